This is an optimization exercise on Yosys and OpenROAD, whose aim is small area, not a production implementation.
Where RTL was checked, it was by simulation tests only, not by an equivalence proof against the original.
The runs stand in the order in which they began. Some may have run side by side, so a run need not build on the results above it, and the first need not be the original design.
Not every run is shown, and edits may drop behaviour that the tests do not exercise.
The RTL of runs 1 to 3, 6 to 8 and 14 was laid out without a check of its function.

==> flow/design.v <==
module fast #(
   parameter PIXEL_DEPTH = 8,
   parameter KERNEL_SIZE = 7,
   parameter PPC = 1
) (
   input bit clk,
   input bit rst_n,
   input logic [KERNEL_SIZE*(KERNEL_SIZE+PPC-1)*PIXEL_DEPTH-1:0] in_data,
   output logic [PIXEL_DEPTH-1+5:0] out_pixel
);
logic [KERNEL_SIZE-1:0][KERNEL_SIZE-1 + (PPC-1): 0][PIXEL_DEPTH-1:0] in_win;
assign in_win = in_data;
localparam LENGTH = 16;
localparam N = 9;  
logic [PIXEL_DEPTH - 1: 0] pixel_circle[LENGTH];
logic [PIXEL_DEPTH - 1: 0] pixel_diff[LENGTH];
logic [PIXEL_DEPTH - 1 + 5: 0] pixel_score;
logic [LENGTH - 1: 0] brighter;
logic [2* LENGTH - 1: 0] brighter_brighter;  
logic [LENGTH - 1: 0] bright_bitmask;
logic [LENGTH - 1: 0] darker;
logic [2* LENGTH - 1: 0] darker_darker;  
logic [LENGTH - 1: 0] dark_bitmask;
logic is_corner;
wire [PIXEL_DEPTH-1:0] center_pixel = in_win[3][3];
always_comb begin
   pixel_circle[0] = in_win[0][3];
   pixel_circle[1] = in_win[0][4];
   pixel_circle[2] = in_win[1][5];
   pixel_circle[3] = in_win[2][6];
   pixel_circle[4] = in_win[3][6];
   pixel_circle[5] = in_win[4][6];
   pixel_circle[6] = in_win[5][5];
   pixel_circle[7] = in_win[6][4];
   pixel_circle[8] = in_win[6][3];
   pixel_circle[9] = in_win[6][2];
   pixel_circle[10] = in_win[5][1];
   pixel_circle[11] = in_win[4][0];
   pixel_circle[12] = in_win[3][0];
   pixel_circle[13] = in_win[2][0];
   pixel_circle[14] = in_win[1][1];
   pixel_circle[15] = in_win[0][2];
end
always_comb begin
   pixel_score = 0;
   for(int i = 0; i < LENGTH; i++) begin
      brighter[i] = center_pixel > pixel_circle[i];
      darker[i] = center_pixel <= pixel_circle[i];
      pixel_diff[i] = (center_pixel > pixel_circle[i]) ? 
         (center_pixel - pixel_circle[i]) : (pixel_circle[i] - center_pixel);
      pixel_score += pixel_diff[i];
   end
end
assign brighter_brighter = {brighter, brighter};
assign darker_darker = {darker, darker};
always_comb begin
   for(int i = 0; i < LENGTH; i++) begin
      bright_bitmask[i] = &brighter_brighter[i +: N];
      dark_bitmask[i] = &darker_darker[i +: N];
   end
   is_corner = (|bright_bitmask) | (|dark_bitmask);
end
always_ff @(posedge clk) begin
   if(~rst_n) begin
      out_pixel <= '0;
   end else begin
      out_pixel <= is_corner ? pixel_score : '0;
   end
end
endmodule
==> flow/run.sh <==
#!/bin/bash
# synth_recipe.tcl (not shown) runs the flow's synth.tcl, then flattens the netlist and writes it again
# the make line also repeats each setting of config.mk as NAME=value (left out here)
make -C /OpenROAD-flow-scripts/flow DESIGN_CONFIG=/design/flow/config.mk WORK_HOME=/design/flow/orfs CLKGATE_MAP_FILE= SYNTH_SCRIPT=/design/flow/synth_recipe.tcl finish
==> flow/config.mk <==
export PLATFORM = sky130hd
export DESIGN_NAME = fast
export DESIGN_NICKNAME = fast
export VERILOG_FILES = /design/flow/design.v
export SDC_FILE = /design/flow/constraint.sdc
export NUM_CORES = 4
export LEC_CHECK = 0
export CAP_MARGIN = 20
export CORE_MARGIN = 2
export CORE_UTILIZATION = 40
export SLEW_MARGIN = 20
==> flow/constraint.sdc <==
create_clock -name core_clock -period 12.0 [get_ports {clk}]
set_input_delay 2.4000 -clock core_clock [delete_from_list [all_inputs] [get_ports {clk}]]
set_output_delay 2.4000 -clock core_clock [all_outputs]
set_load 0.01 [all_outputs]
==> impl_metrics.ini, run 1 <==
[clocking]
clk_path_buf_depth = 2
cts_setup_buffers = 0
cts_root_buf = clkbuf_16
numCtsBuffers = 3
cts_tree = yes
cts_hold_buf = 0
cts_sinks = 13
cts_max_level = 1
post_cts_resized = 0
path_clk_slew_ps = 50

[die]
start_util_pct = 40.61
die_h_um = 185.5
die_w_um = 185.5
core_um2 = 32450
design.portCount = 407
row_count = 66
die_area_um2 = 34420

[detailed_routing]
drc = 0
drtPass1Iterations = 5
ant_nets = 0
vias = 11410
via_per_inst = 5.233
drtIter0Drc = 784
wire_per_inst_um = 18.25
wl_um = 39780

[critical_path]
worst_path_largest_cell_delay_ps = 760
cp-end-kind = flop
cp_max_fo = 10
required_ps = 12140
worstPathArrival_ps = 11190
path_common_cell = fa_1
worstSetupPathType = in -> reg
start_kind = input port
slowest_stage = o22ai_1

[timing]
fmax_mhz = 90.44
worst_pin_slew_ps = 974.8
period_share_pct = 92.14
fin_crit_ps = 11060
rsz0062_at_grt = false
slew_viol_final = 0
finalHoldViolations = 0
tns_ps = 0
report.final.setup_viol = 0
slew_headroom_pct = 35.01

[logic_synthesis]
ys_seq_area_share_pct = 1.975
ys.flop_type = dfxtp_1
synth_area_leaders = ha_1 25%, fa_1 21%, inv_1 8.9%
ys_top_cells_by_count = 311 x inv_1, 261 x ha_1, 140 x fa_1, 102 x a21oi_1, 94 x nand2_1
synthArstFlopShare_pct = 0
ys_warn_count = 3
syn_avg_cell_area_um2 = 8.352
synth_edf_count = 0
synth-seq-cells = 13
syn_area_um2 = 13180
yosysMostFrequentCell = inv_1
ys_types = 63
synth_top_area_share_pct = 24.78
syn_inst = 1578
synth_top_area_cell = ha_1

[placement]
place_hpwl_um = 34010
gp_congestion = 0.9297
placed_cells = 2176
portBuffers = 150

[global_routing]
grt.overflow.total = 0
grt_max_degree = 19
grt_pass1_wl_um = 61630
grt_pass1_vias = 11300
antenna_found_initial = 0
gr-usage-all-layers_pct = 23.54

[finish]
top_regs = out_pixel x13
layout-drive-gt1-share_pct = 5.696
area_growth_pct = 17.50
nNetsFinal = 2534
largest_register_ffs = 13
finalNonFillerCells = 2180
largest_register = out_pixel
antenna_cells = 0

[worst_hold_path]
min_path_type = in -> reg

[run_status]
status = no timing/DRC/antenna violations

[run]
maxCapViolCount = 0
## cell families after synthesis
kind of cell / after synthesis / synth area share [%]
buf+inv: 345 / 10.07
xor+xnor: 99 / 6.579
simple gates: 276 / 10.51
mux: 95 / 7.490
compound gates: 349 / 17.33
flops: 13 / 1.975
fa+ha+maj: 401 / 46.04
## stage by stage
step | util [%] | hold slack [ps] | area (um^2) | setup WS, ps
floorplan | - | 2654 | 13180 | 1351
global placement | 47.47 | 3138 | 15410 | 662.3
detailed placement | 47.47 | 3135 | 15410 | 621.5
CTS | 47.72 | 3063 | 15490 | 852.7
global route | 47.72 | 3080 | 15490 | 454.4
finish | 47.72 | 3064 | 15490 | 942.8
## worst paths after layout
path	end	startpoint	slack [ps]	cells after the start
min	out_pixel[10]	rst_n	3060	4
max	out_pixel[11]	in_data[192]	940	28
## routing by layer
metal / up-vias / track usage, % / share of wire, %
li1: 5632 / - / -
met1: 5422 / 32.00 / 45
met2: 303 / 40.64 / 48
met3: 50 / 2.485 / 5.1
met4: 0 / 4.254 / 2.0
met5: - / 0 / 0
## cell usage in the layout (no fill, tap or decap), types with 24 or more instances in the layout
cell             instances
inv_1                  310
a21o_1                  35
ha_1                   261
nor2_1                  48
clkdlybuf4s50_1        150
mux2_2                  29
and2_1                  24
a21oi_1                102
buf_4                   38
nand4_1                 30
xnor2_1                 60
nand2_1                 94
mux2i_1                 66
xor2_1                  39
o21ai_0                 68
fa_1                   140
## layout make-up
| cell class | instances | area (um^2) |
|---|---|---|
| Tap cell | 442 | 553.0 |
| Fill cell | 3192 | 16970 |
| Inverter | 311 | 1167 |
| Timing Repair Buffer | 190 | 1827 |
| Multi-Input combinational cell | 1220 | 11600 |
| Clock buffer | 4 | 78.83 |
| Sequential cell | 13 | 260.3 |
## critical path: cells and delay by family
kind,cells,cell delay [ps]
adder cells (fa/ha/maj),9,4130
AO/OA/AOI/OAI,6,2330
buffers and inverters,7,1090
AND/OR/NAND/NOR,3,420
multiplexers,1,420
XOR/XNOR,2,380
Power of run 1 is not shown: default switching activity piles up to over one toggle a cycle in this logic, so the estimate is an artifact.
==> inputs of run 2 (changes only) <==
==> flow/design.v (replaced) <==
module fast (
   input bit clk,
   input bit rst_n,
   input logic [391:0] in_data,
   output logic [12:0] out_pixel
);
wire nc0;
wire nc1;
wire nc2;
wire nc3;
wire nc4;
wire nc5;
wire nc6;
wire nc7;
wire x8;
wire k9;
wire s10;
wire c11;
wire s12;
wire c13;
wire s14;
wire c15;
wire s16;
wire c17;
wire s18;
wire c19;
wire s20;
wire c21;
wire s22;
wire c23;
wire a24;
wire p25;
wire d26;
wire d27;
wire d28;
wire d29;
wire d30;
wire d31;
wire d32;
wire x33;
wire k34;
wire s35;
wire c36;
wire s37;
wire c38;
wire s39;
wire c40;
wire s41;
wire c42;
wire s43;
wire c44;
wire s45;
wire c46;
wire s47;
wire c48;
wire a49;
wire p50;
wire d51;
wire d52;
wire d53;
wire d54;
wire d55;
wire d56;
wire d57;
wire x58;
wire k59;
wire s60;
wire c61;
wire s62;
wire c63;
wire s64;
wire c65;
wire s66;
wire c67;
wire s68;
wire c69;
wire s70;
wire c71;
wire s72;
wire c73;
wire a74;
wire p75;
wire d76;
wire d77;
wire d78;
wire d79;
wire d80;
wire d81;
wire d82;
wire x83;
wire k84;
wire s85;
wire c86;
wire s87;
wire c88;
wire s89;
wire c90;
wire s91;
wire c92;
wire s93;
wire c94;
wire s95;
wire c96;
wire s97;
wire c98;
wire a99;
wire p100;
wire d101;
wire d102;
wire d103;
wire d104;
wire d105;
wire d106;
wire d107;
wire x108;
wire k109;
wire s110;
wire c111;
wire s112;
wire c113;
wire s114;
wire c115;
wire s116;
wire c117;
wire s118;
wire c119;
wire s120;
wire c121;
wire s122;
wire c123;
wire a124;
wire p125;
wire d126;
wire d127;
wire d128;
wire d129;
wire d130;
wire d131;
wire d132;
wire x133;
wire k134;
wire s135;
wire c136;
wire s137;
wire c138;
wire s139;
wire c140;
wire s141;
wire c142;
wire s143;
wire c144;
wire s145;
wire c146;
wire s147;
wire c148;
wire a149;
wire p150;
wire d151;
wire d152;
wire d153;
wire d154;
wire d155;
wire d156;
wire d157;
wire x158;
wire k159;
wire s160;
wire c161;
wire s162;
wire c163;
wire s164;
wire c165;
wire s166;
wire c167;
wire s168;
wire c169;
wire s170;
wire c171;
wire s172;
wire c173;
wire a174;
wire p175;
wire d176;
wire d177;
wire d178;
wire d179;
wire d180;
wire d181;
wire d182;
wire x183;
wire k184;
wire s185;
wire c186;
wire s187;
wire c188;
wire s189;
wire c190;
wire s191;
wire c192;
wire s193;
wire c194;
wire s195;
wire c196;
wire s197;
wire c198;
wire a199;
wire p200;
wire d201;
wire d202;
wire d203;
wire d204;
wire d205;
wire d206;
wire d207;
wire x208;
wire k209;
wire s210;
wire c211;
wire s212;
wire c213;
wire s214;
wire c215;
wire s216;
wire c217;
wire s218;
wire c219;
wire s220;
wire c221;
wire s222;
wire c223;
wire a224;
wire p225;
wire d226;
wire d227;
wire d228;
wire d229;
wire d230;
wire d231;
wire d232;
wire x233;
wire k234;
wire s235;
wire c236;
wire s237;
wire c238;
wire s239;
wire c240;
wire s241;
wire c242;
wire s243;
wire c244;
wire s245;
wire c246;
wire s247;
wire c248;
wire a249;
wire p250;
wire d251;
wire d252;
wire d253;
wire d254;
wire d255;
wire d256;
wire d257;
wire x258;
wire k259;
wire s260;
wire c261;
wire s262;
wire c263;
wire s264;
wire c265;
wire s266;
wire c267;
wire s268;
wire c269;
wire s270;
wire c271;
wire s272;
wire c273;
wire a274;
wire p275;
wire d276;
wire d277;
wire d278;
wire d279;
wire d280;
wire d281;
wire d282;
wire x283;
wire k284;
wire s285;
wire c286;
wire s287;
wire c288;
wire s289;
wire c290;
wire s291;
wire c292;
wire s293;
wire c294;
wire s295;
wire c296;
wire s297;
wire c298;
wire a299;
wire p300;
wire d301;
wire d302;
wire d303;
wire d304;
wire d305;
wire d306;
wire d307;
wire x308;
wire k309;
wire s310;
wire c311;
wire s312;
wire c313;
wire s314;
wire c315;
wire s316;
wire c317;
wire s318;
wire c319;
wire s320;
wire c321;
wire s322;
wire c323;
wire a324;
wire p325;
wire d326;
wire d327;
wire d328;
wire d329;
wire d330;
wire d331;
wire d332;
wire x333;
wire k334;
wire s335;
wire c336;
wire s337;
wire c338;
wire s339;
wire c340;
wire s341;
wire c342;
wire s343;
wire c344;
wire s345;
wire c346;
wire s347;
wire c348;
wire a349;
wire p350;
wire d351;
wire d352;
wire d353;
wire d354;
wire d355;
wire d356;
wire d357;
wire x358;
wire k359;
wire s360;
wire c361;
wire s362;
wire c363;
wire s364;
wire c365;
wire s366;
wire c367;
wire s368;
wire c369;
wire s370;
wire c371;
wire s372;
wire c373;
wire a374;
wire p375;
wire d376;
wire d377;
wire d378;
wire d379;
wire d380;
wire d381;
wire d382;
wire x383;
wire k384;
wire s385;
wire c386;
wire s387;
wire c388;
wire s389;
wire c390;
wire s391;
wire c392;
wire s393;
wire c394;
wire s395;
wire c396;
wire s397;
wire c398;
wire a399;
wire p400;
wire d401;
wire d402;
wire d403;
wire d404;
wire d405;
wire d406;
wire d407;
wire s408;
wire c409;
wire s410;
wire c411;
wire s412;
wire c413;
wire s414;
wire c415;
wire s416;
wire c417;
wire s418;
wire c419;
wire s420;
wire c421;
wire s422;
wire c423;
wire s424;
wire c425;
wire s426;
wire c427;
wire s428;
wire c429;
wire s430;
wire c431;
wire s432;
wire c433;
wire s434;
wire c435;
wire s436;
wire c437;
wire s438;
wire c439;
wire s440;
wire c441;
wire s442;
wire c443;
wire s444;
wire c445;
wire s446;
wire c447;
wire s448;
wire c449;
wire s450;
wire c451;
wire s452;
wire c453;
wire s454;
wire c455;
wire s456;
wire c457;
wire s458;
wire c459;
wire s460;
wire c461;
wire s462;
wire c463;
wire s464;
wire c465;
wire s466;
wire c467;
wire s468;
wire c469;
wire s470;
wire c471;
wire s472;
wire c473;
wire s474;
wire c475;
wire s476;
wire c477;
wire s478;
wire c479;
wire s480;
wire c481;
wire s482;
wire c483;
wire s484;
wire c485;
wire s486;
wire c487;
wire s488;
wire c489;
wire s490;
wire c491;
wire s492;
wire c493;
wire s494;
wire c495;
wire s496;
wire c497;
wire s498;
wire c499;
wire s500;
wire c501;
wire s502;
wire c503;
wire s504;
wire c505;
wire s506;
wire c507;
wire s508;
wire c509;
wire s510;
wire c511;
wire s512;
wire c513;
wire s514;
wire c515;
wire s516;
wire c517;
wire s518;
wire c519;
wire s520;
wire c521;
wire s522;
wire c523;
wire s524;
wire c525;
wire s526;
wire c527;
wire s528;
wire c529;
wire s530;
wire c531;
wire s532;
wire c533;
wire s534;
wire c535;
wire s536;
wire c537;
wire s538;
wire c539;
wire s540;
wire c541;
wire s542;
wire c543;
wire s544;
wire c545;
wire s546;
wire c547;
wire s548;
wire c549;
wire s550;
wire c551;
wire s552;
wire c553;
wire s554;
wire c555;
wire s556;
wire c557;
wire s558;
wire c559;
wire s560;
wire c561;
wire s562;
wire c563;
wire s564;
wire c565;
wire s566;
wire c567;
wire s568;
wire c569;
wire s570;
wire c571;
wire s572;
wire c573;
wire s574;
wire c575;
wire s576;
wire c577;
wire s578;
wire c579;
wire s580;
wire c581;
wire s582;
wire c583;
wire s584;
wire c585;
wire s586;
wire c587;
wire s588;
wire c589;
wire s590;
wire c591;
wire s592;
wire c593;
wire s594;
wire c595;
wire s596;
wire c597;
wire s598;
wire c599;
wire s600;
wire c601;
wire s602;
wire c603;
wire s604;
wire c605;
wire s606;
wire c607;
wire s608;
wire c609;
wire s610;
wire c611;
wire s612;
wire c613;
wire s614;
wire c615;
wire s616;
wire c617;
wire s618;
wire c619;
wire s620;
wire c621;
wire s622;
wire c623;
wire s624;
wire c625;
wire s626;
wire c627;
wire s628;
wire c629;
wire s630;
wire c631;
wire s632;
wire c633;
wire s634;
wire c635;
wire s636;
wire c637;
wire s638;
wire c639;
wire s640;
wire c641;
wire s642;
wire c643;
wire s644;
wire c645;
wire s646;
wire c647;
wire s648;
wire c649;
wire s650;
wire c651;
wire s652;
wire c653;
wire s654;
wire c655;
wire s656;
wire c657;
wire s658;
wire c659;
wire s660;
wire c661;
wire s662;
wire c663;
wire s664;
wire c665;
wire s666;
wire c667;
wire s668;
wire c669;
wire s670;
wire c671;
wire s672;
wire c673;
wire s674;
wire c675;
wire s676;
wire c677;
wire s678;
wire c679;
wire s680;
wire c681;
wire s682;
wire c683;
wire s684;
wire c685;
wire s686;
wire c687;
wire s688;
wire c689;
wire s690;
assign nc0 = ~in_data[192];
assign nc1 = ~in_data[193];
assign nc2 = ~in_data[194];
assign nc3 = ~in_data[195];
assign nc4 = ~in_data[196];
assign nc5 = ~in_data[197];
assign nc6 = ~in_data[198];
assign nc7 = ~in_data[199];
assign x8 = in_data[192] ^ in_data[24];
or_cell u_k9 (.a(nc0), .b(in_data[24]), .y(k9));
fa_cell u_s10 (.a(nc1), .b(in_data[25]), .c(k9), .s(s10), .co(c11));
fa_cell u_s12 (.a(nc2), .b(in_data[26]), .c(c11), .s(s12), .co(c13));
fa_cell u_s14 (.a(nc3), .b(in_data[27]), .c(c13), .s(s14), .co(c15));
fa_cell u_s16 (.a(nc4), .b(in_data[28]), .c(c15), .s(s16), .co(c17));
fa_cell u_s18 (.a(nc5), .b(in_data[29]), .c(c17), .s(s18), .co(c19));
fa_cell u_s20 (.a(nc6), .b(in_data[30]), .c(c19), .s(s20), .co(c21));
fa_cell u_s22 (.a(nc7), .b(in_data[31]), .c(c21), .s(s22), .co(c23));
assign a24 = ~c23;
assign p25 = ~(c23 | x8);
assign d26 = s10 ^ a24;
assign d27 = s12 ^ a24;
assign d28 = s14 ^ a24;
assign d29 = s16 ^ a24;
assign d30 = s18 ^ a24;
assign d31 = s20 ^ a24;
assign d32 = s22 ^ a24;
assign x33 = in_data[192] ^ in_data[32];
or_cell u_k34 (.a(nc0), .b(in_data[32]), .y(k34));
fa_cell u_s35 (.a(nc1), .b(in_data[33]), .c(k34), .s(s35), .co(c36));
fa_cell u_s37 (.a(nc2), .b(in_data[34]), .c(c36), .s(s37), .co(c38));
fa_cell u_s39 (.a(nc3), .b(in_data[35]), .c(c38), .s(s39), .co(c40));
fa_cell u_s41 (.a(nc4), .b(in_data[36]), .c(c40), .s(s41), .co(c42));
fa_cell u_s43 (.a(nc5), .b(in_data[37]), .c(c42), .s(s43), .co(c44));
fa_cell u_s45 (.a(nc6), .b(in_data[38]), .c(c44), .s(s45), .co(c46));
fa_cell u_s47 (.a(nc7), .b(in_data[39]), .c(c46), .s(s47), .co(c48));
assign a49 = ~c48;
assign p50 = ~(c48 | x33);
assign d51 = s35 ^ a49;
assign d52 = s37 ^ a49;
assign d53 = s39 ^ a49;
assign d54 = s41 ^ a49;
assign d55 = s43 ^ a49;
assign d56 = s45 ^ a49;
assign d57 = s47 ^ a49;
assign x58 = in_data[192] ^ in_data[96];
or_cell u_k59 (.a(nc0), .b(in_data[96]), .y(k59));
fa_cell u_s60 (.a(nc1), .b(in_data[97]), .c(k59), .s(s60), .co(c61));
fa_cell u_s62 (.a(nc2), .b(in_data[98]), .c(c61), .s(s62), .co(c63));
fa_cell u_s64 (.a(nc3), .b(in_data[99]), .c(c63), .s(s64), .co(c65));
fa_cell u_s66 (.a(nc4), .b(in_data[100]), .c(c65), .s(s66), .co(c67));
fa_cell u_s68 (.a(nc5), .b(in_data[101]), .c(c67), .s(s68), .co(c69));
fa_cell u_s70 (.a(nc6), .b(in_data[102]), .c(c69), .s(s70), .co(c71));
fa_cell u_s72 (.a(nc7), .b(in_data[103]), .c(c71), .s(s72), .co(c73));
assign a74 = ~c73;
assign p75 = ~(c73 | x58);
assign d76 = s60 ^ a74;
assign d77 = s62 ^ a74;
assign d78 = s64 ^ a74;
assign d79 = s66 ^ a74;
assign d80 = s68 ^ a74;
assign d81 = s70 ^ a74;
assign d82 = s72 ^ a74;
assign x83 = in_data[192] ^ in_data[160];
or_cell u_k84 (.a(nc0), .b(in_data[160]), .y(k84));
fa_cell u_s85 (.a(nc1), .b(in_data[161]), .c(k84), .s(s85), .co(c86));
fa_cell u_s87 (.a(nc2), .b(in_data[162]), .c(c86), .s(s87), .co(c88));
fa_cell u_s89 (.a(nc3), .b(in_data[163]), .c(c88), .s(s89), .co(c90));
fa_cell u_s91 (.a(nc4), .b(in_data[164]), .c(c90), .s(s91), .co(c92));
fa_cell u_s93 (.a(nc5), .b(in_data[165]), .c(c92), .s(s93), .co(c94));
fa_cell u_s95 (.a(nc6), .b(in_data[166]), .c(c94), .s(s95), .co(c96));
fa_cell u_s97 (.a(nc7), .b(in_data[167]), .c(c96), .s(s97), .co(c98));
assign a99 = ~c98;
assign p100 = ~(c98 | x83);
assign d101 = s85 ^ a99;
assign d102 = s87 ^ a99;
assign d103 = s89 ^ a99;
assign d104 = s91 ^ a99;
assign d105 = s93 ^ a99;
assign d106 = s95 ^ a99;
assign d107 = s97 ^ a99;
assign x108 = in_data[192] ^ in_data[216];
or_cell u_k109 (.a(nc0), .b(in_data[216]), .y(k109));
fa_cell u_s110 (.a(nc1), .b(in_data[217]), .c(k109), .s(s110), .co(c111));
fa_cell u_s112 (.a(nc2), .b(in_data[218]), .c(c111), .s(s112), .co(c113));
fa_cell u_s114 (.a(nc3), .b(in_data[219]), .c(c113), .s(s114), .co(c115));
fa_cell u_s116 (.a(nc4), .b(in_data[220]), .c(c115), .s(s116), .co(c117));
fa_cell u_s118 (.a(nc5), .b(in_data[221]), .c(c117), .s(s118), .co(c119));
fa_cell u_s120 (.a(nc6), .b(in_data[222]), .c(c119), .s(s120), .co(c121));
fa_cell u_s122 (.a(nc7), .b(in_data[223]), .c(c121), .s(s122), .co(c123));
assign a124 = ~c123;
assign p125 = ~(c123 | x108);
assign d126 = s110 ^ a124;
assign d127 = s112 ^ a124;
assign d128 = s114 ^ a124;
assign d129 = s116 ^ a124;
assign d130 = s118 ^ a124;
assign d131 = s120 ^ a124;
assign d132 = s122 ^ a124;
assign x133 = in_data[192] ^ in_data[272];
or_cell u_k134 (.a(nc0), .b(in_data[272]), .y(k134));
fa_cell u_s135 (.a(nc1), .b(in_data[273]), .c(k134), .s(s135), .co(c136));
fa_cell u_s137 (.a(nc2), .b(in_data[274]), .c(c136), .s(s137), .co(c138));
fa_cell u_s139 (.a(nc3), .b(in_data[275]), .c(c138), .s(s139), .co(c140));
fa_cell u_s141 (.a(nc4), .b(in_data[276]), .c(c140), .s(s141), .co(c142));
fa_cell u_s143 (.a(nc5), .b(in_data[277]), .c(c142), .s(s143), .co(c144));
fa_cell u_s145 (.a(nc6), .b(in_data[278]), .c(c144), .s(s145), .co(c146));
fa_cell u_s147 (.a(nc7), .b(in_data[279]), .c(c146), .s(s147), .co(c148));
assign a149 = ~c148;
assign p150 = ~(c148 | x133);
assign d151 = s135 ^ a149;
assign d152 = s137 ^ a149;
assign d153 = s139 ^ a149;
assign d154 = s141 ^ a149;
assign d155 = s143 ^ a149;
assign d156 = s145 ^ a149;
assign d157 = s147 ^ a149;
assign x158 = in_data[192] ^ in_data[320];
or_cell u_k159 (.a(nc0), .b(in_data[320]), .y(k159));
fa_cell u_s160 (.a(nc1), .b(in_data[321]), .c(k159), .s(s160), .co(c161));
fa_cell u_s162 (.a(nc2), .b(in_data[322]), .c(c161), .s(s162), .co(c163));
fa_cell u_s164 (.a(nc3), .b(in_data[323]), .c(c163), .s(s164), .co(c165));
fa_cell u_s166 (.a(nc4), .b(in_data[324]), .c(c165), .s(s166), .co(c167));
fa_cell u_s168 (.a(nc5), .b(in_data[325]), .c(c167), .s(s168), .co(c169));
fa_cell u_s170 (.a(nc6), .b(in_data[326]), .c(c169), .s(s170), .co(c171));
fa_cell u_s172 (.a(nc7), .b(in_data[327]), .c(c171), .s(s172), .co(c173));
assign a174 = ~c173;
assign p175 = ~(c173 | x158);
assign d176 = s160 ^ a174;
assign d177 = s162 ^ a174;
assign d178 = s164 ^ a174;
assign d179 = s166 ^ a174;
assign d180 = s168 ^ a174;
assign d181 = s170 ^ a174;
assign d182 = s172 ^ a174;
assign x183 = in_data[192] ^ in_data[368];
or_cell u_k184 (.a(nc0), .b(in_data[368]), .y(k184));
fa_cell u_s185 (.a(nc1), .b(in_data[369]), .c(k184), .s(s185), .co(c186));
fa_cell u_s187 (.a(nc2), .b(in_data[370]), .c(c186), .s(s187), .co(c188));
fa_cell u_s189 (.a(nc3), .b(in_data[371]), .c(c188), .s(s189), .co(c190));
fa_cell u_s191 (.a(nc4), .b(in_data[372]), .c(c190), .s(s191), .co(c192));
fa_cell u_s193 (.a(nc5), .b(in_data[373]), .c(c192), .s(s193), .co(c194));
fa_cell u_s195 (.a(nc6), .b(in_data[374]), .c(c194), .s(s195), .co(c196));
fa_cell u_s197 (.a(nc7), .b(in_data[375]), .c(c196), .s(s197), .co(c198));
assign a199 = ~c198;
assign p200 = ~(c198 | x183);
assign d201 = s185 ^ a199;
assign d202 = s187 ^ a199;
assign d203 = s189 ^ a199;
assign d204 = s191 ^ a199;
assign d205 = s193 ^ a199;
assign d206 = s195 ^ a199;
assign d207 = s197 ^ a199;
assign x208 = in_data[192] ^ in_data[360];
or_cell u_k209 (.a(nc0), .b(in_data[360]), .y(k209));
fa_cell u_s210 (.a(nc1), .b(in_data[361]), .c(k209), .s(s210), .co(c211));
fa_cell u_s212 (.a(nc2), .b(in_data[362]), .c(c211), .s(s212), .co(c213));
fa_cell u_s214 (.a(nc3), .b(in_data[363]), .c(c213), .s(s214), .co(c215));
fa_cell u_s216 (.a(nc4), .b(in_data[364]), .c(c215), .s(s216), .co(c217));
fa_cell u_s218 (.a(nc5), .b(in_data[365]), .c(c217), .s(s218), .co(c219));
fa_cell u_s220 (.a(nc6), .b(in_data[366]), .c(c219), .s(s220), .co(c221));
fa_cell u_s222 (.a(nc7), .b(in_data[367]), .c(c221), .s(s222), .co(c223));
assign a224 = ~c223;
assign p225 = ~(c223 | x208);
assign d226 = s210 ^ a224;
assign d227 = s212 ^ a224;
assign d228 = s214 ^ a224;
assign d229 = s216 ^ a224;
assign d230 = s218 ^ a224;
assign d231 = s220 ^ a224;
assign d232 = s222 ^ a224;
assign x233 = in_data[192] ^ in_data[352];
or_cell u_k234 (.a(nc0), .b(in_data[352]), .y(k234));
fa_cell u_s235 (.a(nc1), .b(in_data[353]), .c(k234), .s(s235), .co(c236));
fa_cell u_s237 (.a(nc2), .b(in_data[354]), .c(c236), .s(s237), .co(c238));
fa_cell u_s239 (.a(nc3), .b(in_data[355]), .c(c238), .s(s239), .co(c240));
fa_cell u_s241 (.a(nc4), .b(in_data[356]), .c(c240), .s(s241), .co(c242));
fa_cell u_s243 (.a(nc5), .b(in_data[357]), .c(c242), .s(s243), .co(c244));
fa_cell u_s245 (.a(nc6), .b(in_data[358]), .c(c244), .s(s245), .co(c246));
fa_cell u_s247 (.a(nc7), .b(in_data[359]), .c(c246), .s(s247), .co(c248));
assign a249 = ~c248;
assign p250 = ~(c248 | x233);
assign d251 = s235 ^ a249;
assign d252 = s237 ^ a249;
assign d253 = s239 ^ a249;
assign d254 = s241 ^ a249;
assign d255 = s243 ^ a249;
assign d256 = s245 ^ a249;
assign d257 = s247 ^ a249;
assign x258 = in_data[192] ^ in_data[288];
or_cell u_k259 (.a(nc0), .b(in_data[288]), .y(k259));
fa_cell u_s260 (.a(nc1), .b(in_data[289]), .c(k259), .s(s260), .co(c261));
fa_cell u_s262 (.a(nc2), .b(in_data[290]), .c(c261), .s(s262), .co(c263));
fa_cell u_s264 (.a(nc3), .b(in_data[291]), .c(c263), .s(s264), .co(c265));
fa_cell u_s266 (.a(nc4), .b(in_data[292]), .c(c265), .s(s266), .co(c267));
fa_cell u_s268 (.a(nc5), .b(in_data[293]), .c(c267), .s(s268), .co(c269));
fa_cell u_s270 (.a(nc6), .b(in_data[294]), .c(c269), .s(s270), .co(c271));
fa_cell u_s272 (.a(nc7), .b(in_data[295]), .c(c271), .s(s272), .co(c273));
assign a274 = ~c273;
assign p275 = ~(c273 | x258);
assign d276 = s260 ^ a274;
assign d277 = s262 ^ a274;
assign d278 = s264 ^ a274;
assign d279 = s266 ^ a274;
assign d280 = s268 ^ a274;
assign d281 = s270 ^ a274;
assign d282 = s272 ^ a274;
assign x283 = in_data[192] ^ in_data[224];
or_cell u_k284 (.a(nc0), .b(in_data[224]), .y(k284));
fa_cell u_s285 (.a(nc1), .b(in_data[225]), .c(k284), .s(s285), .co(c286));
fa_cell u_s287 (.a(nc2), .b(in_data[226]), .c(c286), .s(s287), .co(c288));
fa_cell u_s289 (.a(nc3), .b(in_data[227]), .c(c288), .s(s289), .co(c290));
fa_cell u_s291 (.a(nc4), .b(in_data[228]), .c(c290), .s(s291), .co(c292));
fa_cell u_s293 (.a(nc5), .b(in_data[229]), .c(c292), .s(s293), .co(c294));
fa_cell u_s295 (.a(nc6), .b(in_data[230]), .c(c294), .s(s295), .co(c296));
fa_cell u_s297 (.a(nc7), .b(in_data[231]), .c(c296), .s(s297), .co(c298));
assign a299 = ~c298;
assign p300 = ~(c298 | x283);
assign d301 = s285 ^ a299;
assign d302 = s287 ^ a299;
assign d303 = s289 ^ a299;
assign d304 = s291 ^ a299;
assign d305 = s293 ^ a299;
assign d306 = s295 ^ a299;
assign d307 = s297 ^ a299;
assign x308 = in_data[192] ^ in_data[168];
or_cell u_k309 (.a(nc0), .b(in_data[168]), .y(k309));
fa_cell u_s310 (.a(nc1), .b(in_data[169]), .c(k309), .s(s310), .co(c311));
fa_cell u_s312 (.a(nc2), .b(in_data[170]), .c(c311), .s(s312), .co(c313));
fa_cell u_s314 (.a(nc3), .b(in_data[171]), .c(c313), .s(s314), .co(c315));
fa_cell u_s316 (.a(nc4), .b(in_data[172]), .c(c315), .s(s316), .co(c317));
fa_cell u_s318 (.a(nc5), .b(in_data[173]), .c(c317), .s(s318), .co(c319));
fa_cell u_s320 (.a(nc6), .b(in_data[174]), .c(c319), .s(s320), .co(c321));
fa_cell u_s322 (.a(nc7), .b(in_data[175]), .c(c321), .s(s322), .co(c323));
assign a324 = ~c323;
assign p325 = ~(c323 | x308);
assign d326 = s310 ^ a324;
assign d327 = s312 ^ a324;
assign d328 = s314 ^ a324;
assign d329 = s316 ^ a324;
assign d330 = s318 ^ a324;
assign d331 = s320 ^ a324;
assign d332 = s322 ^ a324;
assign x333 = in_data[192] ^ in_data[112];
or_cell u_k334 (.a(nc0), .b(in_data[112]), .y(k334));
fa_cell u_s335 (.a(nc1), .b(in_data[113]), .c(k334), .s(s335), .co(c336));
fa_cell u_s337 (.a(nc2), .b(in_data[114]), .c(c336), .s(s337), .co(c338));
fa_cell u_s339 (.a(nc3), .b(in_data[115]), .c(c338), .s(s339), .co(c340));
fa_cell u_s341 (.a(nc4), .b(in_data[116]), .c(c340), .s(s341), .co(c342));
fa_cell u_s343 (.a(nc5), .b(in_data[117]), .c(c342), .s(s343), .co(c344));
fa_cell u_s345 (.a(nc6), .b(in_data[118]), .c(c344), .s(s345), .co(c346));
fa_cell u_s347 (.a(nc7), .b(in_data[119]), .c(c346), .s(s347), .co(c348));
assign a349 = ~c348;
assign p350 = ~(c348 | x333);
assign d351 = s335 ^ a349;
assign d352 = s337 ^ a349;
assign d353 = s339 ^ a349;
assign d354 = s341 ^ a349;
assign d355 = s343 ^ a349;
assign d356 = s345 ^ a349;
assign d357 = s347 ^ a349;
assign x358 = in_data[192] ^ in_data[64];
or_cell u_k359 (.a(nc0), .b(in_data[64]), .y(k359));
fa_cell u_s360 (.a(nc1), .b(in_data[65]), .c(k359), .s(s360), .co(c361));
fa_cell u_s362 (.a(nc2), .b(in_data[66]), .c(c361), .s(s362), .co(c363));
fa_cell u_s364 (.a(nc3), .b(in_data[67]), .c(c363), .s(s364), .co(c365));
fa_cell u_s366 (.a(nc4), .b(in_data[68]), .c(c365), .s(s366), .co(c367));
fa_cell u_s368 (.a(nc5), .b(in_data[69]), .c(c367), .s(s368), .co(c369));
fa_cell u_s370 (.a(nc6), .b(in_data[70]), .c(c369), .s(s370), .co(c371));
fa_cell u_s372 (.a(nc7), .b(in_data[71]), .c(c371), .s(s372), .co(c373));
assign a374 = ~c373;
assign p375 = ~(c373 | x358);
assign d376 = s360 ^ a374;
assign d377 = s362 ^ a374;
assign d378 = s364 ^ a374;
assign d379 = s366 ^ a374;
assign d380 = s368 ^ a374;
assign d381 = s370 ^ a374;
assign d382 = s372 ^ a374;
assign x383 = in_data[192] ^ in_data[16];
or_cell u_k384 (.a(nc0), .b(in_data[16]), .y(k384));
fa_cell u_s385 (.a(nc1), .b(in_data[17]), .c(k384), .s(s385), .co(c386));
fa_cell u_s387 (.a(nc2), .b(in_data[18]), .c(c386), .s(s387), .co(c388));
fa_cell u_s389 (.a(nc3), .b(in_data[19]), .c(c388), .s(s389), .co(c390));
fa_cell u_s391 (.a(nc4), .b(in_data[20]), .c(c390), .s(s391), .co(c392));
fa_cell u_s393 (.a(nc5), .b(in_data[21]), .c(c392), .s(s393), .co(c394));
fa_cell u_s395 (.a(nc6), .b(in_data[22]), .c(c394), .s(s395), .co(c396));
fa_cell u_s397 (.a(nc7), .b(in_data[23]), .c(c396), .s(s397), .co(c398));
assign a399 = ~c398;
assign p400 = ~(c398 | x383);
assign d401 = s385 ^ a399;
assign d402 = s387 ^ a399;
assign d403 = s389 ^ a399;
assign d404 = s391 ^ a399;
assign d405 = s393 ^ a399;
assign d406 = s395 ^ a399;
assign d407 = s397 ^ a399;
fa_cell u_s408 (.a(x108), .b(x133), .c(x158), .s(s408), .co(c409));
fa_cell u_s410 (.a(x183), .b(x208), .c(x233), .s(s410), .co(c411));
fa_cell u_s412 (.a(x258), .b(x283), .c(x308), .s(s412), .co(c413));
fa_cell u_s414 (.a(x33), .b(x333), .c(x358), .s(s414), .co(c415));
fa_cell u_s416 (.a(x383), .b(x58), .c(x8), .s(s416), .co(c417));
fa_cell u_s418 (.a(x83), .b(s408), .c(s410), .s(s418), .co(c419));
fa_cell u_s420 (.a(s412), .b(s414), .c(s416), .s(s420), .co(c421));
ha_cell u_s422 (.a(s418), .b(s420), .s(s422), .co(c423));
fa_cell u_s424 (.a(c409), .b(c411), .c(c413), .s(s424), .co(c425));
fa_cell u_s426 (.a(c415), .b(c417), .c(c419), .s(s426), .co(c427));
fa_cell u_s428 (.a(c421), .b(s424), .c(c423), .s(s428), .co(c429));
fa_cell u_s430 (.a(s426), .b(s428), .c(p100), .s(s430), .co(c431));
fa_cell u_s432 (.a(p125), .b(p150), .c(p175), .s(s432), .co(c433));
fa_cell u_s434 (.a(p200), .b(p225), .c(p25), .s(s434), .co(c435));
fa_cell u_s436 (.a(p250), .b(p275), .c(p300), .s(s436), .co(c437));
fa_cell u_s438 (.a(p325), .b(p350), .c(p375), .s(s438), .co(c439));
fa_cell u_s440 (.a(p400), .b(p50), .c(p75), .s(s440), .co(c441));
fa_cell u_s442 (.a(d101), .b(d126), .c(d151), .s(s442), .co(c443));
fa_cell u_s444 (.a(d176), .b(d201), .c(d226), .s(s444), .co(c445));
fa_cell u_s446 (.a(d251), .b(d26), .c(d276), .s(s446), .co(c447));
fa_cell u_s448 (.a(d301), .b(d326), .c(d351), .s(s448), .co(c449));
fa_cell u_s450 (.a(d376), .b(d401), .c(d51), .s(s450), .co(c451));
fa_cell u_s452 (.a(d76), .b(s430), .c(s432), .s(s452), .co(c453));
fa_cell u_s454 (.a(s434), .b(s436), .c(s438), .s(s454), .co(c455));
fa_cell u_s456 (.a(s440), .b(s442), .c(s444), .s(s456), .co(c457));
fa_cell u_s458 (.a(s446), .b(s448), .c(s450), .s(s458), .co(c459));
fa_cell u_s460 (.a(s452), .b(s454), .c(s456), .s(s460), .co(c461));
ha_cell u_s462 (.a(s458), .b(s460), .s(s462), .co(c463));
fa_cell u_s464 (.a(c425), .b(c427), .c(c429), .s(s464), .co(c465));
fa_cell u_s466 (.a(s464), .b(d102), .c(d127), .s(s466), .co(c467));
fa_cell u_s468 (.a(d152), .b(d177), .c(d202), .s(s468), .co(c469));
fa_cell u_s470 (.a(d227), .b(d252), .c(d27), .s(s470), .co(c471));
fa_cell u_s472 (.a(d277), .b(d302), .c(d327), .s(s472), .co(c473));
fa_cell u_s474 (.a(d352), .b(d377), .c(d402), .s(s474), .co(c475));
fa_cell u_s476 (.a(d52), .b(d77), .c(c431), .s(s476), .co(c477));
fa_cell u_s478 (.a(c433), .b(c435), .c(c437), .s(s478), .co(c479));
fa_cell u_s480 (.a(c439), .b(c441), .c(c443), .s(s480), .co(c481));
fa_cell u_s482 (.a(c445), .b(c447), .c(c449), .s(s482), .co(c483));
fa_cell u_s484 (.a(c451), .b(s466), .c(s468), .s(s484), .co(c485));
fa_cell u_s486 (.a(s470), .b(s472), .c(s474), .s(s486), .co(c487));
fa_cell u_s488 (.a(c453), .b(c455), .c(s476), .s(s488), .co(c489));
fa_cell u_s490 (.a(s478), .b(c457), .c(c459), .s(s490), .co(c491));
fa_cell u_s492 (.a(s480), .b(s482), .c(s484), .s(s492), .co(c493));
fa_cell u_s494 (.a(s486), .b(s488), .c(s490), .s(s494), .co(c495));
fa_cell u_s496 (.a(c461), .b(s492), .c(c463), .s(s496), .co(c497));
ha_cell u_s498 (.a(s494), .b(s496), .s(s498), .co(c499));
fa_cell u_s500 (.a(c465), .b(d103), .c(d128), .s(s500), .co(c501));
fa_cell u_s502 (.a(d153), .b(d178), .c(d203), .s(s502), .co(c503));
fa_cell u_s504 (.a(d228), .b(d253), .c(d278), .s(s504), .co(c505));
fa_cell u_s506 (.a(d28), .b(d303), .c(d328), .s(s506), .co(c507));
fa_cell u_s508 (.a(d353), .b(d378), .c(d403), .s(s508), .co(c509));
fa_cell u_s510 (.a(d53), .b(d78), .c(c467), .s(s510), .co(c511));
fa_cell u_s512 (.a(c469), .b(c471), .c(c473), .s(s512), .co(c513));
fa_cell u_s514 (.a(c475), .b(s500), .c(s502), .s(s514), .co(c515));
fa_cell u_s516 (.a(s504), .b(s506), .c(s508), .s(s516), .co(c517));
fa_cell u_s518 (.a(c477), .b(c479), .c(c481), .s(s518), .co(c519));
fa_cell u_s520 (.a(c483), .b(c485), .c(c487), .s(s520), .co(c521));
fa_cell u_s522 (.a(s510), .b(s512), .c(s514), .s(s522), .co(c523));
fa_cell u_s524 (.a(s516), .b(c489), .c(c491), .s(s524), .co(c525));
fa_cell u_s526 (.a(s518), .b(s520), .c(c493), .s(s526), .co(c527));
fa_cell u_s528 (.a(s522), .b(c495), .c(s524), .s(s528), .co(c529));
fa_cell u_s530 (.a(s526), .b(c497), .c(s528), .s(s530), .co(c531));
ha_cell u_s532 (.a(c499), .b(s530), .s(s532), .co(c533));
fa_cell u_s534 (.a(d104), .b(d129), .c(d154), .s(s534), .co(c535));
fa_cell u_s536 (.a(d179), .b(d204), .c(d229), .s(s536), .co(c537));
fa_cell u_s538 (.a(d254), .b(d279), .c(d29), .s(s538), .co(c539));
fa_cell u_s540 (.a(d304), .b(d329), .c(d354), .s(s540), .co(c541));
fa_cell u_s542 (.a(d379), .b(d404), .c(d54), .s(s542), .co(c543));
fa_cell u_s544 (.a(d79), .b(c501), .c(c503), .s(s544), .co(c545));
fa_cell u_s546 (.a(c505), .b(c507), .c(c509), .s(s546), .co(c547));
fa_cell u_s548 (.a(s534), .b(s536), .c(s538), .s(s548), .co(c549));
fa_cell u_s550 (.a(s540), .b(s542), .c(c511), .s(s550), .co(c551));
fa_cell u_s552 (.a(c513), .b(c515), .c(c517), .s(s552), .co(c553));
fa_cell u_s554 (.a(s544), .b(s546), .c(s548), .s(s554), .co(c555));
fa_cell u_s556 (.a(c519), .b(c521), .c(s550), .s(s556), .co(c557));
fa_cell u_s558 (.a(s552), .b(c523), .c(s554), .s(s558), .co(c559));
fa_cell u_s560 (.a(c525), .b(s556), .c(c527), .s(s560), .co(c561));
fa_cell u_s562 (.a(s558), .b(c529), .c(s560), .s(s562), .co(c563));
fa_cell u_s564 (.a(c531), .b(s562), .c(c533), .s(s564), .co(c565));
fa_cell u_s566 (.a(d105), .b(d130), .c(d155), .s(s566), .co(c567));
fa_cell u_s568 (.a(d180), .b(d205), .c(d230), .s(s568), .co(c569));
fa_cell u_s570 (.a(d255), .b(d280), .c(d30), .s(s570), .co(c571));
fa_cell u_s572 (.a(d305), .b(d330), .c(d355), .s(s572), .co(c573));
fa_cell u_s574 (.a(d380), .b(d405), .c(d55), .s(s574), .co(c575));
fa_cell u_s576 (.a(d80), .b(c535), .c(c537), .s(s576), .co(c577));
fa_cell u_s578 (.a(c539), .b(c541), .c(c543), .s(s578), .co(c579));
fa_cell u_s580 (.a(s566), .b(s568), .c(s570), .s(s580), .co(c581));
fa_cell u_s582 (.a(s572), .b(s574), .c(c545), .s(s582), .co(c583));
fa_cell u_s584 (.a(c547), .b(c549), .c(s576), .s(s584), .co(c585));
fa_cell u_s586 (.a(s578), .b(s580), .c(c551), .s(s586), .co(c587));
fa_cell u_s588 (.a(c553), .b(s582), .c(s584), .s(s588), .co(c589));
fa_cell u_s590 (.a(c555), .b(c557), .c(s586), .s(s590), .co(c591));
fa_cell u_s592 (.a(s588), .b(c559), .c(s590), .s(s592), .co(c593));
fa_cell u_s594 (.a(c561), .b(s592), .c(c563), .s(s594), .co(c595));
ha_cell u_s596 (.a(s594), .b(c565), .s(s596), .co(c597));
fa_cell u_s598 (.a(d106), .b(d131), .c(d156), .s(s598), .co(c599));
fa_cell u_s600 (.a(d181), .b(d206), .c(d231), .s(s600), .co(c601));
fa_cell u_s602 (.a(d256), .b(d281), .c(d306), .s(s602), .co(c603));
fa_cell u_s604 (.a(d31), .b(d331), .c(d356), .s(s604), .co(c605));
fa_cell u_s606 (.a(d381), .b(d406), .c(d56), .s(s606), .co(c607));
fa_cell u_s608 (.a(d81), .b(c567), .c(c569), .s(s608), .co(c609));
fa_cell u_s610 (.a(c571), .b(c573), .c(c575), .s(s610), .co(c611));
fa_cell u_s612 (.a(s598), .b(s600), .c(s602), .s(s612), .co(c613));
fa_cell u_s614 (.a(s604), .b(s606), .c(c577), .s(s614), .co(c615));
fa_cell u_s616 (.a(c579), .b(c581), .c(s608), .s(s616), .co(c617));
fa_cell u_s618 (.a(s610), .b(s612), .c(c583), .s(s618), .co(c619));
fa_cell u_s620 (.a(c585), .b(s614), .c(s616), .s(s620), .co(c621));
fa_cell u_s622 (.a(c587), .b(s618), .c(c589), .s(s622), .co(c623));
fa_cell u_s624 (.a(s620), .b(c591), .c(s622), .s(s624), .co(c625));
fa_cell u_s626 (.a(c593), .b(s624), .c(c595), .s(s626), .co(c627));
ha_cell u_s628 (.a(c597), .b(s626), .s(s628), .co(c629));
fa_cell u_s630 (.a(d107), .b(d132), .c(d157), .s(s630), .co(c631));
fa_cell u_s632 (.a(d182), .b(d207), .c(d232), .s(s632), .co(c633));
fa_cell u_s634 (.a(d257), .b(d282), .c(d307), .s(s634), .co(c635));
fa_cell u_s636 (.a(d32), .b(d332), .c(d357), .s(s636), .co(c637));
fa_cell u_s638 (.a(d382), .b(d407), .c(d57), .s(s638), .co(c639));
fa_cell u_s640 (.a(d82), .b(c599), .c(c601), .s(s640), .co(c641));
fa_cell u_s642 (.a(c603), .b(c605), .c(c607), .s(s642), .co(c643));
fa_cell u_s644 (.a(s630), .b(s632), .c(s634), .s(s644), .co(c645));
fa_cell u_s646 (.a(s636), .b(s638), .c(c609), .s(s646), .co(c647));
fa_cell u_s648 (.a(c611), .b(c613), .c(s640), .s(s648), .co(c649));
fa_cell u_s650 (.a(s642), .b(s644), .c(c615), .s(s650), .co(c651));
fa_cell u_s652 (.a(c617), .b(s646), .c(s648), .s(s652), .co(c653));
fa_cell u_s654 (.a(c619), .b(s650), .c(c621), .s(s654), .co(c655));
fa_cell u_s656 (.a(s652), .b(c623), .c(s654), .s(s656), .co(c657));
fa_cell u_s658 (.a(c625), .b(s656), .c(c627), .s(s658), .co(c659));
ha_cell u_s660 (.a(c629), .b(s658), .s(s660), .co(c661));
fa_cell u_s662 (.a(c631), .b(c633), .c(c635), .s(s662), .co(c663));
fa_cell u_s664 (.a(c637), .b(c639), .c(c641), .s(s664), .co(c665));
fa_cell u_s666 (.a(c643), .b(c645), .c(s662), .s(s666), .co(c667));
fa_cell u_s668 (.a(c647), .b(c649), .c(s664), .s(s668), .co(c669));
fa_cell u_s670 (.a(s666), .b(c651), .c(c653), .s(s670), .co(c671));
fa_cell u_s672 (.a(s668), .b(c655), .c(s670), .s(s672), .co(c673));
fa_cell u_s674 (.a(c657), .b(s672), .c(c659), .s(s674), .co(c675));
ha_cell u_s676 (.a(c661), .b(s674), .s(s676), .co(c677));
fa_cell u_s678 (.a(c663), .b(c665), .c(c667), .s(s678), .co(c679));
fa_cell u_s680 (.a(c669), .b(s678), .c(c671), .s(s680), .co(c681));
fa_cell u_s682 (.a(c673), .b(s680), .c(c675), .s(s682), .co(c683));
ha_cell u_s684 (.a(c677), .b(s682), .s(s684), .co(c685));
fa_cell u_s686 (.a(c679), .b(c681), .c(c683), .s(s686), .co(c687));
ha_cell u_s688 (.a(c685), .b(s686), .s(s688), .co(c689));
assign s690 = c687 ^ c689;
wire [15:0] A = {a399, a374, a349, a324, a299, a274, a249, a224, a199, a174, a149, a124, a99, a74, a49, a24};
wire [11:0] S = {s690, s688, s684, s676, s660, s628, s596, s564, s532, s498, s462, s422};
wire [15:0] e = ~(A ^ {A[0], A[15:1]});            
wire [15:0] q2 = e & {e[0], e[15:1]};                
wire [15:0] q4 = q2 & {q2[1:0], q2[15:2]};           
wire [15:0] q8 = q4 & {q4[3:0], q4[15:4]};           
wire is_corner = |q8;
always_ff @(posedge clk) begin
   if (~rst_n) out_pixel <= '0;
   else        out_pixel <= is_corner ? {1'b0, S} : '0;
end
endmodule
module fa_cell (input a, input b, input c, output s, output co);
assign {co, s} = {1'b0, a} + {1'b0, b} + {1'b0, c};
endmodule
module ha_cell (input a, input b, output s, output co);
assign {co, s} = {1'b0, a} + {1'b0, b};
endmodule
module or_cell (input a, input b, output y);
assign y = a | b;
endmodule
--- a/flow/config.mk
+++ b/flow/config.mk
@@ -11 +11,2 @@
 export SLEW_MARGIN = 20
+export SYNTH_HIERARCHICAL = 1
==> impl_metrics.ini, run 2 <==
[die]
die_h_um = 138.7
die_w_um = 138.7
core_um2 = 17900
row_count = 49
die_area_um2 = 19230
design.portCount = 407
start_util_pct = 40.53

[logic_synthesis]
yosysMostFrequentCell = fa_1
ys_types = 41
synth-seq-cells = 12
syn_avg_cell_area_um2 = 13.19
synth_area_leaders = fa_1 67%, xnor2_1 14%, dfxtp_1 3.3%
ys_warn_count = 7
syn_area_um2 = 7256
synth_edf_count = 0
ys.flop_type = dfxtp_1
synthArstFlopShare_pct = 0
synth_top_area_share_pct = 67.05
synth_top_area_cell = fa_1
ys_top_cells_by_count = 243 x fa_1, 113 x xnor2_1, 21 x xor2_1, 18 x nand2_1, 18 x nor2_1
ys_seq_area_share_pct = 3.311
syn_inst = 550

[critical_path]
start_kind = input port
cp-end-kind = flop
required_ps = 12180
worstPathArrival_ps = 11910
worstSetupPathType = in -> reg
cp_max_fo = 5

[global_routing]
grt_pass1_wl_um = 34500
antenna_found_initial = 0
gr-usage-all-layers_pct = 23.99
grt_max_degree = 17
grt.overflow.total = 0
grt_pass1_vias = 5840

[timing]
fmax_mhz = 85.21
report.final.setup_viol = 0
worst_pin_slew_ps = 979.7
fin_crit_ps = 11740
slew_headroom_pct = 34.69
slew_viol_final = 0
fin_ws_ps = 264.3
period_share_pct = 97.80
whs_ps = 3068
finalHoldViolations = 0

[finish]
layout-drive-gt1-share_pct = 28.95
layout_commonest_cell = fa_1
largest_register_ffs = 12
final_cell_mix = 156 x fa_1, 148 x clkdlybuf4s50_1, 87 x fa_2, 73 x xnor2_1, 47 x buf_4
area_growth_pct = 41.39
nNetsFinal = 1394
finalNonFillerCells = 975
antenna_cells = 0
top_regs = out_pixel x12
largest_register = out_pixel

[detailed_routing]
wire_per_inst_um = 22.93
vias = 4852
drc = 0
ant_nets = 0
via_per_inst = 4.976
drtIter0Drc = 267
drtPass1Iterations = 5
wl_um = 22360

[run]
maxCapViolCount = 0

[placement]
gp_congestion = 0.8754
placed_cells = 953
place_ws_ps = -685.9
portBuffers = 149
place_hpwl_um = 20120

[clocking]
cts_root_buf = clkbuf_16
path_clk_slew_ps = 60
cts_sinks = 12
cts_hold_buf = 0
cts_tree = yes
numCtsBuffers = 3
cts_max_level = 1
clk_path_buf_depth = 2

[worst_hold_path]
min_path_type = in -> reg

[run_status]
status = no timing/DRC/antenna violations
-- run 2: changes by cell type after synthesis, moves of 30 or more --
cell     previous run  this run
a21o_1             35         0
a21oi_1           102         3
fa_1              140       243
ha_1              261        10
inv_1             311         9
mux2i_1            66         2
nand2_1            94        18
nor2_1             48        18
o21ai_0            68         3
xnor2_1            60       113
-- run 2: area by class of cell --
| type | count | area, um^2 |
|---|---|---|
| Fill cell | 1464 | 7644 |
| Tap cell | 229 | 286.5 |
| Clock buffer | 4 | 88.84 |
| Sequential cell | 12 | 240.2 |
| Timing Repair Buffer | 217 | 2191 |
| Inverter | 9 | 36.28 |
| Multi-Input combinational cell | 504 | 7416 |
-- run 2: final timing paths --
check | from | endpoint | slack (ps) | cells after the start
min | rst_n | out_pixel[0] | 3070 | 3
max | in_data[193] | out_pixel[11] | 260 | 27
-- run 2: per-layer routing --
layer	vias to the layer above	global-route usage, %	routed length (um)
met3	15	2.417	1063
met4	0	4.466	301
met1	2528	33.49	9411
met2	175	41.64	11580
li1	2134	-	-
met5	-	0	0
-- run 2: stage by stage --
step	util (%)	setup TNS [ps]	instance area, um^2
3_3_place_gp	52.06	-1419	9320
2_1_floorplan	-	0	7263
3_5_place_dp	52.06	-1590	9320
6_report	57.30	0	10260
4_1_cts	53.77	0	9627
5_1_grt	57.30	-57.58	10260
-- run 2: modules after synthesis, one instance, submodules excluded --
module | cells | flops+latches | times used
fa_cell | 1 | 0 | 243
fast | 281 | 12 | 1
or_cell | 1 | 0 | 16
ha_cell | 1 | 0 | 10
-- run 2: logic make-up after synthesis --
kind of cell	count (synthesis)	synth area share, %
AO/OA/AOI/OAI	33	3.104
XOR/XNOR	134	16.18
adder cells (fa/ha/maj)	253	68.77
buffers and inverters	34	2.311
flip-flops	12	3.311
multiplexers	3	0.5863
other	1	0.05168
AND/OR/NAND/NOR	80	5.691
-- run 2: what timing repair did --
item | CTS | global route
cloned | 0 | 0
pin swaps | 18 | 39
resized for setup | 61 | 107
buffers inserted | 0 | 18
setup endpoints to repair | 3 | 2
-- run 2: critical path, stage by stage --
cell             delay, ps
clkdlybuf4s50_1        450
inv_1                   60
buf_4                  170
fa_1                   460
fa_1                   400
fa_1                   400
fa_1                   400
fa_1                   400
fa_2                   360
fa_2                   490
xnor2_2                180
fa_1                   580
fa_2                   460
fa_1                   390
fa_1                   400
fa_1                   470
fa_1                   400
fa_1                   390
fa_1                   380
fa_1                   390
fa_1                   390
fa_1                   390
fa_1                   440
ha_1                   200
xor2_1                 170
nand2_1                 90
a31oi_2                200
Power of run 2 is left out for the same reason.
==> inputs of run 3 (changes only) <==
==> flow/flow/run.sh (new file) <==
#!/bin/bash
set -euo pipefail
cat >> config.mk <<'EOT'
export BUFFER_PORTS_ARGS = -buffer_cell sky130_fd_sc_hd__buf_1
export RECOVER_POWER = 100
EOT
bash standard.sh > flow_make.log 2>&1
==> flow/standard.sh (new file) <==
#!/bin/bash
# synth_recipe.tcl (not shown) runs the flow's synth.tcl, then flattens the netlist and writes it again
# the make line also repeats each setting of config.mk as NAME=value (left out here)
make -C /OpenROAD-flow-scripts/flow DESIGN_CONFIG=/design/flow/config.mk WORK_HOME=/design/flow/orfs CLKGATE_MAP_FILE= SYNTH_SCRIPT=/design/flow/synth_recipe.tcl "${@:-finish}"
--- a/flow/config.mk
+++ b/flow/config.mk
@@ -10,3 +10,6 @@
 export CORE_UTILIZATION = 40
+export CTS_BUF_LIST = sky130_fd_sc_hd__clkbuf_4
 export SLEW_MARGIN = 20
 export SYNTH_HIERARCHICAL = 1
+export BUFFER_PORTS_ARGS = -buffer_cell sky130_fd_sc_hd__buf_1
+export RECOVER_POWER = 100
removed: flow/run.sh
==> impl_metrics.ini, run 3 <==
[run_status]
status = finished with violations
violations = capacitance limit, slew limit

[logic_synthesis]
ys_seq_area_share_pct = 3.311
synth_top_area_cell = fa_1
ys.flop_type = dfxtp_1
ys_top_cells_by_count = 243 x fa_1, 113 x xnor2_1, 21 x xor2_1, 18 x nand2_1, 18 x nor2_1
synth-seq-cells = 12
synth_edf_count = 0
yosysMostFrequentCell = fa_1
syn_avg_cell_area_um2 = 13.19
ys_types = 41
ys_warn_count = 7
syn_area_um2 = 7256
synth_top_area_share_pct = 67.05
syn_inst = 550
synthArstFlopShare_pct = 0
synth_area_leaders = fa_1 67%, xnor2_1 14%, dfxtp_1 3.3%

[worst_hold_path]
hold_end = out_pixel[0]
min_path_type = in -> reg
min_from = rst_n
holdPathStages = 3

[finish]
largest_register_ffs = 12
largest_register = out_pixel
layout-drive-gt1-share_pct = 11.65
area_growth_pct = 16.66
layout_commonest_cell = fa_1
nNetsFinal = 1369
final_cell_mix = 220 x fa_1, 149 x buf_1, 109 x xnor2_1, 40 x buf_4, 23 x fa_2
finalNonFillerCells = 951
top_regs = out_pixel x12

[timing]
worst_pin_slew_ps = 1885
report.final.setup_viol = 0
finalHoldViolations = 0
tns_ps = 0
slew_headroom_pct = -26.07
period_share_pct = 98.48
slew_viol_final = 13
fmax_mhz = 84.62
fin_crit_ps = 11820

[die]
die_h_um = 138.7
start_util_pct = 40.53
core_um2 = 17900
row_count = 49
die_w_um = 138.7
design.portCount = 407
die_area_um2 = 19230

[placement]
place_hpwl_um = 19380
placed_cells = 942
portBuffers = 149
gp_congestion = 0.9191

[detailed_routing]
wl_um = 21070
drc = 0
via_per_inst = 5.014
ant_nets = 0
vias = 4768
drtPass1Iterations = 5
drtIter0Drc = 260
wire_per_inst_um = 22.16

[global_routing]
grt_pass1_wl_um = 33250
grt_max_degree = 17
grt_pass1_vias = 5684
gr-usage-all-layers_pct = 23.08
antenna_found_initial = 1
grt.overflow.total = 0

[clocking]
cts_root_buf = clkbuf_4
cts_tree = yes
numCtsBuffers = 3
path_clk_slew_ps = 130
cts_max_level = 1
cts_sinks = 12
clk_path_buf_depth = 2

[critical_path]
critPathTopFamily = adder cells
worstPathArrival_ps = 12070
path_buf_inv = 4
start_kind = input port
worstSetupPathType = in -> reg
cp_max_fo = 5
required_ps = 12250
slowest_stage = fa_1
cp-end-kind = flop
path_common_cell = fa_1
worst_path_largest_cell_delay_ps = 530

[run]
maxCapViolCount = 1
[run 3: how the worst max path moves through the flow]
stage / cells past startpoint / end / slack (ps) / from
after floorplan: 29 / out_pixel[11] / 10 / in_data[192]
after global placement: 28 / out_pixel[11] / -270 / in_data[192]
after detailed placement: 27 / out_pixel[11] / -370 / in_data[192]
after CTS: 28 / out_pixel[11] / 8 / in_data[192]
after global routing: 28 / out_pixel[11] / -5 / in_data[193]
final: 28 / out_pixel[11] / 180 / in_data[193]
[run 3: logic make-up (layout without fill, tap and decap cells)]
kind of cell	count (synthesis)	count (layout)	synth area share [%]
adder cells (fa/ha/maj)	253	253	68.77
XOR/XNOR	134	134	16.18
AND/OR/NAND/NOR	80	80	5.691
buffers and inverters	34	205	2.311
AO/OA/AOI/OAI	33	33	3.104
flip-flops	12	12	3.311
multiplexers	3	3	0.5863
other	1	2	0.05168
[run 3: layout make-up]
type                    count  area [um^2]
inverters                   9        37.54
repair buffers            192        927.1
flip-flops and latches     12        240.2
clock inverters             1        3.754
diodes                      1        2.502
fillers                  1641         9438
multi-input cells         504         6944
clock buffers               3        22.52
well taps                 229        286.5
[run 3: repair_timing]
item / CTS / global route
setup endpoints to repair: 1 / 2
resized for setup: 1 / 30
hold buffers: 0 / 0
pin swaps: 0 / 5
buffers inserted: 0 / 3
[run 3: metrics by stage]
step           util [%]  hold WS, ps  cell area, um^2  setup WS [ps]
6_report          47.28         2618             8464          182.1
4_1_cts           46.48         2636             8322          7.869
3_5_place_dp      46.32         2788             8293         -368.0
2_1_floorplan         -         2516             7263          9.678
5_1_grt           47.28         2660             8464         -5.105
3_3_place_gp      46.32         2791             8293         -269.2
[run 3: metal layers]
metal	vias to the layer above	part of all wire, %	wire length (um)	global-route usage (%)
met1	2483	43	9013	32.67
met2	194	50	10570	39.24
met4	0	1.6	342	4.572
met3	18	5.4	1148	2.521
met5	-	0	0	0
li1	2073	-	-	-
[run 3: modules after synthesis, one instance, submodules excluded]
module / area, um^2 / flip-flops and latches
fast: 2166 / 12
or_cell: 6.256 / 0
ha_cell: 12.51 / 0
fa_cell: 20.02 / 0
Power of run 3 is left out for the same reason.
==> inputs of run 4 (changes only) <==
--- a/flow/design.v
+++ b/flow/design.v
@@ -1036,4 +1036,4 @@
 fa_cell u_s492 (.a(s480), .b(s482), .c(s484), .s(s492), .co(c493));
-fa_cell u_s494 (.a(s486), .b(s488), .c(s490), .s(s494), .co(c495));
-fa_cell u_s496 (.a(c461), .b(s492), .c(c463), .s(s496), .co(c497));
+fa_cell u_s494 (.a(s486), .b(s488), .c(c461), .s(s494), .co(c495));
+fa_cell u_s496 (.a(s490), .b(s492), .c(c463), .s(s496), .co(c497));
 ha_cell u_s498 (.a(s494), .b(s496), .s(s498), .co(c499));
@@ -1052,3 +1052,3 @@
 fa_cell u_s524 (.a(s516), .b(c489), .c(c491), .s(s524), .co(c525));
-fa_cell u_s526 (.a(s518), .b(s520), .c(c493), .s(s526), .co(c527));
+fa_cell u_s526 (.a(s518), .b(c493), .c(s520), .s(s526), .co(c527));
 fa_cell u_s528 (.a(s522), .b(c495), .c(s524), .s(s528), .co(c529));
@@ -1068,4 +1068,4 @@
 fa_cell u_s556 (.a(c519), .b(c521), .c(s550), .s(s556), .co(c557));
-fa_cell u_s558 (.a(s552), .b(c523), .c(s554), .s(s558), .co(c559));
-fa_cell u_s560 (.a(c525), .b(s556), .c(c527), .s(s560), .co(c561));
+fa_cell u_s558 (.a(c523), .b(s552), .c(s554), .s(s558), .co(c559));
+fa_cell u_s560 (.a(c525), .b(c527), .c(s556), .s(s560), .co(c561));
 fa_cell u_s562 (.a(s558), .b(c529), .c(s560), .s(s562), .co(c563));
@@ -1083,6 +1083,6 @@
 fa_cell u_s586 (.a(s578), .b(s580), .c(c551), .s(s586), .co(c587));
-fa_cell u_s588 (.a(c553), .b(s582), .c(s584), .s(s588), .co(c589));
-fa_cell u_s590 (.a(c555), .b(c557), .c(s586), .s(s590), .co(c591));
-fa_cell u_s592 (.a(s588), .b(c559), .c(s590), .s(s592), .co(c593));
-fa_cell u_s594 (.a(c561), .b(s592), .c(c563), .s(s594), .co(c595));
+fa_cell u_s588 (.a(c553), .b(s582), .c(c555), .s(s588), .co(c589));
+fa_cell u_s590 (.a(s584), .b(c557), .c(s586), .s(s590), .co(c591));
+fa_cell u_s592 (.a(c559), .b(s588), .c(c561), .s(s592), .co(c593));
+fa_cell u_s594 (.a(s590), .b(c563), .c(s592), .s(s594), .co(c595));
 ha_cell u_s596 (.a(s594), .b(c565), .s(s596), .co(c597));
@@ -1103,3 +1103,3 @@
 fa_cell u_s626 (.a(c593), .b(s624), .c(c595), .s(s626), .co(c627));
-ha_cell u_s628 (.a(c597), .b(s626), .s(s628), .co(c629));
+ha_cell u_s628 (.a(s626), .b(c597), .s(s628), .co(c629));
 fa_cell u_s630 (.a(d107), .b(d132), .c(d157), .s(s630), .co(c631));
@@ -1137,7 +1137,19 @@
 wire [11:0] S = {s690, s688, s684, s676, s660, s628, s596, s564, s532, s498, s462, s422};
-wire [15:0] e = ~(A ^ {A[0], A[15:1]});            
-wire [15:0] q2 = e & {e[0], e[15:1]};                
-wire [15:0] q4 = q2 & {q2[1:0], q2[15:2]};           
-wire [15:0] q8 = q4 & {q4[3:0], q4[15:4]};           
-wire is_corner = |q8;
+wire [15:0] e = ~(A ^ {A[0], A[15:1]});
+wire [3:0] full, suf3, suf2, pre2, pre3;
+wire [3:0] run;
+genvar j;
+generate for (j = 0; j < 4; j++) begin : blk
+   assign suf2[j] = e[4*j+2] & e[4*j+3];
+   assign suf3[j] = e[4*j+1] & suf2[j];
+   assign full[j] = e[4*j] & suf3[j];
+   assign pre2[j] = e[4*j] & e[4*j+1];
+   assign pre3[j] = pre2[j] & e[4*j+2];
+end
+for (j = 0; j < 4; j++) begin : runs
+   assign run[j] = full[(j+1)%4] & (full[j] | (suf3[j] & e[4*((j+2)%4)])
+                   | (suf2[j] & pre2[(j+2)%4]) | (e[4*j+3] & pre3[(j+2)%4]));
+end
+endgenerate
+wire is_corner = |run;
 always_ff @(posedge clk) begin
--- a/flow/flow/run.sh
+++ b/flow/flow/run.sh
@@ -4,3 +4,2 @@
 export BUFFER_PORTS_ARGS = -buffer_cell sky130_fd_sc_hd__buf_1
-export RECOVER_POWER = 100
 EOT
--- a/flow/config.mk
+++ b/flow/config.mk
@@ -14,2 +14 @@
 export BUFFER_PORTS_ARGS = -buffer_cell sky130_fd_sc_hd__buf_1
-export RECOVER_POWER = 100
==> impl_metrics.ini, run 4 <==
[run_status]
status = no timing/DRC/antenna violations

[logic_synthesis]
synth_top_area_share_pct = 66.91
syn_area_um2 = 7271
syn_avg_cell_area_um2 = 13.69
ys_warn_count = 7
synthArstFlopShare_pct = 0
ys_seq_area_share_pct = 3.304
syn_inst = 531
ys_top_cells_by_count = 243 x fa_1, 120 x xnor2_1, 28 x xor2_1, 18 x nor2_1, 16 x or2_1
synth-seq-cells = 12
ys.flop_type = dfxtp_1
ys_types = 29
synth_top_area_cell = fa_1
synth_edf_count = 0
synth_area_leaders = fa_1 67%, xnor2_1 14%, xor2_1 3.4%
yosysMostFrequentCell = fa_1

[detailed_routing]
wire_per_inst_um = 21.59
ant_nets = 0
vias = 4460
drtIter0Drc = 180
drtPass1Iterations = 5
wl_um = 19780
via_per_inst = 4.869
drc = 0

[worst_hold_path]
min_path_type = in -> reg
holdPathStages = 3
min_from = rst_n
hold_end = out_pixel[11]

[finish]
fillers = 1696
nNetsFinal = 1334
largest_register = out_pixel
largest_register_ffs = 12
layout-drive-gt1-share_pct = 7.726
finalNonFillerCells = 916
postLayoutCoreUtil_pct = 46.03
layout_commonest_cell = fa_1
top_regs = out_pixel x12
final_cell_mix = 232 x fa_1, 149 x buf_1, 118 x xnor2_1, 28 x xor2_1, 23 x buf_4
area_growth_pct = 13.34

[timing]
fmax_mhz = 85.30
slew_headroom_pct = 35.71
slew_viol_final = 0
fin_ws_ps = 276.9
fin_crit_ps = 11720
finalHoldViolations = 0
tns_ps = 0
rsz0062_at_grt = false
report.final.setup_viol = 0
period_share_pct = 97.69
worst_pin_slew_ps = 958.4

[global_routing]
gr-usage-all-layers_pct = 22.07
antenna_found_initial = 1
grt_pass1_wl_um = 31900
grt_pass1_vias = 5606
grt_max_degree = 17
grt.overflow.total = 0

[critical_path]
worstSetupPathType = in -> reg
start_kind = input port
cp_max_fo = 13
worstPathArrival_ps = 11940
required_ps = 12220
cp-end-kind = flop

[placement]
place_hpwl_um = 18910
gp_congestion = 0.9141
place_ws_ps = -235.8
portBuffers = 149
placed_cells = 909

[clocking]
cts_tree = yes
cts_max_level = 1
numCtsBuffers = 3
cts_hold_buf = 0
cts_sinks = 12
clk_path_buf_depth = 2
path_clk_slew_ps = 100
cts_root_buf = clkbuf_4

[run]
maxCapViolCount = 0

[die]
die_h_um = 138.8
core_um2 = 17900
design.portCount = 407
start_util_pct = 40.61
die_area_um2 = 19270
die_w_um = 138.8
row_count = 49
run 4: cell count changes after synthesis, moves of 4 or more:
cell     delta
a21oi_1    +11
nand4_1     -4
buf_6       +6
a31oi_1    -12
xnor2_1     +7
buf_1       -4
nand2_1     -4
xor2_1      +7
buf_2       -7
nand3_1     -6
run 4: how the worst max path moves through the flow:
stage,end,from,depth (start not counted),slack [ps]
floorplan,out_pixel[11],in_data[192],30,10
global placement,out_pixel[11],in_data[192],27,-90
detailed placement,out_pixel[11],in_data[192],27,-240
CTS,out_pixel[11],in_data[192],27,80
global route,out_pixel[11],in_data[192],27,5
finish,out_pixel[11],in_data[192],27,280
run 4: final cells by class:
| cell class | count | area, um^2 | share of cell area (%) |
|---|---|---|---|
| multi-input combinational | 487 | 6848 | 83.10 |
| timing repair buffer | 175 | 807.0 | 9.794 |
| tap | 229 | 286.5 | 3.477 |
| sequential | 12 | 240.2 | 2.915 |
| inverter | 8 | 30.03 | 0.3644 |
| clock buffer | 3 | 22.52 | 0.2733 |
| clock inverter | 1 | 3.754 | 0.04555 |
| antenna | 1 | 2.502 | 0.03037 |
run 4: logic make-up after synthesis:
logic type | count (synthesis) | share of synthesized area [%]
other | 1 | 0.05158
DFF | 12 | 3.304
buffers and inverters | 32 | 3.098
xor gates and xnor gates | 149 | 18.05
adders and majority gates | 253 | 68.63
muxes | 4 | 0.5507
AOI/OAI and AO/OA | 22 | 1.962
and+or+nand+nor | 58 | 4.354
run 4: through the flow:
stage	cell area [um^2]	hold WS, ps
after floorplan	7272	2516
after detailed placement	8114	2817
after global routing	8240	2664
after global placement	8114	2823
final	8240	2637
after CTS	8140	2619
run 4: modules after synthesis (local to each module, per instance):
module	cells inside	times used	flops+latches	area [um^2]
ha_cell	1	10	0	12.51
fast	262	1	12	2181
fa_cell	1	243	0	20.02
or_cell	1	16	0	6.256
run 4: routing by layer:
metal	vias to the layer above	global-route usage (%)	routed length (um)
met2	158	38.35	10140
met5	-	0	0
met4	0	4.625	379
li1	1934	-	-
met1	2352	30.01	8032
met3	16	2.901	1222
run 4: critical path, cell delays in order:
cell and delay [ps]:
buf_1 110, inv_2 110, or2_1 230, fa_1 370
fa_1 430, fa_1 430, fa_1 440, fa_1 400
fa_1 400, fa_1 570, xnor2_1 280, fa_1 500
fa_1 430, fa_1 420, fa_1 550, fa_1 430
fa_1 400, fa_1 420, fa_1 400, fa_1 390
fa_1 390, fa_1 390, fa_1 440, ha_1 200
xor2_1 160, nand2_1 70, a21oi_1 160
run 4: repair_timing:
| item | 4_1_cts | 5_1_grt |
|---|---|---|
| buffers inserted | 0 | 0 |
| endpoints found under the setup margin | 0 | 2 |
| gates resized for setup | 0 | 14 |
| hold endpoints to repair | 0 | 0 |
Power of run 4 is left out for the same reason.
==> inputs of run 5 (changes only) <==
--- a/flow/config.mk
+++ b/flow/config.mk
@@ -7,3 +7,3 @@
 export LEC_CHECK = 0
-export CAP_MARGIN = 20
+export CAP_MARGIN = 40
 export CORE_MARGIN = 2
@@ -11,3 +11,3 @@
 export CTS_BUF_LIST = sky130_fd_sc_hd__clkbuf_4
-export SLEW_MARGIN = 20
+export SLEW_MARGIN = 40
 export SYNTH_HIERARCHICAL = 1
==> impl_metrics.ini, run 5 <==
[clocking]
cts_hold_buf = 0
cts_sinks = 12
cts_root_buf = clkbuf_4
cts_max_level = 1
cts_setup_buffers = 0
cts_tree = yes
numCtsBuffers = 3
path_clk_slew_ps = 100
post_cts_resized = 0
clk_path_buf_depth = 2

[critical_path]
critPathLaunch = in_data[192]
required_ps = 12220
worstSetupPathType = in -> reg
cp_max_fo = 13
slowest_stage = fa_1
crit_cells = 27
start_kind = input port
cp-end-kind = flop
critPathTopFamily = adder cells
worstPathArrival_ps = 11950
critPathCapture = out_pixel[11]
path_buf_inv = 2
worst_path_largest_cell_delay_ps = 560
path_common_cell = fa_1

[timing]
slew_viol_final = 0
rsz0062_at_grt = false
fin_ws_ps = 271.0
finalHoldViolations = 0
worst_pin_slew_ps = 789.6
fin_crit_ps = 11730
slew_headroom_pct = 47.36
report.final.setup_viol = 0
period_share_pct = 97.74
fmax_mhz = 85.26

[finish]
nNetsFinal = 1332
layout_commonest_cell = fa_1
largest_register_ffs = 12
largest_register = out_pixel
final_cell_mix = 233 x fa_1, 149 x buf_1, 117 x xnor2_1, 28 x xor2_1, 23 x buf_4
area_growth_pct = 12.65
top_regs = out_pixel x12
design_area_um2 = 8190
layout-drive-gt1-share_pct = 8.041

[logic_synthesis]
synthArstFlopShare_pct = 0
ys.flop_type = dfxtp_1
syn_avg_cell_area_um2 = 13.69
ys_top_cells_by_count = 243 x fa_1, 120 x xnor2_1, 28 x xor2_1, 18 x nor2_1, 16 x or2_1
ys_types = 29
synth_top_area_cell = fa_1
synth_edf_count = 0
synth-seq-cells = 12
synth_top_area_share_pct = 66.91
syn_area_um2 = 7271
ys_warn_count = 7
syn_inst = 531
synth_area_leaders = fa_1 67%, xnor2_1 14%, xor2_1 3.4%
ys_seq_area_share_pct = 3.304
yosysMostFrequentCell = fa_1

[detailed_routing]
drtIter0Drc = 175
vias = 4465
via_per_inst = 4.885
drtPass1Iterations = 4
wl_um = 19770
drc = 0
ant_nets = 0
wire_per_inst_um = 21.63

[run_status]
status = no timing/DRC/antenna violations

[placement]
dpl-instance-area_um2 = 8114
gp_congestion = 0.9141
place_hpwl_um = 18910
portBuffers = 149
place_ws_ps = -246.1

[global_routing]
antenna_found_initial = 1
grt_pass1_wl_um = 31910
grt_max_degree = 17
grt.overflow.total = 0
grt_pass1_vias = 5654
gr-usage-all-layers_pct = 22.09

[die]
core_um2 = 17900
start_util_pct = 40.61
die_h_um = 138.8
design.portCount = 407
die_area_um2 = 19270
row_count = 49
die_w_um = 138.8

[worst_hold_path]
min_path_type = in -> reg

[run]
maxCapViolCount = 0
[run 5: cell counts after synthesis]
Identical to the previous run, type by type.
[run 5: per-layer routing]
layer / global-route usage [%] / routed length [um]
met2: 38.11 / 10080
met5: 0 / 0
met1: 29.63 / 7879
met3: 3.557 / 1375
met4: 5.104 / 435
[run 5: cells by family (layout without fill, tap and decap cells)]
logic type,Yosys count,in the layout,share of synthesized area [%]
compound gates,22,22,1.962
mux,4,4,0.5507
xor+xnor,149,149,18.05
flops,12,12,3.304
other cells,1,2,0.05158
buf+inv,32,185,3.098
fa+ha+maj,253,253,68.63
simple gates,58,58,4.354
[run 5: worst min path at each step]
stage / startpoint / endpoint / slack, ps / cells past startpoint
after floorplan: rst_n / out_pixel[0] / 2520 / 2
after global placement: out_pixel[7] / out_pixel[7] / 2820 / 1
after detailed placement: out_pixel[11] / out_pixel[11] / 2820 / 1
after CTS: rst_n / out_pixel[10] / 2620 / 3
after global routing: rst_n / out_pixel[11] / 2670 / 3
final: rst_n / out_pixel[11] / 2630 / 3
[run 5: tightest hold or removal path, stage by stage]
cell and delay [ps]:
buf_1 290, nand2_1 140, a21oi_1 40
[run 5: final cells by class]
class                      instances  area (um^2)
fill                            1678         9712
timing repair buffer             173        752.0
multi-input combinational        487         6853
clock buffer                       3        22.52
clock inverter                     1        3.754
antenna                            1        2.502
sequential                        12        240.2
tap                              229        286.5
inverter                           8        30.03
[run 5: Yosys stat by module, one instance, submodules excluded]
module / cell area (um^2) / cells inside / flops+latches
or_cell: 6.256 / 1 / 0
fa_cell: 20.02 / 1 / 0
fast: 2181 / 262 / 12
ha_cell: 12.51 / 1 / 0
[run 5: stage by stage]
| stage | setup TNS (ps) | instances | utilization, % | hold WS, ps |
|---|---|---|---|---|
| after detailed placement | -361.4 | 909 | 45.32 | 2819 |
| after CTS | 0 | 913 | 45.47 | 2615 |
| final | 0 | 914 | 45.75 | 2630 |
| after global routing | 0 | 914 | 45.75 | 2666 |
| after global placement | -99.56 | 909 | 45.32 | 2823 |
| after floorplan | 0 | 531 | - | 2516 |
Power of run 5 is left out for the same reason.
==> inputs of run 6 (changes only) <==
--- a/flow/design.v
+++ b/flow/design.v
@@ -714,3 +714,3 @@
 fa_cell u_s22 (.a(nc7), .b(in_data[31]), .c(c21), .s(s22), .co(c23));
-assign a24 = ~c23;
+inv_cell u_a24 (.a(c23), .y(a24));
 assign p25 = ~(c23 | x8);
@@ -732,3 +732,3 @@
 fa_cell u_s47 (.a(nc7), .b(in_data[39]), .c(c46), .s(s47), .co(c48));
-assign a49 = ~c48;
+inv_cell u_a49 (.a(c48), .y(a49));
 assign p50 = ~(c48 | x33);
@@ -750,3 +750,3 @@
 fa_cell u_s72 (.a(nc7), .b(in_data[103]), .c(c71), .s(s72), .co(c73));
-assign a74 = ~c73;
+inv_cell u_a74 (.a(c73), .y(a74));
 assign p75 = ~(c73 | x58);
@@ -768,3 +768,3 @@
 fa_cell u_s97 (.a(nc7), .b(in_data[167]), .c(c96), .s(s97), .co(c98));
-assign a99 = ~c98;
+inv_cell u_a99 (.a(c98), .y(a99));
 assign p100 = ~(c98 | x83);
@@ -786,3 +786,3 @@
 fa_cell u_s122 (.a(nc7), .b(in_data[223]), .c(c121), .s(s122), .co(c123));
-assign a124 = ~c123;
+inv_cell u_a124 (.a(c123), .y(a124));
 assign p125 = ~(c123 | x108);
@@ -804,3 +804,3 @@
 fa_cell u_s147 (.a(nc7), .b(in_data[279]), .c(c146), .s(s147), .co(c148));
-assign a149 = ~c148;
+inv_cell u_a149 (.a(c148), .y(a149));
 assign p150 = ~(c148 | x133);
@@ -822,3 +822,3 @@
 fa_cell u_s172 (.a(nc7), .b(in_data[327]), .c(c171), .s(s172), .co(c173));
-assign a174 = ~c173;
+inv_cell u_a174 (.a(c173), .y(a174));
 assign p175 = ~(c173 | x158);
@@ -840,3 +840,3 @@
 fa_cell u_s197 (.a(nc7), .b(in_data[375]), .c(c196), .s(s197), .co(c198));
-assign a199 = ~c198;
+inv_cell u_a199 (.a(c198), .y(a199));
 assign p200 = ~(c198 | x183);
@@ -858,3 +858,3 @@
 fa_cell u_s222 (.a(nc7), .b(in_data[367]), .c(c221), .s(s222), .co(c223));
-assign a224 = ~c223;
+inv_cell u_a224 (.a(c223), .y(a224));
 assign p225 = ~(c223 | x208);
@@ -876,3 +876,3 @@
 fa_cell u_s247 (.a(nc7), .b(in_data[359]), .c(c246), .s(s247), .co(c248));
-assign a249 = ~c248;
+inv_cell u_a249 (.a(c248), .y(a249));
 assign p250 = ~(c248 | x233);
@@ -894,3 +894,3 @@
 fa_cell u_s272 (.a(nc7), .b(in_data[295]), .c(c271), .s(s272), .co(c273));
-assign a274 = ~c273;
+inv_cell u_a274 (.a(c273), .y(a274));
 assign p275 = ~(c273 | x258);
@@ -912,3 +912,3 @@
 fa_cell u_s297 (.a(nc7), .b(in_data[231]), .c(c296), .s(s297), .co(c298));
-assign a299 = ~c298;
+inv_cell u_a299 (.a(c298), .y(a299));
 assign p300 = ~(c298 | x283);
@@ -930,3 +930,3 @@
 fa_cell u_s322 (.a(nc7), .b(in_data[175]), .c(c321), .s(s322), .co(c323));
-assign a324 = ~c323;
+inv_cell u_a324 (.a(c323), .y(a324));
 assign p325 = ~(c323 | x308);
@@ -948,3 +948,3 @@
 fa_cell u_s347 (.a(nc7), .b(in_data[119]), .c(c346), .s(s347), .co(c348));
-assign a349 = ~c348;
+inv_cell u_a349 (.a(c348), .y(a349));
 assign p350 = ~(c348 | x333);
@@ -966,3 +966,3 @@
 fa_cell u_s372 (.a(nc7), .b(in_data[71]), .c(c371), .s(s372), .co(c373));
-assign a374 = ~c373;
+inv_cell u_a374 (.a(c373), .y(a374));
 assign p375 = ~(c373 | x358);
@@ -984,3 +984,3 @@
 fa_cell u_s397 (.a(nc7), .b(in_data[23]), .c(c396), .s(s397), .co(c398));
-assign a399 = ~c398;
+inv_cell u_a399 (.a(c398), .y(a399));
 assign p400 = ~(c398 | x383);
@@ -1135,5 +1135,5 @@
 assign s690 = c687 ^ c689;
-wire [15:0] A = {a399, a374, a349, a324, a299, a274, a249, a224, a199, a174, a149, a124, a99, a74, a49, a24};
+wire [15:0] B = {c398, c373, c348, c323, c298, c273, c248, c223, c198, c173, c148, c123, c98, c73, c48, c23};
 wire [11:0] S = {s690, s688, s684, s676, s660, s628, s596, s564, s532, s498, s462, s422};
-wire [15:0] e = ~(A ^ {A[0], A[15:1]});
+wire [15:0] e = ~(B ^ {B[0], B[15:1]});
 wire [3:0] full, suf3, suf2, pre2, pre3;
@@ -1165,2 +1165,5 @@
 endmodule
+module inv_cell (input a, output y);
+assign y = ~a;
+endmodule
 module or_cell (input a, input b, output y);
==> impl_metrics.ini, run 6 <==
[logic_synthesis]
ys_top_cells_by_count = 243 x fa_1, 139 x xor2_1, 24 x inv_1, 18 x nor2_1
syn_inst = 551
synth-seq-cells = 12
yosysMostFrequentCell = fa_1
synth_top_area_share_pct = 66.21
syn_area_um2 = 7347
ys_types = 30
ys_warn_count = 7
synth_edf_count = 0
synth_top_area_cell = fa_1
ys_seq_area_share_pct = 3.270
synth_area_leaders = fa_1 66%, xor2_1 17%, dfxtp_1 3.3%
syn_avg_cell_area_um2 = 13.33
ys.flop_type = dfxtp_1
synthArstFlopShare_pct = 0

[finish]
layout_commonest_cell = fa_1
area_growth_pct = 17.66
nNetsFinal = 1366
layout-drive-gt1-share_pct = 17.97
largest_register_ffs = 12
top_regs = out_pixel x12
largest_register = out_pixel
final_cell_mix = 216 x fa_1, 148 x buf_1, 120 x xor2_1, 42 x buf_4, 27 x fa_2
postLayoutCoreUtil_pct = 48.12
design_area_um2 = 8645

[run]
maxCapViolCount = 0

[critical_path]
slowest_stage = fa_2
required_ps = 12200
cp-end-kind = flop
cp_max_fo = 7
worst_path_largest_cell_delay_ps = 590
path_common_cell = fa_1
worstPathArrival_ps = 11910
worstSetupPathType = in -> reg
start_kind = input port

[timing]
finalHoldViolations = 0
fmax_mhz = 85.40
worst_pin_slew_ps = 649.6
slew_viol_final = 0
rsz0062_at_grt = false
fin_crit_ps = 11710
report.final.setup_viol = 0
period_share_pct = 97.58
tns_ps = 0
slew_headroom_pct = 56.63

[placement]
gp_congestion = 0.9603
dpl-instance-area_um2 = 8351
portBuffers = 149
place_hpwl_um = 19420

[clocking]
numCtsBuffers = 3
cts_sinks = 12
clk_path_buf_depth = 2
cts_root_buf = clkbuf_4
cts_max_level = 1
path_clk_slew_ps = 70
cts_tree = yes

[detailed_routing]
drtPass1Iterations = 4
wl_um = 20470
via_per_inst = 4.754
vias = 4507
ant_nets = 0
wire_per_inst_um = 21.59
drc = 0
drtIter0Drc = 134

[worst_hold_path]
holdPathStages = 3
hold_end = out_pixel[4]
min_path_type = in -> reg
min_from = rst_n

[die]
die_area_um2 = 19470
die_w_um = 139.5
design.portCount = 407
start_util_pct = 40.90
die_h_um = 139.5
row_count = 49
core_um2 = 17960

[global_routing]
gr-usage-all-layers_pct = 21.94
grt_max_degree = 17
grt.overflow.total = 0
grt_pass1_vias = 5611
antenna_found_initial = 1
grt_pass1_wl_um = 31780

[run_status]
status = no timing/DRC/antenna violations
-- run 6: cell count changes in the layout (fill, tap and decap cells not counted), sizes merged --
cell and delta:
or3 -2, clkbuf +2, a2bb2oi +2, xnor2 -110, o32ai +2, clkinvlp +1, buf +20, xor2 +110
mux2i -2, nand2 -2, inv +15, mux2 +2, a21oi -4
-- run 6: logic make-up after synthesis --
logic type	synth area share [%]
adders and majority gates	67.92
and+or+nand+nor	4.360
other	0.05104
muxes	0.6811
DFF	3.270
AOI/OAI and AO/OA	2.146
buffers and inverters	3.815
xor gates and xnor gates	17.76
-- run 6: worst max-delay path, delay by kind of cell --
family | cells | cell delay (ps)
adders and majority gates | 20 | 8210
buffers and inverters | 4 | 570
and+or+nand+nor | 2 | 310
xor gates and xnor gates | 2 | 280
AOI/OAI and AO/OA | 1 | 120
-- run 6: per-stage QoR --
step                      hold slack, ps  setup slack, ps  std cells
final                               2520            290.4        948
after global routing                2550            8.910        948
after CTS                           2513            50.99        944
after detailed placement            2789           -207.7        940
after global placement              2792           -167.3        940
after floorplan                     2516            25.81        551
-- run 6: per-module statistics from Yosys, one instance, submodules excluded --
| module | copies in the design | cell area, um^2 | flip-flops and latches |
|---|---|---|---|
| inv_cell | 16 | 3.754 | 0 |
| fast | 1 | 2197 | 12 |
| fa_cell | 243 | 20.02 | 0 |
| ha_cell | 10 | 12.51 | 0 |
| or_cell | 16 | 6.256 | 0 |
-- run 6: routing by layer --
| metal | GRT usage (%) | wire length, um |
|---|---|---|
| met4 | 2.977 | 258 |
| met3 | 2.856 | 1185 |
| met2 | 38.78 | 10780 |
| met5 | 0 | 0 |
| met1 | 29.87 | 8246 |
-- run 6: cell type report --
class	instances	area (um^2)
well taps	229	286.5
flip-flops and latches	12	240.2
fillers	1640	9319
clock buffers	3	22.52
clock inverters	1	3.754
inverters	24	98.84
repair buffers	195	943.4
diodes	1	2.502
multi-input cells	483	7047
-- run 6: worst max-delay path by stage --
stage / startpoint / to / slack (ps) / cells past startpoint
after floorplan: in_data[192] / out_pixel[11] / 30 / 30
after global placement: in_data[192] / out_pixel[11] / -170 / 28
after detailed placement: in_data[192] / out_pixel[11] / -210 / 28
after CTS: in_data[192] / out_pixel[11] / 50 / 28
after global routing: in_data[192] / out_pixel[11] / 9 / 30
final: in_data[192] / out_pixel[11] / 290 / 29
-- run 6: repair_timing --
| action | in CTS | in global routing |
|---|---|---|
| hold endpoints to repair | 0 | 0 |
| setup endpoints to repair | 0 | 2 |
| gates resized for setup | 0 | 66 |
| hold buffers | 0 | 0 |
| buffers inserted | 0 | 3 |
Power of run 6 is left out for the same reason.
==> inputs of run 7 (changes only) <==
--- a/flow/design.v
+++ b/flow/design.v
@@ -1137,19 +1137,4 @@
 wire [11:0] S = {s690, s688, s684, s676, s660, s628, s596, s564, s532, s498, s462, s422};
-wire [15:0] e = ~(B ^ {B[0], B[15:1]});
-wire [3:0] full, suf3, suf2, pre2, pre3;
-wire [3:0] run;
-genvar j;
-generate for (j = 0; j < 4; j++) begin : blk
-   assign suf2[j] = e[4*j+2] & e[4*j+3];
-   assign suf3[j] = e[4*j+1] & suf2[j];
-   assign full[j] = e[4*j] & suf3[j];
-   assign pre2[j] = e[4*j] & e[4*j+1];
-   assign pre3[j] = pre2[j] & e[4*j+2];
-end
-for (j = 0; j < 4; j++) begin : runs
-   assign run[j] = full[(j+1)%4] & (full[j] | (suf3[j] & e[4*((j+2)%4)])
-                   | (suf2[j] & pre2[(j+2)%4]) | (e[4*j+3] & pre3[(j+2)%4]));
-end
-endgenerate
-wire is_corner = |run;
+wire is_corner;
+corner_cell u_corner (.b(B), .y(is_corner));
 always_ff @(posedge clk) begin
@@ -1165,2 +1150,12 @@
 endmodule
+module corner_cell (input [15:0] b, output y);
+wire [15:0] a = ~b;
+wire [15:0] a2 = b & {b[0], b[15:1]};
+wire [15:0] a4 = a2 & {a2[1:0], a2[15:2]};
+wire [15:0] a8 = a4 & {a4[3:0], a4[15:4]};
+wire [15:0] b2 = a & {a[0], a[15:1]};
+wire [15:0] b4 = b2 & {b2[1:0], b2[15:2]};
+wire [15:0] b8 = b4 & {b4[3:0], b4[15:4]};
+assign y = (|(a8 & {a8[0], a8[15:1]})) | (|(b8 & {b8[0], b8[15:1]}));
+endmodule
 module inv_cell (input a, output y);
==> impl_metrics.ini, run 7 <==
[critical_path]
worst_path_largest_cell_delay_ps = 550
slowest_stage = fa_1
start_kind = input port
worstPathArrival_ps = 11920
cp_max_fo = 7
path_buf_inv = 3
path_common_cell = fa_1
cp-end-kind = flop
critPathTopFamily = adder cells
worstSetupPathType = in -> reg
required_ps = 12160

[clocking]
path_clk_slew_ps = 70
cts_tree = yes
cts_sinks = 12
numCtsBuffers = 3
clk_path_buf_depth = 2
cts_root_buf = clkbuf_4
cts_max_level = 1
cts_setup_buffers = 0

[logic_synthesis]
synth_top_area_cell = fa_1
ys_seq_area_share_pct = 3.383
yosysMostFrequentCell = fa_1
syn_avg_cell_area_um2 = 13.40
synth_edf_count = 0
syn_inst = 530
syn_area_um2 = 7101
ys_types = 34
synth_area_leaders = fa_1 69%, xor2_1 16%, dfxtp_1 3.4%
ys_warn_count = 7
synth-seq-cells = 12
ys_top_cells_by_count = 243 x fa_1, 129 x xor2_1, 24 x inv_1, 23 x nor2_1
ys.flop_type = dfxtp_1
synthArstFlopShare_pct = 0
synth_top_area_share_pct = 68.51

[die]
die_w_um = 137.2
core_um2 = 17300
design.portCount = 407
die_h_um = 137.2
die_area_um2 = 18830
start_util_pct = 41.05
row_count = 48

[timing]
slew_headroom_pct = 55.88
finalHoldViolations = 0
report.final.setup_viol = 0
period_share_pct = 97.98
fmax_mhz = 85.06
worst_pin_slew_ps = 660.9
rsz0062_at_grt = false
fin_crit_ps = 11760
whs_ps = 2554
slew_viol_final = 0

[global_routing]
grt_pass1_wl_um = 31360
grt_max_degree = 17
antenna_found_initial = 2
grt_pass1_vias = 5594
gr-usage-all-layers_pct = 23.09
grt.overflow.total = 0

[finish]
largest_register = out_pixel
layout-drive-gt1-share_pct = 11.84
area_growth_pct = 16.60
nNetsFinal = 1350
finalNonFillerCells = 926
fillers = 1616
postLayoutCoreUtil_pct = 47.87
layout_commonest_cell = fa_1
top_regs = out_pixel x12
antenna_cells = 0
multi_input_area_um2 = 6760
final_cell_mix = 230 x fa_1, 149 x buf_1, 119 x xor2_1, 38 x buf_4, 22 x nor2_1
seq_area_um2 = 240.2
largest_register_ffs = 12

[detailed_routing]
vias = 4590
wl_um = 20160
drtPass1Iterations = 4
drc = 0
drtIter0Drc = 176
ant_nets = 0
wire_per_inst_um = 21.77
via_per_inst = 4.957

[placement]
place_hpwl_um = 18980
portBuffers = 149
placed_cells = 923
gp_congestion = 0.9594

[run_status]
status = no timing/DRC/antenna violations

[worst_hold_path]
min_path_type = in -> reg

[run]
maxCapViolCount = 0
## run 7: changes by cell type after synthesis, moves of 9 or more
cell	change
clkbuf_1	-14
and3_1	+12
xor2_1	-10
xnor2_1	-10
buf_2	+10
nand2_1	-9
## run 7: cells by family after synthesis
family	after synthesis	synth area share, %
compound gates	24	2.379
xor+xnor	129	15.91
fa+ha+maj	253	70.27
buf+inv	45	3.049
flops	12	3.383
other cells	1	0.05281
simple gates	66	4.951
## run 7: area by class of cell
class | instances | area share, %
Timing Repair Buffer | 189 | 10.68
Sequential cell | 12 | 2.902
Multi-Input combinational cell | 473 | 81.65
Tap cell | 225 | 3.400
Inverter | 24 | 1.088
Clock buffer | 3 | 0.2720
## run 7: modules after synthesis, one instance, submodules excluded
module | cells | flops+latches | cell area [um^2] | times used
fa_cell | 1 | 0 | 20.02 | 243
or_cell | 1 | 0 | 6.256 | 16
fast | 199 | 12 | 1665 | 1
ha_cell | 1 | 0 | 12.51 | 10
inv_cell | 1 | 0 | 3.754 | 16
corner_cell | 46 | 0 | 285.3 | 1
## run 7: worst paths after layout
check	start	endpoint	slack, ps	cells past startpoint
worst max-delay path	in_data[192]	out_pixel[11]	240	27
worst min-delay path	rst_n	out_pixel[1]	2550	2
## run 7: timing repair
item,CTS,global route
gates resized for setup,0,34
hold buffers,0,0
endpoints found under the setup margin,0,2
## run 7: routing by layer
layer  global-route usage, %  share of wire [%]  vias to the layer above  wire (um)
li1                        -                  -                     1964          -
met1                   33.65                 43                     2399       8643
met4                   3.494                1.7                        0        337
met3                   3.642                7.0                       24       1412
met2                   37.62                 48                      203       9769
met5                       0                  0                        -          0
## run 7: stage by stage
step	TNS, ps	setup WS, ps	instance area [um^2]
2_1_floorplan	0	168.2	7101
3_3_place_gp	-173.5	-124.5	8140
3_5_place_dp	-413.1	-247.6	8140
4_1_cts	0	55.62	8163
5_1_grt	0	1.466	8279
6_report	0	243.0	8279
Power of run 7 is left out for the same reason.
==> inputs of run 8 (changes only) <==
--- a/flow/design.v
+++ b/flow/design.v
@@ -697,2 +697,16 @@
 wire s690;
+wire s691;
+wire c692;
+wire s693;
+wire c694;
+wire s695;
+wire c696;
+wire s697;
+wire c698;
+wire s699;
+wire s700;
+wire s701;
+wire s702;
+wire s703;
+wire s704;
 assign nc0 = ~in_data[192];
@@ -1000,139 +1014,150 @@
 fa_cell u_s420 (.a(s412), .b(s414), .c(s416), .s(s420), .co(c421));
-ha_cell u_s422 (.a(s418), .b(s420), .s(s422), .co(c423));
-fa_cell u_s424 (.a(c409), .b(c411), .c(c413), .s(s424), .co(c425));
-fa_cell u_s426 (.a(c415), .b(c417), .c(c419), .s(s426), .co(c427));
-fa_cell u_s428 (.a(c421), .b(s424), .c(c423), .s(s428), .co(c429));
-fa_cell u_s430 (.a(s426), .b(s428), .c(p100), .s(s430), .co(c431));
-fa_cell u_s432 (.a(p125), .b(p150), .c(p175), .s(s432), .co(c433));
-fa_cell u_s434 (.a(p200), .b(p225), .c(p25), .s(s434), .co(c435));
-fa_cell u_s436 (.a(p250), .b(p275), .c(p300), .s(s436), .co(c437));
-fa_cell u_s438 (.a(p325), .b(p350), .c(p375), .s(s438), .co(c439));
-fa_cell u_s440 (.a(p400), .b(p50), .c(p75), .s(s440), .co(c441));
-fa_cell u_s442 (.a(d101), .b(d126), .c(d151), .s(s442), .co(c443));
-fa_cell u_s444 (.a(d176), .b(d201), .c(d226), .s(s444), .co(c445));
-fa_cell u_s446 (.a(d251), .b(d26), .c(d276), .s(s446), .co(c447));
-fa_cell u_s448 (.a(d301), .b(d326), .c(d351), .s(s448), .co(c449));
-fa_cell u_s450 (.a(d376), .b(d401), .c(d51), .s(s450), .co(c451));
-fa_cell u_s452 (.a(d76), .b(s430), .c(s432), .s(s452), .co(c453));
-fa_cell u_s454 (.a(s434), .b(s436), .c(s438), .s(s454), .co(c455));
-fa_cell u_s456 (.a(s440), .b(s442), .c(s444), .s(s456), .co(c457));
-fa_cell u_s458 (.a(s446), .b(s448), .c(s450), .s(s458), .co(c459));
-fa_cell u_s460 (.a(s452), .b(s454), .c(s456), .s(s460), .co(c461));
-ha_cell u_s462 (.a(s458), .b(s460), .s(s462), .co(c463));
-fa_cell u_s464 (.a(c425), .b(c427), .c(c429), .s(s464), .co(c465));
-fa_cell u_s466 (.a(s464), .b(d102), .c(d127), .s(s466), .co(c467));
-fa_cell u_s468 (.a(d152), .b(d177), .c(d202), .s(s468), .co(c469));
-fa_cell u_s470 (.a(d227), .b(d252), .c(d27), .s(s470), .co(c471));
-fa_cell u_s472 (.a(d277), .b(d302), .c(d327), .s(s472), .co(c473));
-fa_cell u_s474 (.a(d352), .b(d377), .c(d402), .s(s474), .co(c475));
-fa_cell u_s476 (.a(d52), .b(d77), .c(c431), .s(s476), .co(c477));
-fa_cell u_s478 (.a(c433), .b(c435), .c(c437), .s(s478), .co(c479));
-fa_cell u_s480 (.a(c439), .b(c441), .c(c443), .s(s480), .co(c481));
-fa_cell u_s482 (.a(c445), .b(c447), .c(c449), .s(s482), .co(c483));
-fa_cell u_s484 (.a(c451), .b(s466), .c(s468), .s(s484), .co(c485));
-fa_cell u_s486 (.a(s470), .b(s472), .c(s474), .s(s486), .co(c487));
-fa_cell u_s488 (.a(c453), .b(c455), .c(s476), .s(s488), .co(c489));
-fa_cell u_s490 (.a(s478), .b(c457), .c(c459), .s(s490), .co(c491));
-fa_cell u_s492 (.a(s480), .b(s482), .c(s484), .s(s492), .co(c493));
-fa_cell u_s494 (.a(s486), .b(s488), .c(c461), .s(s494), .co(c495));
-fa_cell u_s496 (.a(s490), .b(s492), .c(c463), .s(s496), .co(c497));
-ha_cell u_s498 (.a(s494), .b(s496), .s(s498), .co(c499));
-fa_cell u_s500 (.a(c465), .b(d103), .c(d128), .s(s500), .co(c501));
-fa_cell u_s502 (.a(d153), .b(d178), .c(d203), .s(s502), .co(c503));
-fa_cell u_s504 (.a(d228), .b(d253), .c(d278), .s(s504), .co(c505));
-fa_cell u_s506 (.a(d28), .b(d303), .c(d328), .s(s506), .co(c507));
-fa_cell u_s508 (.a(d353), .b(d378), .c(d403), .s(s508), .co(c509));
-fa_cell u_s510 (.a(d53), .b(d78), .c(c467), .s(s510), .co(c511));
-fa_cell u_s512 (.a(c469), .b(c471), .c(c473), .s(s512), .co(c513));
-fa_cell u_s514 (.a(c475), .b(s500), .c(s502), .s(s514), .co(c515));
+fa_cell u_s422 (.a(c409), .b(c411), .c(c413), .s(s422), .co(c423));
+fa_cell u_s424 (.a(c415), .b(c417), .c(c419), .s(s424), .co(c425));
+fa_cell u_s426 (.a(c421), .b(s422), .c(s424), .s(s426), .co(c427));
+fa_cell u_s428 (.a(s426), .b(p100), .c(p125), .s(s428), .co(c429));
+fa_cell u_s430 (.a(p150), .b(p175), .c(p200), .s(s430), .co(c431));
+fa_cell u_s432 (.a(p225), .b(p25), .c(p250), .s(s432), .co(c433));
+fa_cell u_s434 (.a(p275), .b(p300), .c(p325), .s(s434), .co(c435));
+fa_cell u_s436 (.a(p350), .b(p375), .c(p400), .s(s436), .co(c437));
+fa_cell u_s438 (.a(p50), .b(p75), .c(d101), .s(s438), .co(c439));
+fa_cell u_s440 (.a(d126), .b(d151), .c(d176), .s(s440), .co(c441));
+fa_cell u_s442 (.a(d201), .b(d226), .c(d251), .s(s442), .co(c443));
+fa_cell u_s444 (.a(d26), .b(d276), .c(d301), .s(s444), .co(c445));
+fa_cell u_s446 (.a(d326), .b(d351), .c(d376), .s(s446), .co(c447));
+fa_cell u_s448 (.a(d401), .b(d51), .c(d76), .s(s448), .co(c449));
+fa_cell u_s450 (.a(s428), .b(s430), .c(s432), .s(s450), .co(c451));
+fa_cell u_s452 (.a(s434), .b(s436), .c(s438), .s(s452), .co(c453));
+fa_cell u_s454 (.a(s440), .b(s442), .c(s444), .s(s454), .co(c455));
+fa_cell u_s456 (.a(s446), .b(s448), .c(s450), .s(s456), .co(c457));
+ha_cell u_s458 (.a(s452), .b(s454), .s(s458), .co(c459));
+fa_cell u_s460 (.a(c423), .b(c425), .c(c427), .s(s460), .co(c461));
+fa_cell u_s462 (.a(s460), .b(d102), .c(d127), .s(s462), .co(c463));
+fa_cell u_s464 (.a(d152), .b(d177), .c(d202), .s(s464), .co(c465));
+fa_cell u_s466 (.a(d227), .b(d252), .c(d27), .s(s466), .co(c467));
+fa_cell u_s468 (.a(d277), .b(d302), .c(d327), .s(s468), .co(c469));
+fa_cell u_s470 (.a(d352), .b(d377), .c(d402), .s(s470), .co(c471));
+fa_cell u_s472 (.a(d52), .b(d77), .c(c429), .s(s472), .co(c473));
+fa_cell u_s474 (.a(c431), .b(c433), .c(c435), .s(s474), .co(c475));
+fa_cell u_s476 (.a(c437), .b(c439), .c(c441), .s(s476), .co(c477));
+fa_cell u_s478 (.a(c443), .b(c445), .c(c447), .s(s478), .co(c479));
+fa_cell u_s480 (.a(c449), .b(s462), .c(s464), .s(s480), .co(c481));
+fa_cell u_s482 (.a(s466), .b(s468), .c(s470), .s(s482), .co(c483));
+fa_cell u_s484 (.a(c451), .b(s472), .c(s474), .s(s484), .co(c485));
+fa_cell u_s486 (.a(c453), .b(c455), .c(s476), .s(s486), .co(c487));
+fa_cell u_s488 (.a(s478), .b(s480), .c(s482), .s(s488), .co(c489));
+fa_cell u_s490 (.a(c457), .b(s484), .c(c459), .s(s490), .co(c491));
+ha_cell u_s492 (.a(s486), .b(s488), .s(s492), .co(c493));
+fa_cell u_s494 (.a(c461), .b(d103), .c(d128), .s(s494), .co(c495));
+fa_cell u_s496 (.a(d153), .b(d178), .c(d203), .s(s496), .co(c497));
+fa_cell u_s498 (.a(d228), .b(d253), .c(d278), .s(s498), .co(c499));
+fa_cell u_s500 (.a(d28), .b(d303), .c(d328), .s(s500), .co(c501));
+fa_cell u_s502 (.a(d353), .b(d378), .c(d403), .s(s502), .co(c503));
+fa_cell u_s504 (.a(d53), .b(d78), .c(c463), .s(s504), .co(c505));
+fa_cell u_s506 (.a(c465), .b(c467), .c(c469), .s(s506), .co(c507));
+fa_cell u_s508 (.a(c471), .b(s494), .c(s496), .s(s508), .co(c509));
+fa_cell u_s510 (.a(s498), .b(s500), .c(s502), .s(s510), .co(c511));
+fa_cell u_s512 (.a(c473), .b(c475), .c(c477), .s(s512), .co(c513));
+fa_cell u_s514 (.a(c479), .b(c481), .c(c483), .s(s514), .co(c515));
 fa_cell u_s516 (.a(s504), .b(s506), .c(s508), .s(s516), .co(c517));
-fa_cell u_s518 (.a(c477), .b(c479), .c(c481), .s(s518), .co(c519));
-fa_cell u_s520 (.a(c483), .b(c485), .c(c487), .s(s520), .co(c521));
-fa_cell u_s522 (.a(s510), .b(s512), .c(s514), .s(s522), .co(c523));
-fa_cell u_s524 (.a(s516), .b(c489), .c(c491), .s(s524), .co(c525));
-fa_cell u_s526 (.a(s518), .b(c493), .c(s520), .s(s526), .co(c527));
-fa_cell u_s528 (.a(s522), .b(c495), .c(s524), .s(s528), .co(c529));
-fa_cell u_s530 (.a(s526), .b(c497), .c(s528), .s(s530), .co(c531));
-ha_cell u_s532 (.a(c499), .b(s530), .s(s532), .co(c533));
-fa_cell u_s534 (.a(d104), .b(d129), .c(d154), .s(s534), .co(c535));
-fa_cell u_s536 (.a(d179), .b(d204), .c(d229), .s(s536), .co(c537));
-fa_cell u_s538 (.a(d254), .b(d279), .c(d29), .s(s538), .co(c539));
-fa_cell u_s540 (.a(d304), .b(d329), .c(d354), .s(s540), .co(c541));
-fa_cell u_s542 (.a(d379), .b(d404), .c(d54), .s(s542), .co(c543));
-fa_cell u_s544 (.a(d79), .b(c501), .c(c503), .s(s544), .co(c545));
-fa_cell u_s546 (.a(c505), .b(c507), .c(c509), .s(s546), .co(c547));
-fa_cell u_s548 (.a(s534), .b(s536), .c(s538), .s(s548), .co(c549));
-fa_cell u_s550 (.a(s540), .b(s542), .c(c511), .s(s550), .co(c551));
-fa_cell u_s552 (.a(c513), .b(c515), .c(c517), .s(s552), .co(c553));
-fa_cell u_s554 (.a(s544), .b(s546), .c(s548), .s(s554), .co(c555));
-fa_cell u_s556 (.a(c519), .b(c521), .c(s550), .s(s556), .co(c557));
-fa_cell u_s558 (.a(c523), .b(s552), .c(s554), .s(s558), .co(c559));
-fa_cell u_s560 (.a(c525), .b(c527), .c(s556), .s(s560), .co(c561));
-fa_cell u_s562 (.a(s558), .b(c529), .c(s560), .s(s562), .co(c563));
-fa_cell u_s564 (.a(c531), .b(s562), .c(c533), .s(s564), .co(c565));
-fa_cell u_s566 (.a(d105), .b(d130), .c(d155), .s(s566), .co(c567));
-fa_cell u_s568 (.a(d180), .b(d205), .c(d230), .s(s568), .co(c569));
-fa_cell u_s570 (.a(d255), .b(d280), .c(d30), .s(s570), .co(c571));
-fa_cell u_s572 (.a(d305), .b(d330), .c(d355), .s(s572), .co(c573));
-fa_cell u_s574 (.a(d380), .b(d405), .c(d55), .s(s574), .co(c575));
-fa_cell u_s576 (.a(d80), .b(c535), .c(c537), .s(s576), .co(c577));
-fa_cell u_s578 (.a(c539), .b(c541), .c(c543), .s(s578), .co(c579));
-fa_cell u_s580 (.a(s566), .b(s568), .c(s570), .s(s580), .co(c581));
-fa_cell u_s582 (.a(s572), .b(s574), .c(c545), .s(s582), .co(c583));
-fa_cell u_s584 (.a(c547), .b(c549), .c(s576), .s(s584), .co(c585));
-fa_cell u_s586 (.a(s578), .b(s580), .c(c551), .s(s586), .co(c587));
-fa_cell u_s588 (.a(c553), .b(s582), .c(c555), .s(s588), .co(c589));
-fa_cell u_s590 (.a(s584), .b(c557), .c(s586), .s(s590), .co(c591));
-fa_cell u_s592 (.a(c559), .b(s588), .c(c561), .s(s592), .co(c593));
-fa_cell u_s594 (.a(s590), .b(c563), .c(s592), .s(s594), .co(c595));
-ha_cell u_s596 (.a(s594), .b(c565), .s(s596), .co(c597));
-fa_cell u_s598 (.a(d106), .b(d131), .c(d156), .s(s598), .co(c599));
-fa_cell u_s600 (.a(d181), .b(d206), .c(d231), .s(s600), .co(c601));
-fa_cell u_s602 (.a(d256), .b(d281), .c(d306), .s(s602), .co(c603));
-fa_cell u_s604 (.a(d31), .b(d331), .c(d356), .s(s604), .co(c605));
-fa_cell u_s606 (.a(d381), .b(d406), .c(d56), .s(s606), .co(c607));
-fa_cell u_s608 (.a(d81), .b(c567), .c(c569), .s(s608), .co(c609));
-fa_cell u_s610 (.a(c571), .b(c573), .c(c575), .s(s610), .co(c611));
-fa_cell u_s612 (.a(s598), .b(s600), .c(s602), .s(s612), .co(c613));
-fa_cell u_s614 (.a(s604), .b(s606), .c(c577), .s(s614), .co(c615));
-fa_cell u_s616 (.a(c579), .b(c581), .c(s608), .s(s616), .co(c617));
-fa_cell u_s618 (.a(s610), .b(s612), .c(c583), .s(s618), .co(c619));
-fa_cell u_s620 (.a(c585), .b(s614), .c(s616), .s(s620), .co(c621));
-fa_cell u_s622 (.a(c587), .b(s618), .c(c589), .s(s622), .co(c623));
-fa_cell u_s624 (.a(s620), .b(c591), .c(s622), .s(s624), .co(c625));
-fa_cell u_s626 (.a(c593), .b(s624), .c(c595), .s(s626), .co(c627));
-ha_cell u_s628 (.a(s626), .b(c597), .s(s628), .co(c629));
-fa_cell u_s630 (.a(d107), .b(d132), .c(d157), .s(s630), .co(c631));
-fa_cell u_s632 (.a(d182), .b(d207), .c(d232), .s(s632), .co(c633));
-fa_cell u_s634 (.a(d257), .b(d282), .c(d307), .s(s634), .co(c635));
-fa_cell u_s636 (.a(d32), .b(d332), .c(d357), .s(s636), .co(c637));
-fa_cell u_s638 (.a(d382), .b(d407), .c(d57), .s(s638), .co(c639));
-fa_cell u_s640 (.a(d82), .b(c599), .c(c601), .s(s640), .co(c641));
-fa_cell u_s642 (.a(c603), .b(c605), .c(c607), .s(s642), .co(c643));
-fa_cell u_s644 (.a(s630), .b(s632), .c(s634), .s(s644), .co(c645));
-fa_cell u_s646 (.a(s636), .b(s638), .c(c609), .s(s646), .co(c647));
-fa_cell u_s648 (.a(c611), .b(c613), .c(s640), .s(s648), .co(c649));
-fa_cell u_s650 (.a(s642), .b(s644), .c(c615), .s(s650), .co(c651));
-fa_cell u_s652 (.a(c617), .b(s646), .c(s648), .s(s652), .co(c653));
-fa_cell u_s654 (.a(c619), .b(s650), .c(c621), .s(s654), .co(c655));
-fa_cell u_s656 (.a(s652), .b(c623), .c(s654), .s(s656), .co(c657));
-fa_cell u_s658 (.a(c625), .b(s656), .c(c627), .s(s658), .co(c659));
-ha_cell u_s660 (.a(c629), .b(s658), .s(s660), .co(c661));
-fa_cell u_s662 (.a(c631), .b(c633), .c(c635), .s(s662), .co(c663));
-fa_cell u_s664 (.a(c637), .b(c639), .c(c641), .s(s664), .co(c665));
-fa_cell u_s666 (.a(c643), .b(c645), .c(s662), .s(s666), .co(c667));
-fa_cell u_s668 (.a(c647), .b(c649), .c(s664), .s(s668), .co(c669));
-fa_cell u_s670 (.a(s666), .b(c651), .c(c653), .s(s670), .co(c671));
-fa_cell u_s672 (.a(s668), .b(c655), .c(s670), .s(s672), .co(c673));
-fa_cell u_s674 (.a(c657), .b(s672), .c(c659), .s(s674), .co(c675));
-ha_cell u_s676 (.a(c661), .b(s674), .s(s676), .co(c677));
-fa_cell u_s678 (.a(c663), .b(c665), .c(c667), .s(s678), .co(c679));
-fa_cell u_s680 (.a(c669), .b(s678), .c(c671), .s(s680), .co(c681));
-fa_cell u_s682 (.a(c673), .b(s680), .c(c675), .s(s682), .co(c683));
-ha_cell u_s684 (.a(c677), .b(s682), .s(s684), .co(c685));
-fa_cell u_s686 (.a(c679), .b(c681), .c(c683), .s(s686), .co(c687));
-ha_cell u_s688 (.a(c685), .b(s686), .s(s688), .co(c689));
-assign s690 = c687 ^ c689;
+fa_cell u_s518 (.a(s510), .b(c485), .c(c487), .s(s518), .co(c519));
+fa_cell u_s520 (.a(s512), .b(c489), .c(s514), .s(s520), .co(c521));
+fa_cell u_s522 (.a(s516), .b(c491), .c(c493), .s(s522), .co(c523));
+ha_cell u_s524 (.a(s518), .b(s520), .s(s524), .co(c525));
+fa_cell u_s526 (.a(d104), .b(d129), .c(d154), .s(s526), .co(c527));
+fa_cell u_s528 (.a(d179), .b(d204), .c(d229), .s(s528), .co(c529));
+fa_cell u_s530 (.a(d254), .b(d279), .c(d29), .s(s530), .co(c531));
+fa_cell u_s532 (.a(d304), .b(d329), .c(d354), .s(s532), .co(c533));
+fa_cell u_s534 (.a(d379), .b(d404), .c(d54), .s(s534), .co(c535));
+fa_cell u_s536 (.a(d79), .b(c495), .c(c497), .s(s536), .co(c537));
+fa_cell u_s538 (.a(c499), .b(c501), .c(c503), .s(s538), .co(c539));
+fa_cell u_s540 (.a(s526), .b(s528), .c(s530), .s(s540), .co(c541));
+fa_cell u_s542 (.a(s532), .b(s534), .c(c505), .s(s542), .co(c543));
+fa_cell u_s544 (.a(c507), .b(c509), .c(c511), .s(s544), .co(c545));
+fa_cell u_s546 (.a(s536), .b(s538), .c(s540), .s(s546), .co(c547));
+fa_cell u_s548 (.a(c513), .b(c515), .c(s542), .s(s548), .co(c549));
+fa_cell u_s550 (.a(c517), .b(s544), .c(s546), .s(s550), .co(c551));
+fa_cell u_s552 (.a(c519), .b(c521), .c(s548), .s(s552), .co(c553));
+fa_cell u_s554 (.a(s550), .b(c523), .c(c525), .s(s554), .co(c555));
+fa_cell u_s556 (.a(d105), .b(d130), .c(d155), .s(s556), .co(c557));
+fa_cell u_s558 (.a(d180), .b(d205), .c(d230), .s(s558), .co(c559));
+fa_cell u_s560 (.a(d255), .b(d280), .c(d30), .s(s560), .co(c561));
+fa_cell u_s562 (.a(d305), .b(d330), .c(d355), .s(s562), .co(c563));
+fa_cell u_s564 (.a(d380), .b(d405), .c(d55), .s(s564), .co(c565));
+fa_cell u_s566 (.a(d80), .b(c527), .c(c529), .s(s566), .co(c567));
+fa_cell u_s568 (.a(c531), .b(c533), .c(c535), .s(s568), .co(c569));
+fa_cell u_s570 (.a(s556), .b(s558), .c(s560), .s(s570), .co(c571));
+fa_cell u_s572 (.a(s562), .b(s564), .c(c537), .s(s572), .co(c573));
+fa_cell u_s574 (.a(c539), .b(c541), .c(s566), .s(s574), .co(c575));
+fa_cell u_s576 (.a(s568), .b(s570), .c(c543), .s(s576), .co(c577));
+fa_cell u_s578 (.a(c545), .b(s572), .c(c547), .s(s578), .co(c579));
+fa_cell u_s580 (.a(s574), .b(c549), .c(s576), .s(s580), .co(c581));
+fa_cell u_s582 (.a(c551), .b(s578), .c(c553), .s(s582), .co(c583));
+ha_cell u_s584 (.a(s580), .b(c555), .s(s584), .co(c585));
+fa_cell u_s586 (.a(d106), .b(d131), .c(d156), .s(s586), .co(c587));
+fa_cell u_s588 (.a(d181), .b(d206), .c(d231), .s(s588), .co(c589));
+fa_cell u_s590 (.a(d256), .b(d281), .c(d306), .s(s590), .co(c591));
+fa_cell u_s592 (.a(d31), .b(d331), .c(d356), .s(s592), .co(c593));
+fa_cell u_s594 (.a(d381), .b(d406), .c(d56), .s(s594), .co(c595));
+fa_cell u_s596 (.a(d81), .b(c557), .c(c559), .s(s596), .co(c597));
+fa_cell u_s598 (.a(c561), .b(c563), .c(c565), .s(s598), .co(c599));
+fa_cell u_s600 (.a(s586), .b(s588), .c(s590), .s(s600), .co(c601));
+fa_cell u_s602 (.a(s592), .b(s594), .c(c567), .s(s602), .co(c603));
+fa_cell u_s604 (.a(c569), .b(c571), .c(s596), .s(s604), .co(c605));
+fa_cell u_s606 (.a(s598), .b(s600), .c(c573), .s(s606), .co(c607));
+fa_cell u_s608 (.a(c575), .b(s602), .c(s604), .s(s608), .co(c609));
+fa_cell u_s610 (.a(c577), .b(s606), .c(c579), .s(s610), .co(c611));
+fa_cell u_s612 (.a(s608), .b(c581), .c(s610), .s(s612), .co(c613));
+ha_cell u_s614 (.a(c583), .b(c585), .s(s614), .co(c615));
+fa_cell u_s616 (.a(d107), .b(d132), .c(d157), .s(s616), .co(c617));
+fa_cell u_s618 (.a(d182), .b(d207), .c(d232), .s(s618), .co(c619));
+fa_cell u_s620 (.a(d257), .b(d282), .c(d307), .s(s620), .co(c621));
+fa_cell u_s622 (.a(d32), .b(d332), .c(d357), .s(s622), .co(c623));
+fa_cell u_s624 (.a(d382), .b(d407), .c(d57), .s(s624), .co(c625));
+fa_cell u_s626 (.a(d82), .b(c587), .c(c589), .s(s626), .co(c627));
+fa_cell u_s628 (.a(c591), .b(c593), .c(c595), .s(s628), .co(c629));
+fa_cell u_s630 (.a(s616), .b(s618), .c(s620), .s(s630), .co(c631));
+fa_cell u_s632 (.a(s622), .b(s624), .c(c597), .s(s632), .co(c633));
+fa_cell u_s634 (.a(c599), .b(c601), .c(s626), .s(s634), .co(c635));
+fa_cell u_s636 (.a(s628), .b(s630), .c(c603), .s(s636), .co(c637));
+fa_cell u_s638 (.a(c605), .b(s632), .c(s634), .s(s638), .co(c639));
+fa_cell u_s640 (.a(c607), .b(s636), .c(c609), .s(s640), .co(c641));
+fa_cell u_s642 (.a(s638), .b(c611), .c(s640), .s(s642), .co(c643));
+ha_cell u_s644 (.a(c613), .b(s642), .s(s644), .co(c645));
+fa_cell u_s646 (.a(c617), .b(c619), .c(c621), .s(s646), .co(c647));
+fa_cell u_s648 (.a(c623), .b(c625), .c(c627), .s(s648), .co(c649));
+fa_cell u_s650 (.a(c629), .b(c631), .c(s646), .s(s650), .co(c651));
+fa_cell u_s652 (.a(c633), .b(c635), .c(s648), .s(s652), .co(c653));
+fa_cell u_s654 (.a(s650), .b(c637), .c(c639), .s(s654), .co(c655));
+fa_cell u_s656 (.a(s652), .b(c641), .c(s654), .s(s656), .co(c657));
+ha_cell u_s658 (.a(c643), .b(s656), .s(s658), .co(c659));
+fa_cell u_s660 (.a(c647), .b(c649), .c(c651), .s(s660), .co(c661));
+fa_cell u_s662 (.a(c653), .b(s660), .c(c655), .s(s662), .co(c663));
+ha_cell u_s664 (.a(c657), .b(s662), .s(s664), .co(c665));
+ha_cell u_s666 (.a(c661), .b(c663), .s(s666), .co(c667));
+ha_cell u_s668 (.a(s418), .b(s420), .s(s668), .co(c669));
+fa_cell u_s670 (.a(c669), .b(s456), .c(s458), .s(s670), .co(c671));
+fa_cell u_s672 (.a(s490), .b(c671), .c(s492), .s(s672), .co(c673));
+fa_cell u_s674 (.a(s522), .b(c673), .c(s524), .s(s674), .co(c675));
+fa_cell u_s676 (.a(s552), .b(s554), .c(c675), .s(s676), .co(c677));
+fa_cell u_s678 (.a(s582), .b(s584), .c(c677), .s(s678), .co(c679));
+fa_cell u_s680 (.a(s612), .b(s614), .c(c679), .s(s680), .co(c681));
+ha_cell u_s682 (.a(c615), .b(s644), .s(s682), .co(c683));
+fa_cell u_s684 (.a(c645), .b(s658), .c(c683), .s(s684), .co(c685));
+fa_cell u_s686 (.a(c659), .b(s664), .c(c685), .s(s686), .co(c687));
+fa_cell u_s688 (.a(c665), .b(s666), .c(c687), .s(s688), .co(c689));
+assign s690 = c667 ^ c689;
+assign s691 = ~(c615 ^ s644);
+assign c692 = c615 | s644;
+fa_cell u_s693 (.a(c645), .b(s658), .c(c692), .s(s693), .co(c694));
+fa_cell u_s695 (.a(c659), .b(s664), .c(c694), .s(s695), .co(c696));
+fa_cell u_s697 (.a(c665), .b(s666), .c(c696), .s(s697), .co(c698));
+assign s699 = c667 ^ c698;
+assign s700 = c681 ? s691 : s682;
+assign s701 = c681 ? s693 : s684;
+assign s702 = c681 ? s695 : s686;
+assign s703 = c681 ? s697 : s688;
+assign s704 = c681 ? s699 : s690;
 wire [15:0] B = {c398, c373, c348, c323, c298, c273, c248, c223, c198, c173, c148, c123, c98, c73, c48, c23};
-wire [11:0] S = {s690, s688, s684, s676, s660, s628, s596, s564, s532, s498, s462, s422};
+wire [11:0] S = {s704, s703, s702, s701, s700, s680, s678, s676, s674, s672, s670, s668};
 wire is_corner;
==> impl_metrics.ini, run 8 <==
[run_status]
status = no timing/DRC/antenna violations

[logic_synthesis]
synth_area_leaders = fa_1 68%, xor2_1 16%, dfxtp_1 3.3%
ys_top_cells_by_count = 245 x fa_1, 128 x xor2_1, 27 x inv_1, 26 x nor2_1, 17 x buf_2
ys.flop_type = dfxtp_1
yosys-mux-area-fraction_pct = 0.6923
synth_top_area_share_pct = 67.84
syn_area_um2 = 7229
synth_xor_area_share_pct = 15.51
ys_types = 36
synthAdderAreaFrac_pct = 69.92
synthArstFlopShare_pct = 0
synth-seq-cells = 12
synth_top_area_cell = fa_1
syn_avg_cell_area_um2 = 13.29
synth_compound_gate_area_share_pct = 2.406
synth-simple-area-share_pct = 4.984
yosysMostFrequentCell = fa_1
synth_edf_count = 0
syn_inst = 544
ys_warn_count = 7
synth_top_family_by_area = adder cells
ys_seq_area_share_pct = 3.323

[clocking]
path_clk_slew_ps = 100
cts_max_level = 1
cts_hold_buf = 0
post_cts_resized = 0
cts_setup_buffers = 0
cts_sinks = 12
clk_path_buf_depth = 2
numCtsBuffers = 3
cts_root_buf = clkbuf_4
cts_tree = yes

[critical_path]
worstPathArrival_ps = 11320
cp-end-kind = flop
cp_max_fo = 16
required_ps = 12240
worstSetupPathType = in -> reg
start_kind = input port

[die]
design.portCount = 407
core_um2 = 17840
die_w_um = 138.4
start_util_pct = 40.52
die_h_um = 138.4
row_count = 49
die_area_um2 = 19170

[timing]
fmax_mhz = 90.24
period_share_pct = 92.35
worst_pin_slew_ps = 662.7
fin_crit_ps = 11080
slew_headroom_pct = 55.82
tns_ps = 0
slew_viol_final = 0
rsz0062_at_grt = false
report.final.setup_viol = 0
finalHoldViolations = 0
whs_ps = 2672

[global_routing]
antenna_found_initial = 1
grt_max_degree = 17
grt_pass1_vias = 5606
gr-usage-all-layers_pct = 22.49
grt.overflow.total = 0
grt_pass1_wl_um = 32330

[detailed_routing]
ant_nets = 0
drc = 0
wire_per_inst_um = 22.17
vias = 4662
wl_um = 20530
drtIter0Drc = 477
via_per_inst = 5.035
drtPass1Iterations = 5

[placement]
gp_congestion = 0.9296
place_hpwl_um = 19400
portBuffers = 149

[worst_hold_path]
min_path_type = in -> reg
holdPathStages = 3

[finish]
layout-drive-gt1-share_pct = 4.310
largest_register_ffs = 12
multi_input_area_um2 = 6770
final_cell_mix = 245 x fa_1, 149 x buf_1, 128 x xor2_1, 26 x nor2_1, 21 x inv_1
largest_register = out_pixel
nNetsFinal = 1348
area_growth_pct = 12.44
top_regs = out_pixel x12
seq_area_um2 = 240.2
fillers = 1638
layout_commonest_cell = fa_1

[run]
maxCapViolCount = 0
-- run 8: cell count changes after synthesis, sizes merged, moves of 2 or more --
| cell | before | now |
|---|---|---|
| inv | 24 | 27 |
| ha | 10 | 12 |
| fa | 243 | 245 |
| and3 | 12 | 7 |
| clkbuf | 2 | 0 |
| nand2b | 0 | 2 |
| nor2 | 23 | 26 |
| mux2i | 0 | 5 |
-- run 8: modules after synthesis (local to each module, per instance) --
module	flops+latches	cells inside	cell area (um^2)	times used
corner_cell	0	46	285.3	1
fa_cell	0	1	20.02	245
fast	12	210	1742	1
ha_cell	0	1	12.51	11
inv_cell	0	1	3.754	16
or_cell	0	1	6.256	16
-- run 8: final cells by class --
cell class                      count  share of cell area (%)
Sequential cell                    12                   2.955
Clock inverter                      1                 0.04618
Antenna cell                        1                 0.03078
Clock buffer                        3                  0.2771
Inverter                           27                   1.247
Timing Repair Buffer              168                   8.635
Tap cell                          229                   3.525
Multi-Input combinational cell    485                   83.28
-- run 8: per-layer routing --
layer	GRT usage (%)	routed length (um)	up-vias
li1	-	-	1983
met1	31.75	8867	2469
met2	37.55	10220	183
met3	2.806	955	27
met4	5.317	486	0
met5	0	0	-
-- run 8: final timing paths --
kind / startpoint / endpoint / slack, ps
worst max-delay path: in_data[192] / out_pixel[11] / 920
worst min-delay path: rst_n / out_pixel[11] / 2670
-- run 8: metrics by stage --
step           util (%)  cell area, um^2  setup WS (ps)  std cells
4_1_cts           45.55             8127          875.5        925
5_1_grt           45.56             8129          481.0        926
3_3_place_gp      45.37             8094          653.9        921
2_1_floorplan         -             7229           1074        544
6_report          45.56             8129          918.2        926
3_5_place_dp      45.40             8100          576.2        921
-- run 8: cells by family (layout without fill, tap and decap cells) --
logic type               count (synthesis)  after routing
AO/OA/AOI/OAI                           25             25
XOR/XNOR                               128            128
adder cells (fa/ha/maj)                257            257
buffers and inverters                   47            199
flip-flops                              12             12
multiplexers                             5              5
other                                    1              2
AND/OR/NAND/NOR                         69             69
-- run 8: worst max-delay path, stage by stage --
cell and delay [ps]:
buf_1 90, inv_1 210, or2_1 330, fa_1 380, fa_1 440, fa_1 430, fa_1 420, fa_1 390
fa_1 400, fa_1 430, inv_1 380, xor2_1 240, fa_1 470, fa_1 410, fa_1 490, fa_1 400
fa_1 540, fa_1 420, ha_1 300, inv_1 70, ha_1 140, inv_1 50, fa_1 380, fa_1 390
fa_1 360, mux2i_1 170, mux2i_1 190
Power of run 8 is left out for the same reason.
==> inputs of run 9 (changes only) <==
--- a/flow/design.v
+++ b/flow/design.v
@@ -704,3 +704,3 @@
 wire s697;
-wire c698;
+wire s698;
 wire s699;
@@ -708,5 +708,2 @@
 wire s701;
-wire s702;
-wire s703;
-wire s704;
 assign nc0 = ~in_data[192];
@@ -1144,4 +1141,4 @@
 fa_cell u_s680 (.a(s612), .b(s614), .c(c679), .s(s680), .co(c681));
-ha_cell u_s682 (.a(c615), .b(s644), .s(s682), .co(c683));
-fa_cell u_s684 (.a(c645), .b(s658), .c(c683), .s(s684), .co(c685));
+fa_cell u_s682 (.a(c615), .b(s644), .c(c681), .s(s682), .co(c683));
+ha_cell u_s684 (.a(c645), .b(s658), .s(s684), .co(c685));
 fa_cell u_s686 (.a(c659), .b(s664), .c(c685), .s(s686), .co(c687));
@@ -1149,15 +1146,13 @@
 assign s690 = c667 ^ c689;
-assign s691 = ~(c615 ^ s644);
-assign c692 = c615 | s644;
-fa_cell u_s693 (.a(c645), .b(s658), .c(c692), .s(s693), .co(c694));
-fa_cell u_s695 (.a(c659), .b(s664), .c(c694), .s(s695), .co(c696));
-fa_cell u_s697 (.a(c665), .b(s666), .c(c696), .s(s697), .co(c698));
-assign s699 = c667 ^ c698;
-assign s700 = c681 ? s691 : s682;
-assign s701 = c681 ? s693 : s684;
-assign s702 = c681 ? s695 : s686;
-assign s703 = c681 ? s697 : s688;
-assign s704 = c681 ? s699 : s690;
+assign s691 = ~(c645 ^ s658);
+assign c692 = c645 | s658;
+fa_cell u_s693 (.a(c659), .b(s664), .c(c692), .s(s693), .co(c694));
+fa_cell u_s695 (.a(c665), .b(s666), .c(c694), .s(s695), .co(c696));
+assign s697 = c667 ^ c696;
+assign s698 = c683 ? s691 : s684;
+assign s699 = c683 ? s693 : s686;
+assign s700 = c683 ? s695 : s688;
+assign s701 = c683 ? s697 : s690;
 wire [15:0] B = {c398, c373, c348, c323, c298, c273, c248, c223, c198, c173, c148, c123, c98, c73, c48, c23};
-wire [11:0] S = {s704, s703, s702, s701, s700, s680, s678, s676, s674, s672, s670, s668};
+wire [11:0] S = {s701, s700, s699, s698, s682, s680, s678, s676, s674, s672, s670, s668};
 wire is_corner;
==> impl_metrics.ini, run 9 <==
[critical_path]
required_ps = 12230
path_buf_inv = 3
worstPathArrival_ps = 11450
crit_cells = 24
path_common_cell = fa_1
cp_max_fo = 16
critPathTopFamily = adder cells
slowest_stage = fa_1
cp-end-kind = flop
start_kind = input port
worstSetupPathType = in -> reg
path_cells = buf_1 > inv_1 > or2_1 > fa_1 > fa_1 > fa_1 > fa_1 > fa_1 > fa_1 > fa_1 > inv_1 > xor2_1 > fa_1 > fa_1 > fa_1 > ha_1 > fa_1 > fa_1 > fa_1 > fa_1 > fa_1 > fa_1 > mux2i_1 > mux2i_1
worst_path_largest_cell_delay_ps = 580

[logic_synthesis]
synth_top_area_share_pct = 67.80
yosysMostFrequentCell = fa_1
synth-seq-cells = 12
syn_inst = 543
ys_top_cells_by_count = 244 x fa_1, 128 x xor2_1, 27 x inv_1, 25 x nor2_1
ys.flop_type = dfxtp_1
yosys-mux-area-fraction_pct = 0.5557
synth_top_family_by_area = adder cells
synth_xor_area_share_pct = 15.56
ys_seq_area_share_pct = 3.334
synth-simple-area-share_pct = 5.036
synth_compound_gate_area_share_pct = 2.414
synth_area_leaders = fa_1 68%, xor2_1 16%, dfxtp_1 3.3%
synth_edf_count = 0
ys_warn_count = 7
ys_types = 37
synth_top_area_cell = fa_1
syn_area_um2 = 7204
synthAdderAreaFrac_pct = 69.89
synthArstFlopShare_pct = 0
syn_avg_cell_area_um2 = 13.27

[die]
row_count = 49
die_w_um = 138.2
die_area_um2 = 19100
die_h_um = 138.2
core_um2 = 17840
start_util_pct = 40.38
design.portCount = 407

[global_routing]
grt_max_degree = 17
grt_pass1_wl_um = 33160
grt_pass1_vias = 5695
antenna_found_initial = 1
grt.overflow.total = 0
gr-usage-all-layers_pct = 23.03

[worst_hold_path]
min_path_type = in -> reg
holdPathStages = 3

[timing]
slew_headroom_pct = 54.75
tns_ps = 0
report.final.setup_viol = 0
fmax_mhz = 89.14
slew_viol_final = 0
rsz0062_at_grt = false
period_share_pct = 93.49
fin_crit_ps = 11220
finalHoldViolations = 0
worst_pin_slew_ps = 678.8

[detailed_routing]
drc = 0
wl_um = 20770
ant_nets = 0
drtIter0Drc = 306
via_per_inst = 5.021
drtPass1Iterations = 5
wire_per_inst_um = 22.55
vias = 4624

[clocking]
cts_sinks = 12
cts_max_level = 1
path_clk_slew_ps = 90
cts_setup_buffers = 0
cts_tree = yes
cts_hold_buf = 0
cts_root_buf = clkbuf_4
post_cts_resized = 0
clk_path_buf_depth = 2
numCtsBuffers = 3

[run_status]
status = no timing/DRC/antenna violations

[finish]
nNetsFinal = 1342
area_growth_pct = 12.14
layout-drive-gt1-share_pct = 3.907
largest_register = out_pixel
top_regs = out_pixel x12
final_cell_mix = 244 x fa_1, 149 x buf_1, 128 x xor2_1, 25 x nor2_1, 21 x inv_1
layout_commonest_cell = fa_1
fillers = 1672
largest_register_ffs = 12

[placement]
gp_congestion = 0.9325
place_hpwl_um = 19290
portBuffers = 149

[run]
maxCapViolCount = 0
## run 9: cell types whose count changed after synthesis, sizes merged
cell | before | now
buf | 20 | 19
nor2 | 26 | 25
and3 | 7 | 8
clkbuf | 0 | 2
mux2i | 5 | 4
fa | 245 | 244
## run 9: modules after synthesis, one instance, submodules excluded
module,copies in the design,cells,flops+latches
ha_cell,11,1,0
inv_cell,16,1,0
fa_cell,244,1,0
or_cell,16,1,0
corner_cell,1,46,0
fast,1,210,12
## run 9: kinds of logic (layout without fill, tap and decap cells)
logic type,Yosys count,in the layout
compound gates,25,25
xor+xnor,128,128
fa+ha+maj,256,256
buf+inv,48,196
flops,12,12
mux,4,4
other cells,1,2
simple gates,69,69
## run 9: worst min-delay path: stages
cell      delay [ps]
buf_1            290
nand3b_1         190
mux2i_1           60
## run 9: final timing paths
check                         from            end  slack (ps)
worst max-delay path  in_data[192]  out_pixel[11]         780
worst min-delay path         rst_n  out_pixel[11]        2680
## run 9: area by class of cell
| class | count | area [um^2] | area share (%) |
|---|---|---|---|
| multi-input combinational | 483 | 6743 | 83.46 |
| timing repair buffer | 165 | 679.4 | 8.409 |
| tap | 229 | 286.5 | 3.547 |
| sequential | 12 | 240.2 | 2.974 |
| inverter | 27 | 101.3 | 1.254 |
| clock buffer | 3 | 22.52 | 0.2788 |
| clock inverter | 1 | 3.754 | 0.04646 |
| antenna | 1 | 2.502 | 0.03097 |
## run 9: per-stage QoR
stage	util, %	hold WS [ps]	area (um^2)	cells	worst slack [ps]
finish	45.28	2678	8079	921	781.6
floorplan	-	2569	7204	543	1205
global route	45.28	2729	8079	921	487.1
detailed placement	45.12	2788	8050	916	468.1
global placement	45.09	2791	8044	916	506.2
CTS	45.27	2667	8077	920	772.3
## run 9: layer usage
layer | part of all wire, % | global-route usage [%] | vias to the layer above
met5 | 0 | 0.2506 | -
met4 | 1.4 | 3.759 | 0
met3 | 5.0 | 2.806 | 17
met2 | 50 | 39.03 | 184
met1 | 43 | 32.80 | 2456
li1 | - | - | 1967
Power of run 9 is left out for the same reason.
==> inputs of run 10 (changes only) <==
--- a/flow/flow/run.sh
+++ b/flow/flow/run.sh
@@ -4,2 +4,3 @@
 export BUFFER_PORTS_ARGS = -buffer_cell sky130_fd_sc_hd__buf_1
+export REMOVE_ABC_BUFFERS = 1
 EOT
--- a/flow/config.mk
+++ b/flow/config.mk
@@ -11,2 +11,3 @@
 export CTS_BUF_LIST = sky130_fd_sc_hd__clkbuf_4
+export GPL_TIMING_DRIVEN = 0
 export SLEW_MARGIN = 40
@@ -14 +15,2 @@
 export BUFFER_PORTS_ARGS = -buffer_cell sky130_fd_sc_hd__buf_1
+export REMOVE_ABC_BUFFERS = 1
==> impl_metrics.ini, run 10 <==
[timing]
rsz0062_at_grt = false
period_share_pct = 97.26
slew_viol_final = 0
fmax_mhz = 85.68
slew_headroom_pct = 51.99
fin_crit_ps = 11670
worst_pin_slew_ps = 718.1
finalHoldViolations = 0
report.final.setup_viol = 0

[critical_path]
cp_max_fo = 17
start_kind = input port
worstPathArrival_ps = 11930
path_cells = buf_2 > inv_1 > or2_1 > fa_1 > fa_1 > fa_1 > fa_1 > fa_1 > fa_1 > fa_1 > inv_1 > xor2_1 > fa_1 > fa_1 > fa_1 > ha_1 > fa_1 > fa_1 > fa_1 > fa_1 > fa_1 > fa_1 > mux2i_1 > mux2i_1
worstSetupPathType = in -> reg
slowest_stage = fa_1
cp-end-kind = flop
required_ps = 12260
worst_path_largest_cell_delay_ps = 660
path_common_cell = fa_1

[detailed_routing]
vias = 4656
ant_nets = 0
drc = 0
drtIter0Drc = 335
wl_um = 20720
drtPass1Iterations = 5
via_per_inst = 5.145
wire_per_inst_um = 22.90

[die]
die_area_um2 = 19100
core_um2 = 17840
design.portCount = 407
die_w_um = 138.2
row_count = 49
start_util_pct = 40.38
die_h_um = 138.2

[finish]
fillers = 1686
postLayoutCoreUtil_pct = 44.68
design_area_um2 = 7971
largest_register_ffs = 12
nNetsFinal = 1326
top_regs = out_pixel x12
area_growth_pct = 10.65
layout_commonest_cell = fa_1
largest_register = out_pixel
final_cell_mix = 244 x fa_1, 148 x buf_1, 128 x xor2_1, 25 x nor2_1, 17 x inv_1
layout-drive-gt1-share_pct = 2.370

[logic_synthesis]
ys_seq_area_share_pct = 3.334
yosysMostFrequentCell = fa_1
syn_avg_cell_area_um2 = 13.27
ys_warn_count = 7
synth_area_leaders = fa_1 68%, xor2_1 16%, dfxtp_1 3.3%
ys_top_cells_by_count = 244 x fa_1, 128 x xor2_1, 27 x inv_1, 25 x nor2_1
ys.flop_type = dfxtp_1
synth_top_area_cell = fa_1
synth_top_area_share_pct = 67.80
synthArstFlopShare_pct = 0
ys_types = 37
synth_edf_count = 0
syn_inst = 543
synth-seq-cells = 12
syn_area_um2 = 7204

[global_routing]
grt_pass1_wl_um = 32250
grt.overflow.total = 0
antenna_found_initial = 1
grt_pass1_vias = 5594
gr-usage-all-layers_pct = 22.69
grt_max_degree = 18

[clocking]
path_clk_slew_ps = 120
clk_path_buf_depth = 2
cts_tree = yes
cts_root_buf = clkbuf_4
cts_sinks = 12
cts_max_level = 1
numCtsBuffers = 3

[run_status]
status = no timing/DRC/antenna violations

[placement]
dpl-instance-area_um2 = 7931
place_hpwl_um = 19000
gp_congestion = 0.9310
portBuffers = 149

[worst_hold_path]
min_path_type = in -> reg

[run]
maxCapViolCount = 0
run 10: cells by family (layout without fill, tap and decap cells):
logic type	after synthesis	count (layout)	synth area share [%]
xor+xnor	128	128	15.56
compound gates	25	25	2.414
buf+inv	48	180	3.161
fa+ha+maj	256	256	69.89
simple gates	69	69	5.036
mux	4	4	0.5558
flops	12	12	3.334
other cells	1	2	0.05205
run 10: per-stage QoR:
stage / instances / setup TNS (ps) / hold WS, ps / setup WS (ps)
6_report: 905 / 0 / 2676 / 328.6
5_1_grt: 905 / 0 / 2666 / 1.325
3_5_place_dp: 900 / -136.6 / 2791 / -100.1
2_1_floorplan: 522 / 0 / 2553 / 1227
3_3_place_gp: 900 / -2760 / 2793 / -662.3
4_1_cts: 904 / 0 / 2625 / 221.0
run 10: cell type report:
cell class	instances	area, um^2	area share [%]
timing repair buffer	149	560.5	7.032
clock buffer	3	22.52	0.2825
tap	229	286.5	3.594
clock inverter	1	3.754	0.04709
multi-input combinational	483	6743	84.59
sequential	12	240.2	3.014
inverter	27	112.6	1.413
antenna	1	2.502	0.03139
run 10: final timing paths:
kind                      from             to  cells after the start  slack (ps)
setup / recovery  in_data[192]  out_pixel[11]                     24         330
hold / removal           rst_n  out_pixel[11]                      3        2680
run 10: layer usage:
metal | up-vias | GRT usage, % | share of wire, %
met5 | - | 0 | 0
met4 | 0 | 6.767 | 3.3
met3 | 37 | 3.949 | 6.8
met2 | 230 | 37.29 | 48
met1 | 2447 | 31.22 | 41
li1 | 1942 | - | -
run 10: critical path, delay by kind of cell:
kind	cells	cell delay, ps
xor+xnor	1	160
simple gates	1	320
buf+inv	3	1160
mux	2	420
fa+ha+maj	17	7470
run 10: repair_timing:
item	4_1_cts	5_1_grt
resized for setup	0	3
hold buffers	0	0
buffers inserted	0	0
endpoints found under the setup margin	0	1
run 10: per-module statistics from Yosys (local to each module, per instance):
module | times used | flops+latches | cells inside | area, um^2
fast | 1 | 12 | 210 | 1737
or_cell | 16 | 0 | 1 | 6.256
fa_cell | 244 | 0 | 1 | 20.02
corner_cell | 1 | 0 | 46 | 285.3
ha_cell | 11 | 0 | 1 | 12.51
inv_cell | 16 | 0 | 1 | 3.754
Power of run 10 is left out for the same reason.
==> inputs of run 11 (changes only) <==
--- a/flow/config.mk
+++ b/flow/config.mk
@@ -10,3 +10,3 @@
 export CORE_UTILIZATION = 40
-export CTS_BUF_LIST = sky130_fd_sc_hd__clkbuf_4
+export CTS_BUF_LIST = sky130_fd_sc_hd__clkbuf_8
 export GPL_TIMING_DRIVEN = 0
==> impl_metrics.ini, run 11 <==
[logic_synthesis]
synth_xor_area_share_pct = 15.56
ys.flop_type = dfxtp_1
synth_top_family_by_area = adder cells
synth_top_area_share_pct = 67.80
synth_compound_gate_area_share_pct = 2.414
syn_area_um2 = 7204
ys_types = 37
synthAdderAreaFrac_pct = 69.89
syn_inst = 543
yosysMostFrequentCell = fa_1
synthArstFlopShare_pct = 0
syn_avg_cell_area_um2 = 13.27
ys_warn_count = 7
yosys-mux-area-fraction_pct = 0.5557
synth-seq-cells = 12
synth_top_area_cell = fa_1
ys_top_cells_by_count = 244 x fa_1, 128 x xor2_1, 27 x inv_1, 25 x nor2_1
synth-simple-area-share_pct = 5.036
synth_area_leaders = fa_1 68%, xor2_1 16%, dfxtp_1 3.3%
synth_edf_count = 0
ys_seq_area_share_pct = 3.334

[run_status]
status = no timing/DRC/antenna violations

[timing]
slew_viol_final = 0
fmax_mhz = 85.88
rsz0062_at_grt = false
fin_crit_ps = 11640
slew_headroom_pct = 51.86
worst_pin_slew_ps = 720.0
period_share_pct = 97.04
finalHoldViolations = 0
report.final.setup_viol = 0
fin_ws_ps = 355.7

[detailed_routing]
drtIter0Drc = 390
wl_um = 20600
via_per_inst = 5.056
vias = 4571
drtPass1Iterations = 4
wire_per_inst_um = 22.78
drc = 0
ant_nets = 0

[die]
start_util_pct = 40.38
die_h_um = 138.2
die_area_um2 = 19100
row_count = 49
design.portCount = 407
die_w_um = 138.2
core_um2 = 17840

[finish]
layout-drive-gt1-share_pct = 3.407
area_growth_pct = 11.32
antenna_cells = 0
final_cell_mix = 244 x fa_1, 148 x buf_1, 128 x xor2_1, 25 x nor2_1, 16 x or2_1
nNetsFinal = 1326
layout_commonest_cell = fa_1
largest_register = out_pixel
postLayoutCoreUtil_pct = 44.95
top_regs = out_pixel x12
largest_register_ffs = 12
finalNonFillerCells = 904

[placement]
gp_congestion = 0.9310
place_hpwl_um = 19000
portBuffers = 149
placed_cells = 900
place_ws_ps = -100.1

[global_routing]
antenna_found_initial = 0
gr-usage-all-layers_pct = 22.70
grt.overflow.total = 0
grt_max_degree = 18
grt_pass1_wl_um = 32220
grt_pass1_vias = 5590

[critical_path]
critPathCapture = out_pixel[11]
worstPathArrival_ps = 11860
critPathLaunch = in_data[192]
worstSetupPathType = in -> reg
required_ps = 12210
cp_max_fo = 17
start_kind = input port
cp-end-kind = flop

[clocking]
cts_tree = yes
cts_sinks = 12
cts_max_level = 1
numCtsBuffers = 3
clk_path_buf_depth = 2
cts_setup_buffers = 0
cts_root_buf = clkbuf_8
path_clk_slew_ps = 80
cts_hold_buf = 0

[run]
maxCapViolCount = 0

[worst_hold_path]
min_path_type = in -> reg
-- run 11: worst min-delay path by stage --
stage,start,slack (ps),endpoint,cells after the start
after floorplan,rst_n,2550,out_pixel[0],1
after global placement,out_pixel[5],2790,out_pixel[5],1
after detailed placement,out_pixel[7],2790,out_pixel[7],1
after CTS,rst_n,2690,out_pixel[11],3
after global routing,rst_n,2740,out_pixel[11],3
final,rst_n,2720,out_pixel[11],3
-- run 11: metrics by stage --
stage / setup TNS [ps] / hold WS [ps] / instance area, um^2
finish: 0 / 2723 / 8020
global route: 0 / 2737 / 8020
CTS: 0 / 2690 / 7986
detailed placement: -136.6 / 2791 / 7931
global placement: -2760 / 2793 / 7924
floorplan: 0 / 2553 / 7078
-- run 11: critical path: stages --
cell,delay (ps)
buf_2,380
inv_1,320
or2_1,340
fa_1,390
fa_1,420
fa_1,400
fa_1,430
fa_1,410
fa_1,390
fa_1,690
clkinvlp_4,360
xor2_1,230
fa_1,470
fa_1,540
fa_1,420
ha_1,220
fa_1,470
fa_1,450
fa_1,400
fa_1,400
fa_1,390
fa_1,530
mux2i_1,230
mux2i_1,190
-- run 11: repair_timing --
item,4_1_cts,5_1_grt
endpoints found under the hold margin,0,0
resized for setup,0,9
setup endpoints to repair,0,1
-- run 11: final cells by class --
type,count,area [um^2]
fill,1684,9821
multi-input combinational,483,6743
timing repair buffer,149,560.5
tap,229,286.5
sequential,12,240.2
inverter,27,135.1
clock buffer,4,55.05
-- run 11: kinds of logic (layout without fill, tap and decap cells) --
family,count (synthesis),after routing
xor gates and xnor gates,128,128
other,1,1
muxes,4,4
buffers and inverters,48,180
and+or+nand+nor,69,69
AOI/OAI and AO/OA,25,25
adders and majority gates,256,256
DFF,12,12
-- run 11: layer usage --
metal	part of all wire (%)	global-route usage [%]
met1	40	31.25
met2	48	37.21
met3	8.8	3.949
met4	3.2	6.928
met5	0	0
-- run 11: Yosys stat by module, one instance, submodules excluded --
module,copies in the design,flops+latches,cells,cell area [um^2]
fast,1,12,210,1737
ha_cell,11,0,1,12.51
inv_cell,16,0,1,3.754
or_cell,16,0,1,6.256
corner_cell,1,0,46,285.3
fa_cell,244,0,1,20.02
Power of run 11 is left out for the same reason.
==> inputs of run 12 (changes only) <==
--- a/flow/design.v
+++ b/flow/design.v
@@ -725,3 +725,3 @@
 fa_cell u_s22 (.a(nc7), .b(in_data[31]), .c(c21), .s(s22), .co(c23));
-inv_cell u_a24 (.a(c23), .y(a24));
+assign a24 = ~c23;
 assign p25 = ~(c23 | x8);
@@ -743,3 +743,3 @@
 fa_cell u_s47 (.a(nc7), .b(in_data[39]), .c(c46), .s(s47), .co(c48));
-inv_cell u_a49 (.a(c48), .y(a49));
+assign a49 = ~c48;
 assign p50 = ~(c48 | x33);
@@ -761,3 +761,3 @@
 fa_cell u_s72 (.a(nc7), .b(in_data[103]), .c(c71), .s(s72), .co(c73));
-inv_cell u_a74 (.a(c73), .y(a74));
+assign a74 = ~c73;
 assign p75 = ~(c73 | x58);
@@ -779,3 +779,3 @@
 fa_cell u_s97 (.a(nc7), .b(in_data[167]), .c(c96), .s(s97), .co(c98));
-inv_cell u_a99 (.a(c98), .y(a99));
+assign a99 = ~c98;
 assign p100 = ~(c98 | x83);
@@ -797,3 +797,3 @@
 fa_cell u_s122 (.a(nc7), .b(in_data[223]), .c(c121), .s(s122), .co(c123));
-inv_cell u_a124 (.a(c123), .y(a124));
+assign a124 = ~c123;
 assign p125 = ~(c123 | x108);
@@ -815,3 +815,3 @@
 fa_cell u_s147 (.a(nc7), .b(in_data[279]), .c(c146), .s(s147), .co(c148));
-inv_cell u_a149 (.a(c148), .y(a149));
+assign a149 = ~c148;
 assign p150 = ~(c148 | x133);
@@ -833,3 +833,3 @@
 fa_cell u_s172 (.a(nc7), .b(in_data[327]), .c(c171), .s(s172), .co(c173));
-inv_cell u_a174 (.a(c173), .y(a174));
+assign a174 = ~c173;
 assign p175 = ~(c173 | x158);
@@ -851,3 +851,3 @@
 fa_cell u_s197 (.a(nc7), .b(in_data[375]), .c(c196), .s(s197), .co(c198));
-inv_cell u_a199 (.a(c198), .y(a199));
+assign a199 = ~c198;
 assign p200 = ~(c198 | x183);
@@ -869,3 +869,3 @@
 fa_cell u_s222 (.a(nc7), .b(in_data[367]), .c(c221), .s(s222), .co(c223));
-inv_cell u_a224 (.a(c223), .y(a224));
+assign a224 = ~c223;
 assign p225 = ~(c223 | x208);
@@ -887,3 +887,3 @@
 fa_cell u_s247 (.a(nc7), .b(in_data[359]), .c(c246), .s(s247), .co(c248));
-inv_cell u_a249 (.a(c248), .y(a249));
+assign a249 = ~c248;
 assign p250 = ~(c248 | x233);
@@ -905,3 +905,3 @@
 fa_cell u_s272 (.a(nc7), .b(in_data[295]), .c(c271), .s(s272), .co(c273));
-inv_cell u_a274 (.a(c273), .y(a274));
+assign a274 = ~c273;
 assign p275 = ~(c273 | x258);
@@ -923,3 +923,3 @@
 fa_cell u_s297 (.a(nc7), .b(in_data[231]), .c(c296), .s(s297), .co(c298));
-inv_cell u_a299 (.a(c298), .y(a299));
+assign a299 = ~c298;
 assign p300 = ~(c298 | x283);
@@ -941,3 +941,3 @@
 fa_cell u_s322 (.a(nc7), .b(in_data[175]), .c(c321), .s(s322), .co(c323));
-inv_cell u_a324 (.a(c323), .y(a324));
+assign a324 = ~c323;
 assign p325 = ~(c323 | x308);
@@ -959,3 +959,3 @@
 fa_cell u_s347 (.a(nc7), .b(in_data[119]), .c(c346), .s(s347), .co(c348));
-inv_cell u_a349 (.a(c348), .y(a349));
+assign a349 = ~c348;
 assign p350 = ~(c348 | x333);
@@ -977,3 +977,3 @@
 fa_cell u_s372 (.a(nc7), .b(in_data[71]), .c(c371), .s(s372), .co(c373));
-inv_cell u_a374 (.a(c373), .y(a374));
+assign a374 = ~c373;
 assign p375 = ~(c373 | x358);
@@ -995,3 +995,3 @@
 fa_cell u_s397 (.a(nc7), .b(in_data[23]), .c(c396), .s(s397), .co(c398));
-inv_cell u_a399 (.a(c398), .y(a399));
+assign a399 = ~c398;
 assign p400 = ~(c398 | x383);
==> impl_metrics.ini, run 12 <==
[die]
start_util_pct = 41.16
row_count = 48
die_w_um = 137.6
die_h_um = 137.6
core_um2 = 17360
die_area_um2 = 18950
design.portCount = 407

[global_routing]
gr-usage-all-layers_pct = 22.04
grt.overflow.total = 0
grt_pass1_wl_um = 30410
grt_pass1_vias = 5359
antenna_found_initial = 4
grt_max_degree = 18

[logic_synthesis]
syn_avg_cell_area_um2 = 13.56
synth-seq-cells = 12
synth_area_leaders = fa_1 68%, xnor2_1 14%, dfxtp_1 3.4%
ys_top_cells_by_count = 244 x fa_1, 112 x xnor2_1, 25 x nor2_1
ys_seq_area_share_pct = 3.363
synthArstFlopShare_pct = 0
ys_warn_count = 7
synth_top_area_share_pct = 68.37
synth_edf_count = 0
synth_top_area_cell = fa_1
syn_area_um2 = 7144
syn_inst = 527
ys_types = 38
yosysMostFrequentCell = fa_1
ys.flop_type = dfxtp_1

[run_status]
status = no timing/DRC/antenna violations

[clocking]
cts_hold_buf = 0
cts_max_level = 1
cts_root_buf = clkbuf_8
clk_path_buf_depth = 2
cts_sinks = 12
path_clk_slew_ps = 50
cts_tree = yes
post_cts_resized = 0
numCtsBuffers = 3
cts_setup_buffers = 0

[critical_path]
cp_max_fo = 17
critPathTopFamily = adder cells
start_kind = input port
path_buf_inv = 2
cp-end-kind = flop
required_ps = 12170
worstSetupPathType = in -> reg
slowest_stage = fa_1
path_common_cell = fa_1
worstPathArrival_ps = 11700
worst_path_largest_cell_delay_ps = 740
path_cells = buf_2 > inv_1 > or2_1 > fa_1 > fa_1 > fa_1 > fa_1 > fa_1 > fa_1 > fa_1 > xnor2_1 > fa_1 > fa_1 > fa_1 > ha_1 > fa_1 > fa_1 > fa_1 > fa_1 > fa_1 > fa_1 > mux2i_1 > mux2i_1

[timing]
slew_viol_final = 0
period_share_pct = 96.14
report.final.setup_viol = 0
fmax_mhz = 86.68
finalHoldViolations = 0
worst_pin_slew_ps = 873.6
fin_ws_ps = 463.4
rsz0062_at_grt = false
fin_crit_ps = 11540
slew_headroom_pct = 41.59

[finish]
area_growth_pct = 11.37
final_cell_mix = 234 x fa_1, 148 x buf_1, 112 x xnor2_1, 25 x nor2_1
nNetsFinal = 1310
layout_commonest_cell = fa_1
largest_register = out_pixel
seq_area_um2 = 240.2
largest_register_ffs = 12
layout-drive-gt1-share_pct = 3.642
fillers = 1612
top_regs = out_pixel x12
multi_input_area_um2 = 6768

[detailed_routing]
drtPass1Iterations = 5
wl_um = 19500
via_per_inst = 5.088
ant_nets = 0
drtIter0Drc = 326
drc = 0
wire_per_inst_um = 21.96
vias = 4518

[placement]
portBuffers = 149
place_hpwl_um = 17800
gp_congestion = 0.8904
place_ws_ps = -103.3

[worst_hold_path]
min_path_type = in -> reg

[run]
maxCapViolCount = 0
-- run 12: layout make-up --
class,instances,share of cell area (%)
multi-input cells,483,85.06
clock buffers,4,0.6919
flip-flops and latches,12,3.019
well taps,225,3.538
repair buffers,149,7.045
inverters,11,0.5189
diodes,4,0.1258
-- run 12: logic make-up (layout without fill, tap and decap cells) --
logic type / after synthesis / count (layout) / synth area share, %
multiplexers: 4 / 4 / 0.5604
AO/OA/AOI/OAI: 25 / 25 / 2.434
AND/OR/NAND/NOR: 69 / 69 / 5.079
XOR/XNOR: 128 / 128 / 15.69
flip-flops: 12 / 12 / 3.363
other: 1 / 5 / 0.05249
adder cells (fa/ha/maj): 256 / 256 / 70.47
buffers and inverters: 32 / 164 / 2.347
-- run 12: per-module statistics from Yosys, one instance, submodules excluded --
module | flops+latches | copies in the design | cells | area [um^2]
ha_cell | 0 | 11 | 1 | 12.51
fa_cell | 0 | 244 | 1 | 20.02
or_cell | 0 | 16 | 1 | 6.256
corner_cell | 0 | 1 | 46 | 285.3
fast | 12 | 1 | 210 | 1737
-- run 12: metal layers --
metal / share of wire, % / track usage (%) / wire (um)
met2: 49 / 36.32 / 9485
met3: 9.0 / 3.606 / 1746
met4: 1.5 / 3.322 / 283
met5: 0.056 / 0 / 11
met1: 41 / 31.56 / 7969
-- run 12: through the flow --
| step | hold slack (ps) | cell area (um^2) | setup TNS, ps | util [%] | cells |
|---|---|---|---|---|---|
| after floorplan | 2553 | 7018 | 0 | - | 506 |
| final | 2582 | 7956 | 0 | 45.84 | 888 |
| after CTS | 2559 | 7915 | 0 | 45.60 | 884 |
| after global routing | 2604 | 7946 | 0 | 45.78 | 884 |
| after detailed placement | 2786 | 7860 | -118.7 | 45.29 | 880 |
| after global placement | 2794 | 7859 | -2356 | 45.28 | 880 |
-- run 12: path summary, 6_finish.rpt --
kind / depth (start not counted) / to / start / slack, ps
max: 23 / out_pixel[11] / in_data[192] / 460
min: 3 / out_pixel[11] / rst_n / 2580
-- run 12: worst min-delay path, cell delays in order --
cell and delay [ps]:
buf_1 180, nand3b_1 130, mux2i_1 60
Power of run 12 is left out for the same reason.
==> inputs of run 13 (changes only) <==
--- a/flow/config.mk
+++ b/flow/config.mk
@@ -9,4 +9,4 @@
 export CORE_MARGIN = 2
-export CORE_UTILIZATION = 40
-export CTS_BUF_LIST = sky130_fd_sc_hd__clkbuf_8
+export CORE_UTILIZATION = 60
+export CTS_BUF_LIST = sky130_fd_sc_hd__clkbuf_4
 export GPL_TIMING_DRIVEN = 0
==> impl_metrics.ini, run 13 <==
[logic_synthesis]
synth-seq-cells = 12
syn_inst = 527
ys.flop_type = dfxtp_1
synth_edf_count = 0
synth_top_area_cell = fa_1
ys_warn_count = 7
synth_top_area_share_pct = 68.37
syn_avg_cell_area_um2 = 13.56
syn_area_um2 = 7144
ys_top_cells_by_count = 244 x fa_1, 112 x xnor2_1, 25 x nor2_1
yosysMostFrequentCell = fa_1
ys_types = 38
synth_area_leaders = fa_1 68%, xnor2_1 14%, dfxtp_1 3.4%
ys_seq_area_share_pct = 3.363
synthArstFlopShare_pct = 0

[run_status]
status = aborted with a tool error
firstError = [ERROR PPL-0024] Number of IO pins (407) exceeds maximum number of available positions (400). Increase the die perimeter from 452.48um to 553.52um.
haltStage = I/O pin placement (3_2_place_iop)

[die]
start_util_pct = 62.04
row_count = 39
die_h_um = 113.1
die_w_um = 113.1
[run 13: cell counts after synthesis]
No cell type changed its count.
[run 13: Yosys stat by module (local to each module, per instance)]
| module | area [um^2] | copies in the design | flip-flops and latches |
|---|---|---|---|
| fast | 1737 | 1 | 12 |
| corner_cell | 285.3 | 1 | 0 |
| fa_cell | 20.02 | 244 | 0 |
| ha_cell | 12.51 | 11 | 0 |
| or_cell | 6.256 | 16 | 0 |
[run 13: logic make-up after synthesis]
logic type	after synthesis	synth area share, %
mux	4	0.5604
xor+xnor	128	15.69
flops	12	3.363
fa+ha+maj	256	70.47
compound gates	25	2.434
simple gates	69	5.079
other cells	1	0.05249
buf+inv	32	2.347
==> inputs of run 14 (changes only) <==
--- a/flow/design.v
+++ b/flow/design.v
@@ -702,8 +702,5 @@
 wire s695;
-wire c696;
+wire s696;
 wire s697;
 wire s698;
-wire s699;
-wire s700;
-wire s701;
 assign nc0 = ~in_data[192];
@@ -1142,17 +1139,15 @@
 fa_cell u_s682 (.a(c615), .b(s644), .c(c681), .s(s682), .co(c683));
-ha_cell u_s684 (.a(c645), .b(s658), .s(s684), .co(c685));
-fa_cell u_s686 (.a(c659), .b(s664), .c(c685), .s(s686), .co(c687));
+fa_cell u_s684 (.a(c645), .b(s658), .c(c683), .s(s684), .co(c685));
+ha_cell u_s686 (.a(c659), .b(s664), .s(s686), .co(c687));
 fa_cell u_s688 (.a(c665), .b(s666), .c(c687), .s(s688), .co(c689));
 assign s690 = c667 ^ c689;
-assign s691 = ~(c645 ^ s658);
-assign c692 = c645 | s658;
-fa_cell u_s693 (.a(c659), .b(s664), .c(c692), .s(s693), .co(c694));
-fa_cell u_s695 (.a(c665), .b(s666), .c(c694), .s(s695), .co(c696));
-assign s697 = c667 ^ c696;
-assign s698 = c683 ? s691 : s684;
-assign s699 = c683 ? s693 : s686;
-assign s700 = c683 ? s695 : s688;
-assign s701 = c683 ? s697 : s690;
+assign s691 = ~(c659 ^ s664);
+assign c692 = c659 | s664;
+fa_cell u_s693 (.a(c665), .b(s666), .c(c692), .s(s693), .co(c694));
+assign s695 = c667 ^ c694;
+assign s696 = c685 ? s691 : s686;
+assign s697 = c685 ? s693 : s688;
+assign s698 = c685 ? s695 : s690;
 wire [15:0] B = {c398, c373, c348, c323, c298, c273, c248, c223, c198, c173, c148, c123, c98, c73, c48, c23};
-wire [11:0] S = {s701, s700, s699, s698, s682, s680, s678, s676, s674, s672, s670, s668};
+wire [11:0] S = {s698, s697, s696, s684, s682, s680, s678, s676, s674, s672, s670, s668};
 wire is_corner;
--- a/flow/config.mk
+++ b/flow/config.mk
@@ -9,4 +9,4 @@
 export CORE_MARGIN = 2
-export CORE_UTILIZATION = 60
-export CTS_BUF_LIST = sky130_fd_sc_hd__clkbuf_4
+export CORE_UTILIZATION = 40
+export CTS_BUF_LIST = sky130_fd_sc_hd__clkbuf_8
 export GPL_TIMING_DRIVEN = 0
==> impl_metrics.ini, run 14 <==
[run_status]
status = no timing/DRC/antenna violations

[finish]
layout-drive-gt1-share_pct = 8.029
largest_register = out_pixel
top_regs = out_pixel x12
layout_commonest_cell = fa_1
largest_register_ffs = 12
antenna_cells = 0
area_growth_pct = 14.36
final_cell_mix = 230 x fa_1, 148 x buf_1, 112 x xnor2_1, 28 x buf_4, 24 x nor2_1
design_area_um2 = 8139
postLayoutCoreUtil_pct = 46.89
nNetsFinal = 1335

[timing]
period_share_pct = 96.94
rsz0062_at_grt = false
tns_ps = 0
slew_headroom_pct = 50.44
fmax_mhz = 85.96
report.final.setup_viol = 0
fin_crit_ps = 11630
worst_pin_slew_ps = 741.2
finalHoldViolations = 0
slew_viol_final = 0

[die]
die_w_um = 137.4
start_util_pct = 41.00
die_area_um2 = 18870
row_count = 48
core_um2 = 17360
design.portCount = 407
die_h_um = 137.4

[logic_synthesis]
synth_edf_count = 0
ys_warn_count = 7
syn_inst = 525
synth_top_area_cell = fa_1
ys_top_cells_by_count = 243 x fa_1, 112 x xnor2_1, 24 x nor2_1
syn_area_um2 = 7117
synthArstFlopShare_pct = 0
yosysMostFrequentCell = fa_1
ys.flop_type = dfxtp_1
syn_avg_cell_area_um2 = 13.56
ys_types = 38
ys_seq_area_share_pct = 3.376
synth_top_area_share_pct = 68.35
synth_area_leaders = fa_1 68%, xnor2_1 14%, dfxtp_1 3.4%
synth-seq-cells = 12

[clocking]
path_clk_slew_ps = 80
cts_hold_buf = 0
cts_tree = yes
cts_sinks = 12
cts_max_level = 1
numCtsBuffers = 3
clk_path_buf_depth = 2
cts_root_buf = clkbuf_8

[critical_path]
required_ps = 12190
slowest_stage = fa_1
path_common_cell = fa_1
cp_max_fo = 17
worstPathArrival_ps = 11820
start_kind = input port
worst_path_largest_cell_delay_ps = 520
worstSetupPathType = in -> reg
path_buf_inv = 2
critPathTopFamily = adder cells
path_cells = clkbuf_4 > inv_1 > or2_1 > fa_1 > fa_1 > fa_1 > fa_1 > fa_1 > fa_1 > fa_2 > nor2_1 > fa_1 > fa_1 > fa_1 > fa_1 > fa_1 > fa_1 > fa_1 > fa_1 > fa_1 > fa_1 > fa_1 > mux2i_1 > mux2i_1
cp-end-kind = flop

[detailed_routing]
via_per_inst = 5.010
vias = 4559
drtPass1Iterations = 4
drtIter0Drc = 230
wire_per_inst_um = 21.37
wl_um = 19450
ant_nets = 0
drc = 0

[global_routing]
gr-usage-all-layers_pct = 22.40
antenna_found_initial = 0
grt_pass1_vias = 5461
grt_pass1_wl_um = 30560
grt.overflow.total = 0
grt_max_degree = 18

[placement]
gp_congestion = 0.9550
place_hpwl_um = 17820
dpl-instance-area_um2 = 7839
portBuffers = 149

[worst_hold_path]
min_from = rst_n
min_path_type = in -> reg
holdPathStages = 3
hold_end = out_pixel[9]

[run]
maxCapViolCount = 0
run 14: cell count changes after synthesis, sizes merged:
cell,delta
and3,+1
fa,-1
mux2i,-1
nor2,-1
run 14: metrics by stage:
| stage | hold slack (ps) | std cells | worst slack (ps) |
|---|---|---|---|
| after floorplan | 2548 | 504 | 790.0 |
| after detailed placement | 2794 | 878 | -514.5 |
| after global placement | 2794 | 878 | -892.9 |
| after global routing | 2779 | 910 | 9.262 |
| final | 2714 | 910 | 367.2 |
| after CTS | 2705 | 882 | 22.53 |
run 14: worst max path at each step:
stage / from / endpoint / slack, ps / cells after the start
floorplan: in_data[193] / out_pixel[11] / 790 / 22
global placement: in_data[192] / out_pixel[11] / -890 / 24
detailed placement: in_data[192] / out_pixel[11] / -510 / 24
CTS: in_data[192] / out_pixel[11] / 20 / 24
global route: in_data[192] / out_pixel[11] / 9 / 24
finish: in_data[192] / out_pixel[11] / 370 / 24
run 14: repair_timing:
action,4_1_cts,5_1_grt
gates resized for setup,8,5
setup endpoints to repair,3,3
setup buffers,0,28
pin swaps,0,5
cloned,0,0
run 14: cell families (layout without fill, tap and decap cells):
| family | count (synthesis) | count (layout) | synth area share, % |
|---|---|---|---|
| adder cells (fa/ha/maj) | 255 | 255 | 70.46 |
| XOR/XNOR | 128 | 128 | 15.75 |
| AND/OR/NAND/NOR | 69 | 69 | 5.133 |
| buffers and inverters | 32 | 192 | 2.356 |
| AO/OA/AOI/OAI | 25 | 25 | 2.444 |
| flip-flops | 12 | 12 | 3.376 |
| multiplexers | 3 | 3 | 0.4220 |
| other | 1 | 1 | 0.05269 |
run 14: cell type report:
type                       instances  area, um^2
clock buffer                       4       55.05
fill                            1605        9218
inverter                          11       41.29
multi-input combinational        481        6748
timing repair buffer             177       773.2
tap                              225       281.5
sequential                        12       240.2
run 14: modules after synthesis (local to each module, per instance):
module / area [um^2] / cells inside
ha_cell: 12.51 / 1
corner_cell: 285.3 / 46
fast: 1729 / 209
or_cell: 6.256 / 1
fa_cell: 20.02 / 1
run 14: worst min-delay path, stage by stage:
cell     delay (ps)
buf_1           280
nand2_1         190
a21oi_1          60
run 14: layer usage:
| metal | GRT usage, % | up-vias | share of wire (%) |
|---|---|---|---|
| met5 | 0 | - | 0 |
| met4 | 8.305 | 0 | 3.6 |
| met3 | 2.465 | 34 | 5.4 |
| met2 | 38.53 | 179 | 52 |
| li1 | - | 1950 | - |
| met1 | 29.37 | 2396 | 39 |
Power of run 14 is left out for the same reason.
==> inputs of run 15 (changes only) <==
--- a/flow/design.v
+++ b/flow/design.v
@@ -702,5 +702,8 @@
 wire s695;
-wire s696;
+wire c696;
 wire s697;
 wire s698;
+wire s699;
+wire s700;
+wire s701;
 assign nc0 = ~in_data[192];
@@ -1139,15 +1142,17 @@
 fa_cell u_s682 (.a(c615), .b(s644), .c(c681), .s(s682), .co(c683));
-fa_cell u_s684 (.a(c645), .b(s658), .c(c683), .s(s684), .co(c685));
-ha_cell u_s686 (.a(c659), .b(s664), .s(s686), .co(c687));
+ha_cell u_s684 (.a(c645), .b(s658), .s(s684), .co(c685));
+fa_cell u_s686 (.a(c659), .b(s664), .c(c685), .s(s686), .co(c687));
 fa_cell u_s688 (.a(c665), .b(s666), .c(c687), .s(s688), .co(c689));
 assign s690 = c667 ^ c689;
-assign s691 = ~(c659 ^ s664);
-assign c692 = c659 | s664;
-fa_cell u_s693 (.a(c665), .b(s666), .c(c692), .s(s693), .co(c694));
-assign s695 = c667 ^ c694;
-assign s696 = c685 ? s691 : s686;
-assign s697 = c685 ? s693 : s688;
-assign s698 = c685 ? s695 : s690;
+assign s691 = ~(c645 ^ s658);
+assign c692 = c645 | s658;
+fa_cell u_s693 (.a(c659), .b(s664), .c(c692), .s(s693), .co(c694));
+fa_cell u_s695 (.a(c665), .b(s666), .c(c694), .s(s695), .co(c696));
+assign s697 = c667 ^ c696;
+assign s698 = c683 ? s691 : s684;
+assign s699 = c683 ? s693 : s686;
+assign s700 = c683 ? s695 : s688;
+assign s701 = c683 ? s697 : s690;
 wire [15:0] B = {c398, c373, c348, c323, c298, c273, c248, c223, c198, c173, c148, c123, c98, c73, c48, c23};
-wire [11:0] S = {s698, s697, s696, s684, s682, s680, s678, s676, s674, s672, s670, s668};
+wire [11:0] S = {s701, s700, s699, s698, s682, s680, s678, s676, s674, s672, s670, s668};
 wire is_corner;
--- a/flow/config.mk
+++ b/flow/config.mk
@@ -10,3 +10,3 @@
 export CORE_UTILIZATION = 40
-export CTS_BUF_LIST = sky130_fd_sc_hd__clkbuf_8
+export CTS_BUF_LIST = sky130_fd_sc_hd__clkbuf_4
 export GPL_TIMING_DRIVEN = 0
==> impl_metrics.ini, run 15 <==
[detailed_routing]
drtPass1Iterations = 5
highest_layer = met5
drc = 0
wire_per_inst_um = 22.00
drtIter0Drc = 370
wl_um = 19510
wl_met2_um = 9564
via_per_inst = 5.086
wl_met1_um = 8227
wl_met3_um = 1445
ant_nets = 0
vias = 4511

[finish]
design_area_um2 = 7925
top_regs = out_pixel x12
fillers = 1620
layout-drive-gt1-share_pct = 3.490
final_cell_mix = 234 x fa_1, 148 x buf_1, 112 x xnor2_1, 25 x nor2_1
nNetsFinal = 1310
layout_commonest_cell = fa_1
largest_register_ffs = 12
largest_register = out_pixel
area_growth_pct = 10.93

[timing]
tns_ps = 0
period_share_pct = 95.85
finalHoldViolations = 0
fin_ws_ps = 498.1
fin_crit_ps = 11500
worst_pin_slew_ps = 861.6
slew_headroom_pct = 42.39
report.final.setup_viol = 0
rsz0062_at_grt = false
fmax_mhz = 86.94
slew_viol_final = 0

[clocking]
numCtsBuffers = 3
cts_max_level = 1
cts_root_buf = clkbuf_4
path_clk_slew_ps = 70
clk_path_buf_depth = 2
cts_hold_buf = 0
cts_tree = yes
cts_sinks = 12

[logic_synthesis]
syn_avg_cell_area_um2 = 13.56
synth_top_area_share_pct = 68.37
syn_area_um2 = 7144
yosysMostFrequentCell = fa_1
ys_types = 38
synthArstFlopShare_pct = 0
ys.flop_type = dfxtp_1
synth_edf_count = 0
synth_area_leaders = fa_1 68%, xnor2_1 14%, dfxtp_1 3.4%
ys_warn_count = 7
ys_top_cells_by_count = 244 x fa_1, 112 x xnor2_1, 25 x nor2_1
synth_top_area_cell = fa_1
ys_seq_area_share_pct = 3.363
synth-seq-cells = 12
syn_inst = 527

[global_routing]
grt.overflow.total = 0
grt_pass1_wl_um = 30400
antenna_found_initial = 4
grt_max_degree = 18
gr-usage-all-layers_pct = 21.96
grt_pass1_vias = 5359

[die]
die_h_um = 137.6
design.portCount = 407
start_util_pct = 41.16
die_w_um = 137.6
core_um2 = 17360
die_area_um2 = 18950
row_count = 48

[critical_path]
critPathTopFamily = adder cells
worst_path_largest_cell_delay_ps = 710
required_ps = 12190
cp_max_fo = 17
worstPathArrival_ps = 11690
path_buf_inv = 2
path_common_cell = fa_1
worstSetupPathType = in -> reg
cp-end-kind = flop
critPathLaunch = in_data[192]
path_cells = buf_2 > inv_1 > or2_1 > fa_1 > fa_1 > fa_1 > fa_1 > fa_1 > fa_1 > fa_1 > xnor2_1 > fa_1 > fa_1 > fa_1 > ha_1 > fa_1 > fa_1 > fa_1 > fa_1 > fa_1 > fa_1 > mux2i_1 > mux2i_1
start_kind = input port
slowest_stage = fa_1

[worst_hold_path]
min_from = rst_n
min_path_type = in -> reg

[placement]
gp_congestion = 0.8904
place_hpwl_um = 17800
portBuffers = 149
dpl-instance-area_um2 = 7860
place_ws_ps = -103.3

[run_status]
status = no timing/DRC/antenna violations

[run]
maxCapViolCount = 0
-- run 15: kinds of logic after synthesis --
logic type / Yosys count / share of synthesized area [%]
fa+ha+maj: 256 / 70.47
other cells: 1 / 0.05249
mux: 4 / 0.5604
buf+inv: 32 / 2.347
compound gates: 25 / 2.434
simple gates: 69 / 5.079
xor+xnor: 128 / 15.69
flops: 12 / 3.363
-- run 15: modules after synthesis (local to each module, per instance) --
module / cells inside / area [um^2]
corner_cell: 46 / 285.3
fa_cell: 1 / 20.02
fast: 210 / 1737
ha_cell: 1 / 12.51
or_cell: 1 / 6.256
-- run 15: final timing paths --
| check | to | cells past startpoint |
|---|---|---|
| max | out_pixel[11] | 23 |
| min | out_pixel[11] | 3 |
-- run 15: routing by layer --
| metal | track usage (%) | vias to the layer above |
|---|---|---|
| met5 | 0 | - |
| met4 | 2.635 | 2 |
| met3 | 3.606 | 20 |
| met2 | 36.37 | 205 |
| met1 | 31.56 | 2378 |
| li1 | - | 1906 |
-- run 15: through the flow --
stage / hold WS (ps) / utilization, % / instances
detailed placement: 2786 / 45.29 / 880
CTS: 2533 / 45.44 / 884
finish: 2545 / 45.66 / 887
floorplan: 2553 / - / 506
global route: 2567 / 45.62 / 884
global placement: 2794 / 45.28 / 880
-- run 15: area by class of cell --
cell class | instances | area (um^2) | area share [%]
inverter | 11 | 41.29 | 0.5210
timing repair buffer | 149 | 560.5 | 7.073
multi-input combinational | 483 | 6768 | 85.40
clock buffer | 3 | 22.52 | 0.2842
clock inverter | 1 | 3.754 | 0.04736
sequential | 12 | 240.2 | 3.031
antenna | 3 | 7.507 | 0.09473
tap | 225 | 281.5 | 3.552
-- run 15: repair_timing --
item / in CTS / in global routing
setup endpoints to repair: 0 / 1
gates resized for setup: 0 / 6
buffers inserted: 0 / 0
Power of run 15 is left out for the same reason.
==> inputs of run 16 (changes only) <==
==> flow/design.v (replaced) <==
module fast (
   input bit clk,
   input bit rst_n,
   input logic [391:0] in_data,
   output logic [12:0] out_pixel
);
wire nc0;
wire nc1;
wire nc2;
wire nc3;
wire nc4;
wire nc5;
wire nc6;
wire x7;
wire k8;
wire s9;
wire c10;
wire s11;
wire c12;
wire s13;
wire c14;
wire s15;
wire c16;
wire s17;
wire c18;
wire s19;
wire c20;
wire s21;
wire c22;
wire a23;
wire p24;
wire d25;
wire d26;
wire d27;
wire d28;
wire d29;
wire d30;
wire d31;
wire x32;
wire k33;
wire s34;
wire c35;
wire s36;
wire c37;
wire s38;
wire c39;
wire s40;
wire c41;
wire s42;
wire c43;
wire s44;
wire c45;
wire s46;
wire c47;
wire a48;
wire p49;
wire d50;
wire d51;
wire d52;
wire d53;
wire d54;
wire d55;
wire d56;
wire x57;
wire k58;
wire s59;
wire c60;
wire s61;
wire c62;
wire s63;
wire c64;
wire s65;
wire c66;
wire s67;
wire c68;
wire s69;
wire c70;
wire s71;
wire c72;
wire a73;
wire p74;
wire d75;
wire d76;
wire d77;
wire d78;
wire d79;
wire d80;
wire d81;
wire x82;
wire k83;
wire s84;
wire c85;
wire s86;
wire c87;
wire s88;
wire c89;
wire s90;
wire c91;
wire s92;
wire c93;
wire s94;
wire c95;
wire s96;
wire c97;
wire a98;
wire p99;
wire d100;
wire d101;
wire d102;
wire d103;
wire d104;
wire d105;
wire d106;
wire x107;
wire k108;
wire s109;
wire c110;
wire s111;
wire c112;
wire s113;
wire c114;
wire s115;
wire c116;
wire s117;
wire c118;
wire s119;
wire c120;
wire s121;
wire c122;
wire a123;
wire p124;
wire d125;
wire d126;
wire d127;
wire d128;
wire d129;
wire d130;
wire d131;
wire x132;
wire k133;
wire s134;
wire c135;
wire s136;
wire c137;
wire s138;
wire c139;
wire s140;
wire c141;
wire s142;
wire c143;
wire s144;
wire c145;
wire s146;
wire c147;
wire a148;
wire p149;
wire d150;
wire d151;
wire d152;
wire d153;
wire d154;
wire d155;
wire d156;
wire x157;
wire k158;
wire s159;
wire c160;
wire s161;
wire c162;
wire s163;
wire c164;
wire s165;
wire c166;
wire s167;
wire c168;
wire s169;
wire c170;
wire s171;
wire c172;
wire a173;
wire p174;
wire d175;
wire d176;
wire d177;
wire d178;
wire d179;
wire d180;
wire d181;
wire x182;
wire k183;
wire s184;
wire c185;
wire s186;
wire c187;
wire s188;
wire c189;
wire s190;
wire c191;
wire s192;
wire c193;
wire s194;
wire c195;
wire s196;
wire c197;
wire a198;
wire p199;
wire d200;
wire d201;
wire d202;
wire d203;
wire d204;
wire d205;
wire d206;
wire x207;
wire k208;
wire s209;
wire c210;
wire s211;
wire c212;
wire s213;
wire c214;
wire s215;
wire c216;
wire s217;
wire c218;
wire s219;
wire c220;
wire s221;
wire c222;
wire a223;
wire p224;
wire d225;
wire d226;
wire d227;
wire d228;
wire d229;
wire d230;
wire d231;
wire x232;
wire k233;
wire s234;
wire c235;
wire s236;
wire c237;
wire s238;
wire c239;
wire s240;
wire c241;
wire s242;
wire c243;
wire s244;
wire c245;
wire s246;
wire c247;
wire a248;
wire p249;
wire d250;
wire d251;
wire d252;
wire d253;
wire d254;
wire d255;
wire d256;
wire x257;
wire k258;
wire s259;
wire c260;
wire s261;
wire c262;
wire s263;
wire c264;
wire s265;
wire c266;
wire s267;
wire c268;
wire s269;
wire c270;
wire s271;
wire c272;
wire a273;
wire p274;
wire d275;
wire d276;
wire d277;
wire d278;
wire d279;
wire d280;
wire d281;
wire x282;
wire k283;
wire s284;
wire c285;
wire s286;
wire c287;
wire s288;
wire c289;
wire s290;
wire c291;
wire s292;
wire c293;
wire s294;
wire c295;
wire s296;
wire c297;
wire a298;
wire p299;
wire d300;
wire d301;
wire d302;
wire d303;
wire d304;
wire d305;
wire d306;
wire x307;
wire k308;
wire s309;
wire c310;
wire s311;
wire c312;
wire s313;
wire c314;
wire s315;
wire c316;
wire s317;
wire c318;
wire s319;
wire c320;
wire s321;
wire c322;
wire a323;
wire p324;
wire d325;
wire d326;
wire d327;
wire d328;
wire d329;
wire d330;
wire d331;
wire x332;
wire k333;
wire s334;
wire c335;
wire s336;
wire c337;
wire s338;
wire c339;
wire s340;
wire c341;
wire s342;
wire c343;
wire s344;
wire c345;
wire s346;
wire c347;
wire a348;
wire p349;
wire d350;
wire d351;
wire d352;
wire d353;
wire d354;
wire d355;
wire d356;
wire x357;
wire k358;
wire s359;
wire c360;
wire s361;
wire c362;
wire s363;
wire c364;
wire s365;
wire c366;
wire s367;
wire c368;
wire s369;
wire c370;
wire s371;
wire c372;
wire a373;
wire p374;
wire d375;
wire d376;
wire d377;
wire d378;
wire d379;
wire d380;
wire d381;
wire x382;
wire k383;
wire s384;
wire c385;
wire s386;
wire c387;
wire s388;
wire c389;
wire s390;
wire c391;
wire s392;
wire c393;
wire s394;
wire c395;
wire s396;
wire c397;
wire a398;
wire p399;
wire d400;
wire d401;
wire d402;
wire d403;
wire d404;
wire d405;
wire d406;
wire s407;
wire c408;
wire s409;
wire c410;
wire s411;
wire c412;
wire s413;
wire c414;
wire s415;
wire c416;
wire s417;
wire c418;
wire s419;
wire c420;
wire s421;
wire c422;
wire s423;
wire c424;
wire s425;
wire c426;
wire s427;
wire c428;
wire s429;
wire c430;
wire s431;
wire c432;
wire s433;
wire c434;
wire s435;
wire c436;
wire s437;
wire c438;
wire s439;
wire c440;
wire s441;
wire c442;
wire s443;
wire c444;
wire s445;
wire c446;
wire s447;
wire c448;
wire s449;
wire c450;
wire s451;
wire c452;
wire s453;
wire c454;
wire s455;
wire c456;
wire s457;
wire c458;
wire s459;
wire c460;
wire s461;
wire c462;
wire s463;
wire c464;
wire s465;
wire c466;
wire s467;
wire c468;
wire s469;
wire c470;
wire s471;
wire c472;
wire s473;
wire c474;
wire s475;
wire c476;
wire s477;
wire c478;
wire s479;
wire c480;
wire s481;
wire c482;
wire s483;
wire c484;
wire s485;
wire c486;
wire s487;
wire c488;
wire s489;
wire c490;
wire s491;
wire c492;
wire s493;
wire c494;
wire s495;
wire c496;
wire s497;
wire c498;
wire s499;
wire c500;
wire s501;
wire c502;
wire s503;
wire c504;
wire s505;
wire c506;
wire s507;
wire c508;
wire s509;
wire c510;
wire s511;
wire c512;
wire s513;
wire c514;
wire s515;
wire c516;
wire s517;
wire c518;
wire s519;
wire c520;
wire s521;
wire c522;
wire s523;
wire c524;
wire s525;
wire c526;
wire s527;
wire c528;
wire s529;
wire c530;
wire s531;
wire c532;
wire s533;
wire c534;
wire s535;
wire c536;
wire s537;
wire c538;
wire s539;
wire c540;
wire s541;
wire c542;
wire s543;
wire c544;
wire s545;
wire c546;
wire s547;
wire c548;
wire s549;
wire c550;
wire s551;
wire c552;
wire s553;
wire c554;
wire s555;
wire c556;
wire s557;
wire c558;
wire s559;
wire c560;
wire s561;
wire c562;
wire s563;
wire c564;
wire s565;
wire c566;
wire s567;
wire c568;
wire s569;
wire c570;
wire s571;
wire c572;
wire s573;
wire c574;
wire s575;
wire c576;
wire s577;
wire c578;
wire s579;
wire c580;
wire s581;
wire c582;
wire s583;
wire c584;
wire s585;
wire c586;
wire s587;
wire c588;
wire s589;
wire c590;
wire s591;
wire c592;
wire s593;
wire c594;
wire s595;
wire c596;
wire s597;
wire c598;
wire s599;
wire c600;
wire s601;
wire c602;
wire s603;
wire c604;
wire s605;
wire c606;
wire s607;
wire c608;
wire s609;
wire c610;
wire s611;
wire c612;
wire s613;
wire c614;
wire s615;
wire c616;
wire s617;
wire c618;
wire s619;
wire c620;
wire s621;
wire c622;
wire s623;
wire c624;
wire s625;
wire c626;
wire s627;
wire c628;
wire s629;
wire c630;
wire s631;
wire c632;
wire s633;
wire c634;
wire s635;
wire c636;
wire s637;
wire c638;
wire s639;
wire c640;
wire s641;
wire c642;
wire s643;
wire c644;
wire s645;
wire c646;
wire s647;
wire c648;
wire s649;
wire c650;
wire s651;
wire c652;
wire s653;
wire c654;
wire s655;
wire c656;
wire s657;
wire c658;
wire s659;
wire c660;
wire s661;
wire c662;
wire s663;
wire c664;
wire s665;
wire c666;
wire s667;
wire c668;
wire s669;
wire c670;
wire s671;
wire c672;
wire s673;
wire c674;
wire s675;
wire c676;
wire s677;
wire c678;
wire s679;
wire c680;
wire s681;
wire c682;
wire s683;
wire c684;
wire s685;
wire c686;
wire s687;
wire c688;
wire s689;
wire s690;
wire c691;
wire s692;
wire c693;
wire s694;
wire c695;
wire s696;
wire s697;
wire s698;
wire s699;
wire s700;
assign nc0 = ~in_data[193];
assign nc1 = ~in_data[194];
assign nc2 = ~in_data[195];
assign nc3 = ~in_data[196];
assign nc4 = ~in_data[197];
assign nc5 = ~in_data[198];
assign nc6 = ~in_data[199];
assign x7 = in_data[192] ^ in_data[24];
nand_cell u_k8 (.a(x7), .b(in_data[192]), .y(k8));
fa_cell u_s9 (.a(nc0), .b(in_data[25]), .c(k8), .s(s9), .co(c10));
fa_cell u_s11 (.a(nc1), .b(in_data[26]), .c(c10), .s(s11), .co(c12));
fa_cell u_s13 (.a(nc2), .b(in_data[27]), .c(c12), .s(s13), .co(c14));
fa_cell u_s15 (.a(nc3), .b(in_data[28]), .c(c14), .s(s15), .co(c16));
fa_cell u_s17 (.a(nc4), .b(in_data[29]), .c(c16), .s(s17), .co(c18));
fa_cell u_s19 (.a(nc5), .b(in_data[30]), .c(c18), .s(s19), .co(c20));
fa_cell u_s21 (.a(nc6), .b(in_data[31]), .c(c20), .s(s21), .co(c22));
assign a23 = ~c22;
assign p24 = ~(c22 | x7);
assign d25 = s9 ^ a23;
assign d26 = s11 ^ a23;
assign d27 = s13 ^ a23;
assign d28 = s15 ^ a23;
assign d29 = s17 ^ a23;
assign d30 = s19 ^ a23;
assign d31 = s21 ^ a23;
assign x32 = in_data[192] ^ in_data[32];
nand_cell u_k33 (.a(x32), .b(in_data[192]), .y(k33));
fa_cell u_s34 (.a(nc0), .b(in_data[33]), .c(k33), .s(s34), .co(c35));
fa_cell u_s36 (.a(nc1), .b(in_data[34]), .c(c35), .s(s36), .co(c37));
fa_cell u_s38 (.a(nc2), .b(in_data[35]), .c(c37), .s(s38), .co(c39));
fa_cell u_s40 (.a(nc3), .b(in_data[36]), .c(c39), .s(s40), .co(c41));
fa_cell u_s42 (.a(nc4), .b(in_data[37]), .c(c41), .s(s42), .co(c43));
fa_cell u_s44 (.a(nc5), .b(in_data[38]), .c(c43), .s(s44), .co(c45));
fa_cell u_s46 (.a(nc6), .b(in_data[39]), .c(c45), .s(s46), .co(c47));
assign a48 = ~c47;
assign p49 = ~(c47 | x32);
assign d50 = s34 ^ a48;
assign d51 = s36 ^ a48;
assign d52 = s38 ^ a48;
assign d53 = s40 ^ a48;
assign d54 = s42 ^ a48;
assign d55 = s44 ^ a48;
assign d56 = s46 ^ a48;
assign x57 = in_data[192] ^ in_data[96];
nand_cell u_k58 (.a(x57), .b(in_data[192]), .y(k58));
fa_cell u_s59 (.a(nc0), .b(in_data[97]), .c(k58), .s(s59), .co(c60));
fa_cell u_s61 (.a(nc1), .b(in_data[98]), .c(c60), .s(s61), .co(c62));
fa_cell u_s63 (.a(nc2), .b(in_data[99]), .c(c62), .s(s63), .co(c64));
fa_cell u_s65 (.a(nc3), .b(in_data[100]), .c(c64), .s(s65), .co(c66));
fa_cell u_s67 (.a(nc4), .b(in_data[101]), .c(c66), .s(s67), .co(c68));
fa_cell u_s69 (.a(nc5), .b(in_data[102]), .c(c68), .s(s69), .co(c70));
fa_cell u_s71 (.a(nc6), .b(in_data[103]), .c(c70), .s(s71), .co(c72));
assign a73 = ~c72;
assign p74 = ~(c72 | x57);
assign d75 = s59 ^ a73;
assign d76 = s61 ^ a73;
assign d77 = s63 ^ a73;
assign d78 = s65 ^ a73;
assign d79 = s67 ^ a73;
assign d80 = s69 ^ a73;
assign d81 = s71 ^ a73;
assign x82 = in_data[192] ^ in_data[160];
nand_cell u_k83 (.a(x82), .b(in_data[192]), .y(k83));
fa_cell u_s84 (.a(nc0), .b(in_data[161]), .c(k83), .s(s84), .co(c85));
fa_cell u_s86 (.a(nc1), .b(in_data[162]), .c(c85), .s(s86), .co(c87));
fa_cell u_s88 (.a(nc2), .b(in_data[163]), .c(c87), .s(s88), .co(c89));
fa_cell u_s90 (.a(nc3), .b(in_data[164]), .c(c89), .s(s90), .co(c91));
fa_cell u_s92 (.a(nc4), .b(in_data[165]), .c(c91), .s(s92), .co(c93));
fa_cell u_s94 (.a(nc5), .b(in_data[166]), .c(c93), .s(s94), .co(c95));
fa_cell u_s96 (.a(nc6), .b(in_data[167]), .c(c95), .s(s96), .co(c97));
assign a98 = ~c97;
assign p99 = ~(c97 | x82);
assign d100 = s84 ^ a98;
assign d101 = s86 ^ a98;
assign d102 = s88 ^ a98;
assign d103 = s90 ^ a98;
assign d104 = s92 ^ a98;
assign d105 = s94 ^ a98;
assign d106 = s96 ^ a98;
assign x107 = in_data[192] ^ in_data[216];
nand_cell u_k108 (.a(x107), .b(in_data[192]), .y(k108));
fa_cell u_s109 (.a(nc0), .b(in_data[217]), .c(k108), .s(s109), .co(c110));
fa_cell u_s111 (.a(nc1), .b(in_data[218]), .c(c110), .s(s111), .co(c112));
fa_cell u_s113 (.a(nc2), .b(in_data[219]), .c(c112), .s(s113), .co(c114));
fa_cell u_s115 (.a(nc3), .b(in_data[220]), .c(c114), .s(s115), .co(c116));
fa_cell u_s117 (.a(nc4), .b(in_data[221]), .c(c116), .s(s117), .co(c118));
fa_cell u_s119 (.a(nc5), .b(in_data[222]), .c(c118), .s(s119), .co(c120));
fa_cell u_s121 (.a(nc6), .b(in_data[223]), .c(c120), .s(s121), .co(c122));
assign a123 = ~c122;
assign p124 = ~(c122 | x107);
assign d125 = s109 ^ a123;
assign d126 = s111 ^ a123;
assign d127 = s113 ^ a123;
assign d128 = s115 ^ a123;
assign d129 = s117 ^ a123;
assign d130 = s119 ^ a123;
assign d131 = s121 ^ a123;
assign x132 = in_data[192] ^ in_data[272];
nand_cell u_k133 (.a(x132), .b(in_data[192]), .y(k133));
fa_cell u_s134 (.a(nc0), .b(in_data[273]), .c(k133), .s(s134), .co(c135));
fa_cell u_s136 (.a(nc1), .b(in_data[274]), .c(c135), .s(s136), .co(c137));
fa_cell u_s138 (.a(nc2), .b(in_data[275]), .c(c137), .s(s138), .co(c139));
fa_cell u_s140 (.a(nc3), .b(in_data[276]), .c(c139), .s(s140), .co(c141));
fa_cell u_s142 (.a(nc4), .b(in_data[277]), .c(c141), .s(s142), .co(c143));
fa_cell u_s144 (.a(nc5), .b(in_data[278]), .c(c143), .s(s144), .co(c145));
fa_cell u_s146 (.a(nc6), .b(in_data[279]), .c(c145), .s(s146), .co(c147));
assign a148 = ~c147;
assign p149 = ~(c147 | x132);
assign d150 = s134 ^ a148;
assign d151 = s136 ^ a148;
assign d152 = s138 ^ a148;
assign d153 = s140 ^ a148;
assign d154 = s142 ^ a148;
assign d155 = s144 ^ a148;
assign d156 = s146 ^ a148;
assign x157 = in_data[192] ^ in_data[320];
nand_cell u_k158 (.a(x157), .b(in_data[192]), .y(k158));
fa_cell u_s159 (.a(nc0), .b(in_data[321]), .c(k158), .s(s159), .co(c160));
fa_cell u_s161 (.a(nc1), .b(in_data[322]), .c(c160), .s(s161), .co(c162));
fa_cell u_s163 (.a(nc2), .b(in_data[323]), .c(c162), .s(s163), .co(c164));
fa_cell u_s165 (.a(nc3), .b(in_data[324]), .c(c164), .s(s165), .co(c166));
fa_cell u_s167 (.a(nc4), .b(in_data[325]), .c(c166), .s(s167), .co(c168));
fa_cell u_s169 (.a(nc5), .b(in_data[326]), .c(c168), .s(s169), .co(c170));
fa_cell u_s171 (.a(nc6), .b(in_data[327]), .c(c170), .s(s171), .co(c172));
assign a173 = ~c172;
assign p174 = ~(c172 | x157);
assign d175 = s159 ^ a173;
assign d176 = s161 ^ a173;
assign d177 = s163 ^ a173;
assign d178 = s165 ^ a173;
assign d179 = s167 ^ a173;
assign d180 = s169 ^ a173;
assign d181 = s171 ^ a173;
assign x182 = in_data[192] ^ in_data[368];
nand_cell u_k183 (.a(x182), .b(in_data[192]), .y(k183));
fa_cell u_s184 (.a(nc0), .b(in_data[369]), .c(k183), .s(s184), .co(c185));
fa_cell u_s186 (.a(nc1), .b(in_data[370]), .c(c185), .s(s186), .co(c187));
fa_cell u_s188 (.a(nc2), .b(in_data[371]), .c(c187), .s(s188), .co(c189));
fa_cell u_s190 (.a(nc3), .b(in_data[372]), .c(c189), .s(s190), .co(c191));
fa_cell u_s192 (.a(nc4), .b(in_data[373]), .c(c191), .s(s192), .co(c193));
fa_cell u_s194 (.a(nc5), .b(in_data[374]), .c(c193), .s(s194), .co(c195));
fa_cell u_s196 (.a(nc6), .b(in_data[375]), .c(c195), .s(s196), .co(c197));
assign a198 = ~c197;
assign p199 = ~(c197 | x182);
assign d200 = s184 ^ a198;
assign d201 = s186 ^ a198;
assign d202 = s188 ^ a198;
assign d203 = s190 ^ a198;
assign d204 = s192 ^ a198;
assign d205 = s194 ^ a198;
assign d206 = s196 ^ a198;
assign x207 = in_data[192] ^ in_data[360];
nand_cell u_k208 (.a(x207), .b(in_data[192]), .y(k208));
fa_cell u_s209 (.a(nc0), .b(in_data[361]), .c(k208), .s(s209), .co(c210));
fa_cell u_s211 (.a(nc1), .b(in_data[362]), .c(c210), .s(s211), .co(c212));
fa_cell u_s213 (.a(nc2), .b(in_data[363]), .c(c212), .s(s213), .co(c214));
fa_cell u_s215 (.a(nc3), .b(in_data[364]), .c(c214), .s(s215), .co(c216));
fa_cell u_s217 (.a(nc4), .b(in_data[365]), .c(c216), .s(s217), .co(c218));
fa_cell u_s219 (.a(nc5), .b(in_data[366]), .c(c218), .s(s219), .co(c220));
fa_cell u_s221 (.a(nc6), .b(in_data[367]), .c(c220), .s(s221), .co(c222));
assign a223 = ~c222;
assign p224 = ~(c222 | x207);
assign d225 = s209 ^ a223;
assign d226 = s211 ^ a223;
assign d227 = s213 ^ a223;
assign d228 = s215 ^ a223;
assign d229 = s217 ^ a223;
assign d230 = s219 ^ a223;
assign d231 = s221 ^ a223;
assign x232 = in_data[192] ^ in_data[352];
nand_cell u_k233 (.a(x232), .b(in_data[192]), .y(k233));
fa_cell u_s234 (.a(nc0), .b(in_data[353]), .c(k233), .s(s234), .co(c235));
fa_cell u_s236 (.a(nc1), .b(in_data[354]), .c(c235), .s(s236), .co(c237));
fa_cell u_s238 (.a(nc2), .b(in_data[355]), .c(c237), .s(s238), .co(c239));
fa_cell u_s240 (.a(nc3), .b(in_data[356]), .c(c239), .s(s240), .co(c241));
fa_cell u_s242 (.a(nc4), .b(in_data[357]), .c(c241), .s(s242), .co(c243));
fa_cell u_s244 (.a(nc5), .b(in_data[358]), .c(c243), .s(s244), .co(c245));
fa_cell u_s246 (.a(nc6), .b(in_data[359]), .c(c245), .s(s246), .co(c247));
assign a248 = ~c247;
assign p249 = ~(c247 | x232);
assign d250 = s234 ^ a248;
assign d251 = s236 ^ a248;
assign d252 = s238 ^ a248;
assign d253 = s240 ^ a248;
assign d254 = s242 ^ a248;
assign d255 = s244 ^ a248;
assign d256 = s246 ^ a248;
assign x257 = in_data[192] ^ in_data[288];
nand_cell u_k258 (.a(x257), .b(in_data[192]), .y(k258));
fa_cell u_s259 (.a(nc0), .b(in_data[289]), .c(k258), .s(s259), .co(c260));
fa_cell u_s261 (.a(nc1), .b(in_data[290]), .c(c260), .s(s261), .co(c262));
fa_cell u_s263 (.a(nc2), .b(in_data[291]), .c(c262), .s(s263), .co(c264));
fa_cell u_s265 (.a(nc3), .b(in_data[292]), .c(c264), .s(s265), .co(c266));
fa_cell u_s267 (.a(nc4), .b(in_data[293]), .c(c266), .s(s267), .co(c268));
fa_cell u_s269 (.a(nc5), .b(in_data[294]), .c(c268), .s(s269), .co(c270));
fa_cell u_s271 (.a(nc6), .b(in_data[295]), .c(c270), .s(s271), .co(c272));
assign a273 = ~c272;
assign p274 = ~(c272 | x257);
assign d275 = s259 ^ a273;
assign d276 = s261 ^ a273;
assign d277 = s263 ^ a273;
assign d278 = s265 ^ a273;
assign d279 = s267 ^ a273;
assign d280 = s269 ^ a273;
assign d281 = s271 ^ a273;
assign x282 = in_data[192] ^ in_data[224];
nand_cell u_k283 (.a(x282), .b(in_data[192]), .y(k283));
fa_cell u_s284 (.a(nc0), .b(in_data[225]), .c(k283), .s(s284), .co(c285));
fa_cell u_s286 (.a(nc1), .b(in_data[226]), .c(c285), .s(s286), .co(c287));
fa_cell u_s288 (.a(nc2), .b(in_data[227]), .c(c287), .s(s288), .co(c289));
fa_cell u_s290 (.a(nc3), .b(in_data[228]), .c(c289), .s(s290), .co(c291));
fa_cell u_s292 (.a(nc4), .b(in_data[229]), .c(c291), .s(s292), .co(c293));
fa_cell u_s294 (.a(nc5), .b(in_data[230]), .c(c293), .s(s294), .co(c295));
fa_cell u_s296 (.a(nc6), .b(in_data[231]), .c(c295), .s(s296), .co(c297));
assign a298 = ~c297;
assign p299 = ~(c297 | x282);
assign d300 = s284 ^ a298;
assign d301 = s286 ^ a298;
assign d302 = s288 ^ a298;
assign d303 = s290 ^ a298;
assign d304 = s292 ^ a298;
assign d305 = s294 ^ a298;
assign d306 = s296 ^ a298;
assign x307 = in_data[192] ^ in_data[168];
nand_cell u_k308 (.a(x307), .b(in_data[192]), .y(k308));
fa_cell u_s309 (.a(nc0), .b(in_data[169]), .c(k308), .s(s309), .co(c310));
fa_cell u_s311 (.a(nc1), .b(in_data[170]), .c(c310), .s(s311), .co(c312));
fa_cell u_s313 (.a(nc2), .b(in_data[171]), .c(c312), .s(s313), .co(c314));
fa_cell u_s315 (.a(nc3), .b(in_data[172]), .c(c314), .s(s315), .co(c316));
fa_cell u_s317 (.a(nc4), .b(in_data[173]), .c(c316), .s(s317), .co(c318));
fa_cell u_s319 (.a(nc5), .b(in_data[174]), .c(c318), .s(s319), .co(c320));
fa_cell u_s321 (.a(nc6), .b(in_data[175]), .c(c320), .s(s321), .co(c322));
assign a323 = ~c322;
assign p324 = ~(c322 | x307);
assign d325 = s309 ^ a323;
assign d326 = s311 ^ a323;
assign d327 = s313 ^ a323;
assign d328 = s315 ^ a323;
assign d329 = s317 ^ a323;
assign d330 = s319 ^ a323;
assign d331 = s321 ^ a323;
assign x332 = in_data[192] ^ in_data[112];
nand_cell u_k333 (.a(x332), .b(in_data[192]), .y(k333));
fa_cell u_s334 (.a(nc0), .b(in_data[113]), .c(k333), .s(s334), .co(c335));
fa_cell u_s336 (.a(nc1), .b(in_data[114]), .c(c335), .s(s336), .co(c337));
fa_cell u_s338 (.a(nc2), .b(in_data[115]), .c(c337), .s(s338), .co(c339));
fa_cell u_s340 (.a(nc3), .b(in_data[116]), .c(c339), .s(s340), .co(c341));
fa_cell u_s342 (.a(nc4), .b(in_data[117]), .c(c341), .s(s342), .co(c343));
fa_cell u_s344 (.a(nc5), .b(in_data[118]), .c(c343), .s(s344), .co(c345));
fa_cell u_s346 (.a(nc6), .b(in_data[119]), .c(c345), .s(s346), .co(c347));
assign a348 = ~c347;
assign p349 = ~(c347 | x332);
assign d350 = s334 ^ a348;
assign d351 = s336 ^ a348;
assign d352 = s338 ^ a348;
assign d353 = s340 ^ a348;
assign d354 = s342 ^ a348;
assign d355 = s344 ^ a348;
assign d356 = s346 ^ a348;
assign x357 = in_data[192] ^ in_data[64];
nand_cell u_k358 (.a(x357), .b(in_data[192]), .y(k358));
fa_cell u_s359 (.a(nc0), .b(in_data[65]), .c(k358), .s(s359), .co(c360));
fa_cell u_s361 (.a(nc1), .b(in_data[66]), .c(c360), .s(s361), .co(c362));
fa_cell u_s363 (.a(nc2), .b(in_data[67]), .c(c362), .s(s363), .co(c364));
fa_cell u_s365 (.a(nc3), .b(in_data[68]), .c(c364), .s(s365), .co(c366));
fa_cell u_s367 (.a(nc4), .b(in_data[69]), .c(c366), .s(s367), .co(c368));
fa_cell u_s369 (.a(nc5), .b(in_data[70]), .c(c368), .s(s369), .co(c370));
fa_cell u_s371 (.a(nc6), .b(in_data[71]), .c(c370), .s(s371), .co(c372));
assign a373 = ~c372;
assign p374 = ~(c372 | x357);
assign d375 = s359 ^ a373;
assign d376 = s361 ^ a373;
assign d377 = s363 ^ a373;
assign d378 = s365 ^ a373;
assign d379 = s367 ^ a373;
assign d380 = s369 ^ a373;
assign d381 = s371 ^ a373;
assign x382 = in_data[192] ^ in_data[16];
nand_cell u_k383 (.a(x382), .b(in_data[192]), .y(k383));
fa_cell u_s384 (.a(nc0), .b(in_data[17]), .c(k383), .s(s384), .co(c385));
fa_cell u_s386 (.a(nc1), .b(in_data[18]), .c(c385), .s(s386), .co(c387));
fa_cell u_s388 (.a(nc2), .b(in_data[19]), .c(c387), .s(s388), .co(c389));
fa_cell u_s390 (.a(nc3), .b(in_data[20]), .c(c389), .s(s390), .co(c391));
fa_cell u_s392 (.a(nc4), .b(in_data[21]), .c(c391), .s(s392), .co(c393));
fa_cell u_s394 (.a(nc5), .b(in_data[22]), .c(c393), .s(s394), .co(c395));
fa_cell u_s396 (.a(nc6), .b(in_data[23]), .c(c395), .s(s396), .co(c397));
assign a398 = ~c397;
assign p399 = ~(c397 | x382);
assign d400 = s384 ^ a398;
assign d401 = s386 ^ a398;
assign d402 = s388 ^ a398;
assign d403 = s390 ^ a398;
assign d404 = s392 ^ a398;
assign d405 = s394 ^ a398;
assign d406 = s396 ^ a398;
fa_cell u_s407 (.a(x107), .b(x132), .c(x157), .s(s407), .co(c408));
fa_cell u_s409 (.a(x182), .b(x207), .c(x232), .s(s409), .co(c410));
fa_cell u_s411 (.a(x257), .b(x282), .c(x307), .s(s411), .co(c412));
fa_cell u_s413 (.a(x32), .b(x332), .c(x357), .s(s413), .co(c414));
fa_cell u_s415 (.a(x382), .b(x57), .c(x7), .s(s415), .co(c416));
fa_cell u_s417 (.a(x82), .b(s407), .c(s409), .s(s417), .co(c418));
fa_cell u_s419 (.a(s411), .b(s413), .c(s415), .s(s419), .co(c420));
fa_cell u_s421 (.a(c408), .b(c410), .c(c412), .s(s421), .co(c422));
fa_cell u_s423 (.a(c414), .b(c416), .c(c418), .s(s423), .co(c424));
fa_cell u_s425 (.a(c420), .b(s421), .c(s423), .s(s425), .co(c426));
fa_cell u_s427 (.a(s425), .b(p124), .c(p149), .s(s427), .co(c428));
fa_cell u_s429 (.a(p174), .b(p199), .c(p224), .s(s429), .co(c430));
fa_cell u_s431 (.a(p24), .b(p249), .c(p274), .s(s431), .co(c432));
fa_cell u_s433 (.a(p299), .b(p324), .c(p349), .s(s433), .co(c434));
fa_cell u_s435 (.a(p374), .b(p399), .c(p49), .s(s435), .co(c436));
fa_cell u_s437 (.a(p74), .b(p99), .c(d100), .s(s437), .co(c438));
fa_cell u_s439 (.a(d125), .b(d150), .c(d175), .s(s439), .co(c440));
fa_cell u_s441 (.a(d200), .b(d225), .c(d25), .s(s441), .co(c442));
fa_cell u_s443 (.a(d250), .b(d275), .c(d300), .s(s443), .co(c444));
fa_cell u_s445 (.a(d325), .b(d350), .c(d375), .s(s445), .co(c446));
fa_cell u_s447 (.a(d400), .b(d50), .c(d75), .s(s447), .co(c448));
fa_cell u_s449 (.a(s427), .b(s429), .c(s431), .s(s449), .co(c450));
fa_cell u_s451 (.a(s433), .b(s435), .c(s437), .s(s451), .co(c452));
fa_cell u_s453 (.a(s439), .b(s441), .c(s443), .s(s453), .co(c454));
fa_cell u_s455 (.a(s445), .b(s447), .c(s449), .s(s455), .co(c456));
ha_cell u_s457 (.a(s451), .b(s453), .s(s457), .co(c458));
fa_cell u_s459 (.a(c422), .b(c424), .c(c426), .s(s459), .co(c460));
fa_cell u_s461 (.a(s459), .b(d101), .c(d126), .s(s461), .co(c462));
fa_cell u_s463 (.a(d151), .b(d176), .c(d201), .s(s463), .co(c464));
fa_cell u_s465 (.a(d226), .b(d251), .c(d26), .s(s465), .co(c466));
fa_cell u_s467 (.a(d276), .b(d301), .c(d326), .s(s467), .co(c468));
fa_cell u_s469 (.a(d351), .b(d376), .c(d401), .s(s469), .co(c470));
fa_cell u_s471 (.a(d51), .b(d76), .c(c428), .s(s471), .co(c472));
fa_cell u_s473 (.a(c430), .b(c432), .c(c434), .s(s473), .co(c474));
fa_cell u_s475 (.a(c436), .b(c438), .c(c440), .s(s475), .co(c476));
fa_cell u_s477 (.a(c442), .b(c444), .c(c446), .s(s477), .co(c478));
fa_cell u_s479 (.a(c448), .b(s461), .c(s463), .s(s479), .co(c480));
fa_cell u_s481 (.a(s465), .b(s467), .c(s469), .s(s481), .co(c482));
fa_cell u_s483 (.a(c450), .b(s471), .c(s473), .s(s483), .co(c484));
fa_cell u_s485 (.a(c452), .b(c454), .c(s475), .s(s485), .co(c486));
fa_cell u_s487 (.a(s477), .b(s479), .c(s481), .s(s487), .co(c488));
fa_cell u_s489 (.a(c456), .b(s483), .c(c458), .s(s489), .co(c490));
ha_cell u_s491 (.a(s485), .b(s487), .s(s491), .co(c492));
fa_cell u_s493 (.a(c460), .b(d102), .c(d127), .s(s493), .co(c494));
fa_cell u_s495 (.a(d152), .b(d177), .c(d202), .s(s495), .co(c496));
fa_cell u_s497 (.a(d227), .b(d252), .c(d27), .s(s497), .co(c498));
fa_cell u_s499 (.a(d277), .b(d302), .c(d327), .s(s499), .co(c500));
fa_cell u_s501 (.a(d352), .b(d377), .c(d402), .s(s501), .co(c502));
fa_cell u_s503 (.a(d52), .b(d77), .c(c462), .s(s503), .co(c504));
fa_cell u_s505 (.a(c464), .b(c466), .c(c468), .s(s505), .co(c506));
fa_cell u_s507 (.a(c470), .b(s493), .c(s495), .s(s507), .co(c508));
fa_cell u_s509 (.a(s497), .b(s499), .c(s501), .s(s509), .co(c510));
fa_cell u_s511 (.a(c472), .b(c474), .c(c476), .s(s511), .co(c512));
fa_cell u_s513 (.a(c478), .b(c480), .c(c482), .s(s513), .co(c514));
fa_cell u_s515 (.a(s503), .b(s505), .c(s507), .s(s515), .co(c516));
fa_cell u_s517 (.a(s509), .b(c484), .c(c486), .s(s517), .co(c518));
fa_cell u_s519 (.a(s511), .b(c488), .c(s513), .s(s519), .co(c520));
fa_cell u_s521 (.a(s515), .b(c490), .c(c492), .s(s521), .co(c522));
ha_cell u_s523 (.a(s517), .b(s519), .s(s523), .co(c524));
fa_cell u_s525 (.a(d103), .b(d128), .c(d153), .s(s525), .co(c526));
fa_cell u_s527 (.a(d178), .b(d203), .c(d228), .s(s527), .co(c528));
fa_cell u_s529 (.a(d253), .b(d278), .c(d28), .s(s529), .co(c530));
fa_cell u_s531 (.a(d303), .b(d328), .c(d353), .s(s531), .co(c532));
fa_cell u_s533 (.a(d378), .b(d403), .c(d53), .s(s533), .co(c534));
fa_cell u_s535 (.a(d78), .b(c494), .c(c496), .s(s535), .co(c536));
fa_cell u_s537 (.a(c498), .b(c500), .c(c502), .s(s537), .co(c538));
fa_cell u_s539 (.a(s525), .b(s527), .c(s529), .s(s539), .co(c540));
fa_cell u_s541 (.a(s531), .b(s533), .c(c504), .s(s541), .co(c542));
fa_cell u_s543 (.a(c506), .b(c508), .c(c510), .s(s543), .co(c544));
fa_cell u_s545 (.a(s535), .b(s537), .c(s539), .s(s545), .co(c546));
fa_cell u_s547 (.a(c512), .b(c514), .c(s541), .s(s547), .co(c548));
fa_cell u_s549 (.a(c516), .b(s543), .c(s545), .s(s549), .co(c550));
fa_cell u_s551 (.a(c518), .b(c520), .c(s547), .s(s551), .co(c552));
fa_cell u_s553 (.a(s549), .b(c522), .c(c524), .s(s553), .co(c554));
fa_cell u_s555 (.a(d104), .b(d129), .c(d154), .s(s555), .co(c556));
fa_cell u_s557 (.a(d179), .b(d204), .c(d229), .s(s557), .co(c558));
fa_cell u_s559 (.a(d254), .b(d279), .c(d29), .s(s559), .co(c560));
fa_cell u_s561 (.a(d304), .b(d329), .c(d354), .s(s561), .co(c562));
fa_cell u_s563 (.a(d379), .b(d404), .c(d54), .s(s563), .co(c564));
fa_cell u_s565 (.a(d79), .b(c526), .c(c528), .s(s565), .co(c566));
fa_cell u_s567 (.a(c530), .b(c532), .c(c534), .s(s567), .co(c568));
fa_cell u_s569 (.a(s555), .b(s557), .c(s559), .s(s569), .co(c570));
fa_cell u_s571 (.a(s561), .b(s563), .c(c536), .s(s571), .co(c572));
fa_cell u_s573 (.a(c538), .b(c540), .c(s565), .s(s573), .co(c574));
fa_cell u_s575 (.a(s567), .b(s569), .c(c542), .s(s575), .co(c576));
fa_cell u_s577 (.a(c544), .b(s571), .c(c546), .s(s577), .co(c578));
fa_cell u_s579 (.a(s573), .b(c548), .c(s575), .s(s579), .co(c580));
fa_cell u_s581 (.a(c550), .b(s577), .c(c552), .s(s581), .co(c582));
ha_cell u_s583 (.a(s579), .b(c554), .s(s583), .co(c584));
fa_cell u_s585 (.a(d105), .b(d130), .c(d155), .s(s585), .co(c586));
fa_cell u_s587 (.a(d180), .b(d205), .c(d230), .s(s587), .co(c588));
fa_cell u_s589 (.a(d255), .b(d280), .c(d30), .s(s589), .co(c590));
fa_cell u_s591 (.a(d305), .b(d330), .c(d355), .s(s591), .co(c592));
fa_cell u_s593 (.a(d380), .b(d405), .c(d55), .s(s593), .co(c594));
fa_cell u_s595 (.a(d80), .b(c556), .c(c558), .s(s595), .co(c596));
fa_cell u_s597 (.a(c560), .b(c562), .c(c564), .s(s597), .co(c598));
fa_cell u_s599 (.a(s585), .b(s587), .c(s589), .s(s599), .co(c600));
fa_cell u_s601 (.a(s591), .b(s593), .c(c566), .s(s601), .co(c602));
fa_cell u_s603 (.a(c568), .b(c570), .c(s595), .s(s603), .co(c604));
fa_cell u_s605 (.a(s597), .b(s599), .c(c572), .s(s605), .co(c606));
fa_cell u_s607 (.a(c574), .b(s601), .c(s603), .s(s607), .co(c608));
fa_cell u_s609 (.a(c576), .b(s605), .c(c578), .s(s609), .co(c610));
fa_cell u_s611 (.a(s607), .b(c580), .c(s609), .s(s611), .co(c612));
ha_cell u_s613 (.a(c582), .b(c584), .s(s613), .co(c614));
fa_cell u_s615 (.a(d106), .b(d131), .c(d156), .s(s615), .co(c616));
fa_cell u_s617 (.a(d181), .b(d206), .c(d231), .s(s617), .co(c618));
fa_cell u_s619 (.a(d256), .b(d281), .c(d306), .s(s619), .co(c620));
fa_cell u_s621 (.a(d31), .b(d331), .c(d356), .s(s621), .co(c622));
fa_cell u_s623 (.a(d381), .b(d406), .c(d56), .s(s623), .co(c624));
fa_cell u_s625 (.a(d81), .b(c586), .c(c588), .s(s625), .co(c626));
fa_cell u_s627 (.a(c590), .b(c592), .c(c594), .s(s627), .co(c628));
fa_cell u_s629 (.a(s615), .b(s617), .c(s619), .s(s629), .co(c630));
fa_cell u_s631 (.a(s621), .b(s623), .c(c596), .s(s631), .co(c632));
fa_cell u_s633 (.a(c598), .b(c600), .c(s625), .s(s633), .co(c634));
fa_cell u_s635 (.a(s627), .b(s629), .c(c602), .s(s635), .co(c636));
fa_cell u_s637 (.a(c604), .b(s631), .c(s633), .s(s637), .co(c638));
fa_cell u_s639 (.a(c606), .b(s635), .c(c608), .s(s639), .co(c640));
fa_cell u_s641 (.a(s637), .b(c610), .c(s639), .s(s641), .co(c642));
ha_cell u_s643 (.a(c612), .b(s641), .s(s643), .co(c644));
fa_cell u_s645 (.a(c616), .b(c618), .c(c620), .s(s645), .co(c646));
fa_cell u_s647 (.a(c622), .b(c624), .c(c626), .s(s647), .co(c648));
fa_cell u_s649 (.a(c628), .b(c630), .c(s645), .s(s649), .co(c650));
fa_cell u_s651 (.a(c632), .b(c634), .c(s647), .s(s651), .co(c652));
fa_cell u_s653 (.a(s649), .b(c636), .c(c638), .s(s653), .co(c654));
fa_cell u_s655 (.a(s651), .b(c640), .c(s653), .s(s655), .co(c656));
ha_cell u_s657 (.a(c642), .b(s655), .s(s657), .co(c658));
fa_cell u_s659 (.a(c646), .b(c648), .c(c650), .s(s659), .co(c660));
fa_cell u_s661 (.a(c652), .b(s659), .c(c654), .s(s661), .co(c662));
ha_cell u_s663 (.a(c656), .b(s661), .s(s663), .co(c664));
ha_cell u_s665 (.a(c660), .b(c662), .s(s665), .co(c666));
ha_cell u_s667 (.a(s417), .b(s419), .s(s667), .co(c668));
fa_cell u_s669 (.a(c668), .b(s455), .c(s457), .s(s669), .co(c670));
fa_cell u_s671 (.a(s489), .b(c670), .c(s491), .s(s671), .co(c672));
fa_cell u_s673 (.a(s521), .b(c672), .c(s523), .s(s673), .co(c674));
fa_cell u_s675 (.a(s551), .b(s553), .c(c674), .s(s675), .co(c676));
fa_cell u_s677 (.a(s581), .b(s583), .c(c676), .s(s677), .co(c678));
fa_cell u_s679 (.a(s611), .b(s613), .c(c678), .s(s679), .co(c680));
fa_cell u_s681 (.a(c614), .b(s643), .c(c680), .s(s681), .co(c682));
ha_cell u_s683 (.a(c644), .b(s657), .s(s683), .co(c684));
fa_cell u_s685 (.a(c658), .b(s663), .c(c684), .s(s685), .co(c686));
fa_cell u_s687 (.a(c664), .b(s665), .c(c686), .s(s687), .co(c688));
assign s689 = c666 ^ c688;
assign s690 = ~(c644 ^ s657);
assign c691 = c644 | s657;
fa_cell u_s692 (.a(c658), .b(s663), .c(c691), .s(s692), .co(c693));
fa_cell u_s694 (.a(c664), .b(s665), .c(c693), .s(s694), .co(c695));
assign s696 = c666 ^ c695;
assign s697 = c682 ? s690 : s683;
assign s698 = c682 ? s692 : s685;
assign s699 = c682 ? s694 : s687;
assign s700 = c682 ? s696 : s689;
wire [15:0] B = {c397, c372, c347, c322, c297, c272, c247, c222, c197, c172, c147, c122, c97, c72, c47, c22};
wire [11:0] S = {s700, s699, s698, s697, s681, s679, s677, s675, s673, s671, s669, s667};
wire is_corner;
corner_cell u_corner (.b(B), .y(is_corner));
always_ff @(posedge clk) begin
   if (~rst_n) out_pixel <= '0;
   else        out_pixel <= is_corner ? {1'b0, S} : '0;
end
endmodule
module fa_cell (input a, input b, input c, output s, output co);
assign {co, s} = {1'b0, a} + {1'b0, b} + {1'b0, c};
endmodule
module ha_cell (input a, input b, output s, output co);
assign {co, s} = {1'b0, a} + {1'b0, b};
endmodule
module corner_cell (input [15:0] b, output y);
wire [15:0] a = ~b;
wire [15:0] a2 = b & {b[0], b[15:1]};
wire [15:0] a4 = a2 & {a2[1:0], a2[15:2]};
wire [15:0] a8 = a4 & {a4[3:0], a4[15:4]};
wire [15:0] b2 = a & {a[0], a[15:1]};
wire [15:0] b4 = b2 & {b2[1:0], b2[15:2]};
wire [15:0] b8 = b4 & {b4[3:0], b4[15:4]};
assign y = (|(a8 & {a8[0], a8[15:1]})) | (|(b8 & {b8[0], b8[15:1]}));
endmodule
module inv_cell (input a, output y);
assign y = ~a;
endmodule
module nand_cell (input a, input b, output y);
assign y = ~(a & b);
endmodule
module or_cell (input a, input b, output y);
assign y = a | b;
endmodule
--- a/flow/config.mk
+++ b/flow/config.mk
@@ -10,3 +10,3 @@
 export CORE_UTILIZATION = 40
-export CTS_BUF_LIST = sky130_fd_sc_hd__clkbuf_4
+export CTS_BUF_LIST = sky130_fd_sc_hd__clkbuf_8
 export GPL_TIMING_DRIVEN = 0
==> impl_metrics.ini, run 16 <==
[finish]
final_cell_mix = 242 x fa_1, 148 x buf_1, 112 x xnor2_1, 25 x nor2_1, 20 x nand2_1
fillers = 1620
postLayoutCoreUtil_pct = 45.55
largest_register = out_pixel
nNetsFinal = 1310
layout-drive-gt1-share_pct = 2.580
layout_commonest_cell = fa_1
finalNonFillerCells = 885
area_growth_pct = 11.23
top_regs = out_pixel x12
largest_register_ffs = 12

[worst_hold_path]
min_path_type = in -> reg
min_from = rst_n

[logic_synthesis]
synthArstFlopShare_pct = 0
ys_seq_area_share_pct = 3.380
syn_area_um2 = 7108
ys_top_cells_by_count = 244 x fa_1, 112 x xnor2_1, 25 x nor2_1, 20 x nand2_1, 16 x buf_2
synth_edf_count = 0
ys_types = 38
syn_avg_cell_area_um2 = 13.51
synth_area_leaders = fa_1 69%, xnor2_1 14%, dfxtp_1 3.4%
synth_top_area_cell = fa_1
yosysMostFrequentCell = fa_1
ys_warn_count = 7
ys.flop_type = dfxtp_1
synth_top_area_share_pct = 68.72
syn_inst = 526
synth-seq-cells = 12

[clocking]
cts_sinks = 12
clk_path_buf_depth = 2
cts_setup_buffers = 0
cts_hold_buf = 0
numCtsBuffers = 3
cts_max_level = 1
cts_root_buf = clkbuf_8
post_cts_resized = 0
path_clk_slew_ps = 50
cts_tree = yes

[timing]
rsz0062_at_grt = false
finalHoldViolations = 0
slew_viol_final = 0
slew_headroom_pct = 40.59
fin_crit_ps = 11570
period_share_pct = 96.38
worst_pin_slew_ps = 888.5
tns_ps = 0
report.final.setup_viol = 0
fmax_mhz = 86.46

[global_routing]
gr-usage-all-layers_pct = 21.48
grt_max_degree = 28
grt_pass1_vias = 5304
grt_pass1_wl_um = 29590
antenna_found_initial = 2
grt.overflow.total = 0

[detailed_routing]
drtPass1Iterations = 6
vias = 4451
wl_um = 18990
drtIter0Drc = 270
via_per_inst = 5.029
wire_per_inst_um = 21.46
drc = 0
ant_nets = 0

[die]
row_count = 48
die_area_um2 = 18850
start_util_pct = 40.95
core_um2 = 17360
design.portCount = 407
die_w_um = 137.3
die_h_um = 137.3

[critical_path]
critPathTopFamily = adder cells
path_cells = buf_2 > buf_12 > xor2_1 > nand2_1 > fa_1 > fa_1 > fa_1 > fa_1 > fa_1 > fa_1 > fa_1 > nor2_1 > fa_1 > fa_1 > fa_1 > fa_1 > fa_1 > fa_1 > fa_1 > fa_1 > fa_1 > fa_1 > mux2i_1 > mux2i_1
worst_path_largest_cell_delay_ps = 710
start_kind = input port
path_common_cell = fa_1
slowest_stage = fa_1
cp_max_fo = 27
critPathLaunch = in_data[192]
worstSetupPathType = in -> reg
worstPathArrival_ps = 11730
cp-end-kind = flop
required_ps = 12160
path_buf_inv = 2

[placement]
place_hpwl_um = 17570
portBuffers = 149
gp_congestion = 0.8642
placed_cells = 880

[run]
maxCapViolCount = 0

[run_status]
status = no timing/DRC/antenna violations
## run 16: logic make-up after synthesis
group           after synthesis  share of synthesized area, %
fa+ha+maj                   256                         70.83
xor+xnor                    128                         15.88
simple gates                 69                         4.541
buf+inv                      31                         2.306
compound gates               25                         2.447
flops                        12                         3.380
mux                           4                        0.5633
other cells                   1                       0.05276
## run 16: stage by stage
| step | setup WS, ps | area (um^2) | hold slack (ps) |
|---|---|---|---|
| 2_1_floorplan | 1114 | 6982 | 2553 |
| 3_3_place_gp | -638.2 | 7823 | 2794 |
| 3_5_place_dp | 78.91 | 7844 | 2789 |
| 4_1_cts | 350.5 | 7899 | 2576 |
| 5_1_grt | 88.98 | 7904 | 2637 |
| 6_report | 434.0 | 7906 | 2600 |
## run 16: path summary, 6_finish.rpt
path / cells after the start / endpoint / slack (ps)
setup / recovery: 24 / out_pixel[11] / 430
hold / removal: 3 / out_pixel[8] / 2600
## run 16: routing by layer
| layer | vias up | GRT usage, % | part of all wire (%) |
|---|---|---|---|
| met5 | - | 0 | 0.084 |
| met4 | 2 | 2.405 | 1.0 |
| met3 | 16 | 2.244 | 5.5 |
| met2 | 182 | 36.90 | 50 |
| met1 | 2344 | 30.68 | 43 |
| li1 | 1907 | - | - |
## run 16: cell type report
cell class                      count  area [um^2]  area share, %
Tap cell                          225        281.5          3.561
Inverter                           10        37.54         0.4748
Sequential cell                    12        240.2          3.038
Antenna cell                        1        2.502        0.03165
Multi-Input combinational cell    483         6709          84.86
Clock buffer                        4        55.05         0.6963
Timing Repair Buffer              150        580.6          7.343
## run 16: worst min-delay path, cell delays in order
cell     delay (ps)
buf_1           180
nand2_1         150
a21oi_1          50
## run 16: per-module statistics from Yosys, one instance, submodules excluded
module | cells | flip-flops and latches
fast | 209 | 12
fa_cell | 1 | 0
ha_cell | 1 | 0
corner_cell | 46 | 0
nand_cell | 1 | 0
Power of run 16 is left out for the same reason.
==> inputs of run 17 (changes only) <==
--- a/flow/config.mk
+++ b/flow/config.mk
@@ -10,3 +10,3 @@
 export CORE_UTILIZATION = 40
-export CTS_BUF_LIST = sky130_fd_sc_hd__clkbuf_8
+export CTS_BUF_LIST = sky130_fd_sc_hd__clkbuf_4
 export GPL_TIMING_DRIVEN = 0
==> impl_metrics.ini, run 17 <==
[finish]
design_area_um2 = 7878
layout-drive-gt1-share_pct = 2.428
finalNonFillerCells = 885
layout_commonest_cell = fa_1
final_cell_mix = 242 x fa_1, 148 x buf_1, 112 x xnor2_1, 25 x nor2_1, 20 x nand2_1
area_growth_pct = 10.83
largest_register = out_pixel
largest_register_ffs = 12
top_regs = out_pixel x12
nNetsFinal = 1310

[die]
core_um2 = 17360
die_w_um = 137.3
die_h_um = 137.3
die_area_um2 = 18850
start_util_pct = 40.95
row_count = 48
design.portCount = 407

[clocking]
clk_path_buf_depth = 2
cts_root_buf = clkbuf_4
cts_sinks = 12
numCtsBuffers = 3
cts_hold_buf = 0
post_cts_resized = 0
cts_tree = yes
cts_max_level = 1
path_clk_slew_ps = 70
cts_setup_buffers = 0

[logic_synthesis]
synth-simple-area-share_pct = 4.541
synth-seq-cells = 12
synth_compound_gate_area_share_pct = 2.447
synth_xor_area_share_pct = 15.88
yosys-mux-area-fraction_pct = 0.5633
ys_types = 38
ys_top_cells_by_count = 244 x fa_1, 112 x xnor2_1, 25 x nor2_1, 20 x nand2_1, 16 x buf_2
syn_area_um2 = 7108
synthArstFlopShare_pct = 0
synth_area_leaders = fa_1 69%, xnor2_1 14%, dfxtp_1 3.4%
synth_edf_count = 0
ys.flop_type = dfxtp_1
synthAdderAreaFrac_pct = 70.83
ys_warn_count = 7
synth_top_area_share_pct = 68.72
yosysMostFrequentCell = fa_1
synth_top_family_by_area = adder cells
ys_seq_area_share_pct = 3.380
syn_inst = 526
syn_avg_cell_area_um2 = 13.51
synth_top_area_cell = fa_1

[global_routing]
grt_pass1_vias = 5297
gr-usage-all-layers_pct = 21.46
grt_pass1_wl_um = 29580
grt_max_degree = 28
antenna_found_initial = 2
grt.overflow.total = 0

[detailed_routing]
drtIter0Drc = 242
wire_per_inst_um = 21.46
drc = 0
via_per_inst = 5.025
vias = 4447
ant_nets = 0
drtPass1Iterations = 5
wl_um = 18990

[critical_path]
required_ps = 12200
slowest_stage = fa_1
worstPathArrival_ps = 11720
path_common_cell = fa_1
path_cells = buf_2 > buf_12 > xor2_1 > nand2_1 > fa_1 > fa_1 > fa_1 > fa_1 > fa_1 > fa_1 > fa_1 > nor2_1 > fa_1 > fa_1 > fa_1 > fa_1 > fa_1 > fa_1 > fa_1 > fa_1 > fa_1 > fa_1 > mux2i_1 > mux2i_1
worstSetupPathType = in -> reg
worst_path_largest_cell_delay_ps = 710
critPathLaunch = in_data[192]
cp-end-kind = flop
cp_max_fo = 27
start_kind = input port

[run]
maxCapViolCount = 0

[placement]
portBuffers = 149
placed_cells = 880
place_hpwl_um = 17570
dpl-instance-area_um2 = 7844
gp_congestion = 0.8642

[run_status]
status = no timing/DRC/antenna violations

[timing]
slew_headroom_pct = 39.99
finalHoldViolations = 0
slew_viol_final = 0
report.final.setup_viol = 0
fin_crit_ps = 11530
rsz0062_at_grt = false
worst_pin_slew_ps = 897.4
period_share_pct = 96.05
fmax_mhz = 86.76

[worst_hold_path]
min_path_type = in -> reg
holdPathStages = 3
min_from = rst_n
-- run 17: cell counts after synthesis --
Identical to the previous run, type by type.
-- run 17: kinds of logic after synthesis --
group | Yosys count
adders and majority gates | 256
xor gates and xnor gates | 128
and+or+nand+nor | 69
buffers and inverters | 31
AOI/OAI and AO/OA | 25
DFF | 12
muxes | 4
other | 1
-- run 17: worst max-delay path, delay by kind of cell --
family / cells / cell delay (ps)
muxes: 2 / 440
adders and majority gates: 17 / 7740
xor gates and xnor gates: 1 / 330
and+or+nand+nor: 2 / 400
buffers and inverters: 2 / 400
-- run 17: layout make-up --
type / instances / area [um^2]
Sequential cell: 12 / 240.2
Multi-Input combinational cell: 483 / 6709
Fill cell: 1626 / 9479
Clock inverter: 1 / 3.754
Antenna cell: 1 / 2.502
Inverter: 10 / 37.54
Tap cell: 225 / 281.5
Timing Repair Buffer: 150 / 580.6
Clock buffer: 3 / 22.52
-- run 17: final timing paths --
kind	slack [ps]	endpoint
setup / recovery	470	out_pixel[11]
hold / removal	2560	out_pixel[8]
-- run 17: per-module statistics from Yosys, one instance, submodules excluded --
module / flip-flops and latches / cells / area [um^2]
fa_cell: 0 / 1 / 20.02
ha_cell: 0 / 1 / 12.51
fast: 12 / 209 / 1740
nand_cell: 0 / 1 / 3.754
corner_cell: 0 / 46 / 285.3
-- run 17: routing by layer --
layer,vias to the layer above,track usage [%],wire [um],share of wire (%)
met5,-,0,16,0.084
met4,2,2.234,208,1.1
met3,18,2.244,986,5.2
met2,178,36.90,9533,50
met1,2344,30.68,8250,43
li1,1905,-,-,-
-- run 17: through the flow --
step	hold WS, ps	setup WS [ps]	utilization, %	TNS, ps
finish	2560	473.5	45.39	0
detailed placement	2789	78.91	45.19	0
floorplan	2553	1114	-	0
CTS	2539	386.4	45.34	0
global route	2596	128.6	45.37	0
global placement	2794	-638.2	45.07	-2816
Power of run 17 is left out for the same reason.
==> inputs of run 18 (changes only) <==
--- a/flow/config.mk
+++ b/flow/config.mk
@@ -7,3 +7,3 @@
 export LEC_CHECK = 0
-export CAP_MARGIN = 40
+export CAP_MARGIN = 20
 export CORE_MARGIN = 2
@@ -12,3 +12,3 @@
 export GPL_TIMING_DRIVEN = 0
-export SLEW_MARGIN = 40
+export SLEW_MARGIN = 20
 export SYNTH_HIERARCHICAL = 1
==> impl_metrics.ini, run 18 <==
[die]
core_um2 = 17360
design.portCount = 407
die_h_um = 137.3
start_util_pct = 40.95
die_w_um = 137.3
die_area_um2 = 18850
row_count = 48

[finish]
nNetsFinal = 1310
seq_area_um2 = 240.2
fillers = 1614
largest_register = out_pixel
layout-drive-gt1-share_pct = 1.672
final_cell_mix = 244 x fa_1, 148 x buf_1, 112 x xnor2_1, 25 x nor2_1, 20 x nand2_1
multi_input_area_um2 = 6704
top_regs = out_pixel x12
area_growth_pct = 10.88
largest_register_ffs = 12
layout_commonest_cell = fa_1

[critical_path]
cp_max_fo = 32
required_ps = 12190
path_cells = clkbuf_4 > xor2_1 > nand2_1 > fa_1 > fa_1 > fa_1 > fa_1 > fa_1 > fa_1 > fa_1 > nor2_1 > fa_1 > fa_1 > fa_1 > fa_1 > fa_1 > fa_1 > fa_1 > fa_1 > fa_1 > fa_1 > mux2i_1 > mux2i_1
worstSetupPathType = in -> reg
worst_path_largest_cell_delay_ps = 730
critPathCapture = out_pixel[11]
worstPathArrival_ps = 11780
critPathLaunch = in_data[192]
slowest_stage = fa_1
path_common_cell = fa_1
start_kind = input port
cp-end-kind = flop

[timing]
rsz0062_at_grt = false
worst_pin_slew_ps = 967.9
whs_ps = 2546
fmax_mhz = 86.32
report.final.setup_viol = 0
finalHoldViolations = 0
slew_headroom_pct = 35.07
period_share_pct = 96.54
slew_viol_final = 0
fin_crit_ps = 11580

[logic_synthesis]
syn_avg_cell_area_um2 = 13.51
ys_warn_count = 7
synth-seq-cells = 12
yosysMostFrequentCell = fa_1
synth_edf_count = 0
ys_types = 38
ys_top_cells_by_count = 244 x fa_1, 112 x xnor2_1, 25 x nor2_1, 20 x nand2_1, 16 x buf_2
synth_top_area_cell = fa_1
synthArstFlopShare_pct = 0
syn_inst = 526
synth_area_leaders = fa_1 69%, xnor2_1 14%, dfxtp_1 3.4%
ys_seq_area_share_pct = 3.380
syn_area_um2 = 7108
synth_top_area_share_pct = 68.72
ys.flop_type = dfxtp_1

[clocking]
clk_path_buf_depth = 2
cts_hold_buf = 0
post_cts_resized = 0
cts_max_level = 1
cts_setup_buffers = 0
cts_tree = yes
cts_root_buf = clkbuf_4
cts_sinks = 12
numCtsBuffers = 3
path_clk_slew_ps = 70

[run_status]
status = no timing/DRC/antenna violations

[detailed_routing]
drtIter0Drc = 262
wl_um = 19020
drtPass1Iterations = 4
ant_nets = 0
via_per_inst = 4.997
wire_per_inst_um = 21.49
vias = 4422
drc = 0

[global_routing]
grt_pass1_wl_um = 29580
grt_pass1_vias = 5226
gr-usage-all-layers_pct = 21.52
grt_max_degree = 33
antenna_found_initial = 1
grt.overflow.total = 0

[worst_hold_path]
min_path_type = in -> reg
min_from = rst_n

[placement]
gp_congestion = 0.8642
portBuffers = 149
place_hpwl_um = 17560

[run]
maxCapViolCount = 0
run 18: cell counts after synthesis:
No cell type changed its count.
run 18: worst max-delay path: cells and delay by family:
| family | cells | cell delay, ps |
|---|---|---|
| adders and majority gates | 17 | 7770 |
| muxes | 2 | 430 |
| buffers and inverters | 1 | 400 |
| xor gates and xnor gates | 1 | 380 |
| and+or+nand+nor | 2 | 380 |
run 18: cell families after synthesis:
group,count (synthesis),share of synthesized area (%)
AO/OA/AOI/OAI,25,2.447
XOR/XNOR,128,15.88
adder cells (fa/ha/maj),256,70.83
buffers and inverters,31,2.306
flip-flops,12,3.380
multiplexers,4,0.5633
other,1,0.05276
AND/OR/NAND/NOR,69,4.541
run 18: how the worst min path moves through the flow:
stage | cells after the start | slack (ps) | to
after floorplan | 1 | 2550 | out_pixel[0]
after global placement | 1 | 2790 | out_pixel[6]
after detailed placement | 1 | 2790 | out_pixel[7]
after CTS | 3 | 2540 | out_pixel[11]
after global routing | 3 | 2610 | out_pixel[11]
final | 3 | 2550 | out_pixel[8]
run 18: final cells by class:
cell class                      instances  area share, %
Antenna cell                            2        0.06350
Clock buffer                            3         0.2858
Inverter                               10         0.4763
Multi-Input combinational cell        483          85.06
Sequential cell                        12          3.048
Tap cell                              225          3.572
Timing Repair Buffer                  150          7.493
run 18: modules after synthesis, one instance, submodules excluded:
module       times used  area (um^2)  flip-flops and latches  cells
corner_cell           1        285.3                       0     46
fa_cell             244        20.02                       0      1
fast                  1         1740                      12    209
ha_cell              11        12.51                       0      1
nand_cell            16        3.754                       0      1
run 18: stage by stage:
step	TNS, ps	util (%)	std cells	area (um^2)	setup slack [ps]
floorplan	0	-	505	6982	1114
global placement	-2816	45.07	879	7823	-638.2
detailed placement	-271.4	45.08	879	7824	-153.4
CTS	0	45.21	882	7846	140.0
global route	0	45.38	883	7876	12.46
finish	0	45.41	885	7881	415.2
run 18: per-layer routing:
layer / up-vias / GRT usage (%) / share of wire, %
met1: 2333 / 31.39 / 43
met5: - / 0 / 0
met2: 170 / 36.12 / 50
li1: 1903 / - / -
met4: 0 / 2.978 / 1.3
met3: 16 / 1.987 / 5.5
Power of run 18 is left out for the same reason.
==> inputs of run 19 (changes only) <==
--- a/flow/flow/run.sh
+++ b/flow/flow/run.sh
@@ -5,2 +5,3 @@
 export REMOVE_ABC_BUFFERS = 1
+export RECOVER_POWER = 100
 EOT
--- a/flow/config.mk
+++ b/flow/config.mk
@@ -7,3 +7,3 @@
 export LEC_CHECK = 0
-export CAP_MARGIN = 20
+export CAP_MARGIN = 40
 export CORE_MARGIN = 2
@@ -12,3 +12,3 @@
 export GPL_TIMING_DRIVEN = 0
-export SLEW_MARGIN = 20
+export SLEW_MARGIN = 40
 export SYNTH_HIERARCHICAL = 1
@@ -16 +16,2 @@
 export REMOVE_ABC_BUFFERS = 1
+export RECOVER_POWER = 100
==> impl_metrics.ini, run 19 <==
[run_status]
status = no timing/DRC/antenna violations

[detailed_routing]
via_per_inst = 5.025
drc = 0
wire_per_inst_um = 21.46
vias = 4447
wl_um = 18990
ant_nets = 0
drtPass1Iterations = 5
drtIter0Drc = 242

[finish]
area_growth_pct = 10.83
top_regs = out_pixel x12
largest_register = out_pixel
layout-drive-gt1-share_pct = 2.428
largest_register_ffs = 12
final_cell_mix = 242 x fa_1, 148 x buf_1, 112 x xnor2_1, 25 x nor2_1, 20 x nand2_1
fillers = 1626
postLayoutCoreUtil_pct = 45.39
layout_commonest_cell = fa_1
nNetsFinal = 1310

[timing]
report.final.setup_viol = 0
fmax_mhz = 86.76
fin_crit_ps = 11530
finalHoldViolations = 0
slew_viol_final = 0
rsz0062_at_grt = false
period_share_pct = 96.05
slew_headroom_pct = 39.99
worst_pin_slew_ps = 897.4

[die]
die_w_um = 137.3
design.portCount = 407
core_um2 = 17360
start_util_pct = 40.95
die_h_um = 137.3
row_count = 48
die_area_um2 = 18850

[logic_synthesis]
synthArstFlopShare_pct = 0
ys.flop_type = dfxtp_1
ys_types = 38
synth_area_leaders = fa_1 69%, xnor2_1 14%, dfxtp_1 3.4%
syn_area_um2 = 7108
synth-seq-cells = 12
ys_warn_count = 7
synth_top_area_share_pct = 68.72
ys_seq_area_share_pct = 3.380
syn_avg_cell_area_um2 = 13.51
synth_top_area_cell = fa_1
syn_inst = 526
yosysMostFrequentCell = fa_1
ys_top_cells_by_count = 244 x fa_1, 112 x xnor2_1, 25 x nor2_1, 20 x nand2_1, 16 x buf_2
synth_edf_count = 0

[critical_path]
cp_max_fo = 27
worstSetupPathType = in -> reg
critPathCapture = out_pixel[11]
start_kind = input port
cp-end-kind = flop
critPathLaunch = in_data[192]
required_ps = 12200
worstPathArrival_ps = 11720

[clocking]
cts_tree = yes
cts_sinks = 12
numCtsBuffers = 3
clk_path_buf_depth = 2
post_cts_resized = 0
cts_max_level = 1
cts_root_buf = clkbuf_4
cts_setup_buffers = 0
cts_hold_buf = 0
path_clk_slew_ps = 70

[global_routing]
met1_usage_pct = 30.68
grt_max_degree = 28
top_usage_layer = met2
grt_pass1_wl_um = 29580
antenna_found_initial = 2
gr-usage-all-layers_pct = 21.46
gr-usage-met3_pct = 2.244
grt.overflow.total = 0
use_met2_pct = 36.90
grt_pass1_vias = 5297

[run]
maxCapViolCount = 0

[placement]
place_hpwl_um = 17570
portBuffers = 149
gp_congestion = 0.8642

[worst_hold_path]
min_path_type = in -> reg
[run 19: cell counts after synthesis]
Identical to the previous run, type by type.
[run 19: metal layers]
layer / wire, um / share of wire [%]
met1: 8250 / 43
met2: 9533 / 50
met3: 986 / 5.2
met4: 208 / 1.1
met5: 16 / 0.084
[run 19: kinds of logic after synthesis]
| family | count (synthesis) | synth area share (%) |
|---|---|---|
| other | 1 | 0.05276 |
| and+or+nand+nor | 69 | 4.541 |
| muxes | 4 | 0.5633 |
| xor gates and xnor gates | 128 | 15.88 |
| adders and majority gates | 256 | 70.83 |
| AOI/OAI and AO/OA | 25 | 2.447 |
| DFF | 12 | 3.380 |
| buffers and inverters | 31 | 2.306 |
[run 19: final cells by class]
cell class	count	area, um^2	share of cell area, %
clock inverters	1	3.754	0.04765
multi-input cells	483	6709	85.17
clock buffers	3	22.52	0.2859
repair buffers	150	580.6	7.370
diodes	1	2.502	0.03177
inverters	10	37.54	0.4765
well taps	225	281.5	3.574
flip-flops and latches	12	240.2	3.050
[run 19: worst min path at each step]
stage | depth (start not counted) | end | start
2_1_floorplan | 1 | out_pixel[0] | rst_n
3_3_place_gp | 1 | out_pixel[6] | out_pixel[6]
3_5_place_dp | 1 | out_pixel[7] | out_pixel[7]
4_1_cts | 3 | out_pixel[11] | rst_n
5_1_grt | 3 | out_pixel[11] | rst_n
6_report | 3 | out_pixel[8] | rst_n
[run 19: through the flow]
step | setup WS, ps | area, um^2 | TNS [ps] | hold WS, ps | cells
final | 473.5 | 7878 | 0 | 2560 | 885
after global placement | -638.2 | 7823 | -2816 | 2794 | 879
after global routing | 128.6 | 7875 | 0 | 2596 | 884
after floorplan | 1114 | 6982 | 0 | 2553 | 505
after detailed placement | 78.91 | 7844 | 0 | 2789 | 880
after CTS | 386.4 | 7870 | 0 | 2539 | 884
[run 19: modules after synthesis (local to each module, per instance)]
module       flops+latches  cells  cell area [um^2]
corner_cell              0     46             285.3
fa_cell                  0      1             20.02
fast                    12    209              1740
ha_cell                  0      1             12.51
nand_cell                0      1             3.754
[run 19: worst max-delay path, cell delays in order]
cell	delay [ps]
buf_2	180
buf_12	220
xor2_1	330
nand2_1	120
fa_1	430
fa_1	410
fa_1	390
fa_1	390
fa_1	410
fa_1	410
fa_1	710
nor2_1	280
fa_1	500
fa_1	450
fa_1	620
fa_1	470
fa_1	460
fa_1	420
fa_1	400
fa_1	390
fa_1	390
fa_1	490
mux2i_1	220
mux2i_1	220
Power of run 19 is left out for the same reason.
==> inputs of run 20 (changes only) <==
--- a/flow/flow/run.sh
+++ b/flow/flow/run.sh
@@ -5,4 +5,8 @@
 export REMOVE_ABC_BUFFERS = 1
-export RECOVER_POWER = 100
 EOT
+RES=orfs/results/$FLOW_PLATFORM/fast/base
+bash standard.sh synth > flow_synth.log 2>&1
+cp $RES/1_2_yosys.v flow_synth_netlist.v
+python3 flow/downsize.py $FLOW_HOME/platforms/$FLOW_PLATFORM/lib/sky130_fd_sc_hd__tt_025C_1v80.lib $RES/1_2_yosys.v > flow_downsize.log 2>&1
+touch $RES/1_2_yosys.v
 bash standard.sh > flow_make.log 2>&1
==> flow/flow/downsize.py (new file) <==
#!/usr/bin/env python3
"""Set every combinational cell of the synthesized netlist to the smallest
variant of its cell family (same function and pins, e.g. a21oi_2 -> a21oi_1).
The layout flow's own repair then upsizes only where timing, slew or load need
it. Flip-flops and don't-use cells are left alone. Usage: downsize.py LIB NETLIST"""
import re, sys

lib_path, net_path = sys.argv[1], sys.argv[2]
lib = open(lib_path).read()

area, pins, dontuse = {}, {}, set()
for m in re.finditer(r'cell \("(sky130_fd_sc_hd__\w+)"\)\s*\{', lib):
    name = m.group(1)
    end = lib.find('\n    cell (', m.end())
    blk = lib[m.end(): end if end > 0 else len(lib)]
    a = re.search(r'\barea\s*:\s*([\d.]+)', blk)
    if a:
        area[name] = float(a.group(1))
    pins[name] = tuple(sorted(re.findall(r'pin \("(\w+)"\)', blk)))
    if re.search(r'dont_use\s*:\s*true', blk):
        dontuse.add(name)

fam = {}
for name in area:
    m = re.match(r'(sky130_fd_sc_hd__\w+?)_(\d+)$', name)
    if m:
        fam.setdefault((m.group(1), pins[name]), []).append(name)

def smallest(cell):
    m = re.match(r'(sky130_fd_sc_hd__\w+?)_(\d+)$', cell)
    if not m or cell not in area:
        return cell
    base = m.group(1)
    if re.search(r'__(df|dl|sdf|edf|conb|clk|tap|fill|decap|diode)', cell):
        return cell
    cands = [c for c in fam.get((base, pins[cell]), []) if c not in dontuse]
    if not cands:
        return cell
    return min(cands, key=lambda c: (area[c], int(c.rsplit('_', 1)[1])))

net = open(net_path).read()
count = 0
def sub(m):
    global count
    new = smallest(m.group(1))
    if new != m.group(1):
        count += 1
    return new + m.group(2)
net = re.sub(r'\b(sky130_fd_sc_hd__\w+)(\s+\S+\s*\()', sub, net)
open(net_path, 'w').write(net)
print(f"downsize.py: {count} cells set to their smallest variant")
--- a/flow/config.mk
+++ b/flow/config.mk
@@ -16,2 +16 @@
 export REMOVE_ABC_BUFFERS = 1
-export RECOVER_POWER = 100
==> impl_metrics.ini, run 20 <==
[logic_synthesis]
ys_seq_area_share_pct = 3.380
synthArstFlopShare_pct = 0
ys_warn_count = 7
synth_edf_count = 0
synth_top_area_share_pct = 68.72
syn_inst = 526
ys_area_um2 = 7108
ys_types = 38
syn_avg_cell_area_um2 = 13.40
synth_top_area_cell = fa_1
synth-seq-cells = 12
ys_top_cells_by_count = 244 x fa_1, 112 x xnor2_1, 25 x nor2_1, 20 x nand2_1, 16 x buf_2
synth_area_leaders = fa_1 69%, xnor2_1 14%, dfxtp_1 3.4%
yosysMostFrequentCell = fa_1
ys.flop_type = dfxtp_1
syn_area_um2 = 7047

[timing]
slew_viol_final = 0
fin_crit_ps = 11430
slew_headroom_pct = 44.31
fmax_mhz = 87.51
rsz0062_at_grt = false
worst_pin_slew_ps = 832.9
period_share_pct = 95.23
finalHoldViolations = 0
report.final.setup_viol = 0

[global_routing]
top_usage_layer = met2
grt_pass1_wl_um = 29990
grt.overflow.total = 0
use_met2_pct = 36.36
antenna_found_initial = 2
met1_usage_pct = 30.26
grt_max_degree = 28
gr-usage-met3_pct = 3.333
gr-usage-all-layers_pct = 21.79
grt_pass1_vias = 5419

[finish]
top_regs = out_pixel x12
nNetsFinal = 1310
finalNonFillerCells = 885
largest_register_ffs = 12
largest_register = out_pixel
area_growth_pct = 11.84
final_cell_mix = 240 x fa_1, 148 x buf_1, 112 x xnor2_1, 25 x nor2_1, 20 x nand2_1
layout_commonest_cell = fa_1
layout-drive-gt1-share_pct = 2.584

[die]
die_area_um2 = 18700
die_h_um = 136.7
design.portCount = 407
die_w_um = 136.7
start_util_pct = 40.88
row_count = 48
core_um2 = 17240

[detailed_routing]
via_per_inst = 5.085
wl_um = 18700
vias = 4500
wire_per_inst_um = 21.12
ant_nets = 0
drtIter0Drc = 318
drtPass1Iterations = 5
drc = 0

[placement]
gp_congestion = 0.8742
place_hpwl_um = 17370
placed_cells = 880
portBuffers = 149

[run_status]
status = no timing/DRC/antenna violations

[clocking]
path_clk_slew_ps = 60
cts_sinks = 12
cts_tree = yes
cts_setup_buffers = 0
cts_root_buf = clkbuf_4
post_cts_resized = 0
cts_hold_buf = 0
clk_path_buf_depth = 2
numCtsBuffers = 3
cts_max_level = 1

[worst_hold_path]
min_path_type = in -> reg

[run]
maxCapViolCount = 0

[critical_path]
required_ps = 12190
start_kind = input port
worstPathArrival_ps = 11620
worstSetupPathType = in -> reg
cp_max_fo = 27
cp-end-kind = flop
## run 20: final timing paths
path,from,end,slack (ps),depth (start not counted)
hold / removal,rst_n,out_pixel[11],2560,3
setup / recovery,in_data[192],out_pixel[11],570,24
## run 20: layout make-up
cell class / count / area, um^2
antenna: 2 / 5.005
clock buffer: 3 / 22.52
fill: 1630 / 9355
inverter: 10 / 37.54
multi-input combinational: 483 / 6706
sequential: 12 / 240.2
tap: 225 / 281.5
timing repair buffer: 150 / 588.1
## run 20: critical path, stage by stage
cell and delay (ps):
buf_2 180, buf_16 200, xor2_1 340, nand2_1 130
fa_1 400, fa_1 390, fa_1 390, fa_1 400
fa_1 400, fa_1 390, fa_1 720, nor2_1 270
fa_1 470, fa_1 470, fa_1 620, fa_1 460
fa_1 460, fa_1 410, fa_1 400, fa_1 390
fa_1 390, fa_1 490, mux2i_1 210, mux2i_1 210
## run 20: logic make-up after synthesis
family	count (synthesis)	share of synthesized area, %
compound gates	25	2.447
buf+inv	31	2.306
fa+ha+maj	256	70.83
simple gates	69	4.541
flops	12	3.380
mux	4	0.5633
xor+xnor	128	15.88
other cells	1	0.05276
## run 20: per-module statistics from Yosys (local to each module, per instance)
module,cells,copies in the design,flops+latches
ha_cell,1,11,0
fast,209,1,12
corner_cell,46,1,0
nand_cell,1,16,0
fa_cell,1,244,0
## run 20: routing by layer
metal	vias up	part of all wire [%]
met2	210	49
met5	-	0
li1	1908	-
met1	2350	41
met4	0	2.4
met3	32	7.0
## run 20: metrics by stage
step	worst slack [ps]	setup TNS (ps)	hold WS, ps	area (um^2)	utilization [%]
finish	572.3	0	2561	7881	45.72
detailed placement	171.4	0	2789	7838	45.47
global placement	-582.5	-2520	2794	7809	45.30
global route	206.6	0	2604	7876	45.70
CTS	494.8	0	2544	7860	45.60
floorplan	1127	0	2553	6968	-
Power of run 20 is left out for the same reason.
==> inputs of run 21 (changes only) <==
--- a/flow/design.v
+++ b/flow/design.v
@@ -1169,10 +1169,187 @@
 module corner_cell (input [15:0] b, output y);
-wire [15:0] a = ~b;
-wire [15:0] a2 = b & {b[0], b[15:1]};
-wire [15:0] a4 = a2 & {a2[1:0], a2[15:2]};
-wire [15:0] a8 = a4 & {a4[3:0], a4[15:4]};
-wire [15:0] b2 = a & {a[0], a[15:1]};
-wire [15:0] b4 = b2 & {b2[1:0], b2[15:2]};
-wire [15:0] b8 = b4 & {b4[3:0], b4[15:4]};
-assign y = (|(a8 & {a8[0], a8[15:1]})) | (|(b8 & {b8[0], b8[15:1]}));
+wire cw00;
+wire cw01;
+wire cw02;
+wire cw03;
+wire cw04;
+wire cw05;
+wire cw06;
+wire cw07;
+wire cw08;
+wire cw09;
+wire cw10;
+wire cw11;
+wire cw12;
+wire cw13;
+wire cw14;
+wire cw15;
+wire cw16;
+wire cw17;
+wire cw18;
+wire cw19;
+wire cw20;
+wire cw21;
+wire cw22;
+wire cw23;
+wire cw24;
+wire cw25;
+wire cw26;
+wire cw27;
+wire cw28;
+wire cw29;
+wire cw30;
+wire cw31;
+wire cw32;
+wire cw33;
+wire cw34;
+wire cw35;
+wire cw36;
+wire cw37;
+wire cw38;
+wire cw39;
+wire cw40;
+wire cw41;
+wire cw42;
+wire cw43;
+wire cw44;
+wire cw45;
+wire cw46;
+wire cw47;
+wire cw48;
+wire cw49;
+wire cw50;
+wire cw51;
+wire cw52;
+wire cw53;
+wire cw54;
+wire cw55;
+wire cw56;
+wire cw57;
+wire cw58;
+wire cw59;
+wire cw60;
+wire cw61;
+wire cw62;
+wire cw63;
+wire cw64;
+wire cw65;
+wire cw66;
+wire cw67;
+wire cw68;
+wire cw69;
+wire cw70;
+wire cw71;
+wire cw72;
+wire cw73;
+wire cw74;
+wire cw75;
+wire cw76;
+wire cw77;
+wire cw78;
+wire cw79;
+wire cw80;
+wire cw81;
+wire cw82;
+wire cw83;
+wire cw84;
+wire cw85;
+wire cw86;
+wire cw87;
+wire cw88;
+wire cw89;
+wire cw90;
+wire cw91;
+wire cw92;
+wire cw93;
+wire cw94;
+g_and3 u47 (.a(b[13]), .b(b[14]), .c(b[15]), .x(cw00));
+g_clkinv u48 (.a(b[0]), .y(cw01));
+g_nand2 u49 (.a(b[1]), .b(b[2]), .y(cw02));
+g_nor2 u50 (.a(cw01), .b(cw02), .y(cw03));
+g_and2 u51 (.a(cw03), .b(cw00), .x(cw04));
+g_clkinv u52 (.a(b[6]), .y(cw05));
+g_clkinv u53 (.a(b[7]), .y(cw06));
+g_clkinv u54 (.a(b[8]), .y(cw07));
+g_nor2 u55 (.a(cw06), .b(cw07), .y(cw08));
+g_nand2 u56 (.a(cw08), .b(b[9]), .y(cw09));
+g_nand2 u57 (.a(b[0]), .b(b[9]), .y(cw10));
+g_o221ai u58 (.a1(b[7]), .a2(b[14]), .b1(b[15]), .b2(cw08), .c1(cw03), .y(cw11));
+g_nand3 u59 (.a(cw11), .b(cw09), .c(cw10), .y(cw12));
+g_nand2 u60 (.a(cw12), .b(cw00), .y(cw13));
+g_o21ai u61 (.a1(cw05), .a2(cw09), .b1(cw13), .y(cw14));
+g_a32oi u62 (.a1(cw14), .a2(b[10]), .a3(b[11]), .b1(b[3]), .b2(cw04), .y(cw15));
+g_a21oi u63 (.a1(b[11]), .a2(b[13]), .b1(b[4]), .y(cw16));
+g_a21oi u64 (.a1(b[13]), .a2(b[14]), .b1(b[5]), .y(cw17));
+g_o21ai u65 (.a1(b[1]), .a2(b[8]), .b1(b[12]), .y(cw18));
+g_a21oi u66 (.a1(cw11), .a2(cw09), .b1(cw05), .y(cw19));
+g_clkinv u67 (.a(b[4]), .y(cw20));
+g_clkinv u68 (.a(b[5]), .y(cw21));
+g_nand2 u69 (.a(b[3]), .b(b[10]), .y(cw22));
+g_nand3 u70 (.a(b[1]), .b(b[2]), .c(b[3]), .y(cw23));
+g_nor2 u71 (.a(b[2]), .b(b[11]), .y(cw24));
+g_a2111oi u72 (.a1(cw23), .a2(cw22), .b1(cw20), .c1(cw21), .d1(cw24), .y(cw25));
+g_o21ai u73 (.a1(cw04), .a2(cw19), .b1(cw25), .y(cw26));
+g_nor3 u74 (.a(b[0]), .b(b[1]), .c(b[15]), .y(cw27));
+g_nand3 u75 (.a(cw27), .b(cw22), .c(cw24), .y(cw28));
+g_nor3 u76 (.a(b[2]), .b(b[3]), .c(b[4]), .y(cw29));
+g_nand2 u77 (.a(cw27), .b(cw29), .y(cw30));
+g_nor3 u78 (.a(b[9]), .b(b[10]), .c(b[11]), .y(cw31));
+g_o21ai u79 (.a1(cw01), .a2(cw06), .b1(cw31), .y(cw32));
+g_nand3 u80 (.a(cw28), .b(cw30), .c(cw32), .y(cw33));
+g_o21ai u81 (.a1(b[6]), .a2(b[7]), .b1(b[15]), .y(cw34));
+g_nor3 u82 (.a(b[12]), .b(b[13]), .c(b[14]), .y(cw35));
+g_o2111ai u83 (.a1(cw07), .a2(cw27), .b1(cw34), .c1(cw35), .d1(cw33), .y(cw36));
+g_a21oi u84 (.a1(b[6]), .a2(b[13]), .b1(cw30), .y(cw37));
+g_nand2 u85 (.a(b[4]), .b(b[13]), .y(cw38));
+g_nand2 u86 (.a(cw31), .b(cw38), .y(cw39));
+g_o21ai u87 (.a1(b[9]), .a2(b[10]), .b1(b[1]), .y(cw40));
+g_nand3 u88 (.a(cw29), .b(cw10), .c(cw40), .y(cw41));
+g_a2111oi u89 (.a1(cw41), .a2(cw39), .b1(b[6]), .c1(b[7]), .d1(b[8]), .y(cw42));
+g_o21ai u90 (.a1(b[6]), .a2(b[7]), .b1(b[14]), .y(cw43));
+g_o21ai u91 (.a1(b[3]), .a2(b[4]), .b1(b[12]), .y(cw44));
+g_o2111ai u92 (.a1(cw37), .a2(cw42), .b1(cw21), .c1(cw43), .d1(cw44), .y(cw45));
+g_and3 u93 (.a(cw45), .b(cw26), .c(cw36), .x(cw46));
+g_o41ai u94 (.a1(cw16), .a2(cw17), .a3(cw18), .a4(cw15), .b1(cw46), .y(y));
+endmodule
+module g_a2111oi (input a1, input a2, input b1, input c1, input d1, output y);
+assign y = (~a1&~b1&~c1&~d1) | (~a2&~b1&~c1&~d1);
+endmodule
+module g_a21oi (input a1, input a2, input b1, output y);
+assign y = (~a1&~b1) | (~a2&~b1);
+endmodule
+module g_a32oi (input a1, input a2, input a3, input b1, input b2, output y);
+assign y = (~a1&~b1) | (~a1&~b2) | (~a2&~b1) | (~a3&~b1) | (~a2&~b2) | (~a3&~b2);
+endmodule
+module g_and2 (input a, input b, output x);
+assign x = (a&b);
+endmodule
+module g_and3 (input a, input b, input c, output x);
+assign x = (a&b&c);
+endmodule
+module g_clkinv (input a, output y);
+assign y = (~a);
+endmodule
+module g_nand2 (input a, input b, output y);
+assign y = (~a) | (~b);
+endmodule
+module g_nand3 (input a, input b, input c, output y);
+assign y = (~a) | (~b) | (~c);
+endmodule
+module g_nor2 (input a, input b, output y);
+assign y = (~a&~b);
+endmodule
+module g_nor3 (input a, input b, input c, output y);
+assign y = (~a&~b&~c);
+endmodule
+module g_o2111ai (input a1, input a2, input b1, input c1, input d1, output y);
+assign y = (~a1&~a2) | (~b1) | (~c1) | (~d1);
+endmodule
+module g_o21ai (input a1, input a2, input b1, output y);
+assign y = (~a1&~a2) | (~b1);
+endmodule
+module g_o221ai (input a1, input a2, input b1, input b2, input c1, output y);
+assign y = (~b1&~b2) | (~a1&~a2) | (~c1);
+endmodule
+module g_o41ai (input a1, input a2, input a3, input a4, input b1, output y);
+assign y = (~a1&~a2&~a3&~a4) | (~b1);
 endmodule
==> impl_metrics.ini, run 21 <==
[clocking]
cts_sinks = 12
cts_root_buf = clkbuf_4
path_clk_slew_ps = 110
cts_setup_buffers = 0
cts_tree = yes
numCtsBuffers = 3
cts_max_level = 1
cts_hold_buf = 0
clk_path_buf_depth = 2
post_cts_resized = 0

[global_routing]
grt.overflow.total = 0
grt_pass1_vias = 5402
antenna_found_initial = 1
gr-usage-all-layers_pct = 22.08
grt_max_degree = 26
grt_pass1_wl_um = 29930

[die]
die_h_um = 136.4
design.portCount = 407
die_w_um = 136.4
core_um2 = 17240
row_count = 48
die_area_um2 = 18620
start_util_pct = 40.71

[critical_path]
required_ps = 12250
worstSetupPathType = in -> reg
cp_max_fo = 25
worstPathArrival_ps = 11690
start_kind = input port
cp-end-kind = flop

[finish]
top_regs = out_pixel x12
largest_register = out_pixel
seq_area_um2 = 240.2
multi_input_area_um2 = 6648
layout-drive-gt1-share_pct = 2.413
final_cell_mix = 243 x fa_1, 148 x buf_1, 112 x xnor2_1, 25 x nand2_1, 21 x nor2_1
fillers = 1606
largest_register_ffs = 12
area_growth_pct = 11.96
finalNonFillerCells = 889
layout_commonest_cell = fa_1
nNetsFinal = 1314

[logic_synthesis]
syn_area_um2 = 7017
ys_warn_count = 7
syn_inst = 528
syn_avg_cell_area_um2 = 13.29

[run]
maxCapViolCount = 0

[placement]
gp_congestion = 0.8814
place_hpwl_um = 17510
portBuffers = 149
place_ws_ps = 175.7
placed_cells = 884

[detailed_routing]
via_per_inst = 4.958
wl_um = 18680
vias = 4408
drtIter0Drc = 219
drc = 0
wire_per_inst_um = 21.02
drtPass1Iterations = 8
ant_nets = 0

[timing]
worst_pin_slew_ps = 775.7
fin_crit_ps = 11430
fmax_mhz = 87.45
fin_ws_ps = 565.2
slew_headroom_pct = 48.14
period_share_pct = 95.29
slew_viol_final = 0
rsz0062_at_grt = false
finalHoldViolations = 0
report.final.setup_viol = 0

[worst_hold_path]
min_path_type = in -> reg

[run_status]
status = no timing/DRC/antenna violations
run 21: cell types whose count changed in the layout (fill, tap and decap cells not counted), moves of 3 or more:
cell | before | now
nand2_1 | 20 | 25
nand4_1 | 4 | 0
o21ai_0 | 1 | 8
nand3_1 | 3 | 6
fa_1 | 240 | 243
nor2_1 | 25 | 21
inv_1 | 3 | 9
fa_2 | 4 | 1
nor3_1 | 1 | 4
a21oi_1 | 10 | 5
run 21: routing by layer:
metal / global-route usage [%] / share of wire [%] / up-vias / wire, um
met2: 39.53 / 52 / 178 / 9786
met3: 2.051 / 4.3 / 33 / 801
met1: 28.79 / 41 / 2307 / 7585
li1: - / - / 1890 / -
met4: 5.845 / 2.7 / 0 / 509
met5: 0 / 0 / - / 0
run 21: cell type report:
cell class,instances,share of cell area (%)
Clock buffer,3,0.2867
Timing Repair Buffer,152,7.613
Inverter,16,0.7645
Tap cell,225,3.583
Multi-Input combinational cell,479,84.62
Sequential cell,12,3.058
Antenna cell,1,0.03185
Clock inverter,1,0.04778
run 21: per-stage QoR:
step	instance area [um^2]	utilization [%]	hold WS [ps]	setup TNS, ps
finish	7856	45.58	2632	0
global route	7856	45.58	2649	0
CTS	7851	45.55	2607	0
detailed placement	7825	45.40	2791	0
global placement	7779	45.13	2793	-2479
floorplan	6938	-	2553	0
run 21: path summary, 6_finish.rpt:
check	start	end	slack [ps]	cells after the start
setup / recovery	in_data[192]	out_pixel[11]	570	24
hold / removal	rst_n	out_pixel[11]	2630	3
run 21: worst max-delay path, stage by stage:
cell	delay (ps)
buf_2	210
buf_16	210
xor2_1	360
nand2_1	130
fa_1	410
fa_1	400
fa_1	410
fa_1	420
fa_1	410
fa_1	400
fa_1	680
nor2_1	260
fa_1	480
fa_1	540
fa_1	430
fa_1	460
fa_1	430
fa_1	490
fa_1	430
fa_1	390
fa_1	390
fa_1	520
mux2i_1	230
mux2i_1	200
Power of run 21 is left out for the same reason.
==> inputs of run 22 (changes only) <==
--- a/flow/design.v
+++ b/flow/design.v
@@ -701,8 +701,5 @@
 wire s694;
-wire c695;
+wire s695;
 wire s696;
 wire s697;
-wire s698;
-wire s699;
-wire s700;
 assign nc0 = ~in_data[193];
@@ -1140,17 +1137,15 @@
 fa_cell u_s681 (.a(c614), .b(s643), .c(c680), .s(s681), .co(c682));
-ha_cell u_s683 (.a(c644), .b(s657), .s(s683), .co(c684));
-fa_cell u_s685 (.a(c658), .b(s663), .c(c684), .s(s685), .co(c686));
+fa_cell u_s683 (.a(c644), .b(s657), .c(c682), .s(s683), .co(c684));
+ha_cell u_s685 (.a(c658), .b(s663), .s(s685), .co(c686));
 fa_cell u_s687 (.a(c664), .b(s665), .c(c686), .s(s687), .co(c688));
 assign s689 = c666 ^ c688;
-assign s690 = ~(c644 ^ s657);
-assign c691 = c644 | s657;
-fa_cell u_s692 (.a(c658), .b(s663), .c(c691), .s(s692), .co(c693));
-fa_cell u_s694 (.a(c664), .b(s665), .c(c693), .s(s694), .co(c695));
-assign s696 = c666 ^ c695;
-assign s697 = c682 ? s690 : s683;
-assign s698 = c682 ? s692 : s685;
-assign s699 = c682 ? s694 : s687;
-assign s700 = c682 ? s696 : s689;
+assign s690 = ~(c658 ^ s663);
+assign c691 = c658 | s663;
+fa_cell u_s692 (.a(c664), .b(s665), .c(c691), .s(s692), .co(c693));
+assign s694 = c666 ^ c693;
+assign s695 = c684 ? s690 : s685;
+assign s696 = c684 ? s692 : s687;
+assign s697 = c684 ? s694 : s689;
 wire [15:0] B = {c397, c372, c347, c322, c297, c272, c247, c222, c197, c172, c147, c122, c97, c72, c47, c22};
-wire [11:0] S = {s700, s699, s698, s697, s681, s679, s677, s675, s673, s671, s669, s667};
+wire [11:0] S = {s697, s696, s695, s683, s681, s679, s677, s675, s673, s671, s669, s667};
 wire is_corner;
==> impl_metrics.ini, run 22 <==
[run_status]
status = no timing/DRC/antenna violations

[worst_hold_path]
hold_end = out_pixel[10]
min_path_type = in -> reg
holdPathStages = 3
min_from = rst_n

[placement]
gp_congestion = 0.8806
portBuffers = 149
place_hpwl_um = 17300

[die]
row_count = 48
core_um2 = 17180
design.portCount = 407
die_w_um = 136.2
start_util_pct = 40.69
die_h_um = 136.2
die_area_um2 = 18550

[critical_path]
required_ps = 12260
path_buf_inv = 2
slowest_stage = fa_1
cp_max_fo = 26
cp-end-kind = flop
worstSetupPathType = in -> reg
worstPathArrival_ps = 11960
worst_path_largest_cell_delay_ps = 690
path_common_cell = fa_1
critPathTopFamily = adder cells
start_kind = input port

[finish]
multi_input_area_um2 = 6638
area_growth_pct = 12.26
fillers = 1631
largest_register_ffs = 12
final_cell_mix = 238 x fa_1, 148 x buf_1, 112 x xnor2_1, 25 x nand2_1, 20 x nor2_1
layout-drive-gt1-share_pct = 3.177
seq_area_um2 = 240.2
largest_register = out_pixel
nNetsFinal = 1311
layout_commonest_cell = fa_1
top_regs = out_pixel x12

[timing]
period_share_pct = 97.51
slew_headroom_pct = 43.91
fmax_mhz = 85.46
fin_crit_ps = 11700
finalHoldViolations = 0
slew_viol_final = 0
worst_pin_slew_ps = 838.8
tns_ps = 0
report.final.setup_viol = 0

[clocking]
clk_path_buf_depth = 2
path_clk_slew_ps = 120
cts_hold_buf = 0
cts_sinks = 12
cts_tree = yes
post_cts_resized = 0
cts_max_level = 1
cts_setup_buffers = 0
numCtsBuffers = 3
cts_root_buf = clkbuf_4

[detailed_routing]
vias = 4382
drtIter0Drc = 314
drtPass1Iterations = 5
drc = 0
via_per_inst = 4.940
wl_um = 18670
ant_nets = 0
wire_per_inst_um = 21.05

[global_routing]
gr-usage-all-layers_pct = 22.08
grt_max_degree = 27
use_met2_pct = 39.22
grt.overflow.total = 0
met1_usage_pct = 29.30
grt_pass1_vias = 5382
antenna_found_initial = 1
grt_pass1_wl_um = 29840
gr-usage-met3_pct = 2.051
top_usage_layer = met2

[run]
maxCapViolCount = 0

[logic_synthesis]
syn_inst = 526
ys_warn_count = 7
syn_area_um2 = 6989
syn_avg_cell_area_um2 = 13.29
## run 22: how the worst max path moves through the flow
| stage | slack, ps | cells past startpoint | from | end |
|---|---|---|---|---|
| floorplan | 800 | 22 | in_data[193] | out_pixel[11] |
| global placement | -970 | 24 | in_data[192] | out_pixel[11] |
| detailed placement | -160 | 25 | in_data[192] | out_pixel[11] |
| CTS | 170 | 25 | in_data[192] | out_pixel[11] |
| global route | -10 | 25 | in_data[192] | out_pixel[11] |
| finish | 300 | 25 | in_data[192] | out_pixel[11] |
## run 22: layer usage
| layer | vias up | part of all wire [%] |
|---|---|---|
| li1 | 1883 | - |
| met2 | 178 | 53 |
| met5 | - | 0 |
| met4 | 0 | 2.1 |
| met3 | 22 | 4.6 |
| met1 | 2299 | 40 |
## run 22: final cells by class
class / count / area share, %
Timing Repair Buffer: 152 / 7.622
Clock inverter: 1 / 0.04784
Clock buffer: 3 / 0.2870
Tap cell: 225 / 3.588
Antenna cell: 1 / 0.03189
Multi-Input combinational cell: 477 / 84.60
Inverter: 16 / 0.7654
Sequential cell: 12 / 3.062
## run 22: worst min-delay path: stages
cell	delay, ps
buf_1	300
nand2_1	200
nor2_1	50
## run 22: per-stage QoR
stage | hold slack (ps) | cell area, um^2 | instances | utilization (%) | worst slack, ps
floorplan | 2548 | 6910 | 505 | - | 800.0
global placement | 2791 | 7751 | 879 | 45.13 | -968.3
detailed placement | 2787 | 7797 | 882 | 45.40 | -161.7
CTS | 2660 | 7824 | 886 | 45.55 | 170.0
global route | 2727 | 7846 | 887 | 45.68 | -9.651
finish | 2660 | 7846 | 887 | 45.68 | 298.5
Power of run 22 is left out for the same reason.
==> inputs of run 23 (changes only) <==
--- a/flow/design.v
+++ b/flow/design.v
@@ -1,2 +1,6 @@
-module fast (
+module fast #(
+   parameter PIXEL_DEPTH = 8,
+   parameter KERNEL_SIZE = 7,
+   parameter PPC = 1
+) (
    input bit clk,
==> impl_metrics.ini, run 23 <==
[run_status]
status = no timing/DRC/antenna violations

[critical_path]
required_ps = 12270
worstSetupPathType = in -> reg
start_kind = input port
worstPathArrival_ps = 11920
cp-end-kind = flop
cp_max_fo = 26

[detailed_routing]
wl_um = 18600
drc = 0
drtIter0Drc = 257
vias = 4379
wire_per_inst_um = 20.99
via_per_inst = 4.942
ant_nets = 0
drtPass1Iterations = 5

[global_routing]
grt_pass1_vias = 5295
grt_max_degree = 27
gr-usage-all-layers_pct = 22.14
grt.overflow.total = 0
antenna_found_initial = 1
grt_pass1_wl_um = 29950

[timing]
report.final.setup_viol = 0
slew_viol_final = 0
rsz0062_at_grt = false
fin_ws_ps = 355.8
worst_pin_slew_ps = 852.6
slew_headroom_pct = 42.99
whs_ps = 2566
fmax_mhz = 85.88
fin_crit_ps = 11640
finalHoldViolations = 0
period_share_pct = 97.04

[finish]
largest_register = out_pixel
postLayoutCoreUtil_pct = 45.69
layout_commonest_cell = fa_1
layout-drive-gt1-share_pct = 3.485
top_regs = out_pixel x12
area_growth_pct = 12.30
final_cell_mix = 235 x fa_1, 148 x buf_1, 112 x xnor2_1, 25 x nand2_1, 20 x nor2_1
nNetsFinal = 1310
largest_register_ffs = 12

[logic_synthesis]
syn_avg_cell_area_um2 = 13.29
ys_warn_count = 7
syn_area_um2 = 6989
syn_inst = 526

[die]
row_count = 48
die_area_um2 = 18550
design.portCount = 407
start_util_pct = 40.69
die_h_um = 136.2
core_um2 = 17180
die_w_um = 136.2

[placement]
place_hpwl_um = 17420
gp_congestion = 0.8869
portBuffers = 149
place_ws_ps = -197.5

[worst_hold_path]
min_from = rst_n
min_path_type = in -> reg
hold_end = out_pixel[9]
holdPathStages = 3

[clocking]
cts_setup_buffers = 0
path_clk_slew_ps = 120
cts_tree = yes
clk_path_buf_depth = 2
numCtsBuffers = 3
cts_sinks = 12
cts_max_level = 1
cts_root_buf = clkbuf_4

[run]
maxCapViolCount = 0
## run 23: cell type report
cell class                      count  area (um^2)
Fill cell                        1618         9328
Timing Repair Buffer              151        593.1
Antenna cell                        1        2.502
Clock buffer                        3        22.52
Clock inverter                      1        3.754
Inverter                           16        60.06
Sequential cell                    12        240.2
Multi-Input combinational cell    477         6645
Tap cell                          225        281.5
## run 23: through the flow
| stage | setup TNS [ps] | area, um^2 | cells |
|---|---|---|---|
| after floorplan | 0 | 6910 | 505 |
| after global placement | -3698 | 7751 | 879 |
| after detailed placement | -372.1 | 7792 | 881 |
| after CTS | 0 | 7819 | 885 |
| after global routing | 0 | 7849 | 886 |
| final | 0 | 7849 | 886 |
## run 23: worst max path at each step
stage / start / to / slack [ps] / depth (start not counted)
6_report: in_data[192] / out_pixel[11] / 360 / 25
5_1_grt: in_data[192] / out_pixel[11] / 8 / 25
4_1_cts: in_data[192] / out_pixel[11] / 130 / 25
3_5_place_dp: in_data[192] / out_pixel[11] / -200 / 25
3_3_place_gp: in_data[192] / out_pixel[11] / -930 / 24
2_1_floorplan: in_data[193] / out_pixel[11] / 800 / 22
## run 23: repair_timing
item,4_1_cts,5_1_grt
setup endpoints to repair,0,3
resized for setup,0,9
hold buffers,0,0
hold endpoints to repair,0,0
## run 23: layer usage
metal	track usage, %	up-vias	routed length, um
met5	0	-	0
li1	-	1879	-
met2	39.89	165	9979
met1	28.85	2304	7365
met3	2.013	31	813
met4	5.556	0	438
## run 23: critical path, cell delays in order
cell     delay, ps
buf_2          200
buf_16         210
xor2_1         330
nand2_1        120
fa_1           410
fa_1           410
fa_1           410
fa_1           430
fa_1           400
fa_1           390
fa_1           670
nor2_1         260
fa_1           430
fa_1           400
fa_1           520
fa_1           450
fa_1           500
fa_1           460
fa_1           400
fa_1           390
fa_1           390
fa_1           400
fa_1           480
mux2i_1        220
mux2i_1        200
Power of run 23 is left out for the same reason.

-- re-timing with driven ports --
No port has a modelled driver above. Below, the same layouts with a new extraction and two added sets of constraints.
Step 1, drivers: a clkbuf_16 drives clk and a buf_2 each remaining input, both assumed.
Step 2 adds t to the input delays and takes it off the output delays; t is the mean of the earliest and latest rising clock arrival at the registers after step 1. Input paths then give back, and output paths get back, about the clock's delay inside the block.
Slacks: no drivers / after step 1 / after step 2; pairs: no drivers / after step 1.
| run | shift t [ns] | slack for setup (ns) | worst data-port slew with drivers (ns) | pins driven straight from the clock port |
|---|---|---|---|---|
| run 1 | 0.279 | 0.943 / 0.953 / 0.674 | 0.05 | 1 |
| run 2 | 0.284 | 0.264 / 0.267 / -0.017 | 0.05 | 1 |
| run 3 | 0.355 | 0.182 / 0.192 / -0.163 | 0.04 | 1 |
| run 4 | 0.306 | 0.277 / 0.279 / -0.027 | 0.04 | 1 |
| run 5 | 0.316 | 0.271 / 0.274 / -0.042 | 0.04 | 1 |
| run 6 | 0.299 | 0.290 / 0.300 / 0.000 | 0.05 | 1 |
| run 7 | 0.290 | 0.243 / 0.231 / -0.059 | 0.04 | 1 |
| run 8 | 0.341 | 0.918 / 0.929 / 0.589 | 0.05 | 1 |
| run 9 | 0.337 | 0.782 / 0.792 / 0.455 | 0.06 | 1 |
| run 10 | 0.341 | 0.329 / 0.340 / 0.000 | 0.04 | 1 |
| run 11 | 0.306 | 0.356 / 0.372 / 0.065 | 0.04 | 1 |
| run 12 | 0.262 | 0.463 / 0.461 / 0.199 | 0.09 | 1 |
| run 14 | 0.297 | 0.367 / 0.377 / 0.080 | 0.05 | 1 |
| run 15 | 0.281 | 0.498 / 0.491 / 0.210 | 0.08 | 1 |
| run 16 | 0.258 | 0.434 / 0.431 / 0.173 | 0.09 | 1 |
| run 17 | 0.286 | 0.474 / 0.468 / 0.181 | 0.09 | 1 |
| run 18 | 0.279 | 0.415 / 0.407 / 0.127 | 0.08 | 1 |
| run 19 | 0.286 | 0.474 / 0.468 / 0.181 | 0.09 | 1 |
| run 20 | 0.290 | 0.572 / 0.572 / 0.282 | 0.10 | 1 |
| run 21 | 0.339 | 0.565 / 0.577 / 0.238 | 0.05 | 1 |
| run 22 | 0.343 | 0.299 / 0.312 / -0.031 | 0.05 | 1 |
| run 23 | 0.355 | 0.356 / 0.371 / 0.016 | 0.05 | 1 |
For run 3, which loses most, drivers alone change the setup slack by +0.010 ns; drivers and shift together by -0.345 ns.
